Context: an optimization exercise on an open-source flow, tuned for small area, a short achievable clock period and few clock cycles. The choices shown serve that exercise and are no tape-out recipe. Function was checked by simulation only, so behaviour that the tests miss may differ from the original. Order is by start time. A run may have started before the one above it ended, and the first run may already hold edits. The series may have gaps, and a smaller design here may also do less where the tests do not look. Power figures rest on the tool's default switching activity, not on a simulated workload.

==> design/flow/design.v <==
`timescale 1us / 1us
module fpu_add( clk, rst, enable, opa, opb, sign, sum_2, exponent_2);
input		clk;
input		rst;
input		enable;
input	[63:0]	opa, opb;
output		sign;
output  [55:0]	sum_2;
output	[10:0]	exponent_2;
reg   sign;
reg   [10:0] exponent_a;
reg   [10:0] exponent_b;
reg   [51:0] mantissa_a;
reg   [51:0] mantissa_b;
reg   expa_gt_expb;
reg   [10:0] exponent_small;
reg   [10:0] exponent_large;
reg   [51:0] mantissa_small;
reg   [51:0] mantissa_large;
reg   small_is_denorm;
reg   large_is_denorm;
reg   large_norm_small_denorm;
reg   [10:0] exponent_diff;
reg   [55:0] large_add;
reg   [55:0] small_add;
reg   [55:0] small_shift;
wire   small_shift_nonzero = |small_shift[55:0];
wire	small_is_nonzero = (exponent_small > 0) | |mantissa_small[51:0]; 
wire   small_fraction_enable = small_is_nonzero & !small_shift_nonzero;
wire   [55:0] small_shift_2 = { 55'b0, 1'b1 };
reg   [55:0] small_shift_3;
reg   [55:0] sum;
wire   sum_overflow = sum[55];  
reg   [55:0] sum_2;
reg   [10:0] exponent;
wire   sum_leading_one = sum_2[54];  
reg   denorm_to_norm;
reg   [10:0] exponent_2;
always @(posedge clk) 
	begin
		if (rst) begin
			sign <= 0;
			exponent_a <= 0;
			exponent_b <= 0;
			mantissa_a <= 0;
			mantissa_b <= 0;
			expa_gt_expb <= 0;
			exponent_small  <= 0;
			exponent_large  <= 0;
			mantissa_small  <= 0;
			mantissa_large  <= 0;
			small_is_denorm <= 0;
			large_is_denorm <= 0;
			large_norm_small_denorm <= 0;
			exponent_diff <= 0;
			large_add <= 0;
			small_add <= 0;
			small_shift <= 0;
			small_shift_3 <= 0;
			sum <= 0;
			sum_2 <= 0;
			exponent <= 0;
			denorm_to_norm <= 0;
			exponent_2 <= 0;
		end
		else if (enable) begin
			sign <= opa[63];
			exponent_a <= opa[62:52];
			exponent_b <= opb[62:52];
			mantissa_a <= opa[51:0];
			mantissa_b <= opb[51:0];
			expa_gt_expb <= exponent_a > exponent_b;
			exponent_small  <= expa_gt_expb ? exponent_b : exponent_a;
			exponent_large  <= expa_gt_expb ? exponent_a : exponent_b;
			mantissa_small  <= expa_gt_expb ? mantissa_b : mantissa_a;
			mantissa_large  <= expa_gt_expb ? mantissa_a : mantissa_b;
			small_is_denorm <= !(exponent_small > 0);
			large_is_denorm <= !(exponent_large > 0);
			large_norm_small_denorm <= (small_is_denorm && !large_is_denorm);
			exponent_diff <= exponent_large - exponent_small - large_norm_small_denorm;
			large_add <= { 1'b0, !large_is_denorm, mantissa_large, 2'b0 };
			small_add <= { 1'b0, !small_is_denorm, mantissa_small, 2'b0 };
			small_shift <= small_add >> exponent_diff;
			small_shift_3 <= small_fraction_enable ? small_shift_2 : small_shift;
			sum <= large_add + small_shift_3;
			sum_2 <= sum_overflow ? sum >> 1 : sum;
			exponent <= sum_overflow ? exponent_large + 1: exponent_large;
			denorm_to_norm <= sum_leading_one & large_is_denorm;
			exponent_2 <= denorm_to_norm ? exponent + 1 : exponent;
		end
	end
endmodule
`timescale 1us / 1us
module fpu_sub( clk, rst, enable, opa, opb, fpu_op, sign, diff_2, exponent_2);
input		clk;
input		rst;
input		enable;
input	[63:0]	opa, opb;	  
input	[2:0]	fpu_op;
output		sign;
output	[55:0]	diff_2;
output	[10:0]	exponent_2;
reg [6:0] 	diff_shift;
reg [6:0] 	diff_shift_2;
reg   [10:0] exponent_a;
reg   [10:0] exponent_b;
reg   [51:0] mantissa_a;
reg   [51:0] mantissa_b;
reg   expa_gt_expb;
reg   expa_et_expb;
reg   mana_gtet_manb;
reg   a_gtet_b;
reg   sign;
reg   [10:0] exponent_small;
reg   [10:0] exponent_large;
reg   [51:0] mantissa_small;
reg   [51:0] mantissa_large;
reg   small_is_denorm;
reg   large_is_denorm;
reg   large_norm_small_denorm;
reg   small_is_nonzero;
reg   [10:0] exponent_diff;
reg   [54:0] minuend;
reg   [54:0] subtrahend;
reg   [54:0] subtra_shift;
wire   subtra_shift_nonzero = |subtra_shift[54:0];
wire   subtra_fraction_enable = small_is_nonzero & !subtra_shift_nonzero;
wire   [54:0] subtra_shift_2 = { 54'b0, 1'b1 };
reg   [54:0] subtra_shift_3;
reg   [54:0] diff;
reg   diffshift_gt_exponent;
reg   diffshift_et_55;  
reg   [54:0] diff_1;
reg   [10:0] exponent;
reg   [10:0] exponent_2;
wire   in_norm_out_denorm = (exponent_large > 0) & (exponent== 0);
reg   [55:0] diff_2;
always @(posedge clk) 
	begin
		if (rst) begin
		exponent_a <= 0;
		exponent_b <= 0;
		mantissa_a <= 0;
		mantissa_b <= 0;
		expa_gt_expb <= 0;
		expa_et_expb <= 0;
		mana_gtet_manb <= 0;
   		a_gtet_b <= 0;
   		sign <= 0;
   		exponent_small  <= 0;
   		exponent_large  <= 0;
  		mantissa_small  <= 0;
   		mantissa_large  <= 0;
   		small_is_denorm <= 0;
   		large_is_denorm <= 0;
   		large_norm_small_denorm <= 0;
   		small_is_nonzero <= 0;
		exponent_diff <= 0;
		minuend <= 0;
		subtrahend <= 0;
		subtra_shift <= 0;
		subtra_shift_3 <= 0;
		diff_shift_2 <= 0;
		diff <= 0;
		diffshift_gt_exponent <= 0;
		diffshift_et_55 <= 0;
		diff_1 <= 0;
		exponent <= 0;
		exponent_2 <= 0;
		diff_2 <= 0;
		end
		else if (enable) begin
		exponent_a <= opa[62:52];
		exponent_b <= opb[62:52];
		mantissa_a <= opa[51:0];
		mantissa_b <= opb[51:0];
		expa_gt_expb <= exponent_a > exponent_b;
		expa_et_expb <= exponent_a == exponent_b;
		mana_gtet_manb <= mantissa_a >= mantissa_b;
   		a_gtet_b <= expa_gt_expb | (expa_et_expb & mana_gtet_manb);
   		sign <= a_gtet_b ? opa[63] :!opb[63] ^ (fpu_op == 3'b000);
   		exponent_small  <= a_gtet_b ? exponent_b : exponent_a;
   		exponent_large  <= a_gtet_b ? exponent_a : exponent_b;
  		mantissa_small  <= a_gtet_b ? mantissa_b : mantissa_a;
   		mantissa_large  <= a_gtet_b ? mantissa_a : mantissa_b;
   		small_is_denorm <= !(exponent_small > 0);
   		large_is_denorm <= !(exponent_large > 0);
   		large_norm_small_denorm <= (small_is_denorm == 1 && large_is_denorm == 0);
   		small_is_nonzero <= (exponent_small > 0) | |mantissa_small[51:0];
		exponent_diff <= exponent_large - exponent_small - large_norm_small_denorm;
		minuend <= { !large_is_denorm, mantissa_large, 2'b00 };
		subtrahend <= { !small_is_denorm, mantissa_small, 2'b00 };
		subtra_shift <= subtrahend >> exponent_diff;
		subtra_shift_3 <= subtra_fraction_enable ? subtra_shift_2 : subtra_shift;
		diff_shift_2 <= diff_shift;
		diff <= minuend - subtra_shift_3;
		diffshift_gt_exponent <= diff_shift_2 > exponent_large;
		diffshift_et_55 <= diff_shift_2 == 55; 
		diff_1 <= diffshift_gt_exponent ? diff << exponent_large : diff << diff_shift_2;
		exponent <= diffshift_gt_exponent ? 0 : (exponent_large - diff_shift_2);
		exponent_2 <= diffshift_et_55 ? 0 : exponent;
		diff_2 <= in_norm_out_denorm ? { 1'b0, diff_1 >> 1} : {1'b0, diff_1};
		end
	end
always @(diff)
   casex(diff)	
    55'b1??????????????????????????????????????????????????????: diff_shift <=  0;
	55'b01?????????????????????????????????????????????????????: diff_shift <=  1;
	55'b001????????????????????????????????????????????????????: diff_shift <=  2;
	55'b0001???????????????????????????????????????????????????: diff_shift <=  3;
	55'b00001??????????????????????????????????????????????????: diff_shift <=  4;
	55'b000001?????????????????????????????????????????????????: diff_shift <=  5;
	55'b0000001????????????????????????????????????????????????: diff_shift <=  6;
	55'b00000001???????????????????????????????????????????????: diff_shift <=  7;
	55'b000000001??????????????????????????????????????????????: diff_shift <=  8;
	55'b0000000001?????????????????????????????????????????????: diff_shift <=  9;
	55'b00000000001????????????????????????????????????????????: diff_shift <=  10;
	55'b000000000001???????????????????????????????????????????: diff_shift <=  11;
	55'b0000000000001??????????????????????????????????????????: diff_shift <=  12;
	55'b00000000000001?????????????????????????????????????????: diff_shift <=  13;
	55'b000000000000001????????????????????????????????????????: diff_shift <=  14;
	55'b0000000000000001???????????????????????????????????????: diff_shift <=  15;
	55'b00000000000000001??????????????????????????????????????: diff_shift <=  16;
	55'b000000000000000001?????????????????????????????????????: diff_shift <=  17;
	55'b0000000000000000001????????????????????????????????????: diff_shift <=  18;
	55'b00000000000000000001???????????????????????????????????: diff_shift <=  19;
	55'b000000000000000000001??????????????????????????????????: diff_shift <=  20;
	55'b0000000000000000000001?????????????????????????????????: diff_shift <=  21;
	55'b00000000000000000000001????????????????????????????????: diff_shift <=  22;
	55'b000000000000000000000001???????????????????????????????: diff_shift <=  23;
	55'b0000000000000000000000001??????????????????????????????: diff_shift <=  24;
	55'b00000000000000000000000001?????????????????????????????: diff_shift <=  25;
	55'b000000000000000000000000001????????????????????????????: diff_shift <=  26;
	55'b0000000000000000000000000001???????????????????????????: diff_shift <=  27;
	55'b00000000000000000000000000001??????????????????????????: diff_shift <=  28;
	55'b000000000000000000000000000001?????????????????????????: diff_shift <=  29;
	55'b0000000000000000000000000000001????????????????????????: diff_shift <=  30;
	55'b00000000000000000000000000000001???????????????????????: diff_shift <=  31;
	55'b000000000000000000000000000000001??????????????????????: diff_shift <=  32;
	55'b0000000000000000000000000000000001?????????????????????: diff_shift <=  33;
	55'b00000000000000000000000000000000001????????????????????: diff_shift <=  34;
	55'b000000000000000000000000000000000001???????????????????: diff_shift <=  35;
	55'b0000000000000000000000000000000000001??????????????????: diff_shift <=  36;
	55'b00000000000000000000000000000000000001?????????????????: diff_shift <=  37;
	55'b000000000000000000000000000000000000001????????????????: diff_shift <=  38;
	55'b0000000000000000000000000000000000000001???????????????: diff_shift <=  39;
	55'b00000000000000000000000000000000000000001??????????????: diff_shift <=  40;
	55'b000000000000000000000000000000000000000001?????????????: diff_shift <=  41;
	55'b0000000000000000000000000000000000000000001????????????: diff_shift <=  42;
	55'b00000000000000000000000000000000000000000001???????????: diff_shift <=  43;
	55'b000000000000000000000000000000000000000000001??????????: diff_shift <=  44;
	55'b0000000000000000000000000000000000000000000001?????????: diff_shift <=  45;
	55'b00000000000000000000000000000000000000000000001????????: diff_shift <=  46;
	55'b000000000000000000000000000000000000000000000001???????: diff_shift <=  47;
	55'b0000000000000000000000000000000000000000000000001??????: diff_shift <=  48;
    55'b00000000000000000000000000000000000000000000000001?????: diff_shift <=  49;
	55'b000000000000000000000000000000000000000000000000001????: diff_shift <=  50;
	55'b0000000000000000000000000000000000000000000000000001???: diff_shift <=  51;
	55'b00000000000000000000000000000000000000000000000000001??: diff_shift <=  52;
	55'b000000000000000000000000000000000000000000000000000001?: diff_shift <=  53;
	55'b0000000000000000000000000000000000000000000000000000001: diff_shift <=  54;
	55'b0000000000000000000000000000000000000000000000000000000: diff_shift <=  55;
	endcase	
endmodule
`timescale 1us / 1us
module fpu_mul( clk, rst, enable, opa, opb, sign, product_7, exponent_5);
input		clk;
input		rst;
input		enable;
input	[63:0]	opa, opb;
output		sign;
output  [55:0] product_7;
output  [11:0] exponent_5;
reg [5:0] 	product_shift;
reg [5:0] 	product_shift_2;
reg   sign;
reg   [51:0] mantissa_a;
reg   [51:0] mantissa_b;
reg   [10:0] exponent_a;
reg   [10:0] exponent_b;
reg		a_is_norm;
reg		b_is_norm;
reg		a_is_zero; 
reg		b_is_zero; 
reg		in_zero;
reg   [11:0] exponent_terms;
reg    exponent_gt_expoffset;
reg   [11:0] exponent_under;
reg   [11:0] exponent_1;
wire   [11:0] exponent = 0;
reg   [11:0] exponent_2;
reg   exponent_gt_prodshift;
reg   [11:0] exponent_3;
reg   [11:0] exponent_4;
reg  exponent_et_zero;
reg   [52:0] mul_a;
reg   [52:0] mul_b;
reg		[40:0] product_a;
reg		[40:0] product_b;
reg		[40:0] product_c;
reg		[25:0] product_d;
reg		[33:0] product_e;
reg		[33:0] product_f;
reg		[35:0] product_g;
reg		[28:0] product_h;
reg		[28:0] product_i;
reg		[30:0] product_j;
reg		[41:0] sum_0;
reg		[35:0] sum_1;
reg		[41:0] sum_2;
reg		[35:0] sum_3;
reg		[36:0] sum_4;
reg		[27:0] sum_5;
reg		[29:0] sum_6;
reg		[36:0] sum_7;
reg		[30:0] sum_8;
reg   [105:0] product;
reg   [105:0] product_1;
reg   [105:0] product_2;
reg   [105:0] product_3;
reg   [105:0] product_4; 
reg   [105:0] product_5;
reg   [105:0] product_6;
reg		product_lsb;  
wire  [55:0] product_7 =  { 1'b0, product_6[105:52], product_lsb }; 
reg  [11:0] exponent_5;		
always @(posedge clk) 
begin
	if (rst) begin
		sign <= 0;
		mantissa_a <= 0;
		mantissa_b <= 0;
		exponent_a <= 0;
		exponent_b <= 0;
		a_is_norm <= 0;
		b_is_norm <= 0;
		a_is_zero <= 0; 
		b_is_zero <= 0; 
		in_zero <= 0;
		exponent_terms <= 0;
		exponent_gt_expoffset <= 0;
		exponent_under <= 0;
		exponent_1 <= 0; 
		exponent_2 <= 0;
		exponent_gt_prodshift <= 0;
		exponent_3 <= 0;
		exponent_4 <= 0;
		exponent_et_zero <= 0;
		mul_a <= 0; 
		mul_b <= 0;
		product_a <= 0;
		product_b <= 0;
		product_c <= 0;
		product_d <= 0;
		product_e <= 0;
		product_f <= 0;
		product_g <= 0;
		product_h <= 0;
		product_i <= 0;
		product_j <= 0;
		sum_0 <= 0;
		sum_1 <= 0;
		sum_2 <= 0;
		sum_3 <= 0;
		sum_4 <= 0;
		sum_5 <= 0;
		sum_6 <= 0;
		sum_7 <= 0;
		sum_8 <= 0;
		product <= 0;
		product_1 <= 0;
		product_2 <= 0; 
		product_3 <= 0;
		product_4 <= 0;
		product_5 <= 0; 
		product_6 <= 0;
		product_lsb <= 0;
		exponent_5 <= 0;
		product_shift_2 <= 0;
	end
	else if (enable) begin
		sign <= opa[63] ^ opb[63];
		mantissa_a <= opa[51:0];
		mantissa_b <= opb[51:0];
		exponent_a <= opa[62:52];
		exponent_b <= opb[62:52];
		a_is_norm <= |exponent_a;
		b_is_norm <= |exponent_b;
		a_is_zero <= !(|opa[62:0]); 
		b_is_zero <= !(|opb[62:0]); 
		in_zero <= a_is_zero | b_is_zero;
		exponent_terms <= exponent_a + exponent_b + !a_is_norm + !b_is_norm;
		exponent_gt_expoffset <= exponent_terms > 1021;
		exponent_under <= 1022 - exponent_terms;
		exponent_1 <= exponent_terms - 1022; 
		exponent_2 <= exponent_gt_expoffset ? exponent_1 : exponent;
		exponent_gt_prodshift <= exponent_2 > product_shift_2;
		exponent_3 <= exponent_2 - product_shift;
		exponent_4 <= exponent_gt_prodshift ? exponent_3 : exponent;
		exponent_et_zero <= exponent_4 == 0;
		mul_a <= { a_is_norm, mantissa_a };
		mul_b <= { b_is_norm, mantissa_b };
		product_a <= mul_a[23:0] * mul_b[16:0];
		product_b <= mul_a[23:0] * mul_b[33:17];
		product_c <= mul_a[23:0] * mul_b[50:34];
		product_d <= mul_a[23:0] * mul_b[52:51];
		product_e <= mul_a[40:24] * mul_b[16:0];
		product_f <= mul_a[40:24] * mul_b[33:17];
		product_g <= mul_a[40:24] * mul_b[52:34];
		product_h <= mul_a[52:41] * mul_b[16:0];
		product_i <= mul_a[52:41] * mul_b[33:17];
		product_j <= mul_a[52:41] * mul_b[52:34];
		sum_0 <= product_a[40:17] + product_b;
		sum_1 <= sum_0[41:7] + product_e;
		sum_2 <= sum_1[35:10] + product_c;
		sum_3 <= sum_2[41:7] + product_h;
		sum_4 <= sum_3 + product_f;
		sum_5 <= sum_4[36:10] + product_d;
		sum_6 <= sum_5[27:7] + product_i;
		sum_7 <= sum_6 + product_g;
		sum_8 <= sum_7[36:17] + product_j;
		product <= { sum_8, sum_7[16:0], sum_5[6:0], sum_4[9:0], sum_2[6:0],
					sum_1[9:0], sum_0[6:0], product_a[16:0] };
		product_1 <= product >> exponent_under;
		product_2 <= exponent_gt_expoffset ? product : product_1; 
		product_3 <= product_2 << product_shift_2;
		product_4 <= product_2 << exponent_2;
		product_5 <= exponent_gt_prodshift ? product_3  : product_4;
		product_6 <= exponent_et_zero ? product_5 >> 1 : product_5;
		product_lsb <= |product_6[51:0];
		exponent_5 <= in_zero ? 12'b0 : exponent_4;
		product_shift_2 <= product_shift;  
	end
end
always @(product)
   casex(product)	
    106'b1?????????????????????????????????????????????????????????????????????????????????????????????????????????: product_shift <=  0;
	106'b01????????????????????????????????????????????????????????????????????????????????????????????????????????: product_shift <=  1;
	106'b001???????????????????????????????????????????????????????????????????????????????????????????????????????: product_shift <=  2;
	106'b0001??????????????????????????????????????????????????????????????????????????????????????????????????????: product_shift <=  3;
	106'b00001?????????????????????????????????????????????????????????????????????????????????????????????????????: product_shift <=  4;
	106'b000001????????????????????????????????????????????????????????????????????????????????????????????????????: product_shift <=  5;
	106'b0000001???????????????????????????????????????????????????????????????????????????????????????????????????: product_shift <=  6;
	106'b00000001??????????????????????????????????????????????????????????????????????????????????????????????????: product_shift <=  7;
	106'b000000001?????????????????????????????????????????????????????????????????????????????????????????????????: product_shift <=  8;
	106'b0000000001????????????????????????????????????????????????????????????????????????????????????????????????: product_shift <=  9;
	106'b00000000001???????????????????????????????????????????????????????????????????????????????????????????????: product_shift <=  10;
	106'b000000000001??????????????????????????????????????????????????????????????????????????????????????????????: product_shift <=  11;
	106'b0000000000001?????????????????????????????????????????????????????????????????????????????????????????????: product_shift <=  12;
	106'b00000000000001????????????????????????????????????????????????????????????????????????????????????????????: product_shift <=  13;
	106'b000000000000001???????????????????????????????????????????????????????????????????????????????????????????: product_shift <=  14;
	106'b0000000000000001??????????????????????????????????????????????????????????????????????????????????????????: product_shift <=  15;
	106'b00000000000000001?????????????????????????????????????????????????????????????????????????????????????????: product_shift <=  16;
	106'b000000000000000001????????????????????????????????????????????????????????????????????????????????????????: product_shift <=  17;
	106'b0000000000000000001???????????????????????????????????????????????????????????????????????????????????????: product_shift <=  18;
	106'b00000000000000000001??????????????????????????????????????????????????????????????????????????????????????: product_shift <=  19;
	106'b000000000000000000001?????????????????????????????????????????????????????????????????????????????????????: product_shift <=  20;
	106'b0000000000000000000001????????????????????????????????????????????????????????????????????????????????????: product_shift <=  21;
	106'b00000000000000000000001???????????????????????????????????????????????????????????????????????????????????: product_shift <=  22;
	106'b000000000000000000000001??????????????????????????????????????????????????????????????????????????????????: product_shift <=  23;
	106'b0000000000000000000000001?????????????????????????????????????????????????????????????????????????????????: product_shift <=  24;
	106'b00000000000000000000000001????????????????????????????????????????????????????????????????????????????????: product_shift <=  25;
	106'b000000000000000000000000001???????????????????????????????????????????????????????????????????????????????: product_shift <=  26;
	106'b0000000000000000000000000001??????????????????????????????????????????????????????????????????????????????: product_shift <=  27;
	106'b00000000000000000000000000001?????????????????????????????????????????????????????????????????????????????: product_shift <=  28;
	106'b000000000000000000000000000001????????????????????????????????????????????????????????????????????????????: product_shift <=  29;
	106'b0000000000000000000000000000001???????????????????????????????????????????????????????????????????????????: product_shift <=  30;
	106'b00000000000000000000000000000001??????????????????????????????????????????????????????????????????????????: product_shift <=  31;
	106'b000000000000000000000000000000001?????????????????????????????????????????????????????????????????????????: product_shift <=  32;
	106'b0000000000000000000000000000000001????????????????????????????????????????????????????????????????????????: product_shift <=  33;
	106'b00000000000000000000000000000000001???????????????????????????????????????????????????????????????????????: product_shift <=  34;
	106'b000000000000000000000000000000000001??????????????????????????????????????????????????????????????????????: product_shift <=  35;
	106'b0000000000000000000000000000000000001?????????????????????????????????????????????????????????????????????: product_shift <=  36;
	106'b00000000000000000000000000000000000001????????????????????????????????????????????????????????????????????: product_shift <=  37;
	106'b000000000000000000000000000000000000001???????????????????????????????????????????????????????????????????: product_shift <=  38;
	106'b0000000000000000000000000000000000000001??????????????????????????????????????????????????????????????????: product_shift <=  39;
	106'b00000000000000000000000000000000000000001?????????????????????????????????????????????????????????????????: product_shift <=  40;
	106'b000000000000000000000000000000000000000001????????????????????????????????????????????????????????????????: product_shift <=  41;
	106'b0000000000000000000000000000000000000000001???????????????????????????????????????????????????????????????: product_shift <=  42;
	106'b00000000000000000000000000000000000000000001??????????????????????????????????????????????????????????????: product_shift <=  43;
	106'b000000000000000000000000000000000000000000001?????????????????????????????????????????????????????????????: product_shift <=  44;
	106'b0000000000000000000000000000000000000000000001????????????????????????????????????????????????????????????: product_shift <=  45;
	106'b00000000000000000000000000000000000000000000001???????????????????????????????????????????????????????????: product_shift <=  46;
	106'b000000000000000000000000000000000000000000000001??????????????????????????????????????????????????????????: product_shift <=  47;
	106'b0000000000000000000000000000000000000000000000001?????????????????????????????????????????????????????????: product_shift <=  48;
    106'b00000000000000000000000000000000000000000000000001????????????????????????????????????????????????????????: product_shift <=  49;
	106'b000000000000000000000000000000000000000000000000001???????????????????????????????????????????????????????: product_shift <=  50;
	106'b0000000000000000000000000000000000000000000000000001??????????????????????????????????????????????????????: product_shift <=  51;
	106'b00000000000000000000000000000000000000000000000000001?????????????????????????????????????????????????????: product_shift <=  52;
	106'b000000000000000000000000000000000000000000000000000000????????????????????????????????????????????????????: product_shift <=  53;
	default: product_shift <=  53;
	endcase	
endmodule
`timescale 1us / 1us
module fpu_div( clk, rst, enable, opa, opb, sign, mantissa_7,
exponent_out);
input		clk;
input		rst;
input		enable;
input	[63:0]	opa;
input	[63:0]	opb;
output		sign;
output	[55:0] mantissa_7;
output  [11:0] exponent_out;
parameter	preset  = 53;
reg [53:0] dividend_reg;
reg [53:0] divisor_reg;
reg enable_reg;
reg enable_reg_2;
reg enable_reg_a;
reg enable_reg_b;
reg enable_reg_c;
reg enable_reg_d;
reg enable_reg_e;
reg [5:0] 	dividend_shift;
reg [5:0] 	dividend_shift_2;
reg [5:0] 	divisor_shift;
reg [5:0] 	divisor_shift_2;
reg [5:0] 	count_out;
reg [11:0]  exponent_out;
wire   sign = opa[63] ^ opb[63];
reg [51:0] mantissa_a;
reg [51:0] mantissa_b;
wire [10:0] expon_a = opa[62:52];
wire [10:0] expon_b = opb[62:52];
wire	a_is_norm = |expon_a;
wire	b_is_norm = |expon_b;
wire	a_is_zero = !(|opa[62:0]); 
wire [11:0] exponent_a = { 1'b0, expon_a};
wire [11:0] exponent_b = { 1'b0, expon_b};
reg [51:0] dividend_a;
reg [51:0] dividend_a_shifted;
wire [52:0] dividend_denorm = { dividend_a_shifted, 1'b0};
wire [53:0]	dividend_1 = a_is_norm ? { 2'b01, dividend_a } : { 1'b0, dividend_denorm};
reg [51:0] divisor_b;
reg [51:0] divisor_b_shifted;
wire [52:0] divisor_denorm = { divisor_b_shifted, 1'b0};
wire [53:0]	divisor_1 = b_is_norm ? { 2'b01, divisor_b } : { 1'b0, divisor_denorm};
wire [5:0] count_index = count_out;
wire count_nonzero = !(count_index == 0);
reg [53:0] quotient;
reg	[53:0] quotient_out;
reg [53:0] remainder;
reg [53:0] remainder_out;
reg remainder_msb;
reg count_nonzero_reg;
reg count_nonzero_reg_2;
reg [11:0] expon_term;
reg expon_uf_1;
reg [11:0] expon_uf_term_1;
reg [11:0] expon_final_1;
reg [11:0] expon_final_2;
reg [11:0] expon_shift_a;
reg [11:0] expon_shift_b;
reg expon_uf_2;
reg [11:0] expon_uf_term_2;
reg [11:0] expon_uf_term_3;
reg expon_uf_gt_maxshift;
reg [11:0] expon_uf_term_4;
reg [11:0] expon_final_3;
reg [11:0] expon_final_4;
wire quotient_msb = quotient_out[53];
reg expon_final_4_et0;
reg expon_final_4_term;
reg [11:0] expon_final_5;
reg [51:0] mantissa_1;
wire [51:0] mantissa_2 = quotient_out[52:1];
wire [51:0] mantissa_3 = quotient_out[51:0];
wire [51:0] mantissa_4 = quotient_msb ? mantissa_2 : mantissa_3;
wire [51:0] mantissa_5 = (expon_final_4 == 1) ? mantissa_2 : mantissa_4;
wire [51:0] mantissa_6 = expon_final_4_et0 ? mantissa_1 : mantissa_5;
wire [107:0] remainder_a = { quotient_out[53:0] , remainder_msb, remainder_out[52:0]};
reg [6:0] remainder_shift_term;
reg [107:0] remainder_b;
wire [55:0] remainder_1 = remainder_b[107:52];
wire [55:0] remainder_2 = { quotient_out[0] , remainder_msb, remainder_out[52:0], 1'b0 };
wire [55:0] remainder_3 = { remainder_msb , remainder_out[52:0], 2'b0 };
wire [55:0] remainder_4 = quotient_msb ? remainder_2 : remainder_3;
wire [55:0] remainder_5 = (expon_final_4 == 1) ? remainder_2 : remainder_4;
wire [55:0] remainder_6 = expon_final_4_et0 ? remainder_1 : remainder_5;
wire	m_norm = |expon_final_5;
wire	rem_lsb = |remainder_6[54:0];	
wire [55:0] mantissa_7 = { 1'b0, m_norm, mantissa_6, remainder_6[55], rem_lsb };
always @ (posedge clk)
begin
	if (rst)
		exponent_out <= 0;
	else 
		exponent_out <= a_is_zero ? 12'b0 : expon_final_5; 
end
always @ (posedge clk)
begin
	if (rst)
		count_out <= 0;
	else if (enable_reg) 
		count_out <= preset;
	else if (count_nonzero)
		count_out <= count_out - 1; 
end
always @ (posedge clk)
begin
	if (rst) begin
		quotient_out <= 0;
		remainder_out <= 0;
		end
	else begin
		quotient_out <= quotient;
		remainder_out <= remainder;
		end
end
always @ (posedge clk)
begin
	if (rst) 
		quotient <= 0;
	else if (count_nonzero_reg)
		quotient[count_index] <= !(divisor_reg > dividend_reg);  
end
always @ (posedge clk)
begin
	if (rst) begin
		remainder <= 0;
		remainder_msb <= 0;
		end  
	else if (!count_nonzero_reg & count_nonzero_reg_2) begin	  
	    remainder <= dividend_reg;
		remainder_msb <= (divisor_reg > dividend_reg) ? 0 : 1;
		end
end
always @ (posedge clk)
begin
	if (rst) begin
		dividend_reg <= 0;
		divisor_reg <= 0;
		end
	else if (enable_reg_e) begin
		dividend_reg <= dividend_1;
		divisor_reg <= divisor_1;
		end
	else if (count_nonzero_reg)
		dividend_reg <= (divisor_reg > dividend_reg) ? dividend_reg << 1 : 
						(dividend_reg - divisor_reg) << 1; 
end
always @ (posedge clk)
begin
	if (rst) begin
		expon_term  <= 0;
 		expon_uf_1 <= 0;
        expon_uf_term_1 <= 0;
        expon_final_1 <= 0;
        expon_final_2 <= 0;
        expon_shift_a <= 0;
        expon_shift_b <= 0;
 		expon_uf_2 <= 0;
        expon_uf_term_2 <= 0;
        expon_uf_term_3 <= 0;
 		expon_uf_gt_maxshift <= 0;
        expon_uf_term_4 <= 0;
        expon_final_3 <= 0;
        expon_final_4 <= 0;
 		expon_final_4_et0 <= 0;
 		expon_final_4_term <= 0;
        expon_final_5 <= 0;
        mantissa_a <= 0;
		mantissa_b <= 0;
		dividend_a <= 0;
		divisor_b <= 0;
		dividend_shift_2 <= 0;
		divisor_shift_2 <= 0;
		remainder_shift_term <= 0;
		remainder_b <= 0;
		dividend_a_shifted <= 0;
		divisor_b_shifted <=  0;
		mantissa_1 <= 0;
		end
	else if (enable_reg_2) begin
		expon_term  <= exponent_a + 1023;
 		expon_uf_1 <= exponent_b > expon_term;
        expon_uf_term_1 <= expon_uf_1 ? (exponent_b - expon_term) : 0;
        expon_final_1 <= expon_term - exponent_b;
        expon_final_2 <= expon_uf_1 ? 0 : expon_final_1;
        expon_shift_a <= a_is_norm ? 0 : dividend_shift_2;
        expon_shift_b <= b_is_norm ? 0 : divisor_shift_2;
 		expon_uf_2 <= expon_shift_a > expon_final_2;
        expon_uf_term_2 <= expon_uf_2 ? (expon_shift_a - expon_final_2) : 0;
        expon_uf_term_3 <= expon_uf_term_2 + expon_uf_term_1;
 		expon_uf_gt_maxshift <= (expon_uf_term_3 > 51);
        expon_uf_term_4 <= expon_uf_gt_maxshift ? 52 : expon_uf_term_3;
        expon_final_3 <= expon_uf_2 ? 0 : (expon_final_2 - expon_shift_a);
        expon_final_4 <= expon_final_3 + expon_shift_b;
 		expon_final_4_et0 <= (expon_final_4 == 0);
 		expon_final_4_term <= expon_final_4_et0 ? 0 : 1;
        expon_final_5 <= quotient_msb ? expon_final_4 : expon_final_4 - expon_final_4_term;
		mantissa_a <= opa[51:0];
		mantissa_b <= opb[51:0];
		dividend_a <= mantissa_a;
		divisor_b <= mantissa_b;
		dividend_shift_2 <= dividend_shift;
		divisor_shift_2 <= divisor_shift;
		remainder_shift_term <= 52 - expon_uf_term_4;
		remainder_b <= remainder_a << remainder_shift_term;
		dividend_a_shifted <= dividend_a << dividend_shift_2;
		divisor_b_shifted <= divisor_b << divisor_shift_2;
		mantissa_1 <= quotient_out[53:2] >> expon_uf_term_4;
		end
end
always @ (posedge clk)
begin
	if (rst) begin
		count_nonzero_reg <= 0;	
		count_nonzero_reg_2 <= 0;
		enable_reg <= 0;
		enable_reg_a <= 0;
		enable_reg_b <= 0;
		enable_reg_c <= 0;
		enable_reg_d <= 0;
		enable_reg_e <= 0;
		end
	else begin
		count_nonzero_reg <= count_nonzero;	 
		count_nonzero_reg_2 <= count_nonzero_reg;
		enable_reg <= enable_reg_e;
		enable_reg_a <= enable;
		enable_reg_b <= enable_reg_a;
		enable_reg_c <= enable_reg_b;
		enable_reg_d <= enable_reg_c;
		enable_reg_e <= enable_reg_d;
		end
end
always @ (posedge clk)
begin
	if (rst) 
		enable_reg_2 <= 0;
	else if (enable)
		enable_reg_2 <= 1;
end
always @(dividend_a)
   casex(dividend_a)
    52'b1???????????????????????????????????????????????????: dividend_shift <= 0;
    52'b01??????????????????????????????????????????????????: dividend_shift <= 1;
    52'b001?????????????????????????????????????????????????: dividend_shift <= 2;
    52'b0001????????????????????????????????????????????????: dividend_shift <= 3;
    52'b00001???????????????????????????????????????????????: dividend_shift <= 4;
    52'b000001??????????????????????????????????????????????: dividend_shift <= 5;
    52'b0000001?????????????????????????????????????????????: dividend_shift <= 6;
    52'b00000001????????????????????????????????????????????: dividend_shift <= 7;
    52'b000000001???????????????????????????????????????????: dividend_shift <= 8;
    52'b0000000001??????????????????????????????????????????: dividend_shift <= 9;
    52'b00000000001?????????????????????????????????????????: dividend_shift <= 10;
    52'b000000000001????????????????????????????????????????: dividend_shift <= 11;
    52'b0000000000001???????????????????????????????????????: dividend_shift <= 12;
    52'b00000000000001??????????????????????????????????????: dividend_shift <= 13;
    52'b000000000000001?????????????????????????????????????: dividend_shift <= 14;
    52'b0000000000000001????????????????????????????????????: dividend_shift <= 15;
    52'b00000000000000001???????????????????????????????????: dividend_shift <= 16;
    52'b000000000000000001??????????????????????????????????: dividend_shift <= 17;
    52'b0000000000000000001?????????????????????????????????: dividend_shift <= 18;
    52'b00000000000000000001????????????????????????????????: dividend_shift <= 19;
    52'b000000000000000000001???????????????????????????????: dividend_shift <= 20;
    52'b0000000000000000000001??????????????????????????????: dividend_shift <= 21;
    52'b00000000000000000000001?????????????????????????????: dividend_shift <= 22;
    52'b000000000000000000000001????????????????????????????: dividend_shift <= 23;
    52'b0000000000000000000000001???????????????????????????: dividend_shift <= 24;
    52'b00000000000000000000000001??????????????????????????: dividend_shift <= 25;
    52'b000000000000000000000000001?????????????????????????: dividend_shift <= 26;
    52'b0000000000000000000000000001????????????????????????: dividend_shift <= 27;
    52'b00000000000000000000000000001???????????????????????: dividend_shift <= 28;
    52'b000000000000000000000000000001??????????????????????: dividend_shift <= 29;
    52'b0000000000000000000000000000001?????????????????????: dividend_shift <= 30;
    52'b00000000000000000000000000000001????????????????????: dividend_shift <= 31;
    52'b000000000000000000000000000000001???????????????????: dividend_shift <= 32;
    52'b0000000000000000000000000000000001??????????????????: dividend_shift <= 33;
    52'b00000000000000000000000000000000001?????????????????: dividend_shift <= 34;
    52'b000000000000000000000000000000000001????????????????: dividend_shift <= 35;
    52'b0000000000000000000000000000000000001???????????????: dividend_shift <= 36;
    52'b00000000000000000000000000000000000001??????????????: dividend_shift <= 37;
    52'b000000000000000000000000000000000000001?????????????: dividend_shift <= 38;
    52'b0000000000000000000000000000000000000001????????????: dividend_shift <= 39;
    52'b00000000000000000000000000000000000000001???????????: dividend_shift <= 40;
    52'b000000000000000000000000000000000000000001??????????: dividend_shift <= 41;
    52'b0000000000000000000000000000000000000000001?????????: dividend_shift <= 42;
    52'b00000000000000000000000000000000000000000001????????: dividend_shift <= 43;
    52'b000000000000000000000000000000000000000000001???????: dividend_shift <= 44;
    52'b0000000000000000000000000000000000000000000001??????: dividend_shift <= 45;
    52'b00000000000000000000000000000000000000000000001?????: dividend_shift <= 46;
    52'b000000000000000000000000000000000000000000000001????: dividend_shift <= 47;
    52'b0000000000000000000000000000000000000000000000001???: dividend_shift <= 48;
    52'b00000000000000000000000000000000000000000000000001??: dividend_shift <= 49;
    52'b000000000000000000000000000000000000000000000000001?: dividend_shift <= 50;
    52'b0000000000000000000000000000000000000000000000000001: dividend_shift <= 51;
    52'b0000000000000000000000000000000000000000000000000000: dividend_shift <= 52;
    endcase
always @(divisor_b)
   casex(divisor_b)
    52'b1???????????????????????????????????????????????????: divisor_shift <= 0;
    52'b01??????????????????????????????????????????????????: divisor_shift <= 1;
    52'b001?????????????????????????????????????????????????: divisor_shift <= 2;
    52'b0001????????????????????????????????????????????????: divisor_shift <= 3;
    52'b00001???????????????????????????????????????????????: divisor_shift <= 4;
    52'b000001??????????????????????????????????????????????: divisor_shift <= 5;
    52'b0000001?????????????????????????????????????????????: divisor_shift <= 6;
    52'b00000001????????????????????????????????????????????: divisor_shift <= 7;
    52'b000000001???????????????????????????????????????????: divisor_shift <= 8;
    52'b0000000001??????????????????????????????????????????: divisor_shift <= 9;
    52'b00000000001?????????????????????????????????????????: divisor_shift <= 10;
    52'b000000000001????????????????????????????????????????: divisor_shift <= 11;
    52'b0000000000001???????????????????????????????????????: divisor_shift <= 12;
    52'b00000000000001??????????????????????????????????????: divisor_shift <= 13;
    52'b000000000000001?????????????????????????????????????: divisor_shift <= 14;
    52'b0000000000000001????????????????????????????????????: divisor_shift <= 15;
    52'b00000000000000001???????????????????????????????????: divisor_shift <= 16;
    52'b000000000000000001??????????????????????????????????: divisor_shift <= 17;
    52'b0000000000000000001?????????????????????????????????: divisor_shift <= 18;
    52'b00000000000000000001????????????????????????????????: divisor_shift <= 19;
    52'b000000000000000000001???????????????????????????????: divisor_shift <= 20;
    52'b0000000000000000000001??????????????????????????????: divisor_shift <= 21;
    52'b00000000000000000000001?????????????????????????????: divisor_shift <= 22;
    52'b000000000000000000000001????????????????????????????: divisor_shift <= 23;
    52'b0000000000000000000000001???????????????????????????: divisor_shift <= 24;
    52'b00000000000000000000000001??????????????????????????: divisor_shift <= 25;
    52'b000000000000000000000000001?????????????????????????: divisor_shift <= 26;
    52'b0000000000000000000000000001????????????????????????: divisor_shift <= 27;
    52'b00000000000000000000000000001???????????????????????: divisor_shift <= 28;
    52'b000000000000000000000000000001??????????????????????: divisor_shift <= 29;
    52'b0000000000000000000000000000001?????????????????????: divisor_shift <= 30;
    52'b00000000000000000000000000000001????????????????????: divisor_shift <= 31;
    52'b000000000000000000000000000000001???????????????????: divisor_shift <= 32;
    52'b0000000000000000000000000000000001??????????????????: divisor_shift <= 33;
    52'b00000000000000000000000000000000001?????????????????: divisor_shift <= 34;
    52'b000000000000000000000000000000000001????????????????: divisor_shift <= 35;
    52'b0000000000000000000000000000000000001???????????????: divisor_shift <= 36;
    52'b00000000000000000000000000000000000001??????????????: divisor_shift <= 37;
    52'b000000000000000000000000000000000000001?????????????: divisor_shift <= 38;
    52'b0000000000000000000000000000000000000001????????????: divisor_shift <= 39;
    52'b00000000000000000000000000000000000000001???????????: divisor_shift <= 40;
    52'b000000000000000000000000000000000000000001??????????: divisor_shift <= 41;
    52'b0000000000000000000000000000000000000000001?????????: divisor_shift <= 42;
    52'b00000000000000000000000000000000000000000001????????: divisor_shift <= 43;
    52'b000000000000000000000000000000000000000000001???????: divisor_shift <= 44;
    52'b0000000000000000000000000000000000000000000001??????: divisor_shift <= 45;
    52'b00000000000000000000000000000000000000000000001?????: divisor_shift <= 46;
    52'b000000000000000000000000000000000000000000000001????: divisor_shift <= 47;
    52'b0000000000000000000000000000000000000000000000001???: divisor_shift <= 48;
    52'b00000000000000000000000000000000000000000000000001??: divisor_shift <= 49;
    52'b000000000000000000000000000000000000000000000000001?: divisor_shift <= 50;
    52'b0000000000000000000000000000000000000000000000000001: divisor_shift <= 51;
    52'b0000000000000000000000000000000000000000000000000000: divisor_shift <= 52;
    endcase
endmodule
`timescale 1us / 1us
module fpu_round( clk, rst, enable, round_mode, sign_term, 
mantissa_term, exponent_term, round_out, exponent_final);
input		clk;
input		rst;
input		enable;
input	[1:0]	round_mode;
input		sign_term;
input	[55:0]	mantissa_term;
input	[11:0]	exponent_term;
output	[63:0]	round_out;
output	[11:0]	exponent_final;
wire	[55:0] rounding_amount = { 53'b0, 1'b1, 2'b0};
wire	round_nearest = (round_mode == 2'b00);
wire	round_to_zero = (round_mode == 2'b01);
wire	round_to_pos_inf = (round_mode == 2'b10);
wire	round_to_neg_inf = (round_mode == 2'b11);
wire 	round_nearest_trigger = round_nearest &  mantissa_term[1]; 
wire	round_to_pos_inf_trigger = !sign_term & |mantissa_term[1:0]; 
wire	round_to_neg_inf_trigger = sign_term & |mantissa_term[1:0];
wire 	round_trigger = ( round_nearest & round_nearest_trigger)
						| (round_to_pos_inf & round_to_pos_inf_trigger) 
						| (round_to_neg_inf & round_to_neg_inf_trigger);
reg	  [55:0] sum_round;
wire	sum_round_overflow = sum_round[55]; 
reg	  [55:0] sum_round_2;
reg   [11:0] exponent_round;
reg	  [55:0] sum_final; 
reg   [11:0] exponent_final;
reg   [63:0] round_out;
always @(posedge clk) 
	begin
		if (rst) begin
			sum_round <= 0;
			sum_round_2 <= 0;
			exponent_round <= 0;
			sum_final <= 0; 
			exponent_final <= 0;
			round_out <= 0;
		end
		else begin
			sum_round <= rounding_amount + mantissa_term;
			sum_round_2 <= sum_round_overflow ? sum_round >> 1 : sum_round;
			exponent_round <= sum_round_overflow ? (exponent_term + 1) : exponent_term;
			sum_final <= round_trigger ? sum_round_2 : mantissa_term; 
			exponent_final <= round_trigger ? exponent_round : exponent_term;
			round_out <= { sign_term, exponent_final[10:0], sum_final[53:2] };
			end
	end
endmodule	
`timescale 1us / 1us
module fpu_exceptions( clk, rst, enable, rmode, opa, opb, in_except,
exponent_in, mantissa_in, fpu_op, out, ex_enable, underflow, overflow, 
inexact, exception, invalid);
input		clk;
input		rst;
input		enable;
input	[1:0]	rmode;
input	[63:0]	opa;
input	[63:0]	opb;
input	[63:0]	in_except;
input	[11:0]	exponent_in;
input	[1:0]	mantissa_in;
input	[2:0]	fpu_op;
output	[63:0]	out;
output		ex_enable;
output		underflow;
output		overflow;
output		inexact;
output		exception;
output		invalid;
reg		[63:0]	out;
reg		ex_enable;
reg		underflow;
reg		overflow;
reg		inexact;
reg		exception;
reg		invalid;
reg		in_et_zero;
reg		opa_et_zero;
reg		opb_et_zero;
reg		input_et_zero;
reg		add;
reg		subtract;
reg		multiply;
reg		divide;
reg		opa_QNaN;
reg		opb_QNaN;
reg		opa_SNaN;
reg		opb_SNaN;
reg		opa_pos_inf;
reg		opb_pos_inf;
reg		opa_neg_inf;
reg		opb_neg_inf;
reg		opa_inf;
reg		opb_inf;
reg		NaN_input;
reg		SNaN_input;
reg		a_NaN;
reg		div_by_0;
reg		div_0_by_0;
reg		div_inf_by_inf;
reg		div_by_inf;
reg		mul_0_by_inf;
reg		mul_inf;
reg		div_inf;
reg		add_inf;
reg		sub_inf;
reg		addsub_inf_invalid;
reg		addsub_inf;
reg		out_inf_trigger;
reg		out_pos_inf;
reg		out_neg_inf;
reg		round_nearest;
reg		round_to_zero;
reg		round_to_pos_inf;
reg		round_to_neg_inf;
reg		inf_round_down_trigger;
reg		mul_uf;
reg		div_uf;								
reg		underflow_trigger;			
reg		invalid_trigger;
reg		overflow_trigger;
reg		inexact_trigger;
reg	 	except_trigger;
reg		enable_trigger;
reg		NaN_out_trigger;
reg		SNaN_trigger;
wire	[10:0]  exp_2047 = 11'b11111111111;
wire	[10:0]  exp_2046 = 11'b11111111110;
reg		[62:0] NaN_output_0; 
reg		[62:0] NaN_output; 
wire	[51:0]  mantissa_max = 52'b1111111111111111111111111111111111111111111111111111;
reg		[62:0]	inf_round_down;
reg		[62:0]	out_inf;
reg		[63:0]	out_0;
reg		[63:0]	out_1;
reg		[63:0]	out_2;
always @(posedge clk)
begin
	if (rst) begin
		in_et_zero <=    0;
		opa_et_zero <=   0;
		opb_et_zero <=   0;
		input_et_zero <= 0;
		add 	<= 	0;
		subtract <= 0;
		multiply <= 0;
		divide 	<= 	0;
		opa_QNaN <= 0;
		opb_QNaN <= 0;
		opa_SNaN <= 0;
		opb_SNaN <= 0;
		opa_pos_inf <= 0;
		opb_pos_inf <= 0;
		opa_neg_inf <= 0;
		opb_neg_inf <= 0; 
		opa_inf <= 0;
		opb_inf <= 0;
		NaN_input <= 0; 
		SNaN_input <= 0;
		a_NaN <= 0;
		div_by_0 <= 0;
		div_0_by_0 <= 0;
		div_inf_by_inf <= 0;
		div_by_inf <= 0;
		mul_0_by_inf <= 0;
		mul_inf <= 0;
		div_inf <= 0;
		add_inf <= 0;
		sub_inf <= 0;
		addsub_inf_invalid <= 0;
		addsub_inf <= 0;
		out_inf_trigger <= 0;
		out_pos_inf <= 0;
		out_neg_inf <= 0;
		round_nearest <= 0;
		round_to_zero <= 0;
		round_to_pos_inf <= 0;
		round_to_neg_inf <= 0;
		inf_round_down_trigger <= 0;
		mul_uf <= 0;
		div_uf <= 0;															
		underflow_trigger <= 0;		
		invalid_trigger <= 0;
		overflow_trigger <= 0;
		inexact_trigger <= 0;
		except_trigger <= 0;
		enable_trigger <= 0;
		NaN_out_trigger <= 0;
		SNaN_trigger <= 0;
		NaN_output_0 <= 0;
		NaN_output <= 0;
		inf_round_down <= 0;
		out_inf <= 0;
		out_0 <= 0;
		out_1 <= 0;
		out_2 <= 0;
		end
	else if (enable) begin
		in_et_zero <= !(|in_except[62:0]);
		opa_et_zero <= !(|opa[62:0]);
		opb_et_zero <= !(|opb[62:0]);
		input_et_zero <= !(|in_except[62:0]);	
		add 	<= 	fpu_op == 3'b000;
		subtract <= 	fpu_op == 3'b001;
		multiply <= 	fpu_op == 3'b010;
		divide 	<= 	fpu_op == 3'b011;
		opa_QNaN <= (opa[62:52] == 2047) & |opa[51:0] & opa[51];
		opb_QNaN <= (opb[62:52] == 2047) & |opb[51:0] & opb[51];
		opa_SNaN <= (opa[62:52] == 2047) & |opa[51:0] & !opa[51];
		opb_SNaN <= (opb[62:52] == 2047) & |opb[51:0] & !opb[51];
		opa_pos_inf <= !opa[63] & (opa[62:52] == 2047) & !(|opa[51:0]);
		opb_pos_inf <= !opb[63] & (opb[62:52] == 2047) & !(|opb[51:0]);
		opa_neg_inf <= opa[63] & (opa[62:52] == 2047) & !(|opa[51:0]);
		opb_neg_inf <= opb[63] & (opb[62:52] == 2047) & !(|opb[51:0]);
		opa_inf <= (opa[62:52] == 2047) & !(|opa[51:0]);
		opb_inf <= (opb[62:52] == 2047) & !(|opb[51:0]);
		NaN_input <= opa_QNaN | opb_QNaN | opa_SNaN | opb_SNaN;
		SNaN_input <= opa_SNaN | opb_SNaN;
		a_NaN <= opa_QNaN | opa_SNaN;
		div_by_0 <= divide & opb_et_zero & !opa_et_zero;
		div_0_by_0 <= divide & opb_et_zero & opa_et_zero;
		div_inf_by_inf <= divide & opa_inf & opb_inf;
		div_by_inf <= divide & !opa_inf & opb_inf;
		mul_0_by_inf <= multiply & ((opa_inf & opb_et_zero) | (opa_et_zero & opb_inf));
		mul_inf <= multiply & (opa_inf | opb_inf) & !mul_0_by_inf;
		div_inf <= divide & opa_inf & !opb_inf;
		add_inf <= (add & (opa_inf | opb_inf));
		sub_inf <= (subtract & (opa_inf | opb_inf));
		addsub_inf_invalid <= (add & opa_pos_inf & opb_neg_inf) | (add & opa_neg_inf & opb_pos_inf) | 
					(subtract & opa_pos_inf & opb_pos_inf) | (subtract & opa_neg_inf & opb_neg_inf);
		addsub_inf <= (add_inf | sub_inf) & !addsub_inf_invalid;
		out_inf_trigger <= addsub_inf | mul_inf | div_inf | div_by_0 | (exponent_in > 2046);
		out_pos_inf <= out_inf_trigger & !in_except[63];
		out_neg_inf <= out_inf_trigger & in_except[63];
		round_nearest <= (rmode == 2'b00);
		round_to_zero <= (rmode == 2'b01);
		round_to_pos_inf <= (rmode == 2'b10);
		round_to_neg_inf <= (rmode == 2'b11);
		inf_round_down_trigger <= (out_pos_inf & round_to_neg_inf) | 
								(out_neg_inf & round_to_pos_inf) |
								(out_inf_trigger & round_to_zero);
		mul_uf <= multiply & !opa_et_zero & !opb_et_zero & in_et_zero;
		div_uf <= divide & !opa_et_zero & in_et_zero;																
		underflow_trigger <= div_by_inf | mul_uf | div_uf;								
		invalid_trigger <= SNaN_input | addsub_inf_invalid | mul_0_by_inf |
						div_0_by_0 | div_inf_by_inf;
		overflow_trigger <= out_inf_trigger & !NaN_input;
		inexact_trigger <= (|mantissa_in[1:0] | out_inf_trigger | underflow_trigger) &
						!NaN_input;
		except_trigger <= invalid_trigger | overflow_trigger | underflow_trigger |
						inexact_trigger;
		enable_trigger <= except_trigger | out_inf_trigger | NaN_input;	
		NaN_out_trigger <= NaN_input | invalid_trigger;
		SNaN_trigger <= invalid_trigger & !SNaN_input;
		NaN_output_0 <= a_NaN ? { exp_2047, 1'b1, opa[50:0]} : { exp_2047, 1'b1, opb[50:0]};
		NaN_output <= SNaN_trigger ? { exp_2047, 2'b01, opa[49:0]} : NaN_output_0;
		inf_round_down <= { exp_2046, mantissa_max };
		out_inf <= inf_round_down_trigger ? inf_round_down : { exp_2047, 52'b0 };
		out_0 <= underflow_trigger ? { in_except[63], 63'b0 } : in_except;
		out_1 <= out_inf_trigger ? { in_except[63], out_inf } : out_0;
		out_2 <= NaN_out_trigger ? { in_except[63], NaN_output} : out_1;
		end
end 
always @(posedge clk)
begin
	if (rst) begin
		ex_enable <= 0;
		underflow <= 0;
		overflow <= 0;	   
		inexact <= 0;
		exception <= 0;
		invalid <= 0;
		out <= 0;
		end
	else if (enable) begin
		ex_enable <= enable_trigger;
		underflow <= underflow_trigger;
		overflow <= overflow_trigger;	   
		inexact <= inexact_trigger;
		exception <= except_trigger;
		invalid <= invalid_trigger;
		out <= out_2;
		end
end 
endmodule
`timescale 1us / 1us
module fpu( clk, rst, enable, rmode, fpu_op, opa, opb, out, ready, underflow,
overflow, inexact, exception, invalid);
input		clk;
input		rst;
input		enable;
input	[1:0]	rmode;
input	[2:0]	fpu_op;
input	[63:0]	opa, opb;
output	[63:0]	out;
output		ready;
output		underflow;
output		overflow;
output		inexact;
output		exception;
output		invalid;
reg [63:0]	opa_reg;
reg [63:0]	opb_reg;
reg [2:0]	fpu_op_reg;
reg [1:0]	rmode_reg;
reg			enable_reg;
reg			enable_reg_1;  
reg			enable_reg_2;  
reg			enable_reg_3;  
reg			op_enable;	  
reg [63:0]	out;
reg [6:0] 	count_cycles;
reg [6:0]	count_ready;
wire		count_busy = (count_ready <= count_cycles);
reg			ready;
reg			ready_0;
reg			ready_1;
reg		underflow;
reg		overflow;
reg		inexact;
reg		exception;
reg		invalid;
wire		underflow_0;
wire		overflow_0;
wire		inexact_0;
wire		exception_0;
wire		invalid_0;
wire	add_enable_0 = (fpu_op_reg == 3'b000) & !(opa_reg[63] ^ opb_reg[63]);
wire	add_enable_1 = (fpu_op_reg == 3'b001) & (opa_reg[63] ^ opb_reg[63]);
reg		add_enable; 
wire	sub_enable_0 = (fpu_op_reg == 3'b000) & (opa_reg[63] ^ opb_reg[63]);
wire	sub_enable_1 = (fpu_op_reg == 3'b001) & !(opa_reg[63] ^ opb_reg[63]);
reg		sub_enable; 
reg		mul_enable; 
reg		div_enable; 
wire	[55:0]	sum_out;
wire	[55:0]	diff_out;
reg		[55:0]	addsub_out;
wire	[55:0]	mul_out;
wire	[55:0]	div_out;
reg		[55:0]	mantissa_round;
wire	[10:0] 	exp_add_out;
wire	[10:0] 	exp_sub_out;
wire	[11:0] 	exp_mul_out;
wire	[11:0] 	exp_div_out;
reg		[11:0] 	exponent_round;
reg		[11:0] 	exp_addsub;
wire	[11:0]	exponent_post_round;
wire	add_sign;
wire	sub_sign;
wire	mul_sign;
wire	div_sign;
reg		addsub_sign;
reg		sign_round;
wire	[63:0]	out_round;
wire	[63:0]	out_except;
fpu_add u1(
	.clk(clk),.rst(rst),.enable(add_enable),.opa(opa_reg),.opb(opb_reg),
	.sign(add_sign),.sum_2(sum_out),.exponent_2(exp_add_out));
fpu_sub u2(
	.clk(clk),.rst(rst),.enable(sub_enable),.opa(opa_reg),.opb(opb_reg),
	.fpu_op(fpu_op_reg),.sign(sub_sign),.diff_2(diff_out),
	.exponent_2(exp_sub_out));
fpu_mul u3(
	.clk(clk),.rst(rst),.enable(mul_enable),.opa(opa_reg),.opb(opb_reg),
	.sign(mul_sign),.product_7(mul_out),.exponent_5(exp_mul_out));	
fpu_div u4(
	.clk(clk),.rst(rst),.enable(div_enable),.opa(opa_reg),.opb(opb_reg),
	.sign(div_sign),.mantissa_7(div_out),.exponent_out(exp_div_out));	
fpu_round u5(.clk(clk),.rst(rst),.enable(op_enable),	.round_mode(rmode_reg),
	.sign_term(sign_round),.mantissa_term(mantissa_round), .exponent_term(exponent_round),
	.round_out(out_round),.exponent_final(exponent_post_round));		
fpu_exceptions u6(.clk(clk),.rst(rst),.enable(op_enable),.rmode(rmode_reg),
	.opa(opa_reg),.opb(opb_reg),
	.in_except(out_round), .exponent_in(exponent_post_round),
	.mantissa_in(mantissa_round[1:0]),.fpu_op(fpu_op_reg),.out(out_except),
	.ex_enable(except_enable),.underflow(underflow_0),.overflow(overflow_0),
	.inexact(inexact_0),.exception(exception_0),.invalid(invalid_0));
always @(posedge clk)
begin
	case (fpu_op_reg)
	3'b000:		mantissa_round <= addsub_out;
	3'b001:		mantissa_round <= addsub_out;
	3'b010:		mantissa_round <= mul_out;
	3'b011:		mantissa_round <= div_out;
	default:	mantissa_round <= 0;
	endcase
end
always @(posedge clk)
begin
	case (fpu_op_reg)
	3'b000:		exponent_round <= exp_addsub;
	3'b001:		exponent_round <= exp_addsub;
	3'b010:		exponent_round <= exp_mul_out;
	3'b011:		exponent_round <= exp_div_out;
	default:	exponent_round <= 0;
	endcase
end
always @(posedge clk)
begin
	case (fpu_op_reg)
	3'b000:		sign_round <= addsub_sign;
	3'b001:		sign_round <= addsub_sign;
	3'b010:		sign_round <= mul_sign;
	3'b011:		sign_round <= div_sign;
	default:	sign_round <= 0;
	endcase
end
always @(posedge clk)
begin
	case (fpu_op_reg)
	3'b000:		count_cycles <= 32;
	3'b001:		count_cycles <= 33;
	3'b010:		count_cycles <= 36;
	3'b011:		count_cycles <= 92; 
	default:	count_cycles <= 0;
	endcase
end
always @(posedge clk)
begin
	if (rst) begin
		add_enable <= 0;
		sub_enable <= 0;
		mul_enable <= 0;
		div_enable <= 0;
		addsub_out <= 0;
		addsub_sign <= 0;
		exp_addsub <= 0;
		end
	else begin
		add_enable <= (add_enable_0 | add_enable_1) & op_enable;
		sub_enable <= (sub_enable_0 | sub_enable_1) & op_enable;
		mul_enable <= (fpu_op_reg == 3'b010) & op_enable;
		div_enable <= (fpu_op_reg == 3'b011) & op_enable & enable_reg_3;
		addsub_out <= add_enable ? sum_out : diff_out;
		addsub_sign <= add_enable ? add_sign : sub_sign;
		exp_addsub <= add_enable ? { 1'b0, exp_add_out} : { 1'b0, exp_sub_out};
		end
end 
always @ (posedge clk)
begin
	if (rst)
		count_ready <= 0;
	else if (enable_reg_1) 
		count_ready <= 0;
	else if (count_busy)
		count_ready <= count_ready + 1; 
end
always @(posedge clk)
begin
	if (rst) begin
		enable_reg <= 0;
		enable_reg_1 <= 0;
		enable_reg_2 <= 0;	   
		enable_reg_3 <= 0;
		end
	else begin
		enable_reg <= enable;
		enable_reg_1 <= enable & !enable_reg;
		enable_reg_2 <= enable_reg_1;  
		enable_reg_3 <= enable_reg_1 | enable_reg_2;
		end
end 
always @(posedge clk) 
begin
	if (rst) begin
		opa_reg <= 0;
		opb_reg <= 0;
		fpu_op_reg <= 0; 
		rmode_reg <= 0;
		op_enable <= 0;
		end
	else if (enable_reg_1) begin
		opa_reg <= opa;
		opb_reg <= opb;
		fpu_op_reg <= fpu_op; 
		rmode_reg <= rmode;
		op_enable <= 1;
		end
end
always @(posedge clk)
begin
	if (rst) begin
		ready_0 <= 0;
		ready_1 <= 0;
		ready <= 0;	   
		end
	else if (enable_reg_1) begin
		ready_0 <= 0;
		ready_1 <= 0;
		ready <= 0;	 
		end
	else begin
		ready_0 <= !count_busy;
		ready_1 <= ready_0;
		ready <= ready_1;  
		end
end 
always @(posedge clk)
begin
	if (rst) begin
		underflow <= 0;
		overflow <= 0;
		inexact <= 0;
		exception <= 0;
		invalid <= 0;	   	 
		out <= 0;
		end
	else if (ready_1) begin
		underflow <= underflow_0;
		overflow <= overflow_0;
		inexact <= inexact_0;
		exception <= exception_0;
		invalid <= invalid_0; 	
		out <= except_enable ? out_except : out_round;
		end
end 
endmodule
==> design/flow/run.sh <==
#!/bin/bash
# synth_recipe.tcl (not shown) runs the flow's synth.tcl, then flattens the netlist and writes it again
# the make line also repeats each setting of config.mk as NAME=value (left out here)
make -C /OpenROAD-flow-scripts/flow DESIGN_CONFIG=/design/flow/config.mk WORK_HOME=/design/flow/orfs CLKGATE_MAP_FILE= SYNTH_SCRIPT=/design/flow/synth_recipe.tcl finish
==> design/flow/config.mk <==
export PLATFORM = sky130hd
export DESIGN_NAME = fpu
export DESIGN_NICKNAME = fpu
export VERILOG_FILES = /design/flow/design.v
export SDC_FILE = /design/flow/constraint.sdc
export NUM_CORES = 8
export LEC_CHECK = 0
export CAP_MARGIN = 20
export CORE_MARGIN = 2
export CORE_UTILIZATION = 45
export SLEW_MARGIN = 20
==> design/flow/constraint.sdc <==
create_clock -name core_clock -period 10.0 [get_ports {clk}]
set_input_delay 2.0000 -clock core_clock [delete_from_list [all_inputs] [get_ports {clk}]]
set_output_delay 2.0000 -clock core_clock [all_outputs]
set_load 0.01 [all_outputs]
==> results.json, run 1 <==
{
  "fin_tns_setup_ps": 0,
  "p_sw_share_pct": 27.9,
  "syn2layout_area_growth_pct": 8.29,
  "pwr-share-seq_pct": 43.4,
  "core_sq_um": 769000,
  "power.internal_uw": 34700,
  "die_h_um": 883,
  "hold_path_class": "reg -> reg",
  "fin_crit_sh_pct": 81.3,
  "ir_drop_uv": 210,
  "insertion_delay_ps": 1140,
  "grt_pass1_vias": 277183,
  "drive_gt1_share_pct": 6.34,
  "syn_inst": 40768,
  "fillers": 73445,
  "min_path_cells": 1,
  "path_class": "reg -> reg",
  "grt_max_degree": 249,
  "grt-ovfl-total": 0,
  "track_usage_pct": 32.7,
  "root_buffer": "clkbuf_16",
  "rows": 322,
  "ys_warn_count": 8,
  "gp_congestion": 1.01,
  "post_cts_buffers": 0,
  "start_util_pct": 45.2,
  "hold_viol": 0,
  "port_buffers": 205,
  "ios": 206,
  "yosys.area.top_type": "dfxtp_1",
  "critPathBufInv": 5,
  "fin_nets": 42998,
  "slew-limit-headroom_pct": 8.84,
  "ys_ff_latch": 4984,
  "cp_slowest_cell": "dfxtp_2",
  "path_depth": 24,
  "outcome": "no timing/DRC/antenna violations",
  "start_kind": "flip-flop",
  "fmax_mhz": 123,
  "postCtsHoldBufs": 0,
  "hpwlAfterDp_um": 982000,
  "vias": 293217,
  "powerDensity_nw_per_um2": 128,
  "grt_pass1_wl_um": 1910000,
  "period_needed_ps": 8130,
  "crit_family": "adder cells",
  "ant_nets": 0,
  "synth.area.top_cells": "dfxtp_1 29%, fa_1 13%, mux2i_1 11%",
  "wirelength_um": 1320000,
  "mostFrequentLayoutCells": "5,490 x nor2_1, 4,782 x dfxtp_1, 4,579 x nand2_1, 3,776 x mux2i_1, 3,252 x inv_1",
  "crit_fanout": 30,
  "final_cells": 49855,
  "endpoint_kind": "flip-flop",
  "synthDominantCellAreaShare_pct": 28.7,
  "synth_cell_types": 99,
  "cts.sinks": 4984,
  "cap_viol_max_count": 0,
  "tightest_slew_ps": 1350,
  "arrival_ps": 9160,
  "syn_avg_cell_area_sq_um": 8.52,
  "drtIter0Drc": 31091,
  "p_clk_share_pct": 45.7,
  "clk_pin_slew_ps": 60,
  "grt_antenna_before_repair": 123,
  "ctsResizeCount": 0,
  "vias_per_cell": 5.88,
  "slowest_delay_ps": 1000,
  "cts_tree": "yes",
  "path_cells": "nand2_1 -> fa_1 -> inv_1 -> fa_1 -> inv_1 -> fa_1 -> inv_1 -> fa_1 -> fa_1 -> inv_1 -> fa_1 -> inv_1 -> ha_1 -> a21o_1 -> a21oi_1 -> nor2b_1 -> a311oi_1 -> a31oi_1 -> o31ai_1 -> a21o_1 -> a31oi_1 -> a31o_2 -> a21oi_1 -> a2bb2oi_1",
  "async_flop_share_pct": 0,
  "crit_top_cell": "fa_1",
  "setup_viol": 0,
  "cts_buffers": 576,
  "ys.flop_type": "dfxtp_1",
  "total_leakage_power_uw": 0.147,
  "clock_skew_ps": 84.9,
  "dieArea_sq_um": 779000,
  "post_drt_wl_per_cell_um": 26.4,
  "dieWidth_um": 883,
  "p_sw_uw": 13400,
  "crit_required_ps": 11030,
  "ys_seq_area_share_pct": 28.7,
  "layout_commonest_cell": "nor2_1",
  "dr.pass1.iters": 9,
  "p_comb_share_pct": 10.9,
  "dp.cells": 48726,
  "htreeDepth": 6,
  "grt_setup_unrepaired": "false",
  "synth-edff-count": 0,
  "reg2regPathDepth": 24,
  "drv_slew": 0,
  "syn_area_sq_um": 347000,
  "clk_path_buf_depth": 4,
  "drc_errors": 0
}
-- stage by stage --
stage	utilization [%]	power (uW)	instance area [sq um]	hold slack, ps	worst slack, ps
2_1_floorplan	-	24500	347000	367	3210
3_3_place_gp	46.3	26300	356000	373	1850
3_5_place_dp	46.3	26400	356000	367	1900
4_1_cts	48.9	48200	376000	393	1910
5_1_grt	48.9	49500	376000	410	1540
6_report	48.9	48100	376000	387	1870
-- per-layer routing --
| layer | vias to the layer above | routed length (um) | GRT usage [%] |
|---|---|---|---|
| met5 | - | 320 | 0 |
| met4 | 43 | 96400 | 20.7 |
| met3 | 2448 | 104000 | 5.36 |
| met2 | 11928 | 563000 | 48.6 |
| met1 | 144482 | 554000 | 44.4 |
| li1 | 134316 | - | - |
-- synthesized netlist by cell type, types with 42 or more instances --
library cell     n
a211o_1         45
a211oi_1      1374
a21o_1         392
a21oi_1       1660
a221oi_1        51
a222oi_1        86
a22o_1          78
a22oi_1        468
a311oi_1       121
a31o_2          55
a31oi_1        193
and2_1        1098
and3_1         132
buf_1          415
clkbuf_1      2601
dfxtp_1       4984
fa_1          2185
ha_1          1578
inv_1         3257
mux2_2         142
mux2i_1       3794
mux4_2         417
nand2_1       4580
nand2b_1       189
nand3_1        590
nand4_1        142
nor2_1        5500
nor2b_1        385
nor3_1         344
nor4_1         237
o211ai_1       145
o21a_1         160
o21ai_0       1457
o21bai_1        90
o22ai_1        177
o31ai_1         60
or2_2           42
or3_1          115
xnor2_1        490
xor2_1         337
-- final timing paths --
path | from | end | slack, ps
setup / recovery | u3.mul_a[12] | u3.product_a[40] | 1870
hold / removal | enable_reg | enable_reg_1 | 390
setup reg to reg | u3.mul_a[12] | u3.product_a[40] | 1870
hold reg to reg | enable_reg | enable_reg_1 | 390
-- cell type report --
class | count | area [sq um] | area share [%]
multi-input cells | 29454 | 224000 | 59.6
clock inverters | 236 | 2920 | 0.776
clock buffers | 802 | 16600 | 4.42
well taps | 10206 | 12800 | 3.40
inverters | 3278 | 12300 | 3.28
diodes | 90 | 225 | 0.0599
flip-flops and latches | 4984 | 100000 | 26.6
repair buffers | 805 | 6990 | 1.86
-- cell families (layout without fill, tap and decap cells) --
logic type	after synthesis	in the layout	share of synthesized area, %
AOI/OAI and AO/OA	6988	6988	13.1
adders and majority gates	3763	3763	18.3
xor gates and xnor gates	827	827	2.09
muxes	4353	4353	14.1
and+or+nand+nor	13523	13523	16.9
DFF	4984	4984	28.7
buffers and inverters	6330	5121	6.86
other	0	90	0
-- power groups by stage --
stage / clock network [uW] / registers [uW] / logic [uW]
floorplan: 0 / 20900 / 3560
global placement: 0 / 21300 / 5070
detailed placement: 0 / 21300 / 5100
CTS: 22300 / 20800 / 5120
global route: 23000 / 20900 / 5610
finish: 22000 / 20900 / 5230
Testbench counts, summed over its fixed seeds: cycles 454,816.
==> inputs of run 2 (changes only) <==
==> design/flow/design.v (replaced) <==
`timescale 1us / 1us
module fpu( clk, rst, enable, rmode, fpu_op, opa, opb, out, ready, underflow,
overflow, inexact, exception, invalid);
input		clk;
input		rst;
input		enable;
input	[1:0]	rmode;
input	[2:0]	fpu_op;
input	[63:0]	opa, opb;
output	[63:0]	out;
output		ready;
output		underflow;
output		overflow;
output		inexact;
output		exception;
output		invalid;
reg [63:0] out;
reg ready, underflow, overflow, inexact, exception, invalid;
localparam [3:0] S_IDLE = 4'd0, S_AS1 = 4'd1, S_AS2 = 4'd2, S_MP = 4'd3, S_MF = 4'd4,
                 S_MC = 4'd5, S_DN = 4'd6, S_DP = 4'd7, S_DC = 4'd8, S_DF = 4'd9,
                 S_DR = 4'd10, S_SLL = 4'd11, S_SLR = 4'd12, S_SF = 4'd13;
reg [3:0] st;
reg [6:0] cnt;
reg en_d;
wire start = enable & !en_d & !rst;
reg [1:0] op;       
reg [1:0] rm;
reg sa, sb, az, bz, ainf, binf, anan, bnan, aq, bq, an_r, bn_r;
reg [53:0] RA;      
reg [55:0] RB;      
reg [55:0] QM;      
reg [58:0] RS;      
reg [58:0] RC;      
reg        cin;     
reg        bprev;   
reg [11:0] EX1;     
reg [11:0] EX2;     
reg        SNZ;     
reg        SGN;     
reg        ESUB;    
reg        FAST;    
reg [5:0]  LZ;      
reg [5:0]  CA, CB;  
reg [11:0] DEF4;
reg [5:0]  DUFT4;
reg        RMSB;
reg [11:0] XE;      
integer i;
wire [10:0] ea = opa[62:52];
wire [10:0] eb = opb[62:52];
wire an = |ea;
wire bn = |eb;
wire a_ge_b = opa[62:0] >= opb[62:0];
wire sdiff = opa[63] ^ opb[63];
wire effsub = fpu_op[0] ? !sdiff : sdiff;
wire [62:0] Lop = a_ge_b ? opa[62:0] : opb[62:0];
wire [62:0] Sop = a_ge_b ? opb[62:0] : opa[62:0];
wire [10:0] el0 = Lop[62:52];
wire [10:0] es0 = Sop[62:52];
wire lnsd0 = (es0 == 0) & (el0 != 0);
wire [10:0] ediff0 = el0 - es0 - lnsd0;
wire [6:0] ediff_sat = (ediff0 > 11'd63) ? 7'd64 : {1'b0, ediff0[5:0]};
wire as_sign = effsub ? (a_ge_b ? opa[63] : (!opb[63] ^ !fpu_op[0])) : opa[63];
wire [11:0] m_terms = ea + eb + !an + !bn;
wire m_gtoff = m_terms > 1021;
wire [11:0] m_under = 12'd1022 - m_terms;
wire [11:0] m_exp2 = m_gtoff ? m_terms - 12'd1022 : 12'd0;
wire [6:0] m_rsh = (m_under > 12'd120) ? 7'd121 : m_under[6:0] + 7'd1;
wire m_fast = an & bn & (m_terms >= 12'd1024);
wire [11:0] d_eterm = {1'b0, ea} + 12'd1023;
wire d_uf1 = {1'b0, eb} > d_eterm;
wire [11:0] d_uft1 = d_uf1 ? ({1'b0, eb} - d_eterm) : 12'd0;
wire [11:0] d_ef2 = d_uf1 ? 12'd0 : (d_eterm - {1'b0, eb});
wire [55:0] as_L = {1'b0, RA[52:0], 2'b00};
wire [55:0] as_S0 = {1'b0, RB[52:0], 2'b00};
wire [55:0] as_S = as_S0 >> EX2[6:0];
reg [55:0] as_mask;
always @* for (i = 0; i < 56; i = i + 1) as_mask[i] = (i >= EX2[6:0]);
wire as_fix = SNZ & !(|(as_S0 & as_mask));
wire [55:0] as_Sx = ESUB ? ~as_S : as_S;
wire as_ci = ESUB ? !as_fix : as_fix;
wire [55:0] as_R = as_L + as_Sx + as_ci;
reg [5:0] as_lz;
always @* begin
	as_lz = 6'd55;
	for (i = 0; i < 55; i = i + 1) if (as_R[i]) as_lz = 6'd54 - i;
end
wire [10:0] as_el = EX1[10:0];
wire as_c = RS[55];
wire [55:0] ad_m = as_c ? {1'b0, RS[55:1]} : RS[55:0];
wire [10:0] ad_e1 = as_el + as_c;
wire [10:0] ad_e2 = (ad_m[54] & (as_el == 0)) ? ad_e1 + 11'd1 : ad_e1;
wire el_le_lz = as_el <= {5'd0, LZ};
wire [5:0] sb_sh = (as_el == 0) ? 6'd0 : el_le_lz ? as_el[5:0] - 6'd1 : LZ;
wire [10:0] sb_exp2 = (el_le_lz | (LZ == 6'd55)) ? 11'd0 : (as_el - LZ);
wire [54:0] sb_d1 = RS[54:0] << sb_sh;
wire [55:0] sb_m = {1'b0, sb_d1};
wire [55:0] as_MR = ESUB ? sb_m : ad_m;
wire [11:0] as_ER = {1'b0, ESUB ? sb_exp2 : ad_e2};
localparam TW = 76;
function [2*TW-1:0] csa;
	input [TW-1:0] x, y, z;
	begin
		csa = {x ^ y ^ z, ((x & y) | (x & z) | (y & z)) << 1};
	end
endfunction
wire [18:0] bd = {RB[17:0], bprev};
reg [TW-1:0] row [0:8];
reg [TW-1:0] negv;
reg [53:0] mm, mx;
reg bneg, bone, btwo;
always @* begin
	negv = 0;
	for (i = 0; i < 9; i = i + 1) begin
		bneg = bd[2*i+2];
		bone = bd[2*i+1] ^ bd[2*i];
		btwo = (bd[2*i+2] & !bd[2*i+1] & !bd[2*i]) | (!bd[2*i+2] & bd[2*i+1] & bd[2*i]);
		mm = bone ? {1'b0, RA[52:0]} : btwo ? {RA[52:0], 1'b0} : 54'd0;
		mx = bneg ? ~mm : mm;
		row[i] = {{(TW-55){1'b0}}, !bneg, mx} << (2*i);
		negv[2*i] = bneg;
	end
end
wire [2*TW-1:0] l1a = csa(row[0], row[1], row[2]);
wire [2*TW-1:0] l1b = csa(row[3], row[4], row[5]);
wire [2*TW-1:0] l1c = csa(row[6], row[7], row[8]);
wire [2*TW-1:0] l1d = csa(negv, {{(TW-56){1'b0}}, RS[55:0]}, {{(TW-56){1'b0}}, RC[55:0]});
wire [2*TW-1:0] l2a = csa(l1a[2*TW-1:TW], l1a[TW-1:0], l1b[2*TW-1:TW]);
wire [2*TW-1:0] l2b = csa(l1b[TW-1:0], l1c[2*TW-1:TW], l1c[TW-1:0]);
wire [2*TW-1:0] l3a = csa(l2a[2*TW-1:TW], l2a[TW-1:0], l2b[2*TW-1:TW]);
wire [2*TW-1:0] l3b = csa(l2b[TW-1:0], l1d[2*TW-1:TW], l1d[TW-1:0]);
wire [2*TW-1:0] l4a = csa(l3a[2*TW-1:TW], l3a[TW-1:0], l3b[2*TW-1:TW]);
wire [2*TW-1:0] l5a = csa(l4a[2*TW-1:TW], l4a[TW-1:0], l3b[TW-1:0]);
wire [TW-1:0] t_s = l5a[2*TW-1:TW];
wire [TW-1:0] t_c = l5a[TW-1:0];
wire [18:0] m_low = t_s[17:0] + t_c[17:0] + cin;
localparam [51:0] NEG_BIAS = 52'h0 - 52'h5555555555555;
wire [51:0] m_phi = RS[51:0] + RC[51:0] + cin + NEG_BIAS;
wire [55:0] mf_MR = m_phi[51] ? {1'b0, m_phi[51:0], RB[53:52], |RB[51:0]}
                              : {1'b0, m_phi[50:0], RB[53:51], |RB[50:0]};
wire [11:0] mf_ER = EX1 - !m_phi[51];
wire [58:0] D8 = {2'b00, RA, 3'b000};
function [58+59+2:0] srt;
	input [58:0] ws, wc;
	input [58:0] dd;
	reg [58:0] ys, yc, x, ns, nc;
	reg [3:0] est;
	reg qp, qn;
	begin
		ys = ws << 1;
		yc = wc << 1;
		est = ys[58:55] + yc[58:55];
		qp = !est[3];
		qn = est[3] & (est != 4'b1111);
		x = qp ? ~dd : (qn ? dd : 59'd0);
		ns = ys ^ yc ^ x;
		nc = ((ys & yc) | (ys & x) | (yc & x)) << 1;
		nc[0] = qp;
		srt = {ns, nc, qp, qn};
	end
endfunction
function [111:0] otf;
	input [55:0] q, qm;
	input qp, qn;
	begin
		otf[111:56] = qp ? {q[54:0], 1'b1} : (qn ? {qm[54:0], 1'b1} : {q[54:0], 1'b0});
		otf[55:0] = qp ? {q[54:0], 1'b0} : (qn ? {qm[54:0], 1'b0} : {qm[54:0], 1'b1});
	end
endfunction
wire [119:0] sr1 = srt(RS, RC, D8);
wire [119:0] sr2 = srt(sr1[119:61], sr1[60:2], D8);
wire [119:0] sr3 = srt(sr2[119:61], sr2[60:2], D8);
wire [119:0] sr4 = srt(sr3[119:61], sr3[60:2], D8);
wire [111:0] qo1 = otf(RB, QM, sr1[1], sr1[0]);
wire [111:0] qo2 = otf(qo1[111:56], qo1[55:0], sr2[1], sr2[0]);
wire [111:0] qo3 = otf(qo2[111:56], qo2[55:0], sr3[1], sr3[0]);
wire [111:0] qo4 = otf(qo3[111:56], qo3[55:0], sr4[1], sr4[0]);
wire [58:0] dw = RS + RC;
wire [58:0] dwd = RS + RC + D8;
wire d_neg = dw[58];
wire [11:0] d_sha = an_r ? 12'd0 : {6'd0, CA - 6'd1};
wire [11:0] d_shb = bn_r ? 12'd0 : {6'd0, CB - 6'd1};
wire d_uf2 = d_sha > EX1;
wire [11:0] d_uft2 = d_uf2 ? (d_sha - EX1) : 12'd0;
wire [11:0] d_uft3 = d_uft2 + EX2;
wire [5:0] d_uft4 = (d_uft3 > 51) ? 6'd52 : d_uft3[5:0];
wire [11:0] d_ef3 = d_uf2 ? 12'd0 : (EX1 - d_sha);
wire [11:0] d_ef4 = d_ef3 + d_shb;
wire d_rmsb = RS[57:0] >= {2'b00, RA, 2'b00};    
wire d_rnz = |RS[54:3];                         
wire d_qmsb = RB[53];
wire d_sel1 = d_qmsb | (DEF4 == 12'd1);
wire [11:0] d_ef5 = d_qmsb ? DEF4 : (DEF4 - (DEF4 != 0));
wire [55:0] df_MR = {1'b0, |d_ef5, d_sel1 ? RB[52:1] : RB[51:0], d_sel1 ? RB[0] : d_rmsb,
                     d_sel1 ? (d_rmsb | d_rnz) : d_rnz};
wire [11:0] df_ER = az ? 12'd0 : d_ef5;
wire [55:0] sm_MR = {1'b0, RS[51:0], RB[53:52], |RB[51:0]};
wire [55:0] sd_MR = {1'b0, 1'b0, RB[53:2], RB[1], RB[0] | RMSB | |RS[52:0]};
wire [55:0] sf_MR = op[0] ? sd_MR : sm_MR;
wire [11:0] sf_ER = op[0] ? 12'd0 : ((az | bz) ? 12'd0 : XE);
reg [55:0] MR;
reg [11:0] ER;
always @* begin
	case (st)
	S_AS2: begin MR = as_MR; ER = as_ER; end
	S_MF:  begin MR = mf_MR; ER = mf_ER; end
	S_DF:  begin MR = df_MR; ER = df_ER; end
	default: begin MR = sf_MR; ER = sf_ER; end
	endcase
end
wire SR = SGN;
wire rn = rm == 2'b00, rz = rm == 2'b01, rp = rm == 2'b10, rmi = rm == 2'b11;
wire rtrig = (rn & MR[1]) | (rp & !SR & |MR[1:0]) | (rmi & SR & |MR[1:0]);
wire rovf = &MR[54:2];
wire [51:0] frac = rtrig ? MR[53:2] + 52'd1 : MR[53:2];
wire [11:0] efinal = (rtrig & rovf) ? ER + 12'd1 : ER;
wire [63:0] round_out = {SR, efinal[10:0], frac};
wire e_big = (ER > 12'd2046) | ((ER == 12'd2046) & rtrig & rovf);
wire in_et_zero = !(|round_out[62:0]);
wire f_add = op == 2'd0, f_sub = op == 2'd1, f_mul = op == 2'd2, f_div = op == 2'd3;
wire opa_SNaN = anan & !aq;
wire opb_SNaN = bnan & !bq;
wire opa_pos_inf = !sa & ainf;
wire opb_pos_inf = !sb & binf;
wire opa_neg_inf = sa & ainf;
wire opb_neg_inf = sb & binf;
wire NaN_input = anan | bnan;
wire SNaN_input = opa_SNaN | opb_SNaN;
wire div_by_0 = f_div & bz & !az;
wire div_0_by_0 = f_div & bz & az;
wire div_inf_by_inf = f_div & ainf & binf;
wire div_by_inf = f_div & !ainf & binf;
wire mul_0_by_inf = f_mul & ((ainf & bz) | (az & binf));
wire mul_inf = f_mul & (ainf | binf) & !mul_0_by_inf;
wire div_inf = f_div & ainf & !binf;
wire add_inf = f_add & (ainf | binf);
wire sub_inf = f_sub & (ainf | binf);
wire addsub_inf_invalid = (f_add & opa_pos_inf & opb_neg_inf) | (f_add & opa_neg_inf & opb_pos_inf) |
                          (f_sub & opa_pos_inf & opb_pos_inf) | (f_sub & opa_neg_inf & opb_neg_inf);
wire addsub_inf = (add_inf | sub_inf) & !addsub_inf_invalid;
wire out_inf_trigger = addsub_inf | mul_inf | div_inf | div_by_0 | e_big;
wire out_pos_inf = out_inf_trigger & !SR;
wire out_neg_inf = out_inf_trigger & SR;
wire inf_round_down_trigger = (out_pos_inf & rmi) | (out_neg_inf & rp) | (out_inf_trigger & rz);
wire mul_uf = f_mul & !az & !bz & in_et_zero;
wire div_uf = f_div & !az & in_et_zero;
wire underflow_trigger = div_by_inf | mul_uf | div_uf;
wire invalid_trigger = SNaN_input | addsub_inf_invalid | mul_0_by_inf | div_0_by_0 | div_inf_by_inf;
wire overflow_trigger = out_inf_trigger & !NaN_input;
wire inexact_trigger = (|MR[1:0] | out_inf_trigger | underflow_trigger) & !NaN_input;
wire except_trigger = invalid_trigger | overflow_trigger | underflow_trigger | inexact_trigger;
wire NaN_out_trigger = NaN_input | invalid_trigger;
wire SNaN_trigger = invalid_trigger & !SNaN_input;
wire [62:0] NaN_output_0 = anan ? {11'h7ff, 1'b1, opa[50:0]} : {11'h7ff, 1'b1, opb[50:0]};
wire [62:0] NaN_output = SNaN_trigger ? {11'h7ff, 2'b01, opa[49:0]} : NaN_output_0;
wire [62:0] out_inf = inf_round_down_trigger ? {11'h7fe, {52{1'b1}}} : {11'h7ff, 52'b0};
wire [63:0] out_0 = underflow_trigger ? {SR, 63'b0} : round_out;
wire [63:0] out_1 = out_inf_trigger ? {SR, out_inf} : out_0;
wire [63:0] out_2 = NaN_out_trigger ? {SR, NaN_output} : out_1;
wire finish = (st == S_AS2) | (st == S_MF) | (st == S_DF) | (st == S_SF);
wire sl_stop = RS[51] | (cnt == 7'd53) | ({5'd0, cnt} == EX1);
wire sl_gtps = (RS[51] | (cnt == 7'd53)) & ({5'd0, cnt} != EX1);
always @(posedge clk) begin
	if (rst) en_d <= 1'b0;
	else en_d <= enable;
end
always @(posedge clk) begin
	if (rst) begin
		st <= S_IDLE;
		ready <= 1'b0;
	end else if (start) begin
		ready <= 1'b0;
		case (fpu_op[1:0])
		2'd0, 2'd1: st <= S_AS1;
		2'd2: st <= S_MP;
		default: st <= (an & bn) ? S_DP : S_DN;
		endcase
	end else begin
		case (st)
		S_AS1: st <= S_AS2;
		S_MP: if (cnt == 7'd2) st <= FAST ? S_MF : S_MC;
		S_MC: st <= SNZ ? S_SLL : S_SLR;
		S_DN: if ((RS[52] | CA == 6'd53) & (RA[52] | CB == 6'd53)) st <= S_DP;
		S_DP: if (cnt == 7'd13) st <= S_DC;
		S_DC: st <= (DEF4 == 12'd0) ? S_DR : S_DF;
		S_DR: st <= S_SLR;
		S_SLL: if (sl_stop) st <= sl_gtps ? S_SF : S_SLR;
		S_SLR: if (cnt == 7'd0) st <= S_SF;
		default: st <= S_IDLE;
		endcase
		if (finish) ready <= 1'b1;
	end
end
always @(posedge clk) begin
	if (finish) begin
		out <= out_2;
		underflow <= underflow_trigger;
		overflow <= overflow_trigger;
		inexact <= inexact_trigger;
		exception <= except_trigger;
		invalid <= invalid_trigger;
	end
end
always @(posedge clk) begin
	if (start) begin
		op <= fpu_op[1:0];
		rm <= rmode;
		sa <= opa[63];
		sb <= opb[63];
		az <= !(|opa[62:0]);
		bz <= !(|opb[62:0]);
		ainf <= (ea == 11'h7ff) & !(|opa[51:0]);
		binf <= (eb == 11'h7ff) & !(|opb[51:0]);
		anan <= (ea == 11'h7ff) & (|opa[51:0]);
		bnan <= (eb == 11'h7ff) & (|opb[51:0]);
		aq <= opa[51];
		bq <= opb[51];
		an_r <= an;
		bn_r <= bn;
		cnt <= 7'd0;
		CA <= 6'd0;
		CB <= 6'd0;
		cin <= 1'b0;
		bprev <= 1'b0;
		RC <= 59'd0;
		QM <= {56{1'b1}};
		case (fpu_op[1:0])
		2'd0, 2'd1: begin
			RA <= {1'b0, el0 != 0, Lop[51:0]};
			RB <= {3'b0, es0 != 0, Sop[51:0]};
			EX1 <= {1'b0, el0};
			EX2 <= {5'd0, ediff_sat};
			SNZ <= |Sop;
			SGN <= as_sign;
			ESUB <= effsub;
		end
		2'd2: begin
			RA <= {1'b0, an, opa[51:0]};
			RB <= {3'b0, bn, opb[51:0]};
			RS <= 59'd0;
			EX1 <= m_exp2;
			EX2 <= {5'd0, m_rsh};
			SNZ <= m_gtoff;
			SGN <= sdiff;
			FAST <= m_fast;
		end
		default: begin
			RA <= {1'b0, bn, opb[51:0]};
			RS <= {6'b0, an, opa[51:0]};
			RB <= 56'd0;
			EX1 <= d_ef2;
			EX2 <= d_uft1;
			SGN <= sdiff;
		end
		endcase
	end else begin
		case (st)
		S_AS1: begin
			RS[55:0] <= as_R;
			LZ <= as_lz;
		end
		S_MP: begin
			RS <= {3'b0, t_s[TW-1:18]};
			RC <= {3'b0, t_c[TW-1:18]};
			cin <= m_low[18];
			RB[53:0] <= {m_low[17:0], RB[53:18]};
			bprev <= RB[17];
			cnt <= cnt + 7'd1;
		end
		S_MC: begin
			RS[51:0] <= m_phi;
			XE <= 12'd0;
			cnt <= SNZ ? 7'd0 : EX2[6:0];
		end
		S_SLL: begin
			if (sl_stop) begin
				XE <= sl_gtps ? EX1 - cnt : 12'd0;
				cnt <= 7'd1;
			end else begin
				RS[51:0] <= {RS[50:0], RB[53]};
				RB[53:0] <= {RB[52:0], 1'b0};
				cnt <= cnt + 7'd1;
			end
		end
		S_SLR: begin
			if (cnt != 0) begin
				cnt <= cnt - 7'd1;
				if (op[0]) begin
					RB[53:0] <= {1'b0, RB[53:1]};
					RMSB <= RB[0];
					RS[52:0] <= {RMSB, RS[52:1]};
				end else begin
					RB[53:0] <= {RS[0], RB[53:1]};
					RS[51:0] <= {1'b0, RS[51:1]};
				end
			end
		end
		S_DN: begin
			if (!(RS[52] | CA == 6'd53)) begin
				RS[53:0] <= {RS[52:0], 1'b0};
				CA <= CA + 6'd1;
			end
			if (!(RA[52] | CB == 6'd53)) begin
				RA <= {RA[52:0], 1'b0};
				CB <= CB + 6'd1;
			end
		end
		S_DP: begin
			RS <= sr4[119:61];
			RC <= sr4[60:2];
			RB <= qo4[111:56];
			QM <= qo4[55:0];
			cnt <= cnt + 7'd1;
		end
		S_DC: begin
			RS <= bz ? 59'd0 : (d_neg ? dwd : dw);
			RB <= bz ? {56{1'b1}} : (d_neg ? QM : RB);
		end
		S_DR: begin
			RMSB <= d_rmsb;
			RS[52:0] <= {RS[54:3], 1'b0};
			cnt <= {1'b0, DUFT4};
		end
		default: ;
		endcase
	end
end
always @(posedge clk) begin
	DEF4 <= d_ef4;
	DUFT4 <= d_uft4;
end
endmodule
--- a/design/flow/config.mk
+++ b/design/flow/config.mk
@@ -5,7 +5,9 @@
 export SDC_FILE = /design/flow/constraint.sdc
 export NUM_CORES = 8
 export LEC_CHECK = 0
+export ABC_AREA = 1
 export CAP_MARGIN = 20
 export CORE_MARGIN = 2
 export CORE_UTILIZATION = 45
+export SETUP_SLACK_MARGIN = 4
 export SLEW_MARGIN = 20
==> results.json, run 2 <==
{
  "outcome": "no timing/DRC/antenna violations",
  "mostFrequentLayoutCells": "2,419 x nand2_1, 1,714 x inv_1, 1,364 x o21ai_0, 979 x buf_4, 784 x xor2_1",
  "htreeDepth": 3,
  "grt_pass1_vias": 107794,
  "ys.flop_type": "edfxtp_1",
  "core_sq_um": 205000,
  "synthSimpleGateAreaFrac_pct": 18.3,
  "synth_commonest_cells": "2,489 x nand2_1, 1,761 x inv_1, 1,583 x o21ai_0",
  "cap_viol_max_count": 0,
  "clock_skew_ps": 45.9,
  "die_h_um": 459,
  "crit_required_ps": 10490,
  "dp.cells": 16428,
  "regMostFlops": "out",
  "port_buffers": 204,
  "cts_buffers": 68,
  "crit_top_cell": "a21oi_1",
  "yosys.area.top_type": "fa_1",
  "insertion_delay_ps": 800,
  "endpoint_kind": "flip-flop",
  "slew-limit-headroom_pct": 5.57,
  "ys_seq_area_share_pct": 13.1,
  "use_met2_pct": 76.1,
  "fin_nets": 15427,
  "path_depth": 37,
  "hold_path_class": "reg -> reg",
  "track_usage_pct": 55.6,
  "synth_xor_area_share_pct": 8.65,
  "crit_path_start": "RC[1]",
  "drtIter0Drc": 21307,
  "min_path_cells": 2,
  "vias_per_cell": 6.94,
  "arrival_ps": 10070,
  "ys_warn_count": 2,
  "synth-edff-count": 299,
  "r2r_start": "RC[1]",
  "crit_fanout": 5,
  "crit_family": "compound AO/OA/AOI/OAI gates",
  "ys_ff_latch": 457,
  "final_cells": 16808,
  "async_flop_share_pct": 0,
  "use_met3_pct": 26.2,
  "clk_path_buf_depth": 3,
  "synth_top_family_by_area": "compound AO/OA/AOI/OAI gates",
  "dieWidth_um": 459,
  "grtUsageMet1_pct": 63.8,
  "grt_setup_unrepaired": "true",
  "top_usage_layer": "met2",
  "syn_inst": 13455,
  "reg2regPathDepth": 37,
  "fmax_mhz": 104,
  "fin_crit_sh_pct": 95.8,
  "cts_tree": "yes",
  "period_needed_ps": 9580,
  "drive_gt1_share_pct": 13.6,
  "vias": 116611,
  "hold_viol": 0,
  "synth-adder-area-share_pct": 23.7,
  "rows": 166,
  "utilization_pct": 53.6,
  "worstHoldStart": "RC[58]",
  "synthMuxAreaShare_pct": 0.431,
  "ios": 206,
  "reg_top3": "out (64), RC (59), RS (59)",
  "setup_viol": 0,
  "critPathBufInv": 2,
  "cts.sinks": 457,
  "synth.area.top_cells": "fa_1 16%, nand2_1 10%, edfxtp_1 9.7%",
  "tightest_slew_ps": 1400,
  "root_buffer": "clkbuf_16",
  "dr.pass1.iters": 15,
  "layout_commonest_cell": "nand2_1",
  "grt_max_degree": 211,
  "grt_pass1_wl_um": 828000,
  "synthDominantCellAreaShare_pct": 15.8,
  "wirelength_um": 612000,
  "syn2layout_area_growth_pct": 18.2,
  "start_util_pct": 45.4,
  "gp_congestion": 1.16,
  "synth_cell_types": 86,
  "syn_area_sq_um": 93000,
  "path_class": "reg -> reg",
  "drc_errors": 0,
  "grt_antenna_before_repair": 109,
  "syn_avg_cell_area_sq_um": 6.91,
  "dieArea_sq_um": 210000,
  "grt-ovfl-total": 0,
  "drv_slew": 0,
  "synth_compound_area_share_pct": 24.8,
  "slowest_delay_ps": 1070,
  "cp_slowest_cell": "o31ai_1",
  "start_kind": "flip-flop",
  "yosysMostFrequentCell": "nand2_1",
  "largest_register_ffs": 64,
  "clk_pin_slew_ps": 70,
  "ant_nets": 0,
  "post_drt_wl_per_cell_um": 36.4,
  "hpwlAfterDp_um": 474000
}
==> run 2: changes by cell type after synthesis, sizes merged, moves of 1331 or more <==
| cell | previous run | this run |
|---|---|---|
| nand2 | 4581 | 2499 |
| dfxtp | 4984 | 158 |
| inv | 3264 | 1792 |
| clkbuf | 2601 | 728 |
| fa | 2185 | 736 |
| nor2 | 5501 | 793 |
| mux2i | 3794 | 40 |
| a211oi | 1374 | 43 |
==> run 2: what timing repair did <==
item	CTS	global route
setup buffers	29	106
cloned	12	12
resized for setup	226	557
pin swaps	122	165
hold buffers	0	0
setup endpoints to repair	430	435
==> run 2: per-layer routing <==
metal | share of wire [%] | vias to the layer above
li1 | - | 46757
met1 | 33 | 55121
met2 | 39 | 11220
met3 | 16 | 3467
met4 | 12 | 46
met5 | 0.17 | -
==> run 2: layout make-up <==
class,count,area (sq um)
multi-input cells,10305,73200
fillers,19981,95100
clock inverters,35,462
flip-flops and latches,457,12100
repair inverters,2,15.0
inverters,1825,6920
well taps,2688,3360
diodes,95,238
repair buffers,1311,11800
clock buffers,90,1820
==> run 2: cells by family after synthesis <==
family	count (synthesis)
xor+xnor	917
fa+ha+maj	1321
simple gates	4098
flops	457
other cells	1
mux	40
compound gates	3926
buf+inv	2695
==> run 2: worst paths after layout <==
check	to	slack, ps
hold reg to reg	RC[58]	490
setup reg to reg	RS[53]	420
hold / removal	RC[58]	490
setup / recovery	RS[53]	420
==> run 2: worst register-to-register path: cells and delay by family, from the launching register on <==
family,cells,cell delay (ps)
flip-flops,1,480
adder cells (fa/ha/maj),2,940
AO/OA/AOI/OAI,21,5770
buffers and inverters,2,360
AND/OR/NAND/NOR,10,1380
XOR/XNOR,2,380
==> run 2: through the flow <==
| step | hold slack, ps | instance area, sq um | setup TNS [ps] | setup slack (ps) |
|---|---|---|---|---|
| after floorplan | 443 | 93600 | -16620 | -437 |
| after global placement | 455 | 103000 | -9.93 | -9.93 |
| after detailed placement | 462 | 103000 | 0 | 36.0 |
| after CTS | 484 | 107000 | 0 | 562 |
| after global routing | 519 | 110000 | 0 | 118 |
| final | 489 | 110000 | 0 | 419 |
Testbench counts for the RTL of run 2, summed over its fixed seeds: cycles 53,172.
Power of run 2 is not shown: the default activity estimate is doubtful for this run.
==> inputs of run 3 (changes only) <==
--- a/design/flow/design.v
+++ b/design/flow/design.v
@@ -1,4 +1,131 @@
 `timescale 1us / 1us
+module fpu_addn(a, b, ci, s);
+parameter N = 56;
+input	[N-1:0]	a, b;
+input		ci;
+output	[N-1:0]	s;
+assign s = a + b + ci;
+endmodule
+`timescale 1us / 1us
+module fpu_mul_pass(a, bd, s, c, cin, s_o, c_o, low);
+input	[52:0]	a;       
+input	[18:0]	bd;      
+input	[55:0]	s, c;    
+input		cin;
+output	[55:0]	s_o, c_o;
+output	[18:0]	low;
+localparam TW = 76;
+function [2*TW-1:0] csa;
+	input [TW-1:0] x, y, z;
+	begin
+		csa = {x ^ y ^ z, ((x & y) | (x & z) | (y & z)) << 1};
+	end
+endfunction
+reg [TW-1:0] row [0:8];
+reg [TW-1:0] negv;
+reg [53:0] mm, mx;
+reg bneg, bone, btwo;
+integer i;
+always @* begin
+	negv = 0;
+	for (i = 0; i < 9; i = i + 1) begin
+		bneg = bd[2*i+2];
+		bone = bd[2*i+1] ^ bd[2*i];
+		btwo = (bd[2*i+2] & !bd[2*i+1] & !bd[2*i]) | (!bd[2*i+2] & bd[2*i+1] & bd[2*i]);
+		mm = bone ? {1'b0, a} : btwo ? {a, 1'b0} : 54'd0;
+		mx = bneg ? ~mm : mm;
+		row[i] = {{(TW-55){1'b0}}, !bneg, mx} << (2*i);
+		negv[2*i] = bneg;
+	end
+end
+wire [2*TW-1:0] l1a = csa(row[0], row[1], row[2]);
+wire [2*TW-1:0] l1b = csa(row[3], row[4], row[5]);
+wire [2*TW-1:0] l1c = csa(row[6], row[7], row[8]);
+wire [2*TW-1:0] l1d = csa(negv, {{(TW-56){1'b0}}, s}, {{(TW-56){1'b0}}, c});
+wire [2*TW-1:0] l2a = csa(l1a[2*TW-1:TW], l1a[TW-1:0], l1b[2*TW-1:TW]);
+wire [2*TW-1:0] l2b = csa(l1b[TW-1:0], l1c[2*TW-1:TW], l1c[TW-1:0]);
+wire [2*TW-1:0] l3a = csa(l2a[2*TW-1:TW], l2a[TW-1:0], l2b[2*TW-1:TW]);
+wire [2*TW-1:0] l3b = csa(l2b[TW-1:0], l1d[2*TW-1:TW], l1d[TW-1:0]);
+wire [2*TW-1:0] l4a = csa(l3a[2*TW-1:TW], l3a[TW-1:0], l3b[2*TW-1:TW]);
+wire [2*TW-1:0] l5a = csa(l4a[2*TW-1:TW], l4a[TW-1:0], l3b[TW-1:0]);
+wire [TW-1:0] t_s = l5a[2*TW-1:TW];
+wire [TW-1:0] t_c = l5a[TW-1:0];
+assign low = t_s[17:0] + {t_c[17:1], cin};    
+assign s_o = t_s[TW-3:18];
+assign c_o = t_c[TW-3:18];
+endmodule
+`timescale 1us / 1us
+module fpu_div_pass(ws, wc, dd, ws_o, wc_o, qp, qn);
+parameter WW = 57;
+parameter NPAIR = 3;
+input	[WW-1:0]	ws, wc, dd;
+output	[WW-1:0]	ws_o, wc_o;
+output	[2*NPAIR-1:0]	qp, qn;
+function [1:0] sel;
+	input [WW-1:0] ys, yc;
+	reg [3:0] a, b, p, g;
+	reg c3, neg;
+	begin
+		a = ys[WW-1:WW-4];
+		b = yc[WW-1:WW-4];
+		p = a ^ b;
+		g = a & b;
+		c3 = g[2] | (p[2] & g[1]) | (p[2] & p[1] & g[0]);
+		neg = p[3] ^ c3;
+		sel = {!neg, neg & !(&p)};
+	end
+endfunction
+function [2*WW-1:0] upd;
+	input [WW-1:0] ys, yc, d;
+	input qp, qn;
+	reg [WW-1:0] x, ns, nc;
+	begin
+		x = qp ? ~d : (qn ? d : {WW{1'b0}});
+		ns = ys ^ yc ^ x;
+		nc = ((ys & yc) | (ys & x) | (yc & x)) << 1;
+		nc[0] = qp;
+		upd = {ns, nc};
+	end
+endfunction
+reg [WW-1:0] s [0:NPAIR];
+reg [WW-1:0] c [0:NPAIR];
+reg [2*NPAIR-1:0] rqp, rqn;
+reg [WW-1:0] ys, yc, s1, c1;
+reg [2*WW-1:0] u, up, uz, un;
+reg [1:0] q1, q2, q2p, q2z, q2n;
+integer i;
+always @* begin
+	s[0] = ws;
+	c[0] = wc;
+	for (i = 0; i < NPAIR; i = i + 1) begin
+		ys = s[i] << 1;
+		yc = c[i] << 1;
+		q1 = sel(ys, yc);
+		up = upd(ys, yc, dd, 1'b1, 1'b0);
+		uz = upd(ys, yc, dd, 1'b0, 1'b0);
+		un = upd(ys, yc, dd, 1'b0, 1'b1);
+		q2p = sel(up[2*WW-1:WW] << 1, up[WW-1:0] << 1);
+		q2z = sel(uz[2*WW-1:WW] << 1, uz[WW-1:0] << 1);
+		q2n = sel(un[2*WW-1:WW] << 1, un[WW-1:0] << 1);
+		q2 = q1[1] ? q2p : (q1[0] ? q2n : q2z);
+		u = upd(ys, yc, dd, q1[1], q1[0]);
+		s1 = u[2*WW-1:WW];
+		c1 = u[WW-1:0];
+		u = upd(s1 << 1, c1 << 1, dd, q2[1], q2[0]);
+		s[i+1] = u[2*WW-1:WW];
+		c[i+1] = u[WW-1:0];
+		rqp[2*NPAIR-1-2*i] = q1[1];
+		rqn[2*NPAIR-1-2*i] = q1[0];
+		rqp[2*NPAIR-2-2*i] = q2[1];
+		rqn[2*NPAIR-2-2*i] = q2[0];
+	end
+end
+assign ws_o = s[NPAIR];
+assign wc_o = c[NPAIR];
+assign qp = rqp;
+assign qn = rqn;
+endmodule
+`timescale 1us / 1us
 module fpu( clk, rst, enable, rmode, fpu_op, opa, opb, out, ready, underflow,
 overflow, inexact, exception, invalid);
 input		clk;
@@ -16,6 +143,10 @@
 output		invalid;
 reg [63:0] out;
 reg ready, underflow, overflow, inexact, exception, invalid;
+localparam NPAIR = 3;
+localparam NPASS = 9;
+localparam K = 2 * NPAIR * NPASS - 53;
+localparam WW = 56 + K;           
 localparam [3:0] S_IDLE = 4'd0, S_AS1 = 4'd1, S_AS2 = 4'd2, S_MP = 4'd3, S_MF = 4'd4,
                  S_MC = 4'd5, S_DN = 4'd6, S_DP = 4'd7, S_DC = 4'd8, S_DF = 4'd9,
                  S_DR = 4'd10, S_SLL = 4'd11, S_SLR = 4'd12, S_SF = 4'd13;
@@ -29,8 +160,8 @@
 reg [53:0] RA;      
 reg [55:0] RB;      
 reg [55:0] QM;      
-reg [58:0] RS;      
-reg [58:0] RC;      
+reg [WW-1:0] RS;    
+reg [WW-1:0] RC;    
 reg        cin;     
 reg        bprev;   
 reg [11:0] EX1;     
@@ -39,7 +170,6 @@
 reg        SGN;     
 reg        ESUB;    
 reg        FAST;    
-reg [5:0]  LZ;      
 reg [5:0]  CA, CB;  
 reg [11:0] DEF4;
 reg [5:0]  DUFT4;
@@ -55,11 +185,11 @@
 wire effsub = fpu_op[0] ? !sdiff : sdiff;
 wire [62:0] Lop = a_ge_b ? opa[62:0] : opb[62:0];
 wire [62:0] Sop = a_ge_b ? opb[62:0] : opa[62:0];
-wire [10:0] el0 = Lop[62:52];
-wire [10:0] es0 = Sop[62:52];
-wire lnsd0 = (es0 == 0) & (el0 != 0);
-wire [10:0] ediff0 = el0 - es0 - lnsd0;
-wire [6:0] ediff_sat = (ediff0 > 11'd63) ? 7'd64 : {1'b0, ediff0[5:0]};
+wire [11:0] dab = {1'b0, ea} - {1'b0, eb} - (!bn & an);
+wire [11:0] dba = {1'b0, eb} - {1'b0, ea} - (!an & bn);
+wire [6:0] dab_s = (|dab[11:6]) ? 7'd64 : {1'b0, dab[5:0]};
+wire [6:0] dba_s = (|dba[11:6]) ? 7'd64 : {1'b0, dba[5:0]};
+wire [6:0] ediff_sat = a_ge_b ? dab_s : dba_s;
 wire as_sign = effsub ? (a_ge_b ? opa[63] : (!opb[63] ^ !fpu_op[0])) : opa[63];
 wire [11:0] m_terms = ea + eb + !an + !bn;
 wire m_gtoff = m_terms > 1021;
@@ -79,105 +209,61 @@
 wire as_fix = SNZ & !(|(as_S0 & as_mask));
 wire [55:0] as_Sx = ESUB ? ~as_S : as_S;
 wire as_ci = ESUB ? !as_fix : as_fix;
-wire [55:0] as_R = as_L + as_Sx + as_ci;
-reg [5:0] as_lz;
-always @* begin
-	as_lz = 6'd55;
-	for (i = 0; i < 55; i = i + 1) if (as_R[i]) as_lz = 6'd54 - i;
-end
+wire [55:0] as_R;
+fpu_addn #(.N(56)) u_as_add(.a(as_L), .b(as_Sx), .ci(as_ci), .s(as_R));
 wire [10:0] as_el = EX1[10:0];
+wire el_z = (as_el == 0);
+wire el_ge2 = (as_el >= 11'd2);
+wire el_le2 = (as_el <= 11'd2);
 wire as_c = RS[55];
 wire [55:0] ad_m = as_c ? {1'b0, RS[55:1]} : RS[55:0];
-wire [10:0] ad_e1 = as_el + as_c;
-wire [10:0] ad_e2 = (ad_m[54] & (as_el == 0)) ? ad_e1 + 11'd1 : ad_e1;
-wire el_le_lz = as_el <= {5'd0, LZ};
-wire [5:0] sb_sh = (as_el == 0) ? 6'd0 : el_le_lz ? as_el[5:0] - 6'd1 : LZ;
-wire [10:0] sb_exp2 = (el_le_lz | (LZ == 6'd55)) ? 11'd0 : (as_el - LZ);
-wire [54:0] sb_d1 = RS[54:0] << sb_sh;
-wire [55:0] sb_m = {1'b0, sb_d1};
-wire [55:0] as_MR = ESUB ? sb_m : ad_m;
-wire [11:0] as_ER = {1'b0, ESUB ? sb_exp2 : ad_e2};
-localparam TW = 76;
-function [2*TW-1:0] csa;
-	input [TW-1:0] x, y, z;
-	begin
-		csa = {x ^ y ^ z, ((x & y) | (x & z) | (y & z)) << 1};
-	end
-endfunction
-wire [18:0] bd = {RB[17:0], bprev};
-reg [TW-1:0] row [0:8];
-reg [TW-1:0] negv;
-reg [53:0] mm, mx;
-reg bneg, bone, btwo;
+wire [10:0] ad_e2 = as_el + as_c + (ad_m[54] & el_z);
+wire lz0 = RS[54];
+wire lz1 = !RS[54] & RS[53];
+wire lz2p = !RS[54] & !RS[53];
+wire sb_r = el_le2 | !lz2p;
+wire sb_sh1 = el_ge2 & !lz0;
+wire [55:0] sr_m = sb_sh1 ? {1'b0, RS[53:0], 1'b0} : {1'b0, RS[54:0]};
+wire [10:0] sr_e = lz0 ? as_el : ((lz1 & el_ge2) ? as_el - 11'd1 : 11'd0);
+reg [5:0] LZ;
 always @* begin
-	negv = 0;
-	for (i = 0; i < 9; i = i + 1) begin
-		bneg = bd[2*i+2];
-		bone = bd[2*i+1] ^ bd[2*i];
-		btwo = (bd[2*i+2] & !bd[2*i+1] & !bd[2*i]) | (!bd[2*i+2] & bd[2*i+1] & bd[2*i]);
-		mm = bone ? {1'b0, RA[52:0]} : btwo ? {RA[52:0], 1'b0} : 54'd0;
-		mx = bneg ? ~mm : mm;
-		row[i] = {{(TW-55){1'b0}}, !bneg, mx} << (2*i);
-		negv[2*i] = bneg;
-	end
+	LZ = 6'd55;
+	for (i = 0; i < 55; i = i + 1) if (RS[i]) LZ = 6'd54 - i;
 end
-wire [2*TW-1:0] l1a = csa(row[0], row[1], row[2]);
-wire [2*TW-1:0] l1b = csa(row[3], row[4], row[5]);
-wire [2*TW-1:0] l1c = csa(row[6], row[7], row[8]);
-wire [2*TW-1:0] l1d = csa(negv, {{(TW-56){1'b0}}, RS[55:0]}, {{(TW-56){1'b0}}, RC[55:0]});
-wire [2*TW-1:0] l2a = csa(l1a[2*TW-1:TW], l1a[TW-1:0], l1b[2*TW-1:TW]);
-wire [2*TW-1:0] l2b = csa(l1b[TW-1:0], l1c[2*TW-1:TW], l1c[TW-1:0]);
-wire [2*TW-1:0] l3a = csa(l2a[2*TW-1:TW], l2a[TW-1:0], l2b[2*TW-1:TW]);
-wire [2*TW-1:0] l3b = csa(l2b[TW-1:0], l1d[2*TW-1:TW], l1d[TW-1:0]);
-wire [2*TW-1:0] l4a = csa(l3a[2*TW-1:TW], l3a[TW-1:0], l3b[2*TW-1:TW]);
-wire [2*TW-1:0] l5a = csa(l4a[2*TW-1:TW], l4a[TW-1:0], l3b[TW-1:0]);
-wire [TW-1:0] t_s = l5a[2*TW-1:TW];
-wire [TW-1:0] t_c = l5a[TW-1:0];
-wire [18:0] m_low = t_s[17:0] + t_c[17:0] + cin;
+wire el_le_lz = as_el <= {5'd0, LZ};
+wire [5:0] sn_sh = el_le_lz ? as_el[5:0] - 6'd1 : LZ;
+wire [10:0] sn_e = (el_le_lz | (LZ == 6'd55)) ? 11'd0 : (as_el - LZ);
+wire [54:0] sn_m = RS[54:0] << sn_sh;
+wire [55:0] as_MR = ESUB ? sr_m : ad_m;
+wire [11:0] as_ER = {1'b0, ESUB ? sr_e : ad_e2};
+wire [55:0] mp_s, mp_c;
+wire [18:0] m_low;
+fpu_mul_pass u_mul_pass(.a(RA[52:0]), .bd({RB[17:0], bprev}), .s(RS[55:0]), .c(RC[55:0]), .cin(cin),
+	.s_o(mp_s), .c_o(mp_c), .low(m_low));
 localparam [51:0] NEG_BIAS = 52'h0 - 52'h5555555555555;
-wire [51:0] m_phi = RS[51:0] + RC[51:0] + cin + NEG_BIAS;
+wire [51:0] mp_x = RS[51:0] ^ RC[51:0] ^ NEG_BIAS;
+wire [51:0] mp_y = {(RS[50:0] & RC[50:0]) | (RS[50:0] & NEG_BIAS[50:0]) | (RC[50:0] & NEG_BIAS[50:0]), cin};
+wire [51:0] m_phi;
+fpu_addn #(.N(52)) u_mul_add(.a(mp_x), .b(mp_y), .ci(1'b0), .s(m_phi));
 wire [55:0] mf_MR = m_phi[51] ? {1'b0, m_phi[51:0], RB[53:52], |RB[51:0]}
                               : {1'b0, m_phi[50:0], RB[53:51], |RB[50:0]};
 wire [11:0] mf_ER = EX1 - !m_phi[51];
-wire [58:0] D8 = {2'b00, RA, 3'b000};
-function [58+59+2:0] srt;
-	input [58:0] ws, wc;
-	input [58:0] dd;
-	reg [58:0] ys, yc, x, ns, nc;
-	reg [3:0] est;
-	reg qp, qn;
-	begin
-		ys = ws << 1;
-		yc = wc << 1;
-		est = ys[58:55] + yc[58:55];
-		qp = !est[3];
-		qn = est[3] & (est != 4'b1111);
-		x = qp ? ~dd : (qn ? dd : 59'd0);
-		ns = ys ^ yc ^ x;
-		nc = ((ys & yc) | (ys & x) | (yc & x)) << 1;
-		nc[0] = qp;
-		srt = {ns, nc, qp, qn};
-	end
-endfunction
-function [111:0] otf;
-	input [55:0] q, qm;
-	input qp, qn;
-	begin
-		otf[111:56] = qp ? {q[54:0], 1'b1} : (qn ? {qm[54:0], 1'b1} : {q[54:0], 1'b0});
-		otf[55:0] = qp ? {q[54:0], 1'b0} : (qn ? {qm[54:0], 1'b0} : {qm[54:0], 1'b1});
-	end
-endfunction
-wire [119:0] sr1 = srt(RS, RC, D8);
-wire [119:0] sr2 = srt(sr1[119:61], sr1[60:2], D8);
-wire [119:0] sr3 = srt(sr2[119:61], sr2[60:2], D8);
-wire [119:0] sr4 = srt(sr3[119:61], sr3[60:2], D8);
-wire [111:0] qo1 = otf(RB, QM, sr1[1], sr1[0]);
-wire [111:0] qo2 = otf(qo1[111:56], qo1[55:0], sr2[1], sr2[0]);
-wire [111:0] qo3 = otf(qo2[111:56], qo2[55:0], sr3[1], sr3[0]);
-wire [111:0] qo4 = otf(qo3[111:56], qo3[55:0], sr4[1], sr4[0]);
-wire [58:0] dw = RS + RC;
-wire [58:0] dwd = RS + RC + D8;
-wire d_neg = dw[58];
+wire [WW-1:0] DK = {{(WW-54-K){1'b0}}, RA, {K{1'b0}}};
+wire [WW-1:0] dp_s, dp_c;
+wire [2*NPAIR-1:0] dp_qp, dp_qn;
+fpu_div_pass #(.WW(WW), .NPAIR(NPAIR)) u_div_pass(.ws(RS), .wc(RC), .dd(DK),
+	.ws_o(dp_s), .wc_o(dp_c), .qp(dp_qp), .qn(dp_qn));
+wire [WW-1:0] dw;
+fpu_addn #(.N(WW)) u_dw_add(.a(RS), .b(RC), .ci(1'b0), .s(dw));
+wire [WW-1:0] dd_x = RS ^ RC ^ DK;
+wire [WW-1:0] dd_y = {(RS[WW-2:0] & RC[WW-2:0]) | (RS[WW-2:0] & DK[WW-2:0]) | (RC[WW-2:0] & DK[WW-2:0]), 1'b0};
+wire [WW-1:0] dwd;
+fpu_addn #(.N(WW)) u_dwd_add(.a(dd_x), .b(dd_y), .ci(1'b0), .s(dwd));
+wire d_neg = dw[WW-1];
+wire [55:0] d_q0, d_q1;
+fpu_addn #(.N(56)) u_q0_add(.a(RB), .b(~QM), .ci(1'b1), .s(d_q0));    
+fpu_addn #(.N(56)) u_q1_add(.a(RB), .b(~QM), .ci(1'b0), .s(d_q1));    
+wire [55:0] d_q = d_neg ? d_q1 : d_q0;
 wire [11:0] d_sha = an_r ? 12'd0 : {6'd0, CA - 6'd1};
 wire [11:0] d_shb = bn_r ? 12'd0 : {6'd0, CB - 6'd1};
 wire d_uf2 = d_sha > EX1;
@@ -186,8 +272,8 @@
 wire [5:0] d_uft4 = (d_uft3 > 51) ? 6'd52 : d_uft3[5:0];
 wire [11:0] d_ef3 = d_uf2 ? 12'd0 : (EX1 - d_sha);
 wire [11:0] d_ef4 = d_ef3 + d_shb;
-wire d_rmsb = RS[57:0] >= {2'b00, RA, 2'b00};    
-wire d_rnz = |RS[54:3];                         
+wire d_rmsb = RS[54+K:0] >= ({{(K+1){1'b0}}, RA} << (K-1));    
+wire d_rnz = |RS[51+K:K];                            
 wire d_qmsb = RB[53];
 wire d_sel1 = d_qmsb | (DEF4 == 12'd1);
 wire [11:0] d_ef5 = d_qmsb ? DEF4 : (DEF4 - (DEF4 != 0));
@@ -208,15 +294,26 @@
 	default: begin MR = sf_MR; ER = sf_ER; end
 	endcase
 end
+wire seln = (st == S_AS2) & ESUB & !sb_r;
 wire SR = SGN;
 wire rn = rm == 2'b00, rz = rm == 2'b01, rp = rm == 2'b10, rmi = rm == 2'b11;
 wire rtrig = (rn & MR[1]) | (rp & !SR & |MR[1:0]) | (rmi & SR & |MR[1:0]);
 wire rovf = &MR[54:2];
-wire [51:0] frac = rtrig ? MR[53:2] + 52'd1 : MR[53:2];
-wire [11:0] efinal = (rtrig & rovf) ? ER + 12'd1 : ER;
+wire [51:0] minc;
+fpu_addn #(.N(52)) u_round_inc(.a(MR[53:2]), .b(52'd0), .ci(1'b1), .s(minc));
+wire [51:0] frac_r = rtrig ? minc : MR[53:2];
+wire rup = rtrig & rovf;                  
+wire [11:0] ER1 = ER + 12'd1;
+wire [11:0] efin_r = rup ? ER1 : ER;
+wire fz_r = rtrig ? (&MR[53:2]) : !(|MR[53:2]);
+wire ez_r = rup ? (ER[10:0] == 11'h7ff) : (ER[10:0] == 11'd0);
+wire eb_r = rup ? (ER >= 12'd2046) : (ER > 12'd2046);
+wire [51:0] frac = seln ? sn_m[53:2] : frac_r;
+wire [11:0] efinal = seln ? {1'b0, sn_e} : efin_r;
 wire [63:0] round_out = {SR, efinal[10:0], frac};
-wire e_big = (ER > 12'd2046) | ((ER == 12'd2046) & rtrig & rovf);
-wire in_et_zero = !(|round_out[62:0]);
+wire e_big = seln ? 1'b0 : eb_r;
+wire mr_ix = seln ? 1'b0 : |MR[1:0];
+wire in_et_zero = seln ? ((sn_e == 11'd0) & !(|sn_m[53:2])) : (fz_r & ez_r);
 wire f_add = op == 2'd0, f_sub = op == 2'd1, f_mul = op == 2'd2, f_div = op == 2'd3;
 wire opa_SNaN = anan & !aq;
 wire opb_SNaN = bnan & !bq;
@@ -247,7 +344,7 @@
 wire underflow_trigger = div_by_inf | mul_uf | div_uf;
 wire invalid_trigger = SNaN_input | addsub_inf_invalid | mul_0_by_inf | div_0_by_0 | div_inf_by_inf;
 wire overflow_trigger = out_inf_trigger & !NaN_input;
-wire inexact_trigger = (|MR[1:0] | out_inf_trigger | underflow_trigger) & !NaN_input;
+wire inexact_trigger = (mr_ix | out_inf_trigger | underflow_trigger) & !NaN_input;
 wire except_trigger = invalid_trigger | overflow_trigger | underflow_trigger | inexact_trigger;
 wire NaN_out_trigger = NaN_input | invalid_trigger;
 wire SNaN_trigger = invalid_trigger & !SNaN_input;
@@ -281,7 +378,7 @@
 		S_MP: if (cnt == 7'd2) st <= FAST ? S_MF : S_MC;
 		S_MC: st <= SNZ ? S_SLL : S_SLR;
 		S_DN: if ((RS[52] | CA == 6'd53) & (RA[52] | CB == 6'd53)) st <= S_DP;
-		S_DP: if (cnt == 7'd13) st <= S_DC;
+		S_DP: if (cnt == NPASS - 1) st <= S_DC;
 		S_DC: st <= (DEF4 == 12'd0) ? S_DR : S_DF;
 		S_DR: st <= S_SLR;
 		S_SLL: if (sl_stop) st <= sl_gtps ? S_SF : S_SLR;
@@ -322,13 +419,13 @@
 		CB <= 6'd0;
 		cin <= 1'b0;
 		bprev <= 1'b0;
-		RC <= 59'd0;
-		QM <= {56{1'b1}};
+		RC <= {WW{1'b0}};
+		QM <= 56'd0;
 		case (fpu_op[1:0])
 		2'd0, 2'd1: begin
-			RA <= {1'b0, el0 != 0, Lop[51:0]};
-			RB <= {3'b0, es0 != 0, Sop[51:0]};
-			EX1 <= {1'b0, el0};
+			RA <= {1'b0, Lop[62:52] != 0, Lop[51:0]};
+			RB <= {3'b0, Sop[62:52] != 0, Sop[51:0]};
+			EX1 <= {1'b0, Lop[62:52]};
 			EX2 <= {5'd0, ediff_sat};
 			SNZ <= |Sop;
 			SGN <= as_sign;
@@ -337,7 +434,7 @@
 		2'd2: begin
 			RA <= {1'b0, an, opa[51:0]};
 			RB <= {3'b0, bn, opb[51:0]};
-			RS <= 59'd0;
+			RS <= {WW{1'b0}};
 			EX1 <= m_exp2;
 			EX2 <= {5'd0, m_rsh};
 			SNZ <= m_gtoff;
@@ -346,7 +443,7 @@
 		end
 		default: begin
 			RA <= {1'b0, bn, opb[51:0]};
-			RS <= {6'b0, an, opa[51:0]};
+			RS <= {{(WW-53){1'b0}}, an, opa[51:0]};
 			RB <= 56'd0;
 			EX1 <= d_ef2;
 			EX2 <= d_uft1;
@@ -357,11 +454,10 @@
 		case (st)
 		S_AS1: begin
 			RS[55:0] <= as_R;
-			LZ <= as_lz;
 		end
 		S_MP: begin
-			RS <= {3'b0, t_s[TW-1:18]};
-			RC <= {3'b0, t_c[TW-1:18]};
+			RS <= {{(WW-56){1'b0}}, mp_s};
+			RC <= {{(WW-56){1'b0}}, mp_c};
 			cin <= m_low[18];
 			RB[53:0] <= {m_low[17:0], RB[53:18]};
 			bprev <= RB[17];
@@ -406,24 +502,26 @@
 			end
 		end
 		S_DP: begin
-			RS <= sr4[119:61];
-			RC <= sr4[60:2];
-			RB <= qo4[111:56];
-			QM <= qo4[55:0];
+			RB <= {RB[55-2*NPAIR:0], dp_qp};
+			QM <= {QM[55-2*NPAIR:0], dp_qn};
 			cnt <= cnt + 7'd1;
 		end
 		S_DC: begin
-			RS <= bz ? 59'd0 : (d_neg ? dwd : dw);
-			RB <= bz ? {56{1'b1}} : (d_neg ? QM : RB);
+			RS <= bz ? {WW{1'b0}} : (d_neg ? dwd : dw);
+			RB <= bz ? {56{1'b1}} : d_q;
 		end
 		S_DR: begin
 			RMSB <= d_rmsb;
-			RS[52:0] <= {RS[54:3], 1'b0};
+			RS[52:0] <= {RS[51+K:K], 1'b0};
 			cnt <= {1'b0, DUFT4};
 		end
 		default: ;
 		endcase
 	end
+	if (!start && st == S_DP) begin
+		RS <= dp_s;
+		RC <= dp_c;
+	end
 end
 always @(posedge clk) begin
 	DEF4 <= d_ef4;
--- a/design/flow/config.mk
+++ b/design/flow/config.mk
@@ -8,6 +8,6 @@
 export ABC_AREA = 1
 export CAP_MARGIN = 20
 export CORE_MARGIN = 2
-export CORE_UTILIZATION = 45
+export CORE_UTILIZATION = 70
 export SETUP_SLACK_MARGIN = 4
 export SLEW_MARGIN = 20
==> results.json, run 3 <==
{
  "outcome": "did not finish",
  "stop_stage": "5_1_grt",
  "firstError": "[ERROR GRT-0116] Global routing finished with congestion. Check the congestion regions in the DRC Viewer.",
  "ys_seq_area_share_pct": 12.3,
  "htreeDepth": 2,
  "synth-edff-count": 348,
  "gp_congestion": 1.32,
  "die_h_um": 384,
  "syn_area_sq_um": 101000,
  "track_usage_pct": 76.0,
  "yosys.area.top_type": "fa_1",
  "async_flop_share_pct": 0,
  "dieWidth_um": 384,
  "hpwlAfterDp_um": 400000,
  "ios": 206,
  "start_util_pct": 70.4,
  "grt_pass1_wl_um": 822000,
  "grt_pass1_vias": 122161,
  "grt-ovfl-total": 170,
  "synth_cell_types": 99,
  "syn_inst": 14076,
  "clk_path_buf_depth": 3,
  "grt_max_degree": 113,
  "root_buffer": "clkbuf_16",
  "cts.sinks": 447,
  "synth_commonest_cells": "2,123 x nand2_1, 1,962 x inv_1, 1,101 x o21ai_0",
  "ys.flop_type": "edfxtp_1",
  "postCtsHoldBufs": 0,
  "ys_warn_count": 6,
  "port_buffers": 204,
  "syn_avg_cell_area_sq_um": 7.17,
  "synth.area.top_cells": "fa_1 18%, edfxtp_1 10%, ha_1 8.6%",
  "yosysMostFrequentCell": "nand2_1",
  "cts_buffers": 58,
  "synthDominantCellAreaShare_pct": 18.1,
  "ys_ff_latch": 447,
  "rows": 139
}
## run 3: cell types whose count changed after synthesis, moves of 95 or more
cell	change
o21ai_1	-95
nor3_1	+120
nor2_1	+252
fa_1	+176
o21ai_0	-482
a21oi_1	+277
nand3_1	+280
ha_1	+112
inv_1	+201
nand2_1	-366
## run 3: worst max-delay path by stage
stage / start / to / slack [ps]
floorplan: RA[52] / RS[42] / 770
global placement: RS[53] / RS[5] / 270
detailed placement: RS[53] / RS[14] / -60
CTS: RC[53] / RS[14] / 1030
## run 3: timing repair
action,CTS
gates cloned,13
pin swaps,79
resized for setup,269
setup endpoints to repair,302
buffers inserted,75
## run 3: routing by layer
layer,overflow,track usage (%)
met2,96,90.6
met3,0,60.2
met5,1,27.4
met1,2,79.3
met4,71,72.6
## run 3: kinds of logic after synthesis
| group | share of synthesized area [%] |
|---|---|
| and+or+nand+nor | 18.7 |
| muxes | 0.516 |
| AOI/OAI and AO/OA | 21.5 |
| other | 0.00372 |
| xor gates and xnor gates | 8.57 |
| buffers and inverters | 11.6 |
| DFF | 12.3 |
| adders and majority gates | 26.7 |
## run 3: through the flow
| step | setup WS (ps) | util [%] | area [sq um] | std cells | setup TNS [ps] |
|---|---|---|---|---|---|
| floorplan | 775 | - | 102000 | 14078 | 0 |
| global placement | 272 | 73.8 | 106000 | 15701 | 0 |
| detailed placement | -60.8 | 73.8 | 106000 | 15702 | -83.6 |
| CTS | 1030 | 76.5 | 110000 | 15898 | 0 |
Testbench counts for the RTL of run 3, summed over its fixed seeds: cycles 47,007.
==> inputs of run 4 (changes only) <==
--- a/design/flow/design.v
+++ b/design/flow/design.v
@@ -4,7 +4,69 @@
 input	[N-1:0]	a, b;
 input		ci;
 output	[N-1:0]	s;
-assign s = a + b + ci;
+wire [N:0] g0 = {a & b, ci};
+wire [N:0] p0 = {a ^ b, 1'b0};
+reg [N:0] g, p, gn, pn;
+integer i, l;
+always @* begin
+	g = g0;
+	p = p0;
+	for (l = 0; (1 << l) < N + 1; l = l + 1) begin
+		gn = g;
+		pn = p;
+		for (i = 0; i < N + 1; i = i + 1)
+			if ((i >> l) & 1) begin
+				gn[i] = g[i] | (p[i] & g[((i >> l) << l) - 1]);
+				pn[i] = p[i] & p[((i >> l) << l) - 1];
+			end
+		g = gn;
+		p = pn;
+	end
+end
+assign s = p0[N:1] ^ g[N-1:0];
+endmodule
+module fpu_incn(a, s);
+parameter N = 52;
+input	[N-1:0]	a;
+output	[N-1:0]	s;
+reg [N-1:0] p, pn;
+integer i, l;
+always @* begin
+	p = a;
+	for (l = 0; (1 << l) < N; l = l + 1) begin
+		pn = p;
+		for (i = 0; i < N; i = i + 1)
+			if ((i >> l) & 1)
+				pn[i] = p[i] & p[((i >> l) << l) - 1];
+		p = pn;
+	end
+end
+assign s = a ^ {p[N-2:0], 1'b1};
+endmodule
+module fpu_geu(a, b, ge);
+parameter N = 58;
+input	[N-1:0]	a, b;
+output		ge;
+wire [N:0] g0 = {a & ~b, 1'b1};
+wire [N:0] p0 = {a ^ ~b, 1'b0};
+reg [N:0] g, p, gn, pn;
+integer i, l;
+always @* begin
+	g = g0;
+	p = p0;
+	for (l = 0; (1 << l) < N + 1; l = l + 1) begin
+		gn = g;
+		pn = p;
+		for (i = 0; i < N + 1; i = i + 1)
+			if ((i >> l) & 1) begin
+				gn[i] = g[i] | (p[i] & g[((i >> l) << l) - 1]);
+				pn[i] = p[i] & p[((i >> l) << l) - 1];
+			end
+		g = gn;
+		p = pn;
+	end
+end
+assign ge = g[N];
 endmodule
 `timescale 1us / 1us
 module fpu_mul_pass(a, bd, s, c, cin, s_o, c_o, low);
@@ -141,15 +203,15 @@
 output		inexact;
 output		exception;
 output		invalid;
-reg [63:0] out;
-reg ready, underflow, overflow, inexact, exception, invalid;
-localparam NPAIR = 3;
-localparam NPASS = 9;
+reg ready;
+localparam NPAIR = 2;
+localparam NPASS = 14;
 localparam K = 2 * NPAIR * NPASS - 53;
 localparam WW = 56 + K;           
 localparam [3:0] S_IDLE = 4'd0, S_AS1 = 4'd1, S_AS2 = 4'd2, S_MP = 4'd3, S_MF = 4'd4,
                  S_MC = 4'd5, S_DN = 4'd6, S_DP = 4'd7, S_DC = 4'd8, S_DF = 4'd9,
-                 S_DR = 4'd10, S_SLL = 4'd11, S_SLR = 4'd12, S_SF = 4'd13;
+                 S_DR = 4'd10, S_SLL = 4'd11, S_SLR = 4'd12, S_SF = 4'd13, S_NL = 4'd14,
+                 S_DC2 = 4'd15;
 reg [3:0] st;
 reg [6:0] cnt;
 reg en_d;
@@ -174,13 +236,13 @@
 reg [11:0] DEF4;
 reg [5:0]  DUFT4;
 reg        RMSB;
-reg [11:0] XE;      
 integer i;
 wire [10:0] ea = opa[62:52];
 wire [10:0] eb = opb[62:52];
 wire an = |ea;
 wire bn = |eb;
-wire a_ge_b = opa[62:0] >= opb[62:0];
+wire a_ge_b;
+fpu_geu #(.N(63)) u_a_ge_b(.a(opa[62:0]), .b(opb[62:0]), .ge(a_ge_b));
 wire sdiff = opa[63] ^ opb[63];
 wire effsub = fpu_op[0] ? !sdiff : sdiff;
 wire [62:0] Lop = a_ge_b ? opa[62:0] : opb[62:0];
@@ -225,15 +287,8 @@
 wire sb_sh1 = el_ge2 & !lz0;
 wire [55:0] sr_m = sb_sh1 ? {1'b0, RS[53:0], 1'b0} : {1'b0, RS[54:0]};
 wire [10:0] sr_e = lz0 ? as_el : ((lz1 & el_ge2) ? as_el - 11'd1 : 11'd0);
-reg [5:0] LZ;
-always @* begin
-	LZ = 6'd55;
-	for (i = 0; i < 55; i = i + 1) if (RS[i]) LZ = 6'd54 - i;
-end
-wire el_le_lz = as_el <= {5'd0, LZ};
-wire [5:0] sn_sh = el_le_lz ? as_el[5:0] - 6'd1 : LZ;
-wire [10:0] sn_e = (el_le_lz | (LZ == 6'd55)) ? 11'd0 : (as_el - LZ);
-wire [54:0] sn_m = RS[54:0] << sn_sh;
+wire nl_stop = RS[54] | ({4'd0, cnt} == as_el - 11'd1) | !(|RS[54:0]);
+wire [10:0] nl_e = RS[54] ? as_el - {4'd0, cnt} : 11'd0;
 wire [55:0] as_MR = ESUB ? sr_m : ad_m;
 wire [11:0] as_ER = {1'b0, ESUB ? sr_e : ad_e2};
 wire [55:0] mp_s, mp_c;
@@ -255,15 +310,10 @@
 	.ws_o(dp_s), .wc_o(dp_c), .qp(dp_qp), .qn(dp_qn));
 wire [WW-1:0] dw;
 fpu_addn #(.N(WW)) u_dw_add(.a(RS), .b(RC), .ci(1'b0), .s(dw));
-wire [WW-1:0] dd_x = RS ^ RC ^ DK;
-wire [WW-1:0] dd_y = {(RS[WW-2:0] & RC[WW-2:0]) | (RS[WW-2:0] & DK[WW-2:0]) | (RC[WW-2:0] & DK[WW-2:0]), 1'b0};
-wire [WW-1:0] dwd;
-fpu_addn #(.N(WW)) u_dwd_add(.a(dd_x), .b(dd_y), .ci(1'b0), .s(dwd));
 wire d_neg = dw[WW-1];
-wire [55:0] d_q0, d_q1;
-fpu_addn #(.N(56)) u_q0_add(.a(RB), .b(~QM), .ci(1'b1), .s(d_q0));    
-fpu_addn #(.N(56)) u_q1_add(.a(RB), .b(~QM), .ci(1'b0), .s(d_q1));    
-wire [55:0] d_q = d_neg ? d_q1 : d_q0;
+wire [55:0] d_q;
+fpu_addn #(.N(56)) u_q_add(.a(RB), .b(~QM), .ci(1'b1), .s(d_q));    
+wire d_fix = d_neg & !bz;
 wire [11:0] d_sha = an_r ? 12'd0 : {6'd0, CA - 6'd1};
 wire [11:0] d_shb = bn_r ? 12'd0 : {6'd0, CB - 6'd1};
 wire d_uf2 = d_sha > EX1;
@@ -272,7 +322,8 @@
 wire [5:0] d_uft4 = (d_uft3 > 51) ? 6'd52 : d_uft3[5:0];
 wire [11:0] d_ef3 = d_uf2 ? 12'd0 : (EX1 - d_sha);
 wire [11:0] d_ef4 = d_ef3 + d_shb;
-wire d_rmsb = RS[54+K:0] >= ({{(K+1){1'b0}}, RA} << (K-1));    
+wire d_rmsb;    
+fpu_geu #(.N(55+K)) u_rmsb(.a(RS[54+K:0]), .b({{(K+1){1'b0}}, RA} << (K-1)), .ge(d_rmsb));
 wire d_rnz = |RS[51+K:K];                            
 wire d_qmsb = RB[53];
 wire d_sel1 = d_qmsb | (DEF4 == 12'd1);
@@ -283,7 +334,7 @@
 wire [55:0] sm_MR = {1'b0, RS[51:0], RB[53:52], |RB[51:0]};
 wire [55:0] sd_MR = {1'b0, 1'b0, RB[53:2], RB[1], RB[0] | RMSB | |RS[52:0]};
 wire [55:0] sf_MR = op[0] ? sd_MR : sm_MR;
-wire [11:0] sf_ER = op[0] ? 12'd0 : ((az | bz) ? 12'd0 : XE);
+wire [11:0] sf_ER = op[0] ? 12'd0 : ((az | bz) ? 12'd0 : EX2);
 reg [55:0] MR;
 reg [11:0] ER;
 always @* begin
@@ -291,16 +342,17 @@
 	S_AS2: begin MR = as_MR; ER = as_ER; end
 	S_MF:  begin MR = mf_MR; ER = mf_ER; end
 	S_DF:  begin MR = df_MR; ER = df_ER; end
+	S_NL:  begin MR = {1'b0, RS[54:0]}; ER = {1'b0, nl_e}; end
 	default: begin MR = sf_MR; ER = sf_ER; end
 	endcase
 end
-wire seln = (st == S_AS2) & ESUB & !sb_r;
+wire seln = ESUB & !sb_r;
 wire SR = SGN;
 wire rn = rm == 2'b00, rz = rm == 2'b01, rp = rm == 2'b10, rmi = rm == 2'b11;
 wire rtrig = (rn & MR[1]) | (rp & !SR & |MR[1:0]) | (rmi & SR & |MR[1:0]);
 wire rovf = &MR[54:2];
 wire [51:0] minc;
-fpu_addn #(.N(52)) u_round_inc(.a(MR[53:2]), .b(52'd0), .ci(1'b1), .s(minc));
+fpu_incn #(.N(52)) u_round_inc(.a(MR[53:2]), .s(minc));
 wire [51:0] frac_r = rtrig ? minc : MR[53:2];
 wire rup = rtrig & rovf;                  
 wire [11:0] ER1 = ER + 12'd1;
@@ -308,12 +360,12 @@
 wire fz_r = rtrig ? (&MR[53:2]) : !(|MR[53:2]);
 wire ez_r = rup ? (ER[10:0] == 11'h7ff) : (ER[10:0] == 11'd0);
 wire eb_r = rup ? (ER >= 12'd2046) : (ER > 12'd2046);
-wire [51:0] frac = seln ? sn_m[53:2] : frac_r;
-wire [11:0] efinal = seln ? {1'b0, sn_e} : efin_r;
+wire [51:0] frac = frac_r;
+wire [11:0] efinal = efin_r;
 wire [63:0] round_out = {SR, efinal[10:0], frac};
-wire e_big = seln ? 1'b0 : eb_r;
-wire mr_ix = seln ? 1'b0 : |MR[1:0];
-wire in_et_zero = seln ? ((sn_e == 11'd0) & !(|sn_m[53:2])) : (fz_r & ez_r);
+wire e_big = eb_r;
+wire mr_ix = |MR[1:0];
+wire in_et_zero = fz_r & ez_r;
 wire f_add = op == 2'd0, f_sub = op == 2'd1, f_mul = op == 2'd2, f_div = op == 2'd3;
 wire opa_SNaN = anan & !aq;
 wire opb_SNaN = bnan & !bq;
@@ -354,7 +406,7 @@
 wire [63:0] out_0 = underflow_trigger ? {SR, 63'b0} : round_out;
 wire [63:0] out_1 = out_inf_trigger ? {SR, out_inf} : out_0;
 wire [63:0] out_2 = NaN_out_trigger ? {SR, NaN_output} : out_1;
-wire finish = (st == S_AS2) | (st == S_MF) | (st == S_DF) | (st == S_SF);
+wire finish = ((st == S_AS2) & !seln) | (st == S_MF) | (st == S_DF) | (st == S_SF) | ((st == S_NL) & nl_stop);
 wire sl_stop = RS[51] | (cnt == 7'd53) | ({5'd0, cnt} == EX1);
 wire sl_gtps = (RS[51] | (cnt == 7'd53)) & ({5'd0, cnt} != EX1);
 always @(posedge clk) begin
@@ -375,11 +427,14 @@
 	end else begin
 		case (st)
 		S_AS1: st <= S_AS2;
+		S_AS2: st <= seln ? S_NL : S_IDLE;
+		S_NL: if (nl_stop) st <= S_IDLE;
 		S_MP: if (cnt == 7'd2) st <= FAST ? S_MF : S_MC;
 		S_MC: st <= SNZ ? S_SLL : S_SLR;
 		S_DN: if ((RS[52] | CA == 6'd53) & (RA[52] | CB == 6'd53)) st <= S_DP;
 		S_DP: if (cnt == NPASS - 1) st <= S_DC;
-		S_DC: st <= (DEF4 == 12'd0) ? S_DR : S_DF;
+		S_DC: st <= d_fix ? S_DC2 : (DEF4 == 12'd0) ? S_DR : S_DF;
+		S_DC2: st <= (DEF4 == 12'd0) ? S_DR : S_DF;
 		S_DR: st <= S_SLR;
 		S_SLL: if (sl_stop) st <= sl_gtps ? S_SF : S_SLR;
 		S_SLR: if (cnt == 7'd0) st <= S_SF;
@@ -388,16 +443,8 @@
 		if (finish) ready <= 1'b1;
 	end
 end
-always @(posedge clk) begin
-	if (finish) begin
-		out <= out_2;
-		underflow <= underflow_trigger;
-		overflow <= overflow_trigger;
-		inexact <= inexact_trigger;
-		exception <= except_trigger;
-		invalid <= invalid_trigger;
-	end
-end
+assign out = {QM[63-WW:0], RC};
+assign {underflow, overflow, inexact, exception, invalid} = QM[68-WW:64-WW];
 always @(posedge clk) begin
 	if (start) begin
 		op <= fpu_op[1:0];
@@ -455,6 +502,12 @@
 		S_AS1: begin
 			RS[55:0] <= as_R;
 		end
+		S_NL: begin
+			if (!nl_stop) begin
+				RS[54:0] <= {RS[53:0], 1'b0};
+				cnt <= cnt + 7'd1;
+			end
+		end
 		S_MP: begin
 			RS <= {{(WW-56){1'b0}}, mp_s};
 			RC <= {{(WW-56){1'b0}}, mp_c};
@@ -465,12 +518,12 @@
 		end
 		S_MC: begin
 			RS[51:0] <= m_phi;
-			XE <= 12'd0;
+			EX2 <= 12'd0;
 			cnt <= SNZ ? 7'd0 : EX2[6:0];
 		end
 		S_SLL: begin
 			if (sl_stop) begin
-				XE <= sl_gtps ? EX1 - cnt : 12'd0;
+				EX2 <= sl_gtps ? EX1 - cnt : 12'd0;
 				cnt <= 7'd1;
 			end else begin
 				RS[51:0] <= {RS[50:0], RB[53]};
@@ -507,8 +560,14 @@
 			cnt <= cnt + 7'd1;
 		end
 		S_DC: begin
-			RS <= bz ? {WW{1'b0}} : (d_neg ? dwd : dw);
+			RS <= bz ? {WW{1'b0}} : dw;
+			RC <= d_fix ? DK : {WW{1'b0}};
 			RB <= bz ? {56{1'b1}} : d_q;
+			QM <= {55'd0, d_fix};
+		end
+		S_DC2: begin
+			RS <= dw;
+			RB <= d_q;
 		end
 		S_DR: begin
 			RMSB <= d_rmsb;
@@ -518,6 +577,11 @@
 		default: ;
 		endcase
 	end
+	if (!start && finish) begin
+		RC <= out_2[WW-1:0];
+		QM[68-WW:0] <= {underflow_trigger, overflow_trigger, inexact_trigger, except_trigger,
+		                invalid_trigger, out_2[63:WW]};
+	end
 	if (!start && st == S_DP) begin
 		RS <= dp_s;
 		RC <= dp_c;
--- a/design/flow/config.mk
+++ b/design/flow/config.mk
@@ -8,6 +8,6 @@
 export ABC_AREA = 1
 export CAP_MARGIN = 20
 export CORE_MARGIN = 2
-export CORE_UTILIZATION = 70
-export SETUP_SLACK_MARGIN = 4
+export CORE_UTILIZATION = 50
+export SETUP_SLACK_MARGIN = 3
 export SLEW_MARGIN = 20
==> results.json, run 4 <==
{
  "outcome": "no timing/DRC/antenna violations",
  "vias": 103356,
  "clock_skew_ps": 49.1,
  "mostFrequentLayoutCells": "2,101 x nand2_1, 1,848 x inv_1, 1,010 x o21ai_0, 898 x a21oi_1, 776 x nor2_1",
  "port_buffers": 204,
  "dieWidth_um": 420,
  "arrival_ps": 7530,
  "synth-edff-count": 281,
  "drive_gt1_share_pct": 8.46,
  "cts_tree": "yes",
  "syn_avg_cell_area_sq_um": 6.94,
  "synth_cell_types": 75,
  "synth_commonest_cells": "2,138 x nand2_1, 1,895 x inv_1, 1,030 x o21ai_0",
  "vias_per_cell": 6.91,
  "synth_xor_area_share_pct": 7.82,
  "die_h_um": 420,
  "tightest_slew_ps": 1390,
  "drc_errors": 0,
  "synthMuxAreaShare_pct": 0.558,
  "hold_path_class": "reg -> reg",
  "insertion_delay_ps": 690,
  "crit_path_start": "RB[5]",
  "drtIter0Drc": 20545,
  "fin_tns_setup_ps": 0,
  "synth_top_family_by_area": "adder cells",
  "async_flop_share_pct": 0,
  "period_needed_ps": 7130,
  "crit_fanout": 35,
  "synth_compound_area_share_pct": 22.4,
  "layout_commonest_cell": "nand2_1",
  "grt-ovfl-total": 0,
  "reg_top3": "RC (59), RS (59)",
  "syn_area_sq_um": 86500,
  "clk_path_buf_depth": 3,
  "yosysMostFrequentCell": "nand2_1",
  "worstHoldStart": "QM[17]",
  "synth-adder-area-share_pct": 26.2,
  "gp_congestion": 1.14,
  "grt_max_degree": 96,
  "start_util_pct": 50.4,
  "ios": 206,
  "endpoint_kind": "flip-flop",
  "synthSimpleGateAreaFrac_pct": 19.1,
  "grt_pass1_wl_um": 686000,
  "grt_pass1_vias": 93684,
  "setup_viol": 0,
  "path_class": "reg -> reg",
  "wirelength_um": 510000,
  "fin_nets": 14061,
  "ys_seq_area_share_pct": 11.8,
  "drv_slew": 0,
  "syn2layout_area_growth_pct": 12.1,
  "root_buffer": "clkbuf_16",
  "ant_nets": 0,
  "yosys.area.top_type": "fa_1",
  "post_drt_wl_per_cell_um": 34.1,
  "synth.area.top_cells": "fa_1 17%, edfxtp_1 9.8%, nand2_1 9.3%",
  "track_usage_pct": 54.6,
  "dr.pass1.iters": 17,
  "cts_buffers": 49,
  "start_kind": "flip-flop",
  "core_sq_um": 172000,
  "grt_antenna_before_repair": 60,
  "ys_warn_count": 12,
  "synthDominantCellAreaShare_pct": 17.1,
  "cap_viol_max_count": 0,
  "ys_ff_latch": 370,
  "syn_inst": 12465,
  "cts.sinks": 370,
  "fmax_mhz": 140,
  "r2r_start": "RB[5]",
  "hold_viol": 0,
  "fin_crit_sh_pct": 71.3,
  "slew-limit-headroom_pct": 6.64,
  "clk_pin_slew_ps": 70,
  "hpwlAfterDp_um": 390000,
  "ys.flop_type": "edfxtp_1",
  "dieArea_sq_um": 176000,
  "rows": 152,
  "htreeDepth": 2,
  "crit_required_ps": 10400,
  "grt_setup_unrepaired": "true"
}
run 4: layout make-up:
type	count	area (sq um)
Tap cell	2310	2890
Fill cell	16344	74700
Multi-Input combinational cell	9401	67200
Antenna cell	58	145
Inverter	1945	7430
Clock buffer	72	1490
Clock inverter	19	179
Sequential cell	370	10200
Timing Repair Buffer	787	7450
run 4: kinds of logic (layout without fill, tap and decap cells):
kind of cell | count (synthesis) | count (layout)
AO/OA/AOI/OAI | 3281 | 3282
XOR/XNOR | 773 | 773
adder cells (fa/ha/maj) | 1371 | 1371
buffers and inverters | 2702 | 2823
flip-flops | 370 | 370
multiplexers | 48 | 48
other | 1 | 61
AND/OR/NAND/NOR | 3919 | 3924
run 4: worst max-delay path, cell delays in order, from the launching register on:
cell       delay (ps)
edfxtp_1          360
buf_4             270
nor2_1            390
inv_1             130
nand2_2            80
buf_4             280
buf_4             460
o22ai_1           160
xor2_1            200
fa_1              480
fa_1              540
fa_1              550
inv_1              60
fa_1              480
inv_1              50
fa_1              700
o221ai_1          290
a2111oi_1         990
nand2_1           150
nand2_1           100
o211ai_1           80
run 4: layer usage:
| metal | GRT usage (%) | up-vias | part of all wire (%) |
|---|---|---|---|
| met5 | 5.81 | - | 0.34 |
| met4 | 35.5 | 64 | 9.3 |
| met3 | 29.4 | 2625 | 19 |
| met2 | 71.8 | 10141 | 37 |
| met1 | 67.6 | 48543 | 35 |
| li1 | - | 41983 | - |
run 4: final timing paths:
path / to / slack [ps] / cells after the start
max: RS[6] / 2870 / 20
min: QM[17] / 470 / 2
max reg2reg: RS[6] / 2870 / 20
min reg2reg: QM[17] / 470 / 2
run 4: repair_timing:
item | 4_1_cts | 5_1_grt
pin swaps | 9 | 47
setup buffers | 95 | 152
resized for setup | 138 | 212
endpoints found under the setup margin | 161 | 154
hold endpoints to repair | 0 | 0
cloned | 8 | 13
hold buffers | 0 | 0
run 4: metrics by stage:
| stage | std cells | util, % | instance area [sq um] | setup slack (ps) | hold WS, ps |
|---|---|---|---|---|---|
| 2_1_floorplan | 12467 | - | 86600 | 3040 | 441 |
| 3_3_place_gp | 14539 | 53.1 | 91200 | 1610 | 458 |
| 3_5_place_dp | 14541 | 53.1 | 91200 | 1570 | 462 |
| 4_1_cts | 14735 | 55.0 | 94500 | 2980 | 471 |
| 5_1_grt | 14915 | 56.4 | 96900 | 2900 | 493 |
| 6_report | 14962 | 56.5 | 97000 | 2870 | 474 |
Testbench counts for the RTL of run 4, summed over its fixed seeds: cycles 54,165.
Power of run 4 is not shown: default switching activity piles up to over one toggle a cycle in this logic, so the estimate is an artifact.

## afterwards: timing with drivers on the ports
The results above use ideal ports. As a check the final layouts listed here were re-extracted and re-timed, cells and wires unchanged.
Step 1 (the two cells are an assumption about what drives the block):
set clk [get_ports {clk}]
set_driving_cell -lib_cell sky130_fd_sc_hd__clkbuf_16 $clk
set_driving_cell -lib_cell sky130_fd_sc_hd__buf_2 [delete_from_list [all_inputs] $clk]
Step 2, shift: input delay + t, output delay - t, t = (earliest + latest rising clock arrival at the registers) / 2. This alone moves slack from input paths to output paths.
a / b / c = ideal / step 1 / step 2; a / b = the first two.
| run | shift t [ns] | slack for setup (ns) | worst register clock-pin slew, ns |
|---|---|---|---|
| run 1 | 1.264 | 1.866 / 1.866 / 1.866 | 0.08 / 0.08 |
| run 2 | 0.873 | 0.419 / 0.419 / 0.419 | 0.07 / 0.07 |
| run 4 | 0.744 | 2.872 / 2.872 / 2.340 | 0.08 / 0.08 |
After both steps setup and hold are still met in every run listed. For run 4, which loses most, drivers alone change the setup slack by 0.000 ns; drivers and shift together by -0.532 ns.
